Context: an optimization exercise on an open-source flow, tuned for small area. The choices shown serve that exercise and are no tape-out recipe.
RTL that was checked went through simulation tests only; none was proved equivalent to the original.
The runs stand in the order in which they began. Some may have run side by side, so a run need not build on the results above it, and the first need not be the original design.
The series may have gaps, and a smaller design here may also do less where the tests do not look.
For runs 1 to 6, only the layout was checked, not whether the RTL still works.
Power and IR drop assume default switching activity. The clock port is modelled as an ideal driver; clocking choices that lean on that would not hold on a real chip.

===== flow/config.mk =====
export PLATFORM = sky130hd
export DESIGN_NAME = top_PF
export DESIGN_NICKNAME = top_PF
export VERILOG_FILES = /design/flow/design.v
export SDC_FILE = /design/flow/constraint.sdc
export NUM_CORES = 4
export LEC_CHECK = 0
export CAP_MARGIN = 20
export CORE_MARGIN = 2
export CORE_UTILIZATION = 40
export SLEW_MARGIN = 20

===== flow/constraint.sdc =====
create_clock -name core_clock -period 20.0 [get_ports {clk}]
set_input_delay 4.0000 -clock core_clock [delete_from_list [all_inputs] [get_ports {clk}]]
set_output_delay 4.0000 -clock core_clock [all_outputs]
set_load 0.01 [all_outputs]

===== flow/design.v =====
module LSCLK	 
        #(
            parameter NB_COUNTER = 11,      
			parameter COUNT_LIM  = 11'd900  
        )
        (
        input clk,   
        input rst,
        output o_clock  
        );
reg r_o_clock;
reg [NB_COUNTER-1:0] clock_counter;
always @(posedge clk or posedge rst) begin
	if(rst) begin
		r_o_clock 	  <= 1'b0;
		clock_counter <= {NB_COUNTER{1'b0}};
	end
	else begin
		if(clock_counter == COUNT_LIM/2 - 1) begin
		r_o_clock     <= 1'b1;        								 
        clock_counter <= clock_counter + {{NB_COUNTER-1{1'b0}},{1'b1}};  
		end
		else if(clock_counter == COUNT_LIM - 1) begin
		    r_o_clock       <= 1'b0;  				 
            clock_counter   <= {NB_COUNTER{1'b0}};   
		end
		else begin
			clock_counter <= clock_counter + {{NB_COUNTER-1{1'b0}},{1'b1}};  
		end
	end
end
assign o_clock = r_o_clock;
endmodule
module signal_demux 
        #(
            parameter NB_SAMPLE = 8
        )
        (
        input signed [NB_SAMPLE-1:0] i_signals,  
        input clk,  							 
        input rst,
		input i_enable,							 
        output o_demux, 						 
        output signed [NB_SAMPLE-1:0] o_xn,		 
        output signed [NB_SAMPLE-1:0] o_dn 		 
        );
reg flag_enable;
reg r_demux;
reg [NB_SAMPLE-1:0] r_i_dn;
reg [NB_SAMPLE-1:0] r_i_xn;
reg [NB_SAMPLE-1:0] r_i_xn_aux;  
always @(posedge clk or posedge rst) begin
	if(rst) begin
		flag_enable <= 1'b0;
		r_demux		<= 1'b0;
		r_i_dn      <= {NB_SAMPLE{1'b0}};
        r_i_xn      <= {NB_SAMPLE{1'b0}};
		r_i_xn_aux  <= {NB_SAMPLE{1'b0}};
	end
	else begin
		if(i_enable && flag_enable) begin
			flag_enable <= 1'b0;
			if(r_demux) begin
                r_i_dn  <= i_signals;    
				r_i_xn_aux<=r_i_xn;		 
                r_demux <= 1'b0;         
            end
            else begin
                r_i_xn  <= i_signals;    
                r_demux <= 1'b1;         
            end
		end
		else if(!i_enable && !flag_enable)
			flag_enable <= 1'b1;
	end
end
assign o_xn = r_i_xn_aux;
assign o_dn = r_i_dn;
assign o_demux = ~r_demux;
endmodule
module MAF
        #(
            parameter NB_SAMPLE = 8 ,
            parameter NB_COEFF 	= 16,
            parameter MAF1 		= 20, 	 
			parameter MAF2 		= 12,	 
			parameter NB_COUNTER= 6  	 
        )
        (
        input signed [NB_SAMPLE-1:0] i_xn,   	 
        input clk,  						  	 
        input rst,
        input i_enable, 						 
        output signed [NB_SAMPLE-1:0] o_signal   
        );
localparam NB_SAT  		= NB_COUNTER;   
localparam NB_ADD  		= NB_SAMPLE + NB_SAT;  
localparam NBF_SAMPLE	= 7;	
localparam NBF_COEFF 	= 15;
wire signed [NB_COEFF-1:0] N1;  
wire signed [NB_COEFF-1:0] N2;  
wire signed [NB_COEFF-1:0] CF;  
assign N1 = 16'd328;   
assign N2 = 16'd546;   
assign CF = 16'd18500;  
reg  signed [NB_SAMPLE-1:0] 			r_xn [MAF1-1:1]; 	 
reg signed  [NB_ADD   -1:0] 			acum;				 
reg signed  [NB_ADD   + NB_COEFF-1 :0] 	y1; 				 
reg  signed [NB_SAMPLE	-1:0] 			r_yn [MAF2-1:1]; 	 
reg signed  [NB_ADD   	-2:0] 			acum2;				 
reg signed  [NB_ADD	-1+ NB_COEFF-1 :0] 	y2; 			 	 
wire signed [NB_COEFF	-1:0] 			y2_aux;				 
wire signed [NB_COEFF + NB_COEFF-1 :0] 	y3;  			 	 
reg flag_enable;
reg [NB_COUNTER-1:0] op_count;  
integer ptr1;
integer ptr2;
always @(posedge clk or posedge rst) begin
	if(rst) begin
		flag_enable <= 1'b0;
		op_count	<= {NB_COUNTER{1'b0}};
		acum 		<= {NB_ADD{1'b0}};
		acum2		<= {NB_ADD - 1{1'b0}};
		y1			<= {NB_ADD + NB_COEFF{1'b0}};
		y2			<= {NB_ADD + NB_COEFF - 1{1'b0}};
		for(ptr1=1;ptr1<MAF1;ptr1=ptr1+1) begin:reiniciar
			r_xn[ptr1] <= {NB_SAMPLE{1'b0}};
			if(ptr1<MAF2)
				r_yn[ptr1] <= {NB_SAMPLE{1'b0}};
        end
	end
	else begin
		if(i_enable && flag_enable) begin
			flag_enable <= 1'b0;
			op_count 	<= {NB_COUNTER{1'b0}};  
			for(ptr2=1;ptr2<MAF1;ptr2=ptr2+1) begin:actualizar
				if(ptr2==1) begin
					r_xn[ptr2] <= i_xn;
					r_yn[ptr2] <= y1[NBF_SAMPLE+NBF_COEFF -: NB_SAMPLE];
				end
				else begin
					r_xn[ptr2] <= r_xn[ptr2-1];
					if(ptr2<MAF2)
						r_yn[ptr2] <= r_yn[ptr2-1];  
				end
			end
			y1 <= acum  * N1;  
		    y2 <= acum2 * N2;  
		end
		else if(!i_enable && !flag_enable)
			flag_enable <= 1'b1;
		if(op_count<MAF1) begin
			op_count <= op_count + {{NB_COUNTER-1{1'b0}},{1'b1}};  
			if(op_count) begin
				acum <= acum + r_xn[op_count];
				if(op_count<MAF2) begin
					acum2 <= acum2 + r_yn[op_count];
				end
			end
			else begin
				acum <= {{NB_SAT{i_xn[NB_SAMPLE-1]}},{i_xn}}; 				 
				acum2 <= y1[NBF_SAMPLE+NBF_COEFF + NB_SAT-1 -: NB_ADD-1];	 
			end
		end
	end
end
assign y2_aux = y2[NBF_SAMPLE+NBF_COEFF -: NB_COEFF];	 
assign y3 = y2_aux * CF;  
assign o_signal = y3[NB_COEFF + NB_COEFF-3-:NB_SAMPLE];  
endmodule
module AF 
        #(
            parameter NB_SAMPLE  = 8,
            parameter NBF_SAMPLE = 7,
            parameter NB_COEFF   = 16,
            parameter NBF_COEFF  = 16,  
            parameter FILTER_ORDER = 30,		 
			parameter NB_COUNTER   = 5     		 
        )
        (
        input signed [NB_SAMPLE-1:0] i_dn,    	 
        input signed [NB_SAMPLE-1:0] i_xn,    	 
        input clk,  							 
        input rst,								 
		input i_enable,							 
        output signed [NB_COEFF-1:0] o_en   	 
        );
localparam NB_SAT  = 5;   
localparam NB_PROD = NB_SAMPLE + NB_COEFF; 		 
localparam NB_ADD  = NB_PROD + NB_SAT; 	   		 
reg flag_enable;
reg [NB_COUNTER-1:0] op_count;
reg  signed [NB_SAMPLE-1:0] r_i_xn [FILTER_ORDER-1:1];   
wire signed [NB_COEFF -1:0] w_i_dn;						 
wire signed [NB_COEFF	:0] w_o_en;
reg signed [NB_COEFF-1:0] hn0 [FILTER_ORDER-1:0];   
reg signed [NB_COEFF  :0] hn1 [FILTER_ORDER-1:0];   
reg signed [NB_PROD -1:0] prod;   
reg signed [NB_ADD  -1:0] acum;   
reg signed [NB_COEFF-1:0] yn; 	  
wire signed [NB_COEFF-1:0] mu2;	 
wire signed [NB_COEFF + NB_COEFF : 0] mu2en;  
reg signed [NB_COEFF + NB_COEFF + NB_SAMPLE : 0] mu2enxn;  
wire signed [NB_COEFF-1:0] LF;	 
reg signed [NB_COEFF-1 + NB_COEFF : 0] LFhn0;  
wire signed [NB_COEFF-1:0] CF;	 
wire signed [NB_COEFF+NB_COEFF-1:0] yn_comp;	 
assign mu2	= 16'h0021;		 
assign LF 	= 16'd32735;	 
assign CF	= 16'd16384;	 
integer ptr1;
integer ptr2;
always @(posedge clk or posedge rst) begin
	if(rst) begin
		flag_enable <= 1'b0;
		op_count	<= {NB_COUNTER{1'b0}};
		prod	<= {NB_PROD{1'b0}};
		acum	<= {NB_ADD{1'b0}};
		yn		<= {NB_COEFF{1'b0}};
		mu2enxn	<= {NB_COEFF + NB_COEFF + NB_SAMPLE + 1{1'b0}};  
		for(ptr1=0;ptr1<FILTER_ORDER;ptr1=ptr1+1) begin:reiniciar
			hn1[ptr1]  	<= {NB_COEFF+1{1'b0}};
			hn0[ptr1]  	<= {NB_COEFF{1'b0}};
			if(ptr1)
				r_i_xn[ptr1]<= {NB_SAMPLE{1'b0}};
        end
	end
	else begin
		if(i_enable && flag_enable) begin
			op_count 	<= {NB_COUNTER{1'b0}};  
			flag_enable <= 1'b0;
			r_i_xn[1] 	<= i_xn;  
			for(ptr2=0;ptr2<FILTER_ORDER;ptr2=ptr2+1) begin:actualizar
				if(ptr2>1)
					r_i_xn[ptr2] <= r_i_xn[ptr2-1];
				hn0[ptr2] <= hn1[ptr2][NB_COEFF-1:0];
			end 
			yn 		<= acum[NB_ADD-1 - NB_SAT -: NB_COEFF];	 
		end
		else if(!i_enable && !flag_enable)
			flag_enable <= 1'b1;
		if(op_count<FILTER_ORDER) begin
			op_count <= op_count + {{NB_COUNTER-1{1'b0}},{1'b1}};  
			if(op_count) begin
				prod <= hn0[op_count] * r_i_xn[op_count];	 
				acum <= acum + {{NB_SAT{prod[NB_PROD-1]}},{prod}};  
				mu2enxn <= mu2en * r_i_xn[op_count];	 
			end
			else begin
				prod <= hn0[op_count] * i_xn;
				mu2enxn <= mu2en * i_xn;	 
				acum <= {{NB_SAT{prod[NB_PROD-1]}},{prod}};
			end
			hn1[op_count] <= LFhn0[30-:NB_COEFF] + mu2enxn[37-:NB_COEFF];  
		end
	end
end
always@(*) begin
	if(op_count<FILTER_ORDER)
		LFhn0 = LF * hn0[op_count];
	else
		LFhn0 = LF * hn0[op_count-1];
end
assign mu2en = mu2 * w_o_en;  
assign w_i_dn = {i_dn,{NB_COEFF-NB_SAMPLE{1'b0}}};	 
assign w_o_en = w_i_dn - yn;	 
assign o_en = w_o_en[NB_COEFF-1 -: NB_COEFF];  
endmodule
module portadora
				#(
					parameter NB_DATA 	= 16,	 
					parameter NB_COUNT	= 5 ,	 
					parameter NB_SAMPLE	= 30
				)
				(
                 i_clock,
                 i_reset,
				 i_enable,
                 o_signal                 
                 );
   localparam MEM_INIT_FILE = "triang30.hex";
   output [NB_DATA - 1 : 0] o_signal;
   reg    [NB_DATA - 1 : 0] w_signal;
   input                    i_clock;	 
   input                    i_reset;
   input					i_enable;	 
   reg [NB_COUNT - 1 : 0] counter; 				 
   reg [NB_DATA  - 1 : 0] data[NB_SAMPLE-1:0] ; 	 
	reg flag_enable;
  initial begin
    $readmemh("triang30.hex", data);
  end
   always@(posedge i_clock or posedge i_reset) begin
      if(i_reset) begin
		 flag_enable <= 1'b0;
         counter  <= {NB_COUNT{1'b0}};
	  end
      else begin
		if(i_enable && flag_enable) begin
		flag_enable <= 1'b0;
			if(counter<NB_SAMPLE) 
				counter  <= counter + {{NB_COUNT-1{1'b0}},{1'b1}};
			else
				counter  <= {NB_COUNT{1'b0}};
		end
		else if(!i_enable && !flag_enable)
			flag_enable <= 1'b1;
	  end
   end
   assign o_signal = w_signal;
	always@(*) begin
		if(counter<NB_SAMPLE)
			w_signal = data[counter];
		else
			w_signal = data[0];
	end
endmodule
module spwm
			#(
				parameter NB_DATA = 16	 
			)
			(
            input signed [NB_DATA-1:0] i_c,     
            input signed [NB_DATA-1:0] i_p,     
            output [1:0] pwm   
            );
reg g1, g4;	 
wire signed [NB_DATA-1:0] i_c_n;  
wire signed [1:0] gQ;
assign i_c_n = ~i_c + {{NB_DATA-1{1'b0}},{1'b1}};  
always @(*) begin
        if(i_p<=i_c)  
            g1 = 1'b1;
        else
            g1 = 1'b0;
        if(i_p<=i_c_n)
            g4 = 1'b1;
        else
            g4 = 1'b0;
end
assign gQ = g1 - g4;  
assign pwm[1] = gQ[1];
assign pwm[0] = gQ[1]^gQ[0];
endmodule
module dead_time
				(
				input [1:0] i_pwm,	 
				input clk,			 
				input rst,
				output [1:0] o_pwm	 
				);
localparam N = 10;	 
reg [1:0] r_pwm[N-1:1];
reg dead_time_control;
integer ptr1;
integer ptr2;
always@(posedge clk or posedge rst) begin
	if(rst) begin
		for(ptr1=1;ptr1<N;ptr1=ptr1+1) begin:reiniciar
			r_pwm[ptr1] <= {2{1'b0}};
        end
	end
	else begin
		for(ptr2=1;ptr2<N;ptr2=ptr2+1) begin:actualizar
			if(ptr2==1)			
				r_pwm[ptr2] <= i_pwm;			
			else			
				r_pwm[ptr2] <= r_pwm[ptr2-1];
		end
	end
end
always@(*) begin
		if((r_pwm[N-1]==2'b01 && i_pwm==2'b10) || (r_pwm[N-1]==2'b10 && i_pwm==2'b01))
			dead_time_control = 1'b1;
		else
			dead_time_control = 1'b0;
end
assign o_pwm[0] = (dead_time_control) ? (1'b0) : i_pwm[0];
assign o_pwm[1] = (dead_time_control) ? (1'b0) : i_pwm[1];
endmodule
module top_PF
        #(
			parameter NB_CLOCK_COUNTER 		= 10,     	 
			parameter COUNT_LIM  			= 10'd180, 	 
            parameter MAF1 					= 100, 		 
			parameter MAF2 					= 60,	 	 
            parameter NB_MAF_COUNTER        = 7,
			parameter NB_SAMPLE  			= 8,
            parameter NBF_SAMPLE 			= 7,
            parameter NB_COEFF   			= 16,
            parameter NBF_COEFF  			= 16, 		 
            parameter FILTER_ORDER 			= 30,		 
			parameter NB_FILTER_COUNTER		= 5     	 
        )
        (
        input signed [NB_SAMPLE-1:0] i_signals,    		 
        input clk,  									 
        input rst,										 
		output o_clock,									 
		output signed [NB_SAMPLE-1:0] o_signal,			 
        output [1:0] pwm  								 
        );
localparam COUNT_LIM2 =24;	 
wire ls_clock;
wire demux_clock;
wire carrier_clock;
wire signed [NB_SAMPLE-1:0] i_xn_to_filter;
wire signed [NB_SAMPLE-1:0] i_xn_filtered;  
wire signed [NB_SAMPLE-1:0] i_dn;
wire signed [NB_COEFF-1:0] w_o_en;
wire signed [NB_COEFF-1:0] carrier_signal;
wire [1:0] w_pwm;
assign o_clock = ls_clock;
wire clk_o;
wire signed [NB_SAMPLE-1:0] i_signals_aux;  
wire signed [NB_SAMPLE-1:0] o_signal_aux;   
assign i_signals_aux = {~i_signals[NB_SAMPLE-1],i_signals   [NB_SAMPLE-2:0]};
assign o_signal =   {~o_signal_aux[NB_SAMPLE-1],o_signal_aux[NB_SAMPLE-2:0]};
assign o_signal_aux = w_o_en[NB_COEFF-1-:NB_SAMPLE];
assign clk_o = clk;
LSCLK	 
        #(
            .NB_COUNTER(NB_CLOCK_COUNTER),    	 
			.COUNT_LIM (COUNT_LIM )				 
        )
		u_LSCLK
        (
        .clk	(clk_o),		 
        .rst	(~rst),
        .o_clock(ls_clock)	 
        );
LSCLK	 
        #(
           .NB_COUNTER(NB_CLOCK_COUNTER),    	 
			.COUNT_LIM (24)				 
        )
		u_LSCLK2
        (
        .clk	(clk_o),		 
        .rst	(~rst),
        .o_clock(carrier_clock)	 
        );
signal_demux 
        #(
            .NB_SAMPLE(NB_SAMPLE)
        )
		u_signal_demux
        (
        .i_signals	(i_signals_aux),		 
        .clk		(clk_o),				 
        .rst		(~rst),				 
		.i_enable	(ls_clock),			 
        .o_demux	(demux_clock),		 
        .o_xn		(i_xn_to_filter),	 
        .o_dn 		(i_dn) 				 
        );
MAF
        #(
            .NB_SAMPLE	(NB_SAMPLE	),
            .NB_COEFF 	(NB_COEFF 	),
            .MAF1 		(MAF1 		),    
			.MAF2 		(MAF2 		),	  
            .NB_COUNTER(NB_MAF_COUNTER)
        )
		u_MAF
        (
        .i_xn		(i_xn_to_filter), 	 
        .clk		(clk_o), 				 
        .rst		(~rst),
		.i_enable	(demux_clock),  	 
        .o_signal	(i_xn_filtered) 	 
        );
AF 
        #(
            .NB_SAMPLE		(NB_SAMPLE		  ),
            .NBF_SAMPLE		(NBF_SAMPLE		  ),
            .NB_COEFF		(NB_COEFF		  ),
            .NBF_COEFF		(NBF_COEFF		  ), 	 
            .FILTER_ORDER	(FILTER_ORDER	  ),	 
			.NB_COUNTER		(NB_FILTER_COUNTER)      
        )
		u_AF
        (
        .i_dn		(i_dn),    				 
        .i_xn		(i_xn_filtered),    	 
        .clk		(clk_o),  				 
        .rst		(~rst),					 
		.i_enable	(demux_clock),			 
        .o_en		(w_o_en)   			 
        );
portadora
		#(
			.NB_DATA 	(16),	 
			.NB_COUNT	(5 ),	 
			.NB_SAMPLE	(30)
		)
		u_portadora
		(
        .i_clock	(clk_o),
        .i_reset	(~rst),
		.i_enable	(carrier_clock),
        .o_signal	(carrier_signal)                 
        );
spwm
			#(
				.NB_DATA (16)	 
			)
			u_spwm
			(
            .i_c(w_o_en),     
            .i_p(carrier_signal),     
            .pwm(w_pwm)      
            );
dead_time
	u_DT
				(
				.i_pwm	(w_pwm),	 
				.clk	(clk_o),			 
				.rst	(~rst),
				.o_pwm	(pwm)	 
				);
endmodule

===== flow/triang30.hex =====
8000
9111
A222
B333
C444
D555
E666
F777
0889
199A
2AAB
3BBC
4CCD
5DDE
6EEF
7FFF
6EEF
5DDE
4CCD
3BBC
2AAB
199A
0889
F777
E666
D555
C444
B333
A222
9111

===== flow/run.sh =====
#!/bin/bash
# synth_recipe.tcl (not shown) runs the flow's synth.tcl, then flattens the netlist and writes it again
# the make line also repeats each setting of config.mk as NAME=value (left out here)
make -C /OpenROAD-flow-scripts/flow DESIGN_CONFIG=/design/flow/config.mk WORK_HOME=/design/flow/orfs CLKGATE_MAP_FILE= SYNTH_SCRIPT=/design/flow/synth_recipe.tcl finish

==> results of run 1 <==
[sequential cells by signal (all words and copies together), names as in the netlist, 10 cells and up]
name and flops:
u_AF.acum 24, u_AF.hn0 480, u_AF.hn1 480, u_AF.mu2enxn 10
u_AF.prod 24, u_AF.r_i_xn 232, u_AF.yn 16, u_DT.r_pwm 18
u_LSCLK.clock_counter 10, u_LSCLK2.clock_counter 10, u_MAF.acum 15, u_MAF.acum2 14
u_MAF.r_xn 792, u_MAF.r_yn 472, u_MAF.y1 10, u_MAF.y2 16
[power groups by stage]
stage / Clock [uW] / Sequential, uW / Combinational, uW
after CTS: 5620 / 5410 / 260
after floorplan: 0 / 5510 / 76.6
final: 5550 / 5410 / 253
after global routing: 5840 / 5410 / 284
after detailed placement: 0 / 5510 / 259
after global placement: 0 / 5510 / 259
[layer usage]
layer  vias to the layer above  track usage  share of wire  wire length, um
li1                      47600            -              -                -
met1                     56600        0.338           0.40           207000
met2                      4627        0.412           0.46           234000
met3                      1469       0.0471          0.078            39700
met4                        12        0.134          0.062            31600
met5                         -            0        0.00018               94
[cells in the mapped netlist, drive strengths merged, types with 41 or more instances]
master  number  area share
xor2        77      0.0044
a21o        68      0.0033
nand3      197      0.0064
xnor2      151      0.0086
o21ai      670       0.022
fa         778        0.10
nand2     1157       0.028
inv       1231       0.030
nand4      140      0.0057
buf         73      0.0023
a21oi      289      0.0094
nand2b      66      0.0027
nor2       638       0.016
clkbuf     727       0.018
and2        67      0.0027
and3        45      0.0018
ha         762       0.062
mux2      2046        0.15
nor3       121      0.0040
o21a        41      0.0020
a22o       210       0.012
dfrtp     2671        0.43
a222oi      91      0.0059
mux2i       45      0.0029
nor2b       68      0.0028
a31oi       67      0.0027
a22oi      473       0.023
a221oi     257       0.015
[final cells by class]
type	count	area, um^2
sequential	2671	66800
timing repair buffer	334	2720
clock inverter	98	1270
antenna	8	20.0
tap	5060	6330
fill	35800	214000
multi-input combinational	8997	81000
inverter	1235	4640
clock buffer	420	8500
[stage by stage]
stage / utilization / hold slack, ns / std cells
after floorplan: - / 0.331 / 13700
after global placement: 0.420 / 0.333 / 18300
after detailed placement: 0.420 / 0.335 / 18300
after CTS: 0.445 / 0.339 / 18800
after global routing: 0.445 / 0.342 / 18800
final: 0.445 / 0.339 / 18800
[logic make-up (layout without fill, tap and decap cells)]
group	count (synthesis)	after routing
buf+inv	2035	2087
fa+ha+maj	1540	1540
other cells	0	8
simple gates	2666	2666
mux	2093	2093
xor+xnor	228	228
compound gates	2470	2470
flops	2671	2671
[worst min path at each step]
stage / start / to / slack [ns] / cells past startpoint
after floorplan: u_DT.r_pwm[1][0]$_DFF_PN0_ / u_DT.r_pwm[2][0]$_DFF_PN0_ / 0.33 / 0
after global placement: u_DT.r_pwm[4][1]$_DFF_PN0_ / u_DT.r_pwm[5][1]$_DFF_PN0_ / 0.33 / 0
after detailed placement: u_DT.r_pwm[4][1]$_DFF_PN0_ / u_DT.r_pwm[5][1]$_DFF_PN0_ / 0.33 / 0
after CTS: u_DT.r_pwm[4][1]$_DFF_PN0_ / u_DT.r_pwm[5][1]$_DFF_PN0_ / 0.34 / 0
after global routing: u_DT.r_pwm[4][1]$_DFF_PN0_ / u_DT.r_pwm[5][1]$_DFF_PN0_ / 0.34 / 0
final: u_DT.r_pwm[4][1]$_DFF_PN0_ / u_DT.r_pwm[5][1]$_DFF_PN0_ / 0.34 / 0
==> impl_results.md, run 1 <==
- Status: finished clean
- Syn-to-layout area delta: 11.0%
- Mapped Nets: 15300
- Detailed Place HPWL: 344 mm
- Most frequent cells in the layout: dfrtp_1 (2668), mux2_2 (2045), inv_1 (1230)
- Via/cell ratio: 5.86
- CTS Hold Bufs: 0
- Final Cell Area: 171000 um^2
- Startpoint Class: register
- Share of post-route cells with drive strength above 1: 0.221
- CP max stage cell: nor3b_4
- Synth Cell Area: 154000 um^2
- Comb power frac: 0.023
- Vias in the first global route: 110000
- Power Internal: 8690 uW
- CP arrival: 15.12 ns
- Xor and xnor area share after synthesis: 0.0130
- GP Congestion: 0.955
- Clock power share: 0.495
- RSZ-0062 raised after global routing: false
- I/O pins: 21
- Routed Antenna Nets: 0
- Adder-cell share of the synthesized area: 0.163
- Average wire per standard cell: 27.2 um
- Crit-path leading delay family: adder cells
- CTS Buf Count: 292
- Leak: 0.0825 uW
- WP buf/inv: 11
- DP Area: 162000 um^2
- Final WL: 512 mm
- Worst setup path class: register to register
- Total power: 11200 uW
- Setup WS pre-CTS: 5.81 ns
- Port bufs: 20
- First-pass GRT wire length: 756 mm
- Fin nets: 15100
- Post-synth top flop: dfrtp_1
- Clk sink count: 2671
- Max incr delay on CP: 0.70 ns
- Simple-gate share of the synthesized area: 0.0778
- Post-synthesis register bit count: 2671
- Max-slew headroom: 0.171
- Most common cell after layout, fill and taps aside: dfrtp_1
- Overall routing resource usage: 0.259
- Mapped Cells: 13700
- Seq pwr share: 0.483
- CP Capture Type: register
- Compound-Gate Fraction of Synth Area: 0.111
- First drt pass iteration count: 12
- Tcrit/Tclk final: 0.722
- Worst-margin pin slew: 1.23 ns
- Pwr dens: 65.5 nW/um^2
- Final WS setup: 5.57 ns
- Asr flop ratio synth: 1.00
- DRT iter0 DRCs: 12100
- Max Freq: 69.3 MHz
- Max Slew Vio Count: 0
- Die height: 625 um
- Sw Ratio: 0.225
- Clk_skew: 0.0737 ns
- Worst setup path endpoint: u_AF.hn1[7][15]$_DFFE_PN0P_
- Worst r2r src: u_AF.op_count[1]$_DFFE_PN0P_
- CP Data Required Time: 20.68 ns
- Hold WC Path Type: register to register
- Longest Clk Path Bufs: 4
- Initial Util: 0.401
- Largest net degree at the start of global routing: 199
- TritonCTS clock tree: built
- Postcts setup bufs: 0
- Clk Latency, worst-skew pair: 0.91 ns
- Yosys cell types: 104
- Hold Fails Final Rpt: 0
- Synth warnings: 38
- Num rows: 228
- CTS root buf: clkbuf_16
- Switching power: 2530 uW
- Maxcap violations: 0
- H-tree depth: 5
- DR vias: 110000
- Syn Area/Cell: 11.3 um^2
- Core area: 385000 um^2
- Peak supply drop: 0.0677 mV
- Gr ovfl total: 0
- Worst path depth: 47
- TNS Setup: 0 ns
- Post-synthesis mux area share: 0.152
- Final setup violation count: 0
- R2R setup slack: 5.57 ns
- Clock slew at reported path FFs: 0.06 ns
- Die Area: 391000 um^2
- Crit. Startpoint: u_AF.op_count[1]$_DFFE_PN0P_
- Initial antenna violation count: 18
- Worst-case reg-to-reg path depth: 47
- Post-cts resize count: 0
- Fraction of the yosys area taken by sequential cells: 0.433
- Reg-to-reg endpoint: u_AF.hn1[7][15]$_DFFE_PN0P_
- Die X: 625 um
- Largest family of logic cells by synthesized area: adder cells
- DR DRC count: 0
- Post-synth EDFFs: 0
- Crit path max fanout: 34
- Tmin final: 14.43 ns
==> run 2, diff against run 1 <==
==> flow/design.v (replaced) <==
module top_PF (
    input  signed [7:0] i_signals,
    input               clk,
    input               rst,
    output              o_clock,
    output signed [7:0] o_signal,
    output        [1:0] pwm
);
reg [3:0] pa;    
reg [4:0] pb;    
wire pb_wrap = (pb == 5'd23);
always @(posedge clk or negedge rst)
  if (!rst) begin
    pa <= 4'd0;
    pb <= 5'd0;
  end else begin
    pb <= pb_wrap ? 5'd0 : pb + 5'd1;
    if (pb_wrap) pa <= (pa == 4'd14) ? 4'd0 : pa + 4'd1;
  end
wire pa3  = (pa == 4'd3);
wire pa7  = (pa == 4'd7);
wire pa11 = (pa == 4'd11);
wire pa12 = (pa == 4'd12);
wire pa13 = (pa == 4'd13);
wire ev_x    = pa3  && (pb == 5'd18);    
wire ev_dn   = pa11 && (pb == 5'd6);     
wire ev_s    = pa11 && (pb == 5'd7);     
wire c0      = pa11 && (pb == 5'd8);     
wire ev_p2   = pa11 && (pb == 5'd21);    
wire c31     = pa12 && (pb == 5'd15);    
wire c60     = pa13 && (pb == 5'd20);    
wire lapA    = (pa11 && pb >= 5'd9) || (pa12 && pb <= 5'd13);    
wire mcalc   = (pa12 && pb >= 5'd15) || (pa13 && pb <= 5'd19);   
wire slip    = mcalc || c60;                                     
wire ge90  = (pa > 4'd3) || (pa3 && pb >= 5'd18);
wire le179 = (pa < 4'd7) || (pa7 && pb <= 5'd11);
wire ge270 = (pa > 4'd11) || (pa11 && pb >= 5'd6);
assign o_clock = (ge90 && le179) || ge270;
reg clr;
reg  [7:0] r1 [0:97];
reg  [7:0] xin;
reg  [6:0] q1;
reg        pend1, run1;
wire [7:0] h1 = r1[0];
wire       start1 = pend1 && (q1 == 7'd0);
reg  signed [14:0] acc1;
integer i;
always @(posedge clk) begin
  for (i = 0; i < 97; i = i + 1) r1[i] <= r1[i+1];
  r1[97] <= clr ? 8'd0 : (start1 ? xin : h1);
end
always @(posedge clk)
  if (ev_x) xin <= {~i_signals[7], i_signals[6:0]};
always @(posedge clk or negedge rst)
  if (!rst) begin
    q1 <= 7'd0;
    pend1 <= 1'b0;
    run1 <= 1'b0;
    clr <= 1'b1;
  end else begin
    q1 <= (start1 || q1 == 7'd97) ? 7'd0 : q1 + 7'd1;
    if (ev_x) pend1 <= 1'b1;
    else if (start1) pend1 <= 1'b0;
    if (start1) run1 <= 1'b1;
    else if (q1 == 7'd96) run1 <= 1'b0;
    if (q1 == 7'd97) clr <= 1'b0;
  end
always @(posedge clk)
  if (start1) acc1 <= $signed({{6{xin[7]}}, xin, 1'b0}) + $signed({{7{h1[7]}}, h1});
  else if (run1) acc1 <= acc1 + $signed({{7{h1[7]}}, h1});
wire signed [23:0] y1 = $signed({{9{acc1[14]}}, acc1}) * 24'sd328;
wire [8:0] W = y1[23:15];
reg  [7:0] r2 [0:58];
reg  [5:0] q2;
reg        pend2, run2;
wire [7:0] h2 = r2[0];
wire       start2 = pend2 && (q2 == 6'd0);
reg  signed [13:0] acc2;
always @(posedge clk) begin
  for (i = 0; i < 58; i = i + 1) r2[i] <= r2[i+1];
  r2[58] <= clr ? 8'd0 : (start2 ? W[7:0] : h2);
end
always @(posedge clk or negedge rst)
  if (!rst) begin
    q2 <= 6'd0;
    pend2 <= 1'b0;
    run2 <= 1'b0;
    acc2 <= 14'sd0;
  end else begin
    q2 <= (start2 || q2 == 6'd58) ? 6'd0 : q2 + 6'd1;
    if (ev_p2) pend2 <= 1'b1;
    else if (start2) pend2 <= 1'b0;
    if (start2) run2 <= 1'b1;
    else if (q2 == 6'd57) run2 <= 1'b0;
    if (start2) acc2 <= $signed({{5{W[8]}}, W}) + $signed({{6{h2[7]}}, h2});
    else if (run2) acc2 <= acc2 + $signed({{6{h2[7]}}, h2});
  end
wire signed [22:0] y2  = $signed({{9{acc2[13]}}, acc2}) * 23'sd546;
wire signed [15:0] y2a = y2[22:7];
wire signed [29:0] y3  = $signed({{14{y2a[15]}}, y2a}) * 30'sd18500;
wire [7:0] V = y3[29:22];
reg  [7:0]  xr [0:29];
reg  [15:0] hr [0:29];
reg  [7:0]  vreg;
reg  signed [23:0] acc;
reg  signed [15:0] yn;
reg  [7:0]  dn;
reg  [7:0]  mreg, mleft;
wire [7:0]  xh = xr[0];
wire [15:0] hh = hr[0];
wire signed [16:0] wo = $signed({dn, 8'd0}) - $signed(yn);
wire signed [16:0] mop1 = slip ? wo : $signed({hh[15], hh});
wire signed [7:0]  mop2 = c0 ? vreg : xh;
wire signed [24:0] mp   = mop1 * mop2;
wire signed [30:0] m33  = $signed({{6{mp[24]}}, mp}) * 31'sd33;
wire [7:0] mnew = m33[29:22];
wire [7:0] msel = c31 ? mleft : mreg;
wire signed [31:0] lf = $signed({{16{hh[15]}}, hh}) * 32'sd32735;
wire [15:0] hnew = lf[30:15] + {{8{msel[7]}}, msel};
wire hupd = c0 || mcalc;
always @(posedge clk) begin
  for (i = 0; i < 29; i = i + 1) begin
    xr[i] <= xr[i+1];
    hr[i] <= hr[i+1];
  end
  xr[29] <= clr ? 8'd0 : (slip ? vreg : xh);
  hr[29] <= clr ? 16'd0 : (hupd ? hnew : hh);
  if (c0) vreg <= V;
  else if (slip) vreg <= xh;
end
always @(posedge clk or negedge rst)
  if (!rst) begin
    acc <= 24'sd0;
    yn <= 16'sd0;
    dn <= 8'd0;
    mreg <= 8'd0;
    mleft <= 8'd0;
  end else begin
    if (c0) acc <= mp[23:0];
    else if (lapA) acc <= acc + mp[23:0];
    if (ev_s) yn <= acc[23:8];
    if (ev_dn) dn <= {~i_signals[7], i_signals[6:0]};
    if (mcalc) mreg <= mnew;
    if (c60) mleft <= mnew;
  end
assign o_signal = {~wo[15], wo[14:8]};
reg [4:0] c31c;   
always @(posedge clk or negedge rst)
  if (!rst) c31c <= 5'd0;
  else if (pb == 5'd12) c31c <= (c31c < 5'd30) ? c31c + 5'd1 : 5'd0;
wire [4:0] tri5 = (c31c <= 5'd15) ? c31c : 5'd30 - c31c;
wire [3:0] t = tri5[3:0];
wire [15:0] T16 = {t, t, t, t};
wire [15:0] c  = wo[15:0];
wire [15:0] cn = ~c + 16'd1;
wire g1 = (T16 <= (c  ^ 16'h8000));
wire g4 = (T16 <= (cn ^ 16'h8000));
wire [1:0] raw = {~g1 & g4, g1 & ~g4};
reg [1:0] dt [1:9];
always @(posedge clk) begin
  dt[1] <= raw;
  for (i = 2; i <= 9; i = i + 1) dt[i] <= dt[i-1];
end
wire young = clr && (pa == 4'd0) && (pb < 5'd9);
wire [1:0] r9 = young ? 2'b00 : dt[9];
wire dead = (r9 == 2'b01 && raw == 2'b10) || (r9 == 2'b10 && raw == 2'b01);
assign pwm = dead ? 2'b00 : raw;
endmodule
removed: flow/triang30.hex
==> impl_results.md, run 2 <==
- Startpoint Class: register
- Overall routing resource usage: 0.132 (-0.127)
- Max reg flops: 784 (-1.0%)
- Worst-margin pin slew: 1.13 ns (-0.0981 ns)
- Hold Fails Final Rpt: 0 (unchanged)
- Tcrit/Tclk final: 0.505 (-0.216)
- Worst r2r src: pb[1]$_DFF_PN0_
- Port bufs: 20 (unchanged)
- Mapped Cells: 5254 (-62%)
- I/O pins: 21 (unchanged)
- Gr ovfl total: 0 (unchanged)
- Post-synth EDFFs: 31 (+31)
- Clk sink count: 2135 (-20%)
- Post-synthesis register bit count: 2135 (-20%)
- H-tree depth: 4 (-1)
- DR DRC count: 0 (unchanged)
- Synth warnings: 6 (-84%)
- Post-synth top area share: 0.580 (+0.147)
- GP Congestion: 0.855 (-10%)
- Worst setup path class: register to register
- Max-slew headroom: 0.240 (+0.0686)
- Mapped Nets: 6105 (-60%)
- CP max stage cell: mux2i_1
- Largest net degree at the start of global routing: 60 (-70%)
- Asr flop ratio synth: 0.0515 (-0.948)
- TritonCTS clock tree: built
- Final setup violation count: 0 (unchanged)
- Status: finished clean
- Met2 routed WL: 50.4 mm (-78%)
- Worst-case reg-to-reg path depth: 35 (-26%)
- Top Registers: r1 x784, hr x480, r2 x472
- Clock slew at reported path FFs: 0.06 ns (about the same)
- HP Start: xr[28][1]$_DFF_P_
- Max Slew Vio Count: 0 (unchanged)
- Initial antenna violation count: 2 (-16)
- DP Area: 71700 um^2 (-56%)
- First drt pass iteration count: 6 (-6)
- First-pass GRT wire length: 184 mm (-76%)
- Postcts setup bufs: 0 (unchanged)
- Fin nets: 6264 (-58%)
- DRT iter0 DRCs: 1399 (-88%)
- Syn-to-layout area delta: 13.7%
- CP Data Required Time: 20.65 ns (-0.03 ns)
- Initial Util: 0.402 (+0.000713)
- Final Cell Area: 78200 um^2 (-54%)
- Largest register by flop count: r1
- Top-count cell post-synth: dfxtp_1
- CTS root buf: clkbuf_16
- Longest Clk Path Bufs: 3 (-1)
- Final WL: 112 mm (-78%)
- Tmin final: 10.10 ns (-4.33 ns)
- Crit path max fanout: 32 (-5.9%)
- Max Freq: 99.0 MHz (+43%)
- Clk_skew: 0.0673 ns (-0.00641 ns)
- CP arrival: 10.76 ns (-4.36 ns)
- RSZ-0062 raised after global routing: false
- Reg-to-reg endpoint: mleft[6]$_DFFE_PN0P_
- Detailed-routed wire length on met3: 4.38 mm (-89%)
- Clk Latency, worst-skew pair: 0.83 ns (-0.08 ns)
- TNS Setup: 0 ns (unchanged)
- Most frequent cells in the layout: dfxtp_1 (1993), inv_1 (671), ha_1 (512)
- Synth Cell Area: 68800 um^2 (-55%)
- Detailed Place HPWL: 77.8 mm (-77%)
- R2R setup slack: 9.90 ns (+4.33 ns)
- Vias in the first global route: 34800 (-68%)
- Post-synth top flop: dfxtp_1
- Maxcap violations: 0 (unchanged)
- Die Area: 175000 um^2 (-55%)
- Die X: 419 um (-33%)
- Max incr delay on CP: 0.71 ns (about the same)
- Most common cell after layout, fill and taps aside: dfxtp_1
- Share of post-route cells with drive strength above 1: 0.0789 (-0.142)
- Routed met1 length: 55.0 mm (-73%)
- Via/cell ratio: 4.38 (-25%)
- Routed Antenna Nets: 0 (unchanged)
- Hold WC Path Type: register to register
- Die height: 419 um (-33%)
- Syn Area/Cell: 13.1 um^2 (+16%)
- Post-cts resize count: 0 (unchanged)
- Average wire per standard cell: 14.4 um (-47%)
- Hold endpoint: xr[27][1]$_DFF_P_
- Yosys cell types: 74 (-29%)
- Synth cell count leaders: dfxtp_1 (1994), inv_1 (671), ha_1 (512)
- Num rows: 152 (-33%)
- Hold Crit Depth: 0 (unchanged)
- CTS Hold Bufs: 0 (unchanged)
- Synth area leaders: dfxtp_1 (58%), fa_1 (9.6%), ha_1 (9.3%)
- CP Capture Type: register
- Fraction of the yosys area taken by sequential cells: 0.634 (+0.201)
- Post-synth top area cell: dfxtp_1
- CTS Buf Count: 183 (-37%)
- DR vias: 34200 (-69%)
- Core area: 171000 um^2 (-56%)
- Fill count: 15300 (-57%)
- Top layer in use: met5
run 2: cell types whose count changed after synthesis, moves of 250 or more:
cell and change:
a22oi_1 -472, dfrtp_1 -2562, dfxtp_1 +1994, fa_1 -449
nor2_1 -391, clkbuf_1 -676, mux2_2 -1996, inv_1 -559
ha_1 -250, nand2_1 -971, o21ai_0 -558, a221oi_1 -256
run 2: metal layers:
layer,GRT usage,up-vias
met3,0.0273,174
met1,0.182,16500
met2,0.208,441
li1,-,17100
met5,0,-
met4,0.0424,2
run 2: final cells by class:
cell class              instances  area, um^2  share of cell area
clock buffers                 255        5290              0.0677
repair buffers                 43         374             0.00478
multi-input cells            2379       22400               0.286
diodes                          1        2.50           0.0000320
inverters                     671        2520              0.0322
flip-flops and latches       2135       43600               0.558
clock inverters                83        1220              0.0156
well taps                    2233        2790              0.0357
run 2: cell families (layout without fill, tap and decap cells):
logic type                 count (synthesis)  in the layout  synth area share
AOI/OAI and AO/OA                        537            537            0.0486
buffers and inverters                    740           1052            0.0410
other                                      0              1                 0
DFF                                     2135           2135             0.634
muxes                                     79             79            0.0126
adders and majority gates                841            841             0.189
xor gates and xnor gates                 214            214            0.0275
and+or+nand+nor                          708            708            0.0475
run 2: metrics by stage:
step	std cells	hold WS (ns)	utilization	setup WS, ns
detailed placement	7460	0.312	0.419	9.98
global route	7799	0.283	0.457	9.12
global placement	7460	0.310	0.419	10.05
finish	7800	0.283	0.457	9.90
CTS	7798	0.292	0.457	9.91
floorplan	5254	0.310	-	11.07
run 2: worst max-delay path by stage:
stage / start / to / slack [ns] / cells after the start
floorplan: pb[3]$_DFF_PN0_ / mleft[6]$_DFFE_PN0P_ / 11.07 / 37
detailed placement: pb[1]$_DFF_PN0_ / mleft[6]$_DFFE_PN0P_ / 9.98 / 35
global placement: pb[1]$_DFF_PN0_ / mreg[6]$_DFFE_PN0N_ / 10.05 / 35
CTS: pb[1]$_DFF_PN0_ / mleft[6]$_DFFE_PN0P_ / 9.91 / 35
global route: pb[1]$_DFF_PN0_ / mreg[6]$_DFFE_PN0N_ / 9.12 / 35
finish: pb[1]$_DFF_PN0_ / mleft[6]$_DFFE_PN0P_ / 9.90 / 35
run 2: critical path: cells and delay by family (launching register included):
kind | cells | cell delay, ns
AND/OR/NAND/NOR | 3 | 0.46
flip-flops | 1 | 0.49
AO/OA/AOI/OAI | 16 | 3.40
buffers and inverters | 4 | 0.60
XOR/XNOR | 2 | 0.66
multiplexers | 2 | 0.97
adder cells (fa/ha/maj) | 8 | 3.33
Power of run 2 is not shown: the default activity estimate is doubtful for this run.
==> run 3, diff against run 2 <==
--- a/flow/design.v
+++ b/flow/design.v
@@ -1,3 +1,46 @@
+module pf_add #(parameter W = 8) (
+    input  [W-1:0] a,
+    input  [W-1:0] b,
+    input          ci,
+    output [W-1:0] s,
+    output         co
+);
+wire [W:0] c;
+assign c[0] = ci;
+genvar k;
+generate
+  for (k = 0; k < W; k = k + 1) begin : bit_
+    wire p = a[k] ^ b[k];
+    assign s[k]   = p ^ c[k];
+    assign c[k+1] = (a[k] & b[k]) | (p & c[k]);
+  end
+endgenerate
+assign co = c[W];
+endmodule
+module pf_mul #(parameter WA = 17) (
+    input  [WA-1:0]   a,
+    input  [7:0]      b,
+    output [WA+7:0]   p
+);
+wire [WA:0] ax = {a[WA-1], a};
+wire [WA:0] s [0:7];
+assign s[0] = b[0] ? ax : {(WA+1){1'b0}};
+genvar r;
+generate
+  for (r = 1; r < 8; r = r + 1) begin : row_
+    wire [WA:0] sh = {s[r-1][WA], s[r-1][WA:1]};
+    wire [WA:0] pp = b[r] ? ax : {(WA+1){1'b0}};
+    wire co;
+    if (r < 7) begin : add_
+      pf_add #(WA+1) u (.a(sh), .b(pp), .ci(1'b0), .s(s[r]), .co(co));
+    end else begin : sub_
+      pf_add #(WA+1) u (.a(sh), .b(~pp), .ci(1'b1), .s(s[r]), .co(co));
+    end
+    assign p[r-1] = s[r-1][0];
+  end
+endgenerate
+assign p[WA+7:7] = s[7];
+endmodule
 module top_PF (
     input  signed [7:0] i_signals,
     input               clk,
@@ -26,7 +69,8 @@
 wire ev_dn   = pa11 && (pb == 5'd6);     
 wire ev_s    = pa11 && (pb == 5'd7);     
 wire c0      = pa11 && (pb == 5'd8);     
-wire ev_p2   = pa11 && (pb == 5'd21);    
+wire ev_p2   = pa12 && (pb == 5'd14);    
+wire c30     = pa12 && (pb == 5'd14);    
 wire c31     = pa12 && (pb == 5'd15);    
 wire c60     = pa13 && (pb == 5'd20);    
 wire lapA    = (pa11 && pb >= 5'd9) || (pa12 && pb <= 5'd13);    
@@ -65,20 +109,35 @@
     else if (q1 == 7'd96) run1 <= 1'b0;
     if (q1 == 7'd97) clr <= 1'b0;
   end
+wire [14:0] a1_in = start1 ? {{6{xin[7]}}, xin, 1'b0} : acc1;
+wire [14:0] a1_sum;
+pf_add #(15) u_a1 (.a(a1_in), .b({{7{h1[7]}}, h1}), .ci(1'b0), .s(a1_sum), .co());
 always @(posedge clk)
-  if (start1) acc1 <= $signed({{6{xin[7]}}, xin, 1'b0}) + $signed({{7{h1[7]}}, h1});
-  else if (run1) acc1 <= acc1 + $signed({{7{h1[7]}}, h1});
-wire signed [23:0] y1 = $signed({{9{acc1[14]}}, acc1}) * 24'sd328;
-wire [8:0] W = y1[23:15];
-reg  [7:0] r2 [0:58];
+  if (start1 || run1) acc1 <= a1_sum;
+wire [20:0] a1x = {{6{acc1[14]}}, acc1};
+wire [20:0] t9, t41;
+pf_add #(21) u_w1 (.a(a1x), .b({a1x[17:0], 3'b000}), .ci(1'b0), .s(t9),  .co());
+pf_add #(21) u_w2 (.a(t9),  .b({a1x[15:0], 5'b00000}), .ci(1'b0), .s(t41), .co());
+wire [8:0] W = t41[20:12];
+reg  [3:0] r2 [0:57];
 reg  [5:0] q2;
 reg        pend2, run2;
-wire [7:0] h2 = r2[0];
-wire       start2 = pend2 && (q2 == 6'd0);
+wire [3:0] h2 = r2[0];
+wire       start2 = pend2 && !run2 && (q2 == 6'd0);
+wire       end2   = run2 && (q2 == 6'd0);
 reg  signed [13:0] acc2;
-always @(posedge clk) begin
-  for (i = 0; i < 58; i = i + 1) r2[i] <= r2[i+1];
-  r2[58] <= clr ? 8'd0 : (start2 ? W[7:0] : h2);
+reg  [7:0] zold, zrun;
+wire [7:0] zsrc = start2 ? zold : zrun;
+wire [7:0] znext;
+pf_add #(8) u_z (.a(zsrc), .b({{4{h2[3]}}, h2}), .ci(1'b0), .s(znext), .co());
+wire [13:0] a2_in = start2 ? {{5{W[8]}}, W} : acc2;
+wire [13:0] a2_sum;
+pf_add #(14) u_a2 (.a(a2_in), .b({{6{zsrc[7]}}, zsrc}), .ci(1'b0), .s(a2_sum), .co());
+wire [3:0] enew = W[3:0] - zrun[3:0];
+always @(posedge clk) begin
+  for (i = 0; i < 57; i = i + 1) r2[i] <= r2[i+1];
+  r2[57] <= clr ? 4'd0 : (end2 ? enew : h2);
+  if (start2 || run2) zrun <= znext;
 end
 always @(posedge clk or negedge rst)
   if (!rst) begin
@@ -86,62 +145,88 @@
     pend2 <= 1'b0;
     run2 <= 1'b0;
     acc2 <= 14'sd0;
-  end else begin
-    q2 <= (start2 || q2 == 6'd58) ? 6'd0 : q2 + 6'd1;
+    zold <= 8'd0;
+  end else begin
+    q2 <= (end2 || q2 == 6'd57) ? 6'd0 : q2 + 6'd1;
     if (ev_p2) pend2 <= 1'b1;
     else if (start2) pend2 <= 1'b0;
     if (start2) run2 <= 1'b1;
-    else if (q2 == 6'd57) run2 <= 1'b0;
-    if (start2) acc2 <= $signed({{5{W[8]}}, W}) + $signed({{6{h2[7]}}, h2});
-    else if (run2) acc2 <= acc2 + $signed({{6{h2[7]}}, h2});
-  end
-wire signed [22:0] y2  = $signed({{9{acc2[13]}}, acc2}) * 23'sd546;
-wire signed [15:0] y2a = y2[22:7];
-wire signed [29:0] y3  = $signed({{14{y2a[15]}}, y2a}) * 30'sd18500;
-wire [7:0] V = y3[29:22];
-reg  [7:0]  xr [0:29];
+    else if (end2) run2 <= 1'b0;
+    if (start2 || run2) acc2 <= a2_sum;
+    if (start2) zold <= znext;
+  end
+wire [22:0] bx = {{9{acc2[13]}}, acc2};
+wire [22:0] b17, b273;
+pf_add #(23) u_v1 (.a(bx),  .b({bx[18:0], 4'b0000}), .ci(1'b0), .s(b17),  .co());
+pf_add #(23) u_v2 (.a(b17), .b({bx[14:0], 8'b00000000}), .ci(1'b0), .s(b273), .co());
+wire [27:0] qx = {{12{b273[21]}}, b273[21:6]};
+wire [27:0] q17, q529, q4625;
+pf_add #(28) u_v3 (.a(qx),   .b({qx[23:0], 4'b0000}), .ci(1'b0), .s(q17),  .co());
+pf_add #(28) u_v4 (.a(q17),  .b({qx[18:0], 9'b0}),    .ci(1'b0), .s(q529), .co());
+pf_add #(28) u_v5 (.a(q529), .b({qx[15:0], 12'b0}),   .ci(1'b0), .s(q4625), .co());
+wire [7:0] V = q4625[27:20];
+reg  [3:0]  xr [0:29];
+reg  [3:0]  dv;
+reg  [7:0]  x0r, xrun;
 reg  [15:0] hr [0:29];
-reg  [7:0]  vreg;
 reg  signed [23:0] acc;
 reg  signed [15:0] yn;
 reg  [7:0]  dn;
 reg  [7:0]  mreg, mleft;
-wire [7:0]  xh = xr[0];
+wire [3:0]  xh = xr[0];
 wire [15:0] hh = hr[0];
-wire signed [16:0] wo = $signed({dn, 8'd0}) - $signed(yn);
-wire signed [16:0] mop1 = slip ? wo : $signed({hh[15], hh});
-wire signed [7:0]  mop2 = c0 ? vreg : xh;
-wire signed [24:0] mp   = mop1 * mop2;
-wire signed [30:0] m33  = $signed({{6{mp[24]}}, mp}) * 31'sd33;
+wire [16:0] wo;
+pf_add #(17) u_wo (.a({dn[7], dn, 8'd0}), .b(~{yn[15], yn}), .ci(1'b1), .s(wo), .co());
+wire [16:0] mop1 = slip ? wo : {hh[15], hh};
+wire [7:0]  mop2 = xrun;
+wire [24:0] mp;
+pf_mul #(17) u_mul (.a(mop1), .b(mop2), .p(mp));
+wire [29:0] mpx = {{5{mp[24]}}, mp};
+wire [29:0] m33;
+pf_add #(30) u_m33 (.a(mpx), .b({mpx[24:0], 5'b00000}), .ci(1'b0), .s(m33), .co());
 wire [7:0] mnew = m33[29:22];
 wire [7:0] msel = c31 ? mleft : mreg;
-wire signed [31:0] lf = $signed({{16{hh[15]}}, hh}) * 32'sd32735;
-wire [15:0] hnew = lf[30:15] + {{8{msel[7]}}, msel};
+wire [20:0] hx = {{5{hh[15]}}, hh};
+wire [20:0] h33;
+pf_add #(21) u_h33 (.a(hx), .b({hx[15:0], 5'b00000}), .ci(1'b0), .s(h33), .co());
+wire [7:0] fl = {{2{h33[20]}}, h33[20:15]};    
+wire nz = |hh[14:0];
+wire [7:0] dlt;
+pf_add #(8) u_dl (.a(msel), .b(~fl), .ci(~nz), .s(dlt), .co());
+wire [15:0] hnew;
+pf_add #(16) u_hn (.a(hh), .b({{8{dlt[7]}}, dlt}), .ci(1'b0), .s(hnew), .co());
 wire hupd = c0 || mcalc;
+wire [7:0] xstep;
+pf_add #(8) u_xs (.a(xrun), .b(~{{4{xh[3]}}, xh}), .ci(1'b1), .s(xstep), .co());
+wire [23:0] acc_sum;
+pf_add #(24) u_acc (.a(c0 ? 24'd0 : acc), .b(mp[23:0]), .ci(1'b0), .s(acc_sum), .co());
 always @(posedge clk) begin
   for (i = 0; i < 29; i = i + 1) begin
     xr[i] <= xr[i+1];
     hr[i] <= hr[i+1];
   end
-  xr[29] <= clr ? 8'd0 : (slip ? vreg : xh);
+  xr[29] <= clr ? 4'd0 : (slip ? dv : xh);
   hr[29] <= clr ? 16'd0 : (hupd ? hnew : hh);
-  if (c0) vreg <= V;
-  else if (slip) vreg <= xh;
+  if (c0) dv <= V[3:0] - x0r[3:0];
+  else if (slip) dv <= xh;
+  if (c0 || c30) xrun <= x0r;
+  else if (lapA || mcalc) xrun <= xstep;
 end
 always @(posedge clk or negedge rst)
   if (!rst) begin
     acc <= 24'sd0;
     yn <= 16'sd0;
     dn <= 8'd0;
+    x0r <= 8'd0;
     mreg <= 8'd0;
     mleft <= 8'd0;
   end else begin
-    if (c0) acc <= mp[23:0];
-    else if (lapA) acc <= acc + mp[23:0];
+    if (c0 || lapA) acc <= acc_sum;
     if (ev_s) yn <= acc[23:8];
     if (ev_dn) dn <= {~i_signals[7], i_signals[6:0]};
     if (mcalc) mreg <= mnew;
     if (c60) mleft <= mnew;
+    if (c30) x0r <= V;
   end
 assign o_signal = {~wo[15], wo[14:8]};
 reg [4:0] c31c;   
@@ -152,9 +237,11 @@
 wire [3:0] t = tri5[3:0];
 wire [15:0] T16 = {t, t, t, t};
 wire [15:0] c  = wo[15:0];
-wire [15:0] cn = ~c + 16'd1;
-wire g1 = (T16 <= (c  ^ 16'h8000));
-wire g4 = (T16 <= (cn ^ 16'h8000));
+wire [15:0] cn;
+pf_add #(16) u_neg (.a(~c), .b(16'd0), .ci(1'b1), .s(cn), .co());
+wire g1, g4;    
+pf_add #(16) u_g1 (.a(c  ^ 16'h8000), .b(~T16), .ci(1'b1), .s(), .co(g1));
+pf_add #(16) u_g4 (.a(cn ^ 16'h8000), .b(~T16), .ci(1'b1), .s(), .co(g4));
 wire [1:0] raw = {~g1 & g4, g1 & ~g4};
 reg [1:0] dt [1:9];
 always @(posedge clk) begin
--- a/flow/config.mk
+++ b/flow/config.mk
@@ -7,5 +7,6 @@
 export LEC_CHECK = 0
 export CAP_MARGIN = 20
 export CORE_MARGIN = 2
-export CORE_UTILIZATION = 40
+export CORE_UTILIZATION = 70
+export CTS_BUF_LIST = sky130_fd_sc_hd__clkbuf_4
 export SLEW_MARGIN = 20
==> impl_results.md, run 3 <==
- Register area: 37200 um^2 (-15%)
- CTS root buf: clkbuf_4
- Max incr delay on CP: 0.59 ns (-0.12 ns)
- Max reg flops: 784 (unchanged)
- Syn-to-layout area delta: 12.2%
- Port bufs: 20 (unchanged)
- Worst setup path class: register to register
- GP Congestion: 0.859 (+0.46%)
- Fraction of the yosys area taken by sequential cells: 0.737 (+0.103)
- Clk sink count: 1803 (-16%)
- Tmin final: 18.38 ns (+8.27 ns)
- Hold Fails Final Rpt: 0 (unchanged)
- Hold endpoint: hr[24][3]$_DFF_P_
- Post-synth top area cell: dfxtp_1
- Status: finished clean
- Footprint of the multi-input gates: 11900 um^2 (-47%)
- Final WL: 89.3 mm (-21%)
- TNS Setup: 0 ns (unchanged)
- Max Freq: 54.4 MHz (-45%)
- Routed Antenna Nets: 0 (unchanged)
- Crit path max fanout: 11 (-66%)
- Worst r2r src: pb[1]$_DFF_PN0_
- Top-count cell post-synth: dfxtp_1
- Die Area: 74200 um^2 (-58%)
- R2R setup slack: 1.62 ns (-8.27 ns)
- Worst-margin pin slew: 1.08 ns (-0.0514 ns)
- Overall routing resource usage: 0.256 (+0.124)
- Clk Latency, worst-skew pair: 1.18 ns (+0.35 ns)
- Post-synth top area share: 0.649 (+0.0688)
- Synth cell count leaders: dfxtp_1 (1634), fa_1 (285), inv_1 (278)
- Tcrit/Tclk final: 0.919 (+0.414)
- Synth area leaders: dfxtp_1 (65%), fa_1 (11%), dfrtp_1 (6.2%)
- Num rows: 98 (-36%)
- Syn Area/Cell: 15.0 um^2 (+14%)
- Post-synthesis register bit count: 1803 (-16%)
- Max Slew Vio Count: 0 (unchanged)
- DRT iter0 DRCs: 1482 (+5.9%)
- Postcts setup bufs: 0 (unchanged)
- Most common cell after layout, fill and taps aside: dfxtp_1
- Mapped Nets: 3795 (-38%)
- Via/cell ratio: 4.96 (+13%)
- Largest register by flop count: r1
- Average wire per standard cell: 18.0 um (+25%)
- Detailed Place HPWL: 53.7 mm (-31%)
- Die height: 272 um (-35%)
- Post-cts resize count: 0 (unchanged)
- RSZ-0062 raised after global routing: false
- Mapped Cells: 3367 (-36%)
- DR DRC count: 0 (unchanged)
- First-pass GRT wire length: 147 mm (-21%)
- Share of post-route cells with drive strength above 1: 0.173 (+0.0937)
- Largest net degree at the start of global routing: 80 (+33%)
- Clock slew at reported path FFs: 0.08 ns (+0.02 ns)
- Synth Cell Area: 50400 um^2 (-27%)
- CP Data Required Time: 20.93 ns (+0.28 ns)
- Final Cell Area: 56500 um^2 (-28%)
- Synth warnings: 7 (+1)
- Clk_skew: 0.165 ns (+0.0975 ns)
- CTS Buf Count: 402 (+120%)
- Initial Util: 0.706 (+0.304)
- HP Start: hr[25][3]$_DFF_P_
- H-tree depth: 5 (+1)
- Top Registers: r1 x784, hr x480, r2 x232
- Reg-to-reg endpoint: mleft[6]$_DFFE_PN0P_
- Startpoint Class: register
- Vias in the first global route: 28300 (-19%)
- CTS Hold Bufs: 0 (unchanged)
- Core area: 71400 um^2 (-58%)
- CP max stage cell: fa_1
- Asr flop ratio synth: 0.0699 (+0.0184)
- DR vias: 24600 (-28%)
- I/O pins: 21 (unchanged)
- DP Area: 51600 um^2 (-28%)
- Hold WC Path Type: register to register
- Longest Clk Path Bufs: 4 (+1)
- Post-synth top flop: dfxtp_1
- CP Capture Type: register
- Die X: 272 um (-35%)
- CP arrival: 19.31 ns (+8.55 ns)
- Fill count: 3828 (-75%)
- Max-slew headroom: 0.258 (+0.0180)
- Initial antenna violation count: 9 (+7)
- Most frequent cells in the layout: dfxtp_1 (1634), clkbuf_4 (590), fa_1 (285)
- Post-synth EDFFs: 43 (+39%)
- First drt pass iteration count: 8 (+2)
- Hold Crit Depth: 0 (unchanged)
- Maxcap violations: 0 (unchanged)
- Final setup violation count: 0 (unchanged)
- Fin nets: 4168 (-33%)
- Yosys cell types: 65 (-12%)
- Gr ovfl total: 0 (unchanged)
- TritonCTS clock tree: built
- Most frequent CP cell: fa_1
- Worst-case reg-to-reg path depth: 53 (+51%)
run 3: worst max-delay path by stage:
stage	startpoint	endpoint	slack [ns]	cells after the start
after floorplan	pb[0]$_DFF_PN0_	mreg[6]$_DFFE_PN0P_	2.78	52
after global placement	pb[0]$_DFF_PN0_	mleft[6]$_DFFE_PN0P_	2.05	53
after detailed placement	pb[0]$_DFF_PN0_	mleft[6]$_DFFE_PN0P_	1.59	53
after CTS	pb[1]$_DFF_PN0_	mleft[6]$_DFFE_PN0P_	1.51	53
after global routing	pb[0]$_DFF_PN0_	mleft[6]$_DFFE_PN0P_	0.90	53
final	pb[1]$_DFF_PN0_	mleft[6]$_DFFE_PN0P_	1.62	53
run 3: cell type report:
| type | instances | area share |
|---|---|---|
| Clock buffer | 590 | 0.0784 |
| Antenna cell | 4 | 0.000177 |
| Inverter | 278 | 0.0185 |
| Tap cell | 950 | 0.0210 |
| Sequential cell | 1803 | 0.657 |
| Multi-Input combinational cell | 1223 | 0.211 |
| Timing Repair Buffer | 32 | 0.00516 |
| Clock inverter | 83 | 0.00837 |
run 3: cell families after synthesis:
group / after synthesis / share of synthesized area
flops: 1803 / 0.737
simple gates: 460 / 0.0407
fa+ha+maj: 418 / 0.146
buf+inv: 341 / 0.0261
compound gates: 250 / 0.0304
mux: 62 / 0.0134
xor+xnor: 33 / 0.00574
run 3: through the flow:
stage	util	setup slack, ns	hold WS (ns)	instances
after floorplan	-	2.78	0.310	3367
after global placement	0.723	2.05	0.310	4286
after detailed placement	0.723	1.59	0.312	4286
after CTS	0.792	1.51	0.224	4959
after global routing	0.792	0.898	0.232	4962
final	0.792	1.62	0.229	4963
run 3: metal layers:
metal	GRT usage	wire length (um)	part of all wire	vias up
li1	-	-	-	11500
met1	0.311	36700	0.41	12200
met2	0.431	45400	0.51	650
met3	0.0668	4460	0.050	223
met4	0.118	2790	0.031	4
met5	0	32	0.00036	-
run 3: critical path: cells and delay by family (launching register included):
family,cells,cell delay [ns]
fa+ha+maj,37,14.87
compound gates,7,1.68
simple gates,3,0.52
flops,1,0.50
buf+inv,5,0.34
mux,1,0.33
Power of run 3 is not shown: the default activity estimate is doubtful for this run.
==> run 4, diff against run 3 <==
--- a/flow/config.mk
+++ b/flow/config.mk
@@ -7,6 +7,5 @@
 export LEC_CHECK = 0
 export CAP_MARGIN = 20
 export CORE_MARGIN = 2
-export CORE_UTILIZATION = 70
-export CTS_BUF_LIST = sky130_fd_sc_hd__clkbuf_4
+export CORE_UTILIZATION = 40
 export SLEW_MARGIN = 20
==> impl_results.md, run 4 <==
- First-pass GRT wire length: 121 mm (-17%)
- CP Capture Type: register
- Mapped Nets: 3795 (unchanged)
- Synth Cell Area: 50400 um^2 (unchanged)
- Initial antenna violation count: 1 (-8)
- Top-count cell post-synth: dfxtp_1
- Clock slew at reported path FFs: 0.06 ns (-0.02 ns)
- Max incr delay on CP: 0.70 ns (+0.11 ns)
- Most frequent cells in the layout: dfxtp_1 (1634), fa_1 (285), inv_1 (278)
- Core area: 125000 um^2 (+76%)
- H-tree depth: 4 (-1)
- Post-cts resize count: 0 (unchanged)
- Die height: 359 um (+32%)
- Mapped Cells: 3367 (unchanged)
- Final Cell Area: 58400 um^2 (+3.3%)
- DR vias: 22200 (-9.8%)
- First drt pass iteration count: 7 (-1)
- Routed Antenna Nets: 0 (unchanged)
- Longest Clk Path Bufs: 3 (-1)
- Final setup violation count: 0 (unchanged)
- Final WL: 71.0 mm (-20%)
- Worst-margin pin slew: 0.981 ns (-0.102 ns)
- Synth area leaders: dfxtp_1 (65%), fa_1 (11%), dfrtp_1 (6.2%)
- RSZ-0062 raised after global routing: false
- Initial Util: 0.402 (-0.304)
- Share of post-route cells with drive strength above 1: 0.0981 (-0.0745)
- Syn Area/Cell: 15.0 um^2 (unchanged)
- Startpoint Class: register
- Max reg flops: 784 (unchanged)
- Tmin final: 18.39 ns (+0.0113 ns)
- Clk sink count: 1803 (unchanged)
- DR DRC count: 0 (unchanged)
- CTS root buf: clkbuf_16
- Largest net degree at the start of global routing: 51 (-36%)
- DP Area: 52500 um^2 (+1.7%)
- Max Freq: 54.4 MHz (about the same)
- Post-synth EDFFs: 43 (unchanged)
- Maxcap violations: 0 (unchanged)
- Post-synth top area share: 0.649 (unchanged)
- Crit path max fanout: 11 (unchanged)
- CP arrival: 19.07 ns (-0.24 ns)
- I/O pins: 21 (unchanged)
- Hold WC Path Type: register to register
- Tcrit/Tclk final: 0.920 (about the same)
- Die X: 359 um (+32%)
- CTS Hold Bufs: 0 (unchanged)
- Synth cell count leaders: dfxtp_1 (1634), fa_1 (285), inv_1 (278)
- Hold Fails Final Rpt: 0 (unchanged)
- Max Slew Vio Count: 0 (unchanged)
- Postcts setup bufs: 0 (unchanged)
- Gr ovfl total: 0 (unchanged)
- Via/cell ratio: 4.19 (-16%)
- Die Area: 129000 um^2 (+74%)
- Worst setup path class: register to register
- DRT iter0 DRCs: 1032 (-30%)
- Fraction of the yosys area taken by sequential cells: 0.737 (unchanged)
- Yosys cell types: 65 (unchanged)
- TNS Setup: 0 ns (unchanged)
- Synth warnings: 7 (unchanged)
- Overall routing resource usage: 0.116 (-0.140)
- Post-synth top area cell: dfxtp_1
- Most frequent CP cell: fa_1
- GP Congestion: 0.828 (-3.7%)
- Largest register by flop count: r1
- Most common cell after layout, fill and taps aside: dfxtp_1
- Detailed Place HPWL: 45.1 mm (-16%)
- Status: finished clean
- Max-slew headroom: 0.327 (+0.0697)
- CP Data Required Time: 20.68 ns (-0.25 ns)
- Port bufs: 20 (unchanged)
- CP max stage cell: o31ai_4
- Num rows: 130 (+33%)
- Vias in the first global route: 23400 (-17%)
- Fin nets: 3937 (-5.5%)
- Average wire per standard cell: 13.4 um (-26%)
- Clk Latency, worst-skew pair: 0.79 ns (-0.39 ns)
- Top Registers: r1 x784, hr x480, r2 x232
- Post-synthesis register bit count: 1803 (unchanged)
- CTS Buf Count: 170 (-58%)
- Clk_skew: 0.0510 ns (-0.114 ns)
- Post-synth top flop: dfxtp_1
- Asr flop ratio synth: 0.0699 (unchanged)
- Syn-to-layout area delta: 15.8%
- TritonCTS clock tree: built
## run 4: cell counts after synthesis
No cell type changed its count.
## run 4: path summary, 6_finish.rpt
| path | start | endpoint | slack [ns] | depth (start not counted) |
|---|---|---|---|---|
| worst max-delay path | pb[1]$_DFF_PN0_ | mreg[6]$_DFFE_PN0P_ | 1.61 | 53 |
| worst min-delay path | dt[6][0]$_DFF_P_ | dt[7][0]$_DFF_P_ | 0.30 | 0 |
| worst max register to register | pb[1]$_DFF_PN0_ | mreg[6]$_DFFE_PN0P_ | 1.61 | 53 |
| worst min register to register | dt[6][0]$_DFF_P_ | dt[7][0]$_DFF_P_ | 0.30 | 0 |
| max in group asynchronous | rst | pend2$_DFFE_PN0P_ | 15.75 | 2 |
| min in group asynchronous | rst | pb[4]$_DFF_PN0_ | 3.19 | 1 |
## run 4: kinds of logic (layout without fill, tap and decap cells)
kind of cell / after synthesis / in the layout / share of synthesized area
flops: 1803 / 1803 / 0.737
compound gates: 250 / 250 / 0.0304
xor+xnor: 33 / 33 / 0.00574
mux: 62 / 62 / 0.0134
other cells: 0 / 2 / 0
buf+inv: 341 / 622 / 0.0261
fa+ha+maj: 418 / 418 / 0.146
simple gates: 460 / 460 / 0.0407
## run 4: cell type report
cell class,count,area [um^2]
inverters,278,1040
clock inverters,75,966
diodes,2,5.00
well taps,1650,2060
flip-flops and latches,1803,37200
fillers,11000,66900
repair buffers,33,295
clock buffers,236,4900
multi-input cells,1223,11900
## run 4: routing by layer
layer / global-route usage / vias up / wire length (um)
met5: 0 / - / 0
met4: 0.0544 / 0 / 2450
met3: 0.0299 / 170 / 3200
met2: 0.166 / 348 / 29000
met1: 0.165 / 10800 / 36400
li1: - / 10900 / -
## run 4: critical path: cells and delay by family (launching register included)
family                     cells  cell delay (ns)
muxes                          1             0.39
and+or+nand+nor                3             0.50
buffers and inverters          5             0.32
adders and majority gates     37            14.70
DFF                            1             0.49
AOI/OAI and AO/OA              7             1.86
## run 4: metrics by stage
stage | util | hold slack (ns) | setup slack (ns) | std cells
detailed placement | 0.419 | 0.312 | 1.63 | 4987
floorplan | - | 0.310 | 2.78 | 3367
CTS | 0.466 | 0.300 | 1.58 | 5298
finish | 0.466 | 0.302 | 1.61 | 5300
global placement | 0.419 | 0.310 | 1.85 | 4987
global route | 0.466 | 0.294 | 0.936 | 5298
Power of run 4 is not shown: the default activity estimate is doubtful for this run.
==> run 5, diff against run 4 <==
--- a/flow/config.mk
+++ b/flow/config.mk
@@ -7,5 +7,8 @@
 export LEC_CHECK = 0
 export CAP_MARGIN = 20
 export CORE_MARGIN = 2
-export CORE_UTILIZATION = 40
+export CORE_UTILIZATION = 70
+export CTS_BUF_LIST = sky130_fd_sc_hd__clkbuf_16
+export CTS_CLUSTER_DIAMETER = 40
+export CTS_CLUSTER_SIZE = 30
 export SLEW_MARGIN = 20
==> impl_results.md, run 5 <==
- Yosys cell types: 65 (unchanged)
- Die Area: 74200 um^2 (-42%)
- Post-cts resize count: 0 (unchanged)
- Hold Crit Depth: 0 (unchanged)
- Post-synth top area share: 0.649 (unchanged)
- Most frequent cells in the layout: dfxtp_1 (1634), inv_1 (285), fa_1 (285)
- Final WL: 96.1 mm (+35%)
- Final Cell Area: 56300 um^2 (-3.5%)
- Synth area leaders: dfxtp_1 (65%), fa_1 (11%), dfrtp_1 (6.2%)
- Num rows: 98 (-25%)
- HP Start: hr[9][14]$_DFF_P_
- Status: finished clean
- Die height: 272 um (-24%)
- Crit path max fanout: 10 (-1)
- DR vias: 23800 (+7.4%)
- Hold WC Path Type: register to register
- Hold Fails Final Rpt: 0 (unchanged)
- Share of post-route cells with drive strength above 1: 0.0852 (-0.0129)
- Max incr delay on CP: 0.58 ns (-0.12 ns)
- CTS Hold Bufs: 0 (unchanged)
- Die X: 272 um (-24%)
- Fraction of the yosys area taken by sequential cells: 0.737 (unchanged)
- DR DRC count: 0 (unchanged)
- Vias in the first global route: 26500 (+13%)
- Clk_skew: 0.0732 ns (+0.0223 ns)
- Gr ovfl total: 0 (unchanged)
- Synth warnings: 7 (unchanged)
- CP Data Required Time: 20.58 ns (-0.10 ns)
- Clk Latency, worst-skew pair: 0.75 ns (-0.04 ns)
- Synth Cell Area: 50400 um^2 (unchanged)
- Mapped Nets: 3795 (unchanged)
- Core area: 71400 um^2 (-43%)
- Post-synth EDFFs: 43 (unchanged)
- Longest Clk Path Bufs: 3 (unchanged)
- RSZ-0062 raised after global routing: false
- Synth cell count leaders: dfxtp_1 (1634), fa_1 (285), inv_1 (278)
- Worst-case reg-to-reg path depth: 53 (unchanged)
- Post-synth top area cell: dfxtp_1
- Worst setup path class: register to register
- I/O pins: 21 (unchanged)
- Initial antenna violation count: 3 (+2)
- First drt pass iteration count: 6 (-1)
- Crit. Startpoint: pb[0]$_DFF_PN0_
- Post-synthesis register bit count: 1803 (unchanged)
- H-tree depth: 4 (unchanged)
- Worst-margin pin slew: 1.04 ns (+0.0640 ns)
- Fin nets: 3898 (-0.99%)
- Maxcap violations: 0 (unchanged)
- Syn Area/Cell: 15.0 um^2 (unchanged)
- Average wire per standard cell: 21.2 um (+58%)
- Fin util: 0.790 (+0.323)
- First-pass GRT wire length: 153 mm (+26%)
- Startpoint Class: register
- Initial Util: 0.706 (+0.304)
- Max Freq: 54.0 MHz (-0.72%)
- Final setup violation count: 0 (unchanged)
- Clock slew at reported path FFs: 0.10 ns (+0.04 ns)
- Top Registers: r1 x784, hr x480, r2 x232
- Post-synth top flop: dfxtp_1
- Max reg flops: 784 (unchanged)
- Clk sink count: 1803 (unchanged)
- CP Capture Type: register
- TNS Setup: 0 ns (unchanged)
- Mapped Cells: 3367 (unchanged)
- Routed Antenna Nets: 0 (unchanged)
- Max-slew headroom: 0.283 (-0.0439)
- CP arrival: 19.10 ns (+0.03 ns)
- Largest register by flop count: r1
- Antenna cells: 0 (-2)
- TritonCTS clock tree: built
- Top-count cell post-synth: dfxtp_1
- Detailed Place HPWL: 53.7 mm (+19%)
- Fill count: 3623 (-67%)
- Worst r2r src: pb[0]$_DFF_PN0_
- Via/cell ratio: 5.26 (+26%)
- Tmin final: 18.52 ns (+0.133 ns)
- DRT iter0 DRCs: 1847 (+79%)
- DP Area: 51600 um^2 (-1.7%)
- GP Congestion: 0.859 (+3.8%)
- Asr flop ratio synth: 0.0699 (unchanged)
- Most common cell after layout, fill and taps aside: dfxtp_1
- Tcrit/Tclk final: 0.926 (+0.00667)
- CP max stage cell: fa_1
- Most frequent CP cell: fa_1
- Syn-to-layout area delta: 11.8%
- Port bufs: 20 (unchanged)
- Largest net degree at the start of global routing: 80 (+57%)
- CTS Buf Count: 132 (-22%)
- Overall routing resource usage: 0.273 (+0.157)
- Max Slew Vio Count: 0 (unchanged)
- Postcts setup bufs: 0 (unchanged)
- CTS root buf: clkbuf_16
==> run 5: path summary, 6_finish.rpt <==
kind,endpoint,slack (ns)
max in group asynchronous,q1[5]$_DFF_PN0_,15.45
setup reg to reg,mleft[6]$_DFFE_PN0P_,1.48
setup / recovery,mleft[6]$_DFFE_PN0P_,1.48
hold reg to reg,hr[8][14]$_DFF_P_,0.31
hold / removal,hr[8][14]$_DFF_P_,0.31
min in group asynchronous,acc[3]$_DFFE_PN0P_,3.30
==> run 5: logic make-up (layout without fill, tap and decap cells) <==
family,Yosys count,in the layout,synth area share
simple gates,460,460,0.0407
flops,1803,1803,0.737
fa+ha+maj,418,418,0.146
xor+xnor,33,33,0.00574
buf+inv,341,553,0.0261
mux,62,62,0.0134
compound gates,250,250,0.0304
==> run 5: area by class of cell <==
| class | instances | area (um^2) | share of cell area |
|---|---|---|---|
| Timing Repair Buffer | 32 | 292 | 0.00517 |
| Tap cell | 950 | 1190 | 0.0211 |
| Inverter | 278 | 1040 | 0.0185 |
| Clock inverter | 109 | 1380 | 0.0244 |
| Multi-Input combinational cell | 1223 | 11900 | 0.212 |
| Clock buffer | 134 | 3350 | 0.0595 |
| Sequential cell | 1803 | 37200 | 0.659 |
==> run 5: metrics by stage <==
| step | setup WS [ns] | hold WS, ns | std cells |
|---|---|---|---|
| final | 1.48 | 0.311 | 4529 |
| after global routing | 0.800 | 0.311 | 4529 |
| after CTS | 1.39 | 0.303 | 4529 |
| after detailed placement | 1.59 | 0.312 | 4286 |
| after global placement | 2.05 | 0.310 | 4286 |
| after floorplan | 2.78 | 0.310 | 3367 |
==> run 5: worst max-delay path: cells and delay by family (launching register included) <==
| family | cells | cell delay, ns |
|---|---|---|
| fa+ha+maj | 37 | 14.88 |
| compound gates | 7 | 1.70 |
| simple gates | 3 | 0.56 |
| flops | 1 | 0.51 |
| buf+inv | 5 | 0.34 |
| mux | 1 | 0.33 |
==> run 5: routing by layer <==
| layer | GRT usage | share of wire |
|---|---|---|
| met1 | 0.339 | 0.40 |
| met2 | 0.473 | 0.51 |
| met4 | 0.124 | 0.043 |
| met3 | 0.0462 | 0.049 |
| met5 | 0 | 0 |
Power of run 5 is not shown: the default activity estimate is doubtful for this run.
==> run 6, diff against run 5 <==
--- a/flow/config.mk
+++ b/flow/config.mk
@@ -8,7 +8,7 @@
 export CAP_MARGIN = 20
 export CORE_MARGIN = 2
 export CORE_UTILIZATION = 70
-export CTS_BUF_LIST = sky130_fd_sc_hd__clkbuf_16
+export CTS_BUF_LIST = sky130_fd_sc_hd__clkbuf_8
 export CTS_CLUSTER_DIAMETER = 40
-export CTS_CLUSTER_SIZE = 30
+export CTS_CLUSTER_SIZE = 16
 export SLEW_MARGIN = 20
==> impl_results.md, run 6 <==
- CTS root buf: clkbuf_8
- Post-synth EDFFs: 43 (unchanged)
- Worst setup path class: register to register
- Startpoint Class: register
- Top-count cell post-synth: dfxtp_1
- Clk Latency, worst-skew pair: 0.83 ns (+0.08 ns)
- Crit path max fanout: 11 (+1)
- Syn-to-layout area delta: 8.22%
- Synth cell count leaders: dfxtp_1 (1634), fa_1 (285), inv_1 (278)
- CTS Buf Count: 152 (+15%)
- Hold Fails Final Rpt: 0 (unchanged)
- Post-cts resize count: 0 (unchanged)
- R2R setup slack: 1.57 ns (+0.09 ns)
- First-pass GRT wire length: 134 mm (-13%)
- Syn Area/Cell: 15.0 um^2 (unchanged)
- Hold Crit Depth: 0 (unchanged)
- Clk sink count: 1803 (unchanged)
- Average wire per standard cell: 17.9 um (-16%)
- Core area: 71400 um^2 (unchanged)
- Fill count: 3996 (+10%)
- Mapped Cells: 3367 (unchanged)
- Mapped Nets: 3795 (unchanged)
- First drt pass iteration count: 7 (+1)
- Fin util: 0.764 (-0.0254)
- Post-synth top flop: dfxtp_1
- Fraction of the yosys area taken by sequential cells: 0.737 (unchanged)
- Longest Clk Path Bufs: 3 (unchanged)
- Postcts setup bufs: 0 (unchanged)
- Maxcap violations: 0 (unchanged)
- Post-synthesis register bit count: 1803 (unchanged)
- Die Area: 74200 um^2 (unchanged)
- Max incr delay on CP: 0.59 ns (about the same)
- Max reg flops: 784 (unchanged)
- HP Start: hr[28][5]$_DFF_P_
- RSZ-0062 raised after global routing: false
- GP Congestion: 0.859 (unchanged)
- Overall routing resource usage: 0.232 (-0.0412)
- Most frequent CP cell: fa_1
- Final WL: 80.8 mm (-16%)
- Largest register by flop count: r1
- Clk_skew: 0.0720 ns (-0.00124 ns)
- Port bufs: 20 (unchanged)
- Initial Util: 0.706 (unchanged)
- Vias in the first global route: 25000 (-5.7%)
- CP Capture Type: register
- Worst-margin pin slew: 1.05 ns (+0.00568 ns)
- Top Registers: r1 x784, hr x480, r2 x232
- Num rows: 98 (unchanged)
- Synth warnings: 7 (unchanged)
- Most frequent cells in the layout: dfxtp_1 (1634), inv_1 (298), fa_1 (285)
- Reg-to-reg endpoint: mleft[6]$_DFFE_PN0P_
- Tmin final: 18.43 ns (-0.0906 ns)
- Worst r2r src: pb[1]$_DFF_PN0_
- Hold WC Path Type: register to register
- Detailed Place HPWL: 53.7 mm (unchanged)
- Yosys cell types: 65 (unchanged)
- Die height: 272 um (unchanged)
- Post-synth top area cell: dfxtp_1
- Die X: 272 um (unchanged)
- H-tree depth: 4 (unchanged)
- TritonCTS clock tree: built
- DRT iter0 DRCs: 1456 (-21%)
- Initial antenna violation count: 4 (+1)
- Most common cell after layout, fill and taps aside: dfxtp_1
- Tcrit/Tclk final: 0.922 (-0.00453)
- Share of post-route cells with drive strength above 1: 0.0807 (-0.00448)
- Synth Cell Area: 50400 um^2 (unchanged)
- Synth area leaders: dfxtp_1 (65%), fa_1 (11%), dfrtp_1 (6.2%)
- Crit-path leading delay family: adder cells
- TNS Setup: 0 ns (unchanged)
- CP arrival: 19.10 ns (about the same)
- Clock slew at reported path FFs: 0.10 ns (about the same)
- Worst-case reg-to-reg path depth: 53 (unchanged)
- Post-synth top area share: 0.649 (unchanged)
- CP max stage cell: fa_1
- DR DRC count: 0 (unchanged)
- CP Data Required Time: 20.66 ns (+0.08 ns)
- Max Slew Vio Count: 0 (unchanged)
- WP buf/inv: 5 (unchanged)
- CTS Hold Bufs: 0 (unchanged)
- Largest net degree at the start of global routing: 80 (unchanged)
- Crit. Startpoint: pb[1]$_DFF_PN0_
- I/O pins: 21 (unchanged)
- Asr flop ratio synth: 0.0699 (unchanged)
- Fin nets: 3918 (+0.51%)
- Gr ovfl total: 0 (unchanged)
- Via/cell ratio: 5.01 (-4.7%)
- DR vias: 22600 (-5.0%)
- Max Freq: 54.3 MHz (+0.49%)
- Status: finished clean
- Hold endpoint: hr[27][5]$_DFF_P_
- Max-slew headroom: 0.280 (-0.00390)
- Final setup violation count: 0 (unchanged)
- Routed Antenna Nets: 0 (unchanged)
-- run 6: cell counts after synthesis --
No cell type changed its count.
-- run 6: worst max-delay path by stage --
stage	to	cells past startpoint
6_report	mleft[6]$_DFFE_PN0P_	53
5_1_grt	mleft[6]$_DFFE_PN0P_	53
4_1_cts	mleft[6]$_DFFE_PN0P_	53
3_5_place_dp	mleft[6]$_DFFE_PN0P_	53
3_3_place_gp	mleft[6]$_DFFE_PN0P_	53
2_1_floorplan	mreg[6]$_DFFE_PN0P_	52
-- run 6: cell families after synthesis --
group           count (synthesis)  share of synthesized area
xor+xnor                       33                    0.00574
flops                        1803                      0.737
compound gates                250                     0.0304
buf+inv                       341                     0.0261
simple gates                  460                     0.0407
fa+ha+maj                     418                      0.146
mux                            62                     0.0134
-- run 6: area by class of cell --
cell class,instances,area (um^2),area share
sequential,1803,37200,0.681
multi-input combinational,1223,11900,0.219
clock buffer,159,2190,0.0401
tap,950,1190,0.0218
inverter,278,1040,0.0191
clock inverter,72,731,0.0134
timing repair buffer,32,292,0.00535
antenna,1,2.50,0.0000459
-- run 6: layer usage --
metal | routed length, um | track usage | up-vias
met5 | 0 | 0 | -
met4 | 2040 | 0.0779 | 0
met3 | 3580 | 0.0430 | 166
met2 | 39400 | 0.385 | 503
met1 | 35800 | 0.313 | 11200
li1 | - | - | 10800
-- run 6: per-stage QoR --
step	hold WS, ns	worst slack [ns]	std cells	instance area, um^2
after global routing	0.294	0.892	4518	54500
after global placement	0.310	2.05	4286	51600
after CTS	0.298	1.50	4517	54500
final	0.298	1.57	4518	54500
after floorplan	0.310	2.78	3367	50400
after detailed placement	0.312	1.59	4286	51600
Power of run 6 is not shown: the default activity estimate is doubtful for this run.
==> run 7, diff against run 6 <==
--- a/flow/design.v
+++ b/flow/design.v
@@ -193,8 +193,9 @@
 wire nz = |hh[14:0];
 wire [7:0] dlt;
 pf_add #(8) u_dl (.a(msel), .b(~fl), .ci(~nz), .s(dlt), .co());
-wire [15:0] hnew;
-pf_add #(16) u_hn (.a(hh), .b({{8{dlt[7]}}, dlt}), .ci(1'b0), .s(hnew), .co());
+wire [15:0] hnew;    
+wire [7:0]  dlg = hupd ? dlt : 8'd0;
+pf_add #(16) u_hn (.a(hh), .b({{8{dlg[7]}}, dlg}), .ci(1'b0), .s(hnew), .co());
 wire hupd = c0 || mcalc;
 wire [7:0] xstep;
 pf_add #(8) u_xs (.a(xrun), .b(~{{4{xh[3]}}, xh}), .ci(1'b1), .s(xstep), .co());
@@ -206,7 +207,7 @@
     hr[i] <= hr[i+1];
   end
   xr[29] <= clr ? 4'd0 : (slip ? dv : xh);
-  hr[29] <= clr ? 16'd0 : (hupd ? hnew : hh);
+  hr[29] <= clr ? 16'd0 : hnew;
   if (c0) dv <= V[3:0] - x0r[3:0];
   else if (slip) dv <= xh;
   if (c0 || c30) xrun <= x0r;
@@ -236,20 +237,25 @@
 wire [4:0] tri5 = (c31c <= 5'd15) ? c31c : 5'd30 - c31c;
 wire [3:0] t = tri5[3:0];
 wire [15:0] T16 = {t, t, t, t};
+wire tp1 = t[3] & ~(&t[2:0]);
 wire [15:0] c  = wo[15:0];
 wire [15:0] cn;
 pf_add #(16) u_neg (.a(~c), .b(16'd0), .ci(1'b1), .s(cn), .co());
 wire g1, g4;    
-pf_add #(16) u_g1 (.a(c  ^ 16'h8000), .b(~T16), .ci(1'b1), .s(), .co(g1));
-pf_add #(16) u_g4 (.a(cn ^ 16'h8000), .b(~T16), .ci(1'b1), .s(), .co(g4));
+pf_add #(16) u_g1 (.a(c  ^ 16'h8000), .b(~T16), .ci(~tp1), .s(), .co(g1));
+pf_add #(16) u_g4 (.a(cn ^ 16'h8000), .b(~T16), .ci(~tp1), .s(), .co(g4));
 wire [1:0] raw = {~g1 & g4, g1 & ~g4};
-reg [1:0] dt [1:9];
-always @(posedge clk) begin
-  dt[1] <= raw;
-  for (i = 2; i <= 9; i = i + 1) dt[i] <= dt[i-1];
+reg [1:0] s6, s7, s12;
+always @(posedge clk) begin
+  if (pb == 5'd6)  s6  <= raw;
+  if (pb == 5'd7)  s7  <= raw;
+  if (pb == 5'd12) s12 <= raw;
 end
 wire young = clr && (pa == 4'd0) && (pb < 5'd9);
-wire [1:0] r9 = young ? 2'b00 : dt[9];
+wire [1:0] d9 = (pb >= 5'd7  && pb <= 5'd15) ? s6  :
+                (pb == 5'd16)                ? s7  :
+                (pb >= 5'd17 && pb <= 5'd21) ? s12 : raw;
+wire [1:0] r9 = young ? 2'b00 : d9;
 wire dead = (r9 == 2'b01 && raw == 2'b10) || (r9 == 2'b10 && raw == 2'b01);
 assign pwm = dead ? 2'b00 : raw;
 endmodule
--- a/flow/config.mk
+++ b/flow/config.mk
@@ -5,6 +5,7 @@
 export SDC_FILE = /design/flow/constraint.sdc
 export NUM_CORES = 4
 export LEC_CHECK = 0
+export ABC_AREA = 1
 export CAP_MARGIN = 20
 export CORE_MARGIN = 2
 export CORE_UTILIZATION = 70
==> impl_results.md, run 7 <==
- CTS Hold Bufs: 0 (unchanged)
- Initial Util: 0.705 (-0.000734)
- Synth cell count leaders: dfxtp_1 (1616), inv_1 (416), nand2_1 (348)
- Crit-path leading delay family: adder cells
- Simple-gate share of the synthesized area: 0.0480 (+0.00731)
- Worst-margin pin slew: 0.965 ns (-0.0857 ns)
- First drt pass iteration count: 6 (-1)
- Register area: 37000 um^2 (-0.48%)
- Mapped Cells: 3575 (+6.2%)
- Adder-cell share of the synthesized area: 0.147 (+0.000653)
- DR vias: 23000 (+1.4%)
- TritonCTS clock tree: built
- Largest family of logic cells by synthesized area: adder cells
- DP Area: 51500 um^2 (-0.23%)
- Tmin final: 18.07 ns (-0.362 ns)
- Die X: 272 um (-0.14%)
- Yosys cell types: 47 (-28%)
- Die height: 272 um (-0.14%)
- Top-count cell post-synth: dfxtp_1
- Initial antenna violation count: 4 (unchanged)
- Asr flop ratio synth: 0.0704 (+0.000468)
- Clk sink count: 1791 (-0.67%)
- Compound-Gate Fraction of Synth Area: 0.0260 (-0.00447)
- Longest Clk Path Bufs: 3 (unchanged)
- Num rows: 98 (unchanged)
- H-tree depth: 4 (unchanged)
- Syn Area/Cell: 14.1 um^2 (-6.1%)
- Max Slew Vio Count: 0 (unchanged)
- DRT iter0 DRCs: 1273 (-13%)
- Final setup violation count: 0 (unchanged)
- Synth area leaders: dfxtp_1 (64%), fa_1 (11%), dfrtp_1 (6.2%)
- Clk Latency, worst-skew pair: 0.83 ns (about the same)
- Xor and xnor area share after synthesis: 0.00471 (-0.00103)
- Mapped Nets: 4004 (+5.5%)
- GP Congestion: 0.887 (+3.3%)
- Max-slew headroom: 0.354 (+0.0748)
- CP max stage cell: fa_1
- Port bufs: 20 (unchanged)
- CTS Buf Count: 153 (+0.66%)
- DR DRC count: 0 (unchanged)
- Share of post-route cells with drive strength above 1: 0.0687 (-0.0120)
- Status: finished clean
- Maxcap violations: 0 (unchanged)
- Max incr delay on CP: 0.54 ns (-0.05 ns)
- CP arrival: 18.76 ns (-0.34 ns)
- Largest register by flop count: r1
- Worst setup path class: register to register
- Via/cell ratio: 4.83 (-3.6%)
- Max reg flops: 784 (unchanged)
- Post-cts resize count: 0 (unchanged)
- Synth warnings: 6 (-1)
- Post-synth top area share: 0.644 (-0.00538)
- Fin util: 0.766 (+0.00167)
- Footprint of the multi-input gates: 11500 um^2 (-4.0%)
- Postcts setup bufs: 0 (unchanged)
- Hold WC Path Type: register to register
- Final Cell Area: 54600 um^2 (about the same)
- Crit path max fanout: 33 (+22)
- Detailed Place HPWL: 51.8 mm (-3.5%)
- WP buf/inv: 6 (+1)
- CP Data Required Time: 20.69 ns (+0.03 ns)
- Clk_skew: 0.0708 ns (-0.00114 ns)
- Average wire per standard cell: 16.6 um (-7.3%)
- CP Capture Type: register
- I/O pins: 21 (unchanged)
- Fraction of the yosys area taken by sequential cells: 0.736 (-0.00155)
- WHS: 0.286 ns (-0.0120 ns)
- Most frequent CP cell: fa_1
- Routed Antenna Nets: 0 (unchanged)
- Post-synth top flop: dfxtp_1
- Vias in the first global route: 24900 (-0.38%)
- Fin nets: 4138 (+5.6%)
- Overall routing resource usage: 0.227 (-0.00563)
- Startpoint Class: register
- First-pass GRT wire length: 130 mm (-2.5%)
- Post-synthesis mux area share: 0.00219 (-0.0112)
- Clock slew at reported path FFs: 0.10 ns (about the same)
- TNS Setup: 0 ns (unchanged)
- CTS root buf: clkbuf_8
- Max Freq: 55.3 MHz (+2.0%)
- Most frequent cells in the layout: dfxtp_1 (1616), inv_1 (441), nand2_1 (347)
- Core area: 71200 um^2 (-0.17%)
- Post-synth EDFFs: 49 (+14%)
- RSZ-0062 raised after global routing: false
- Largest net degree at the start of global routing: 60 (-25%)
- Top Registers: r1 x784, hr x480, r2 x232
- Final WL: 78.7 mm (-2.6%)
- Tcrit/Tclk final: 0.904 (-0.0181)
- Post-synth top area cell: dfxtp_1
- Most common cell after layout, fill and taps aside: dfxtp_1
- Syn-to-layout area delta: 8.56%
- Die Area: 74000 um^2 (-0.27%)
- Gr ovfl total: 0 (unchanged)
- Post-synthesis register bit count: 1791 (-0.67%)
- Hold Fails Final Rpt: 0 (unchanged)
- Synth Cell Area: 50300 um^2 (-0.28%)
- Fill count: 3994 (-0.050%)
## run 7: cell count changes in the layout (fill, tap and decap cells not counted), moves of 18 or more
cell,delta
nand2_1,+217
nand2b_1,-32
dfxtp_1,-18
mux2_2,-34
nor2b_1,-19
inv_1,+143
and2_1,-18
o21ai_0,+38
## run 7: cell families (layout without fill, tap and decap cells)
kind of cell    after synthesis  count (layout)
mux                          10              10
xor+xnor                     27              27
simple gates                610             610
other cells                   0               1
fa+ha+maj                   419             419
flops                      1791            1791
compound gates              238             238
buf+inv                     480             704
## run 7: metal layers
| layer | global-route usage | part of all wire | vias to the layer above |
|---|---|---|---|
| met2 | 0.368 | 0.47 | 448 |
| met5 | 0 | 0.00039 | - |
| li1 | - | - | 11200 |
| met4 | 0.0643 | 0.020 | 4 |
| met3 | 0.0459 | 0.042 | 145 |
| met1 | 0.315 | 0.46 | 11200 |
## run 7: area by class of cell
cell class | count | share of cell area
Inverter | 431 | 0.0297
Sequential cell | 1791 | 0.678
Tap cell | 950 | 0.0218
Antenna cell | 1 | 0.0000459
Multi-Input combinational cell | 1304 | 0.210
Timing Repair Buffer | 28 | 0.00472
Clock inverter | 77 | 0.0138
Clock buffer | 168 | 0.0424
## run 7: worst register-to-register path, delay by kind of cell, from the launching register on
kind	cells	cell delay (ns)
AOI/OAI and AO/OA	3	0.43
and+or+nand+nor	6	1.41
DFF	1	0.47
buffers and inverters	6	0.84
adders and majority gates	36	14.77
## run 7: worst paths after layout
path,to,cells past startpoint,startpoint,slack (ns)
min in group asynchronous,yn[2]$_DFFE_PN0P_,1,rst,3.11
worst min register to register,hr[1][14]$_DFF_P_,0,hr[2][14]$_DFF_P_,0.29
worst max register to register,mreg[6]$_DFFE_PN0P_,51,pb[0]$_DFF_PN0_,1.93
worst min-delay path,hr[1][14]$_DFF_P_,0,hr[2][14]$_DFF_P_,0.29
worst max-delay path,mreg[6]$_DFFE_PN0P_,51,pb[0]$_DFF_PN0_,1.93
max in group asynchronous,acc2[12]$_DFFE_PN0P_,3,rst,15.09
## run 7: metrics by stage
| step | std cells | setup WS (ns) |
|---|---|---|
| 5_1_grt | 4750 | 1.07 |
| 2_1_floorplan | 3575 | 3.46 |
| 6_report | 4750 | 1.93 |
| 3_3_place_gp | 4504 | 2.35 |
| 4_1_cts | 4749 | 1.87 |
| 3_5_place_dp | 4504 | 1.95 |
Power of run 7 is not shown: the default activity estimate is doubtful for this run.
==> run 8, diff against run 7 <==
--- a/flow/config.mk
+++ b/flow/config.mk
@@ -9,7 +9,7 @@
 export CAP_MARGIN = 20
 export CORE_MARGIN = 2
 export CORE_UTILIZATION = 70
-export CTS_BUF_LIST = sky130_fd_sc_hd__clkbuf_8
-export CTS_CLUSTER_DIAMETER = 40
-export CTS_CLUSTER_SIZE = 16
+export CTS_BUF_LIST = sky130_fd_sc_hd__clkbuf_16
+export CTS_CLUSTER_DIAMETER = 60
+export CTS_CLUSTER_SIZE = 28
 export SLEW_MARGIN = 20
==> impl_results.md, run 8 <==
- CP arrival: 18.80 ns (+0.04 ns)
- Final Cell Area: 54300 um^2 (-0.47%)
- Most common cell after layout, fill and taps aside: dfxtp_1
- Maxcap violations: 0 (unchanged)
- Clk_skew: 0.0519 ns (-0.0190 ns)
- Fin nets: 4071 (-1.6%)
- Worst-margin pin slew: 0.983 ns (+0.0182 ns)
- Largest register by flop count: r1
- CTS Hold Bufs: 0 (unchanged)
- Max Freq: 54.8 MHz (-1.0%)
- Clk Latency, worst-skew pair: 0.67 ns (-0.16 ns)
- Max-slew headroom: 0.345 (-0.00977)
- Gr ovfl total: 0 (unchanged)
- HP Start: hr[2][14]$_DFF_P_
- Hold Fails Final Rpt: 0 (unchanged)
- WP buf/inv: 7 (+1)
- Clk sink count: 1791 (unchanged)
- CTS Buf Count: 86 (-44%)
- Clock slew at reported path FFs: 0.09 ns (about the same)
- Initial antenna violation count: 3 (-1)
- Syn-to-layout area delta: 8.05%
- I/O pins: 21 (unchanged)
- Hold endpoint: hr[1][14]$_DFF_P_
- Average wire per standard cell: 18.0 um (+8.4%)
- Yosys cell types: 47 (unchanged)
- Final WL: 83.3 mm (+5.9%)
- Largest net degree at the start of global routing: 60 (unchanged)
- TritonCTS clock tree: built
- Placed cells: 4504 (unchanged)
- H-tree depth: 3 (-1)
- Die height: 272 um (unchanged)
- Synth cell count leaders: dfxtp_1 (1616), inv_1 (416), nand2_1 (348)
- Max incr delay on CP: 0.54 ns (about the same)
- Status: finished clean
- Crit path max fanout: 33 (unchanged)
- CTS root buf: clkbuf_16
- Worst setup path class: register to register
- Core area: 71200 um^2 (unchanged)
- Syn Area/Cell: 14.1 um^2 (unchanged)
- Post-cts resize count: 0 (unchanged)
- Overall routing resource usage: 0.237 (+0.0104)
- Asr flop ratio synth: 0.0704 (unchanged)
- Top-count cell post-synth: dfxtp_1
- Port bufs: 20 (unchanged)
- Share of post-route cells with drive strength above 1: 0.0442 (-0.0245)
- CP max stage cell: fa_1
- Final non-filler cell total: 4638 (-2.4%)
- CP Capture Type: register
- Hold Crit Depth: 0 (unchanged)
- Tcrit/Tclk final: 0.913 (+0.00912)
- Post-synth EDFFs: 49 (unchanged)
- Mapped Cells: 3575 (unchanged)
- Max Slew Vio Count: 0 (unchanged)
- GP Congestion: 0.887 (unchanged)
- DRT iter0 DRCs: 1590 (+25%)
- Post-synth top area share: 0.644 (unchanged)
- DP Area: 51500 um^2 (unchanged)
- Reg-to-reg endpoint: mleft[6]$_DFFE_PN0P_
- First drt pass iteration count: 5 (-1)
- Hold WC Path Type: register to register
- Post-synthesis register bit count: 1791 (unchanged)
- Antenna cells: 0 (-1)
- Final setup violation count: 0 (unchanged)
- Most frequent cells in the layout: dfxtp_1 (1616), inv_1 (426), nand2_1 (347)
- DR vias: 22900 (-0.35%)
- Mapped Nets: 4004 (unchanged)
- Vias in the first global route: 25000 (+0.23%)
- Most frequent CP cell: fa_1
- Post-synth top flop: dfxtp_1
- First-pass GRT wire length: 136 mm (+4.3%)
- Die X: 272 um (unchanged)
- Fraction of the yosys area taken by sequential cells: 0.736 (unchanged)
- Post-synth top area cell: dfxtp_1
- Tmin final: 18.25 ns (+0.182 ns)
- Initial Util: 0.705 (unchanged)
- Longest Clk Path Bufs: 3 (unchanged)
- Max reg flops: 784 (unchanged)
- Crit. Startpoint: pb[0]$_DFF_PN0_
- R2R setup slack: 1.75 ns (-0.18 ns)
- Detailed Place HPWL: 51.8 mm (unchanged)
- Startpoint Class: register
- CP Data Required Time: 20.54 ns (-0.15 ns)
- Worst r2r src: pb[0]$_DFF_PN0_
- Routed Antenna Nets: 0 (unchanged)
- Top Registers: r1 x784, hr x480, r2 x232
- DR DRC count: 0 (unchanged)
- Postcts setup bufs: 0 (unchanged)
- Num rows: 98 (unchanged)
- Synth warnings: 6 (unchanged)
- RSZ-0062 raised after global routing: false
- Via/cell ratio: 4.93 (+2.1%)
- TNS Setup: 0 ns (unchanged)
- Crit-path leading delay family: adder cells
- Synth Cell Area: 50300 um^2 (unchanged)
- Worst-case reg-to-reg path depth: 53 (+3.9%)
- Die Area: 74000 um^2 (unchanged)
- Synth area leaders: dfxtp_1 (64%), fa_1 (11%), dfrtp_1 (6.2%)
==> run 8: cell counts after synthesis <==
Identical to the previous run, type by type.
==> run 8: layer usage <==
layer / vias to the layer above / wire length [um] / part of all wire / track usage
met5: - / 28 / 0.00034 / 0
li1: 11000 / - / - / -
met1: 11300 / 37600 / 0.45 / 0.328
met4: 4 / 1950 / 0.023 / 0.0638
met3: 136 / 2730 / 0.033 / 0.0290
met2: 435 / 41100 / 0.49 / 0.402
==> run 8: cell families (layout without fill, tap and decap cells) <==
family | count (synthesis) | count (layout) | share of synthesized area
muxes | 10 | 10 | 0.00219
buffers and inverters | 480 | 593 | 0.0365
adders and majority gates | 419 | 419 | 0.147
AOI/OAI and AO/OA | 238 | 238 | 0.0260
xor gates and xnor gates | 27 | 27 | 0.00471
DFF | 1791 | 1791 | 0.736
and+or+nand+nor | 610 | 610 | 0.0480
==> run 8: final cells by class <==
cell class	count	area, um^2
multi-input combinational	1304	11500
tap	950	1190
clock buffer	88	2200
timing repair buffer	28	258
inverter	431	1620
clock inverter	46	606
fill	3966	16900
sequential	1791	37000
==> run 8: worst max-delay path by stage <==
stage	to	cells after the start
floorplan	mleft[6]$_DFFE_PN0P_	51
global placement	mleft[6]$_DFFE_PN0P_	51
detailed placement	mleft[6]$_DFFE_PN0P_	51
CTS	mleft[6]$_DFFE_PN0P_	53
global route	mleft[6]$_DFFE_PN0P_	55
finish	mleft[6]$_DFFE_PN0P_	53
==> run 8: metrics by stage <==
| step | util | hold slack (ns) | setup slack, ns |
|---|---|---|---|
| after global placement | 0.723 | 0.310 | 2.35 |
| after floorplan | - | 0.310 | 3.46 |
| after CTS | 0.762 | 0.305 | 1.72 |
| final | 0.762 | 0.303 | 1.75 |
| after detailed placement | 0.723 | 0.312 | 1.95 |
| after global routing | 0.762 | 0.320 | 0.903 |
Power of run 8 is not shown: the default activity estimate is doubtful for this run.
==> run 9, diff against run 8 <==
--- a/flow/config.mk
+++ b/flow/config.mk
@@ -9,7 +9,7 @@
 export CAP_MARGIN = 20
 export CORE_MARGIN = 2
 export CORE_UTILIZATION = 70
-export CTS_BUF_LIST = sky130_fd_sc_hd__clkbuf_16
-export CTS_CLUSTER_DIAMETER = 60
-export CTS_CLUSTER_SIZE = 28
+export CTS_BUF_LIST = sky130_fd_sc_hd__clkbuf_8
+export CTS_CLUSTER_DIAMETER = 35
+export CTS_CLUSTER_SIZE = 18
 export SLEW_MARGIN = 20
==> impl_results.md, run 9 <==
- Tcrit/Tclk final: 0.902 (-0.0108)
- Synth cell count leaders: dfxtp_1 (1616), inv_1 (416), nand2_1 (348)
- Largest family of logic cells by synthesized area: adder cells
- Max incr delay on CP: 0.54 ns (about the same)
- Simple-gate share of the synthesized area: 0.0480 (unchanged)
- First drt pass iteration count: 7 (+2)
- Synth warnings: 6 (unchanged)
- Routed Antenna Nets: 0 (unchanged)
- Gr ovfl total: 0 (unchanged)
- Via/cell ratio: 4.82 (-2.2%)
- Top-count cell post-synth: dfxtp_1
- Clock slew at reported path FFs: 0.10 ns (about the same)
- Initial Util: 0.705 (unchanged)
- Overall routing resource usage: 0.232 (-0.00526)
- Hold WC Path Type: register to register
- CP Capture Type: register
- Share of post-route cells with drive strength above 1: 0.0832 (+0.0390)
- First-pass GRT wire length: 133 mm (-1.9%)
- Maxcap violations: 0 (unchanged)
- Max-slew headroom: 0.355 (+0.0102)
- Syn-to-layout area delta: 9.95%
- Final WL: 80.9 mm (-3.0%)
- Max reg flops: 784 (unchanged)
- H-tree depth: 4 (+1)
- Post-synth top area share: 0.644 (unchanged)
- Tmin final: 18.04 ns (-0.216 ns)
- Max Slew Vio Count: 0 (unchanged)
- Postcts setup bufs: 0 (unchanged)
- Final WS setup: 1.96 ns (+0.216 ns)
- TNS Setup: 0 ns (unchanged)
- CTS Buf Count: 161 (+87%)
- Final Cell Area: 55300 um^2 (+1.8%)
- CP arrival: 18.73 ns (-0.07 ns)
- Crit path max fanout: 33 (unchanged)
- Die Area: 74000 um^2 (unchanged)
- Port bufs: 20 (unchanged)
- Post-synth top area cell: dfxtp_1
- Average wire per standard cell: 16.9 um (-6.2%)
- Initial antenna violation count: 3 (unchanged)
- Post-synth EDFFs: 49 (unchanged)
- Most common cell after layout, fill and taps aside: dfxtp_1
- Final setup violation count: 0 (unchanged)
- Adder-cell share of the synthesized area: 0.147 (unchanged)
- Syn Area/Cell: 14.1 um^2 (unchanged)
- Clk Latency, worst-skew pair: 0.82 ns (+0.15 ns)
- Asr flop ratio synth: 0.0704 (unchanged)
- Xor and xnor area share after synthesis: 0.00471 (unchanged)
- DR DRC count: 0 (unchanged)
- Num rows: 98 (unchanged)
- CTS Hold Bufs: 0 (unchanged)
- Most frequent cells in the layout: dfxtp_1 (1616), inv_1 (429), nand2_1 (347)
- Post-cts resize count: 0 (unchanged)
- Top Registers: r1 x784, hr x480, r2 x232
- Mapped Nets: 4004 (unchanged)
- Clk sink count: 1791 (unchanged)
- Fraction of the yosys area taken by sequential cells: 0.736 (unchanged)
- Post-synthesis register bit count: 1791 (unchanged)
- CP Data Required Time: 20.70 ns (+0.16 ns)
- CTS root buf: clkbuf_8
- I/O pins: 21 (unchanged)
- Compound-Gate Fraction of Synth Area: 0.0260 (unchanged)
- Vias in the first global route: 25200 (+0.87%)
- Post-synth top flop: dfxtp_1
- Clk_skew: 0.0588 ns (+0.00697 ns)
- Detailed Place HPWL: 51.8 mm (unchanged)
- RSZ-0062 raised after global routing: false
- Worst setup path class: register to register
- TritonCTS clock tree: built
- Worst-margin pin slew: 0.964 ns (-0.0188 ns)
- Mapped Cells: 3575 (unchanged)
- Synth area leaders: dfxtp_1 (64%), fa_1 (11%), dfrtp_1 (6.2%)
- Most frequent CP cell: fa_1
- Largest register by flop count: r1
- DP Area: 51500 um^2 (unchanged)
- Yosys cell types: 47 (unchanged)
- Max Freq: 55.4 MHz (+1.2%)
- DR vias: 23100 (+1.2%)
- DRT iter0 DRCs: 1291 (-19%)
- Status: finished clean
- CP max stage cell: fa_1
- Hold Fails Final Rpt: 0 (unchanged)
- Core area: 71200 um^2 (unchanged)
- GP Congestion: 0.887 (unchanged)
- Die height: 272 um (unchanged)
- Die X: 272 um (unchanged)
- Synth Cell Area: 50300 um^2 (unchanged)
- Setup WS pre-CTS: 1.95 ns (unchanged)
- Fin nets: 4146 (+1.8%)
- Largest net degree at the start of global routing: 60 (unchanged)
- Longest Clk Path Bufs: 3 (unchanged)
- Startpoint Class: register
- Post-synthesis mux area share: 0.00219 (unchanged)
## run 9: cell counts after synthesis
No cell type changed its count.
## run 9: through the flow
stage / util / hold WS (ns) / cells
global placement: 0.723 / 0.310 / 4504
floorplan: - / 0.310 / 3575
finish: 0.776 / 0.291 / 4797
CTS: 0.776 / 0.285 / 4796
detailed placement: 0.723 / 0.312 / 4504
global route: 0.776 / 0.297 / 4797
## run 9: area by class of cell
class | instances | area (um^2)
clock inverter | 121 | 1410
clock buffer | 171 | 2350
fill | 3860 | 16000
tap | 950 | 1190
sequential | 1791 | 37000
inverter | 431 | 1620
multi-input combinational | 1304 | 11500
timing repair buffer | 28 | 258
antenna | 1 | 2.50
## run 9: critical path: cells and delay by family, from the launching register on
family | cells | cell delay (ns)
AO/OA/AOI/OAI | 3 | 0.44
buffers and inverters | 7 | 0.86
adder cells (fa/ha/maj) | 37 | 14.94
AND/OR/NAND/NOR | 6 | 1.21
flip-flops | 1 | 0.47
## run 9: cell families (layout without fill, tap and decap cells)
kind of cell    after synthesis  in the layout
mux                          10             10
simple gates                610            610
compound gates              238            238
xor+xnor                     27             27
flops                      1791           1791
other cells                   0              1
buf+inv                     480            751
fa+ha+maj                   419            419
## run 9: path summary, 6_finish.rpt
kind	start	slack [ns]	cells past startpoint	to
min in group asynchronous	rst	3.13	1	acc[9]$_DFFE_PN0P_
max	pb[0]$_DFF_PN0_	1.96	53	mleft[6]$_DFFE_PN0P_
min reg2reg	hr[23][0]$_DFF_P_	0.29	0	hr[22][0]$_DFF_P_
max in group asynchronous	rst	15.03	3	x0r[5]$_DFFE_PN0P_
max reg2reg	pb[0]$_DFF_PN0_	1.96	53	mleft[6]$_DFFE_PN0P_
min	hr[23][0]$_DFF_P_	0.29	0	hr[22][0]$_DFF_P_
## run 9: per-layer routing
metal,GRT usage,up-vias,share of wire
met2,0.382,444,0.48
met4,0.0743,0,0.022
met5,0,-,0
met3,0.0392,144,0.038
met1,0.319,11300,0.46
li1,-,11200,-
Power of run 9 is not shown: the default activity estimate is doubtful for this run.
==> run 10, diff against run 9 <==
--- a/flow/design.v
+++ b/flow/design.v
@@ -17,29 +17,34 @@
 endgenerate
 assign co = c[W];
 endmodule
-module pf_mul #(parameter WA = 17) (
+module pf_mulb #(parameter WA = 17) (
     input  [WA-1:0]   a,
     input  [7:0]      b,
     output [WA+7:0]   p
 );
-wire [WA:0] ax = {a[WA-1], a};
-wire [WA:0] s [0:7];
-assign s[0] = b[0] ? ax : {(WA+1){1'b0}};
-genvar r;
+localparam W = WA + 2;            
+wire [W-1:0] ax  = {{2{a[WA-1]}}, a};
+wire [W-1:0] ax2 = {a[WA-1], a, 1'b0};
+wire [8:0] bb = {b, 1'b0};
+wire [W-1:0] s [0:3];
+genvar i;
 generate
-  for (r = 1; r < 8; r = r + 1) begin : row_
-    wire [WA:0] sh = {s[r-1][WA], s[r-1][WA:1]};
-    wire [WA:0] pp = b[r] ? ax : {(WA+1){1'b0}};
-    wire co;
-    if (r < 7) begin : add_
-      pf_add #(WA+1) u (.a(sh), .b(pp), .ci(1'b0), .s(s[r]), .co(co));
-    end else begin : sub_
-      pf_add #(WA+1) u (.a(sh), .b(~pp), .ci(1'b1), .s(s[r]), .co(co));
+  for (i = 0; i < 4; i = i + 1) begin : dig_
+    wire b0 = bb[2*i], b1 = bb[2*i+1], b2 = bb[2*i+2];
+    wire one = b0 ^ b1;
+    wire two = (b2 & ~b1 & ~b0) | (~b2 & b1 & b0);
+    wire neg = b2;
+    wire [W-1:0] q = (({W{one}} & ax) | ({W{two}} & ax2)) ^ {W{neg}};
+    if (i == 0) begin : first_
+      pf_add #(W) u (.a(q), .b({W{1'b0}}), .ci(neg), .s(s[0]), .co());
+    end else begin : row_
+      wire [W-1:0] sh = {{2{s[i-1][W-1]}}, s[i-1][W-1:2]};
+      pf_add #(W) u (.a(sh), .b(q), .ci(neg), .s(s[i]), .co());
+      assign p[2*i-1:2*i-2] = s[i-1][1:0];
     end
-    assign p[r-1] = s[r-1][0];
   end
 endgenerate
-assign p[WA+7:7] = s[7];
+assign p[WA+7:6] = s[3][WA+1:0];
 endmodule
 module top_PF (
     input  signed [7:0] i_signals,
@@ -180,11 +185,11 @@
 wire [16:0] mop1 = slip ? wo : {hh[15], hh};
 wire [7:0]  mop2 = xrun;
 wire [24:0] mp;
-pf_mul #(17) u_mul (.a(mop1), .b(mop2), .p(mp));
-wire [29:0] mpx = {{5{mp[24]}}, mp};
-wire [29:0] m33;
-pf_add #(30) u_m33 (.a(mpx), .b({mpx[24:0], 5'b00000}), .ci(1'b0), .s(m33), .co());
-wire [7:0] mnew = m33[29:22];
+pf_mulb #(17) u_mul (.a(mop1), .b(mop2), .p(mp));
+wire c22;
+pf_add #(17) u_c22 (.a(mp[16:0]), .b(mp[21:5]), .ci(1'b0), .s(), .co(c22));
+wire [7:0] mnew;
+pf_add #(8) u_mn (.a(mp[24:17]), .b({{5{mp[24]}}, mp[24:22]}), .ci(c22), .s(mnew), .co());
 wire [7:0] msel = c31 ? mleft : mreg;
 wire [20:0] hx = {{5{hh[15]}}, hh};
 wire [20:0] h33;
@@ -238,12 +243,19 @@
 wire [3:0] t = tri5[3:0];
 wire [15:0] T16 = {t, t, t, t};
 wire tp1 = t[3] & ~(&t[2:0]);
-wire [15:0] c  = wo[15:0];
-wire [15:0] cn;
-pf_add #(16) u_neg (.a(~c), .b(16'd0), .ci(1'b1), .s(cn), .co());
-wire g1, g4;    
-pf_add #(16) u_g1 (.a(c  ^ 16'h8000), .b(~T16), .ci(~tp1), .s(), .co(g1));
-pf_add #(16) u_g4 (.a(cn ^ 16'h8000), .b(~T16), .ci(~tp1), .s(), .co(g4));
+wire [15:0] u  = wo[15:0] ^ 16'h8000;
+wire [15:0] un = ~u;
+wire [3:0]  tl1 = t + {3'b000, tp1};
+wire [3:0]  tl4 = t + {3'b000, tp1} - 4'd1;
+wire ge1a = (u[3:0] >= tl1);
+wire ge1b = (u[7:4] > t)   || (u[7:4] == t   && ge1a);
+wire ge1c = (u[11:8] > t)  || (u[11:8] == t  && ge1b);
+wire g1   = (u[15:12] > t) || (u[15:12] == t && ge1c);
+wire ge4a = (un[3:0] >= tl4);
+wire ge4b = (un[7:4] > t)   || (un[7:4] == t   && ge4a);
+wire ge4c = (un[11:8] > t)  || (un[11:8] == t  && ge4b);
+wire ge4d = (un[15:12] > t) || (un[15:12] == t && ge4c);
+wire g4   = (t == 4'd0) || ((|u) && ge4d);
 wire [1:0] raw = {~g1 & g4, g1 & ~g4};
 reg [1:0] s6, s7, s12;
 always @(posedge clk) begin
==> flow/flow/run.sh (new file) <==
#!/bin/bash
# The standard layout (standard.sh, every ORFS step unchanged), with
# one CTS option added: no dummy loads on the clock tree's leaf nets.  The
# other CTS options are the ones cts.tcl builds from config.mk.
set -euo pipefail
CTS="-sink_clustering_enable -repair_clock_nets -dont_use_dummy_load"
CTS="$CTS -buf_list sky130_fd_sc_hd__clkbuf_16"
CTS="$CTS -sink_clustering_size 28 -sink_clustering_max_diameter 60"
bash standard.sh "CTS_ARGS=$CTS" finish > standard_flow.log 2>&1
==> flow/standard.sh (new file) <==
#!/bin/bash
# synth_recipe.tcl (not shown) runs the flow's synth.tcl, then flattens the netlist and writes it again
# the make line also repeats each setting of config.mk as NAME=value (left out here)
make -C /OpenROAD-flow-scripts/flow DESIGN_CONFIG=/design/flow/config.mk WORK_HOME=/design/flow/orfs CLKGATE_MAP_FILE= SYNTH_SCRIPT=/design/flow/synth_recipe.tcl "${@:-finish}"
--- a/flow/config.mk
+++ b/flow/config.mk
@@ -9,7 +9,7 @@
 export CAP_MARGIN = 20
 export CORE_MARGIN = 2
 export CORE_UTILIZATION = 70
-export CTS_BUF_LIST = sky130_fd_sc_hd__clkbuf_8
-export CTS_CLUSTER_DIAMETER = 35
-export CTS_CLUSTER_SIZE = 18
+export CTS_BUF_LIST = sky130_fd_sc_hd__clkbuf_16
+export CTS_CLUSTER_DIAMETER = 60
+export CTS_CLUSTER_SIZE = 28
 export SLEW_MARGIN = 20
removed: flow/run.sh
==> impl_results.md, run 10 <==
- Post-synth EDFFs: 49 (unchanged)
- Max Freq: 61.4 MHz (+11%)
- First drt pass iteration count: 5 (-2)
- Num rows: 97 (-1.0%)
- Fill count: 3989 (+3.3%)
- Syn Area/Cell: 14.2 um^2 (+0.79%)
- Yosys cell types: 61 (+30%)
- Final setup violation count: 0 (unchanged)
- Fin nets: 3955 (-4.6%)
- DR vias: 23100 (unchanged)
- Clk_skew: 0.0906 ns (+0.0317 ns)
- Status: finished clean
- Tcrit/Tclk final: 0.815 (-0.0872)
- Synth warnings: 6 (unchanged)
- Met3 Use GR: 0.0426 (+0.00337)
- Largest net degree at the start of global routing: 76 (+27%)
- GP Congestion: 0.845 (-4.7%)
- First-pass GRT wire length: 142 mm (+6.4%)
- Vias in the first global route: 25200 (+0.20%)
- Top Registers: r1 x784, hr x480, r2 x232
- Core area: 70300 um^2 (-1.4%)
- CP max stage cell: nor2_4
- Max Slew Vio Count: 0 (unchanged)
- Synth area leaders: dfxtp_1 (65%), fa_1 (9.0%), dfrtp_1 (6.3%)
- Die X: 271 um (-0.39%)
- CP Capture Type: register
- Top-count cell post-synth: dfxtp_1
- Mapped Nets: 3893 (-2.8%)
- Post-synth top flop: dfxtp_1
- Fraction of the yosys area taken by sequential cells: 0.742 (+0.00587)
- Detailed Place HPWL: 55.9 mm (+8.0%)
- Clk sink count: 1791 (unchanged)
- Maxcap violations: 0 (unchanged)
- Routed Antenna Nets: 0 (unchanged)
- Post-synthesis register bit count: 1791 (unchanged)
- GR Util met1: 0.340 (+0.0207)
- Max-slew headroom: 0.385 (+0.0305)
- Share of post-route cells with drive strength above 1: 0.0455 (-0.0377)
- I/O pins: 21 (unchanged)
- Asr flop ratio synth: 0.0704 (unchanged)
- Largest register by flop count: r1
- TritonCTS clock tree: built
- Crit path max fanout: 22 (-33%)
- Die height: 271 um (-0.39%)
- Hold WC Path Type: register to register
- DRT iter0 DRCs: 1676 (+30%)
- Clock slew at reported path FFs: 0.10 ns (about the same)
- Average wire per standard cell: 19.7 um (+17%)
- Most frequent CP cell: fa_1
- Startpoint Class: register
- Max reg flops: 784 (unchanged)
- Synth Cell Area: 49900 um^2 (-0.79%)
- Post-synth top area share: 0.649 (+0.00514)
- H-tree depth: 3 (-1)
- Antenna cells: 0 (-1)
- Port bufs: 20 (unchanged)
- Die Area: 73400 um^2 (-0.78%)
- Hold Fails Final Rpt: 0 (unchanged)
- Post-cts resize count: 0 (unchanged)
- RSZ-0062 raised after global routing: false
- Clk Latency, worst-skew pair: 0.67 ns (-0.15 ns)
- CTS root buf: clkbuf_16
- Most Used Layer, Global Route: met2
- Max incr delay on CP: 0.56 ns (+0.02 ns)
- TNS Setup: 0 ns (unchanged)
- Gr ovfl total: 0 (unchanged)
- CP arrival: 16.86 ns (-1.87 ns)
- Post-synth top area cell: dfxtp_1
- Postcts setup bufs: 0 (unchanged)
- Initial antenna violation count: 0 (-3)
- Final WL: 88.9 mm (+9.9%)
- Initial Util: 0.709 (+0.00407)
- Synth cell count leaders: dfxtp_1 (1616), inv_1 (368), nand2_1 (266)
- Overall routing resource usage: 0.252 (+0.0199)
- DR DRC count: 0 (unchanged)
- CP Data Required Time: 20.56 ns (-0.14 ns)
- CTS Buf Count: 85 (-47%)
- CTS Hold Bufs: 0 (unchanged)
- Syn-to-layout area delta: 6.74%
- Longest Clk Path Bufs: 3 (unchanged)
- Tmin final: 16.29 ns (-1.74 ns)
- GR Util met2: 0.417 (+0.0350)
- Worst setup path class: register to register
- Mapped Cells: 3519 (-1.6%)
- Worst-margin pin slew: 0.915 ns (-0.0497 ns)
- Via/cell ratio: 5.12 (+6.2%)
- Most frequent cells in the layout: dfxtp_1 (1616), inv_1 (368), nand2_1 (265)
- Most common cell after layout, fill and taps aside: dfxtp_1
run 10: cell types whose count changed after synthesis, sizes merged, moves of 11 or more:
cell / previous run / this run
o21ai: 121 / 132
fa: 285 / 224
inv: 424 / 381
buf: 10 / 24
nand2: 350 / 273
o22ai: 2 / 66
nor2: 211 / 136
xor2: 15 / 83
run 10: metal layers:
layer,share of wire,wire length [um]
met1,0.43,38100
met3,0.050,4400
met4,0.035,3120
met5,0,0
met2,0.49,43300
run 10: layout make-up:
| cell class | instances | area, um^2 | share of cell area |
|---|---|---|---|
| Sequential cell | 1791 | 37000 | 0.695 |
| Multi-Input combinational cell | 1286 | 11200 | 0.210 |
| Clock buffer | 85 | 2130 | 0.0400 |
| Inverter | 384 | 1450 | 0.0272 |
| Tap cell | 940 | 1180 | 0.0221 |
| Timing Repair Buffer | 33 | 299 | 0.00562 |
run 10: worst paths after layout:
| check | slack [ns] | depth (start not counted) | endpoint | from |
|---|---|---|---|---|
| worst min-delay path | 0.28 | 0 | r2[48][0]$_DFF_P_ | r2[49][0]$_DFF_P_ |
| worst max register to register | 3.71 | 46 | mreg[6]$_DFFE_PN0P_ | pb[0]$_DFF_PN0_ |
| worst min register to register | 0.28 | 0 | r2[48][0]$_DFF_P_ | r2[49][0]$_DFF_P_ |
| min in group asynchronous | 3.38 | 1 | acc[2]$_DFFE_PN0P_ | rst |
| max in group asynchronous | 15.28 | 2 | dn[1]$_DFFE_PN0P_ | rst |
| worst max-delay path | 3.71 | 46 | mreg[6]$_DFFE_PN0P_ | pb[0]$_DFF_PN0_ |
run 10: critical path: cells and delay by family (launching register included):
kind	cells	cell delay [ns]
compound gates	4	1.10
xor+xnor	1	0.18
fa+ha+maj	33	12.91
simple gates	4	1.02
buf+inv	4	0.48
flops	1	0.48
run 10: cell families (layout without fill, tap and decap cells):
kind of cell,count (synthesis),after routing,share of synthesized area
xor+xnor,94,94,0.0165
mux,10,10,0.00221
simple gates,477,477,0.0398
flops,1791,1791,0.742
fa+ha+maj,364,364,0.125
compound gates,341,341,0.0405
buf+inv,442,502,0.0343
run 10: per-stage QoR:
step | instances | utilization | worst slack (ns) | cell area [um^2] | hold WS (ns)
after floorplan | 3519 | - | 5.00 | 49900 | 0.310
after global placement | 4434 | 0.727 | 3.99 | 51100 | 0.310
after detailed placement | 4434 | 0.727 | 3.75 | 51100 | 0.312
after CTS | 4519 | 0.757 | 3.69 | 53200 | 0.266
after global routing | 4519 | 0.757 | 2.97 | 53200 | 0.269
final | 4519 | 0.757 | 3.71 | 53200 | 0.276
Power of run 10 is not shown: the default activity estimate is doubtful for this run.
==> run 11, diff against run 10 <==
==> flow/run.sh (new file) <==
#!/bin/bash
# synth_recipe.tcl (not shown) runs the flow's synth.tcl, then flattens the netlist and writes it again
# the make line also repeats each setting of config.mk as NAME=value (left out here)
make -C /OpenROAD-flow-scripts/flow DESIGN_CONFIG=/design/flow/config.mk WORK_HOME=/design/flow/orfs CLKGATE_MAP_FILE= SYNTH_SCRIPT=/design/flow/synth_recipe.tcl finish
removed: flow/flow/run.sh
removed: flow/standard.sh
==> impl_results.md, run 11 <==
- Die height: 271 um (unchanged)
- Post-synthesis register bit count: 1791 (unchanged)
- I/O pins: 21 (unchanged)
- Adder-cell share of the synthesized area: 0.125 (unchanged)
- Initial antenna violation count: 1 (+1)
- Worst r2r src: pb[0]$_DFF_PN0_
- Synth cell count leaders: dfxtp_1 (1616), inv_1 (368), nand2_1 (266)
- Fraction of the yosys area taken by sequential cells: 0.742 (unchanged)
- Detailed Place HPWL: 55.9 mm (unchanged)
- Largest register by flop count: r1
- Most frequent cells in the layout: dfxtp_1 (1616), inv_1 (381), nand2_1 (265)
- TNS Setup: 0 ns (unchanged)
- Maxcap violations: 0 (unchanged)
- Yosys cell types: 61 (unchanged)
- Most common cell after layout, fill and taps aside: dfxtp_1
- Final WL: 91.8 mm (+3.3%)
- Top Registers: r1 x784, hr x480, r2 x232
- Routed Antenna Nets: 0 (unchanged)
- DRT iter0 DRCs: 1615 (-3.6%)
- Clock slew at reported path FFs: 0.10 ns (about the same)
- Synth Cell Area: 49900 um^2 (unchanged)
- Core area: 70300 um^2 (unchanged)
- Syn-to-layout area delta: 8.09%
- Share of post-route cells with drive strength above 1: 0.0543 (+0.00877)
- CTS Hold Bufs: 0 (unchanged)
- Vias in the first global route: 25600 (+1.4%)
- Die X: 271 um (unchanged)
- Hold Fails Final Rpt: 0 (unchanged)
- Worst setup path class: register to register
- Postcts setup bufs: 0 (unchanged)
- Clk sink count: 1791 (unchanged)
- Worst setup path endpoint: mreg[6]$_DFFE_PN0P_
- First-pass GRT wire length: 146 mm (+3.1%)
- Asr flop ratio synth: 0.0704 (unchanged)
- Max-slew headroom: 0.405 (+0.0196)
- Mapped Cells: 3519 (unchanged)
- Post-synth top area share: 0.649 (unchanged)
- Longest Clk Path Bufs: 3 (unchanged)
- Tcrit/Tclk final: 0.814 (about the same)
- Tmin final: 16.29 ns (-0.00875 ns)
- Post-synthesis mux area share: 0.00221 (unchanged)
- Post-synth top area cell: dfxtp_1
- Initial Util: 0.709 (unchanged)
- CP Data Required Time: 20.60 ns (+0.04 ns)
- Fin nets: 3955 (unchanged)
- Most frequent CP cell: fa_1
- Simple-gate share of the synthesized area: 0.0398 (unchanged)
- CTS root buf: clkbuf_16
- Via/cell ratio: 5.16 (+0.81%)
- Setup WS pre-CTS: 3.75 ns (unchanged)
- DR DRC count: 0 (unchanged)
- Average wire per standard cell: 20.1 um (+2.2%)
- Worst-margin pin slew: 0.885 ns (-0.0292 ns)
- CP arrival: 16.88 ns (+0.02 ns)
- DR vias: 23600 (+1.9%)
- Final setup violation count: 0 (unchanged)
- Final WS setup: 3.71 ns (+0.00875 ns)
- Final Cell Area: 53900 um^2 (+1.3%)
- Num rows: 97 (unchanged)
- First drt pass iteration count: 8 (+3)
- Synth warnings: 6 (unchanged)
- Largest family of logic cells by synthesized area: adder cells
- Clk Latency, worst-skew pair: 0.69 ns (+0.02 ns)
- Compound-Gate Fraction of Synth Area: 0.0405 (unchanged)
- Post-synth top flop: dfxtp_1
- Port bufs: 20 (unchanged)
- Max reg flops: 784 (unchanged)
- H-tree depth: 3 (unchanged)
- Overall routing resource usage: 0.260 (+0.00858)
- Startpoint Class: register
- Crit path max fanout: 22 (unchanged)
- Max Slew Vio Count: 0 (unchanged)
- Max incr delay on CP: 0.56 ns (about the same)
- Crit. Startpoint: pb[0]$_DFF_PN0_
- R2R setup slack: 3.71 ns (about the same)
- Gr ovfl total: 0 (unchanged)
- Die Area: 73400 um^2 (unchanged)
- Post-synth EDFFs: 49 (unchanged)
- GP Congestion: 0.845 (unchanged)
- Synth area leaders: dfxtp_1 (65%), fa_1 (9.0%), dfrtp_1 (6.3%)
- Syn Area/Cell: 14.2 um^2 (unchanged)
- Max Freq: 61.4 MHz (about the same)
- RSZ-0062 raised after global routing: false
- Antenna cells: 0 (unchanged)
- Mapped Nets: 3893 (unchanged)
- Largest net degree at the start of global routing: 76 (unchanged)
- CTS Buf Count: 85 (unchanged)
- Clk_skew: 0.0401 ns (-0.0505 ns)
- Worst-case reg-to-reg path depth: 46 (unchanged)
- CP max stage cell: nor2_4
- Xor and xnor area share after synthesis: 0.0165 (unchanged)
- Hold WC Path Type: register to register
- Post-cts resize count: 0 (unchanged)
- DP Area: 51100 um^2 (unchanged)
- TritonCTS clock tree: built
- CP Capture Type: register
- Status: finished clean
- Reg-to-reg endpoint: mreg[6]$_DFFE_PN0P_
- Top-count cell post-synth: dfxtp_1
==> run 11: how the worst min path moves through the flow <==
stage | startpoint | to | slack (ns) | cells after the start
finish | r2[54][0]$_DFF_P_ | r2[53][0]$_DFF_P_ | 0.31 | 0
global route | hr[28][8]$_DFF_P_ | hr[27][8]$_DFF_P_ | 0.31 | 0
CTS | hr[28][8]$_DFF_P_ | hr[27][8]$_DFF_P_ | 0.31 | 0
detailed placement | hr[16][13]$_DFF_P_ | hr[15][13]$_DFF_P_ | 0.31 | 0
global placement | hr[14][0]$_DFF_P_ | hr[13][0]$_DFF_P_ | 0.31 | 0
floorplan | hr[1][0]$_DFF_P_ | hr[0][0]$_DFF_P_ | 0.31 | 0
==> run 11: cell families after synthesis <==
kind of cell,count (synthesis)
flops,1791
simple gates,477
buf+inv,442
fa+ha+maj,364
compound gates,341
xor+xnor,94
mux,10
==> run 11: metal layers <==
metal	wire length, um	vias to the layer above	GRT usage	share of wire
met3	3340	196	0.0359	0.036
li1	-	11100	-	-
met1	39400	11800	0.351	0.43
met4	2810	0	0.0803	0.031
met2	46200	574	0.442	0.50
met5	0	-	0	0
==> run 11: per-stage QoR <==
step | instances | hold slack (ns) | util
2_1_floorplan | 3519 | 0.310 | -
3_3_place_gp | 4434 | 0.310 | 0.727
3_5_place_dp | 4434 | 0.312 | 0.727
4_1_cts | 4567 | 0.313 | 0.767
5_1_grt | 4567 | 0.311 | 0.767
6_report | 4567 | 0.313 | 0.767
==> run 11: critical path, delay by kind of cell (launching register included) <==
family | cells | cell delay (ns)
buffers and inverters | 4 | 0.46
and+or+nand+nor | 4 | 1.02
AOI/OAI and AO/OA | 4 | 1.08
adders and majority gates | 33 | 12.92
xor gates and xnor gates | 1 | 0.19
DFF | 1 | 0.48
==> run 11: final cells by class <==
type | instances | area (um^2)
sequential | 1791 | 37000
fill | 3901 | 16400
multi-input combinational | 1286 | 11200
clock buffer | 86 | 2150
inverter | 384 | 1450
tap | 940 | 1180
clock inverter | 47 | 651
timing repair buffer | 33 | 299
Power of run 11 is not shown: the default activity estimate is doubtful for this run.
==> run 12, diff against run 11 <==
--- a/flow/design.v
+++ b/flow/design.v
@@ -86,39 +86,35 @@
 wire ge270 = (pa > 4'd11) || (pa11 && pb >= 5'd6);
 assign o_clock = (ge90 && le179) || ge270;
 reg clr;
-reg  [7:0] r1 [0:97];
-reg  [7:0] xin;
-reg  [6:0] q1;
-reg        pend1, run1;
-wire [7:0] h1 = r1[0];
-wire       start1 = pend1 && (q1 == 7'd0);
+always @(posedge clk or negedge rst)
+  if (!rst) clr <= 1'b1;
+  else if (pa == 4'd2 && pb == 5'd9) clr <= 1'b0;     
+reg  [7:0] re [0:48];
+reg  [7:0] ro [0:48];
+reg        par;           
 reg  signed [14:0] acc1;
+wire [7:0] xnew = {~i_signals[7], i_signals[6:0]};
+wire w1 = (pa3 && pb >= 5'd19) || (pa == 4'd4) || (pa == 4'd5 && pb <= 5'd18);    
+wire w2 = (pa == 4'd5 && pb >= 5'd19) || (pa == 4'd6) || (pa7 && pb <= 5'd19);    
+wire rsel = w1 ? ~par : par;
+wire [7:0] h1 = rsel ? ro[0] : re[0];
 integer i;
 always @(posedge clk) begin
-  for (i = 0; i < 97; i = i + 1) r1[i] <= r1[i+1];
-  r1[97] <= clr ? 8'd0 : (start1 ? xin : h1);
-end
-always @(posedge clk)
-  if (ev_x) xin <= {~i_signals[7], i_signals[6:0]};
-always @(posedge clk or negedge rst)
-  if (!rst) begin
-    q1 <= 7'd0;
-    pend1 <= 1'b0;
-    run1 <= 1'b0;
-    clr <= 1'b1;
-  end else begin
-    q1 <= (start1 || q1 == 7'd97) ? 7'd0 : q1 + 7'd1;
-    if (ev_x) pend1 <= 1'b1;
-    else if (start1) pend1 <= 1'b0;
-    if (start1) run1 <= 1'b1;
-    else if (q1 == 7'd96) run1 <= 1'b0;
-    if (q1 == 7'd97) clr <= 1'b0;
-  end
-wire [14:0] a1_in = start1 ? {{6{xin[7]}}, xin, 1'b0} : acc1;
+  for (i = 0; i < 48; i = i + 1) begin
+    re[i] <= re[i+1];
+    ro[i] <= ro[i+1];
+  end
+  re[48] <= clr ? 8'd0 : ((ev_x && !par) ? xnew : re[0]);
+  ro[48] <= clr ? 8'd0 : ((ev_x &&  par) ? xnew : ro[0]);
+end
+always @(posedge clk or negedge rst)
+  if (!rst) par <= 1'b0;
+  else if (ev_x) par <= ~par;
+wire [14:0] a1_in = ev_x ? {{6{xnew[7]}}, xnew, 1'b0} : acc1;
 wire [14:0] a1_sum;
 pf_add #(15) u_a1 (.a(a1_in), .b({{7{h1[7]}}, h1}), .ci(1'b0), .s(a1_sum), .co());
 always @(posedge clk)
-  if (start1 || run1) acc1 <= a1_sum;
+  if (ev_x || w1 || w2) acc1 <= a1_sum;
 wire [20:0] a1x = {{6{acc1[14]}}, acc1};
 wire [20:0] t9, t41;
 pf_add #(21) u_w1 (.a(a1x), .b({a1x[17:0], 3'b000}), .ci(1'b0), .s(t9),  .co());
==> flow/flow/run.sh (new file) <==
#!/bin/bash
# The standard layout (standard.sh, every ORFS step unchanged), with
# one CTS option added: no dummy loads on the clock tree's leaf nets.  The
# other CTS options are the ones cts.tcl builds from config.mk.
set -euo pipefail
CTS="-sink_clustering_enable -repair_clock_nets -dont_use_dummy_load"
CTS="$CTS -buf_list sky130_fd_sc_hd__clkbuf_16"
CTS="$CTS -sink_clustering_size 28 -sink_clustering_max_diameter 60"
bash standard.sh "CTS_ARGS=$CTS" finish > standard_flow.log 2>&1
==> flow/standard.sh (new file) <==
#!/bin/bash
# synth_recipe.tcl (not shown) runs the flow's synth.tcl, then flattens the netlist and writes it again
# the make line also repeats each setting of config.mk as NAME=value (left out here)
make -C /OpenROAD-flow-scripts/flow DESIGN_CONFIG=/design/flow/config.mk WORK_HOME=/design/flow/orfs CLKGATE_MAP_FILE= SYNTH_SCRIPT=/design/flow/synth_recipe.tcl "${@:-finish}"
removed: flow/run.sh
==> impl_results.md, run 12 <==
- Mapped Nets: 3896 (+0.077%)
- Tmin final: 16.19 ns (-0.0903 ns)
- GP Congestion: 0.919 (+8.8%)
- First-pass GRT wire length: 166 mm (+14%)
- Fraction of the yosys area taken by sequential cells: 0.738 (-0.00415)
- Max incr delay on CP: 0.54 ns (-0.02 ns)
- DR vias: 24800 (+5.2%)
- Core area: 70000 um^2 (-0.35%)
- Hold endpoint: xr[28][1]$_DFF_P_
- Via/cell ratio: 5.49 (+6.3%)
- Status: finished clean
- Hold WC Path Type: register to register
- Initial Util: 0.707 (-0.00206)
- Max Freq: 61.7 MHz (+0.56%)
- CP Capture Type: register
- Gr ovfl total: 0 (unchanged)
- I/O pins: 21 (unchanged)
- Crit path max fanout: 35 (+59%)
- Asr flop ratio synth: 0.0665 (-0.00387)
- Largest register by flop count: hr
- RSZ-0062 raised after global routing: false
- HP Start: xr[29][1]$_SDFF_PP0_
- Post-synth EDFFs: 41 (-16%)
- Largest net degree at the start of global routing: 76 (unchanged)
- Maxcap violations: 0 (unchanged)
- Average wire per standard cell: 24.0 um (+19%)
- Clock slew at reported path FFs: 0.11 ns (about the same)
- Synth warnings: 7 (+1)
- Port bufs: 20 (unchanged)
- CP arrival: 16.66 ns (-0.22 ns)
- Startpoint Class: register
- CTS Buf Count: 84 (-1.2%)
- Synth Cell Area: 49500 um^2 (-0.63%)
- Post-synth top area share: 0.653 (+0.00415)
- Hold Fails Final Rpt: 0 (unchanged)
- Worst-case reg-to-reg path depth: 48 (+4.3%)
- Die X: 270 um (-0.31%)
- Worst r2r src: pb[0]$_DFF_PN0_
- Reg-to-reg endpoint: mleft[6]$_DFFE_PN0P_
- Synth cell count leaders: dfxtp_1 (1616), inv_1 (366), nand2_1 (257)
- Final setup violation count: 0 (unchanged)
- Top Registers: hr x480, re x392, ro x392
- First drt pass iteration count: 8 (unchanged)
- CP Data Required Time: 20.46 ns (-0.14 ns)
- Syn-to-layout area delta: 6.72%
- Max reg flops: 480 (-39%)
- Clk sink count: 1775 (-0.89%)
- Syn Area/Cell: 14.1 um^2 (-0.80%)
- CP max stage cell: fa_1
- Post-cts resize count: 0 (unchanged)
- Post-synth top flop: dfxtp_1
- Post-synth top area cell: dfxtp_1
- TritonCTS clock tree: built
- Top-count cell post-synth: dfxtp_1
- R2R setup slack: 3.81 ns (+0.09 ns)
- Most frequent CP cell: fa_1
- Overall routing resource usage: 0.305 (+0.0450)
- Postcts setup bufs: 0 (unchanged)
- CTS root buf: clkbuf_16
- DR DRC count: 0 (unchanged)
- Initial antenna violation count: 4 (+3)
- Vias in the first global route: 27000 (+5.4%)
- Most frequent cells in the layout: dfxtp_1 (1616), inv_1 (366), nand2_1 (256)
- H-tree depth: 3 (unchanged)
- TNS Setup: 0 ns (unchanged)
- Routed Antenna Nets: 0 (unchanged)
- Detailed Place HPWL: 63.3 mm (+13%)
- Max Slew Vio Count: 0 (unchanged)
- Fin nets: 3954 (-0.025%)
- Tcrit/Tclk final: 0.810 (-0.00451)
- Hold Crit Depth: 0 (unchanged)
- CTS Hold Bufs: 0 (unchanged)
- Post-synthesis register bit count: 1775 (-0.89%)
- DRT iter0 DRCs: 2450 (+52%)
- Worst-margin pin slew: 1.05 ns (+0.164 ns)
- Die height: 270 um (-0.31%)
- Fill count: 3753 (-3.8%)
- Longest Clk Path Bufs: 3 (unchanged)
- Clk Latency, worst-skew pair: 0.69 ns (about the same)
- Num rows: 97 (unchanged)
- Die Area: 72900 um^2 (-0.62%)
- Synth area leaders: dfxtp_1 (65%), fa_1 (9.1%), dfrtp_1 (5.9%)
- Clk_skew: 0.147 ns (+0.107 ns)
- Worst setup path class: register to register
- Yosys cell types: 62 (+1.6%)
- Share of post-route cells with drive strength above 1: 0.0486 (-0.00573)
- Final WL: 108 mm (+18%)
- Antenna cells: 0 (unchanged)
- Mapped Cells: 3525 (+0.17%)
- Most common cell after layout, fill and taps aside: dfxtp_1
- Max-slew headroom: 0.293 (-0.112)
-- run 12: critical path: cells and delay by family (launching register included) --
kind | cells | cell delay [ns]
AOI/OAI and AO/OA | 4 | 0.99
and+or+nand+nor | 5 | 0.89
buffers and inverters | 4 | 0.37
xor gates and xnor gates | 1 | 0.18
DFF | 1 | 0.47
adders and majority gates | 34 | 13.13
-- run 12: how the worst max path moves through the flow --
stage               startpoint                   end  slack (ns)  cells after the start
4_1_cts        pb[0]$_DFF_PN0_  mleft[6]$_DFFE_PN0P_        3.72                     48
3_3_place_gp   pb[0]$_DFF_PN0_  mleft[6]$_DFFE_PN0P_        4.06                     48
6_report       pb[0]$_DFF_PN0_  mleft[6]$_DFFE_PN0P_        3.81                     48
5_1_grt        pb[0]$_DFF_PN0_  mleft[6]$_DFFE_PN0P_        2.98                     48
2_1_floorplan  pb[0]$_DFF_PN0_  mleft[6]$_DFFE_PN0P_        5.06                     49
3_5_place_dp   pb[0]$_DFF_PN0_  mleft[6]$_DFFE_PN0P_        3.77                     48
-- run 12: cells by family (layout without fill, tap and decap cells) --
group / after synthesis / after routing / share of synthesized area
fa+ha+maj: 361 / 361 / 0.125
xor+xnor: 95 / 95 / 0.0169
flops: 1775 / 1775 / 0.738
compound gates: 363 / 363 / 0.0425
mux: 14 / 14 / 0.00313
simple gates: 468 / 468 / 0.0398
buf+inv: 449 / 505 / 0.0350
-- run 12: through the flow --
| stage | setup WS, ns | std cells | util | hold WS, ns | instance area (um^2) |
|---|---|---|---|---|---|
| floorplan | 5.06 | 3525 | - | 0.310 | 49500 |
| CTS | 3.72 | 4521 | 0.755 | 0.219 | 52800 |
| global route | 2.98 | 4521 | 0.755 | 0.214 | 52900 |
| global placement | 4.06 | 4437 | 0.725 | 0.310 | 50700 |
| detailed placement | 3.77 | 4437 | 0.725 | 0.312 | 50700 |
| finish | 3.81 | 4521 | 0.755 | 0.216 | 52900 |
-- run 12: cell type report --
| cell class | count | area [um^2] | area share |
|---|---|---|---|
| Sequential cell | 1775 | 36500 | 0.691 |
| Multi-Input combinational cell | 1301 | 11300 | 0.213 |
| Clock buffer | 84 | 2100 | 0.0398 |
| Inverter | 386 | 1450 | 0.0275 |
| Tap cell | 940 | 1180 | 0.0222 |
| Timing Repair Buffer | 35 | 314 | 0.00594 |
-- run 12: metal layers --
metal	part of all wire	routed length [um]	global-route usage
met5	0.00042	45	0
met4	0.066	7120	0.168
met3	0.067	7280	0.0629
met2	0.50	53800	0.518
met1	0.37	40100	0.367
Power of run 12 is not shown: the default activity estimate is doubtful for this run.
==> run 13, diff against run 12 <==
--- a/flow/flow/run.sh
+++ b/flow/flow/run.sh
@@ -5,5 +5,5 @@
 set -euo pipefail
 CTS="-sink_clustering_enable -repair_clock_nets -dont_use_dummy_load"
 CTS="$CTS -buf_list sky130_fd_sc_hd__clkbuf_16"
-CTS="$CTS -sink_clustering_size 28 -sink_clustering_max_diameter 60"
+CTS="$CTS -sink_clustering_size 28 -sink_clustering_max_diameter 90"
 bash standard.sh "CTS_ARGS=$CTS" finish > standard_flow.log 2>&1
==> impl_results.md, run 13 <==
- Post-synth EDFFs: 41 (unchanged)
- First drt pass iteration count: 6 (-2)
- Initial Util: 0.707 (unchanged)
- Mapped Nets: 3896 (unchanged)
- RSZ-0062 raised after global routing: false
- Xor and xnor area share after synthesis: 0.0169 (unchanged)
- TritonCTS clock tree: built
- Port bufs: 20 (unchanged)
- Clk sink count: 1775 (unchanged)
- Post-synthesis register bit count: 1775 (unchanged)
- Fraction of the yosys area taken by sequential cells: 0.738 (unchanged)
- Hold Crit Depth: 0 (unchanged)
- Syn Area/Cell: 14.1 um^2 (unchanged)
- Most common cell after layout, fill and taps aside: dfxtp_1
- Synth warnings: 7 (unchanged)
- R2R setup slack: 3.78 ns (-0.02 ns)
- Gr ovfl total: 0 (unchanged)
- H-tree depth: 3 (unchanged)
- Top Registers: hr x480, re x392, ro x392
- DP Area: 50700 um^2 (unchanged)
- Status: finished clean
- GP Congestion: 0.919 (unchanged)
- Placed cells: 4437 (unchanged)
- CTS root buf: clkbuf_16
- Worst setup path endpoint: mleft[6]$_DFFE_PN0P_
- Tmin final: 16.22 ns (+0.0240 ns)
- CP arrival: 16.73 ns (+0.07 ns)
- Max reg flops: 480 (unchanged)
- Final WL: 108 mm (-0.27%)
- Fin nets: 3947 (-0.18%)
- Post-synth top flop: dfxtp_1
- Final setup violation count: 0 (unchanged)
- Hold Fails Final Rpt: 0 (unchanged)
- Die Area: 72900 um^2 (unchanged)
- Yosys cell types: 62 (unchanged)
- Max Slew Vio Count: 0 (unchanged)
- Die X: 270 um (unchanged)
- Synth area leaders: dfxtp_1 (65%), fa_1 (9.1%), dfrtp_1 (5.9%)
- CP max stage cell: fa_1
- I/O pins: 21 (unchanged)
- Crit path max fanout: 35 (unchanged)
- DRT iter0 DRCs: 2079 (-15%)
- Crit. Startpoint: pb[0]$_DFF_PN0_
- Max Freq: 61.7 MHz (-0.15%)
- HP Start: hr[27][1]$_DFF_P_
- Final non-filler cell total: 4516 (-0.11%)
- Largest register by flop count: hr
- Routed Antenna Nets: 0 (unchanged)
- Post-cts resize count: 0 (unchanged)
- Compound-Gate Fraction of Synth Area: 0.0425 (unchanged)
- Simple-gate share of the synthesized area: 0.0398 (unchanged)
- Detailed Place HPWL: 63.3 mm (unchanged)
- Worst-case reg-to-reg path depth: 48 (unchanged)
- First-pass GRT wire length: 165 mm (-0.26%)
- Average wire per standard cell: 23.9 um (-0.16%)
- Post-synthesis mux area share: 0.00313 (unchanged)
- Largest net degree at the start of global routing: 76 (unchanged)
- Vias in the first global route: 27000 (+0.12%)
- Worst-margin pin slew: 1.07 ns (+0.0250 ns)
- Final Cell Area: 52700 um^2 (-0.32%)
- Overall routing resource usage: 0.304 (-0.00148)
- CP Capture Type: register
- Hold WC Path Type: register to register
- Startpoint Class: register
- Adder-cell share of the synthesized area: 0.125 (unchanged)
- Worst r2r src: pb[0]$_DFF_PN0_
- Synth Cell Area: 49500 um^2 (unchanged)
- Clock slew at reported path FFs: 0.10 ns (about the same)
- Asr flop ratio synth: 0.0665 (unchanged)
- Max incr delay on CP: 0.54 ns (about the same)
- CTS Buf Count: 76 (-9.5%)
- DR DRC count: 0 (unchanged)
- Postcts setup bufs: 0 (unchanged)
- CP Data Required Time: 20.51 ns (+0.05 ns)
- Longest Clk Path Bufs: 3 (unchanged)
- Largest family of logic cells by synthesized area: adder cells
- Most frequent cells in the layout: dfxtp_1 (1616), inv_1 (366), nand2_1 (256)
- Max-slew headroom: 0.283 (-0.0101)
- Die height: 270 um (unchanged)
- Initial antenna violation count: 3 (-1)
- CTS Hold Bufs: 0 (unchanged)
- Clk Latency, worst-skew pair: 0.67 ns (-0.02 ns)
- Clk_skew: 0.123 ns (-0.0247 ns)
- Top-count cell post-synth: dfxtp_1
- Post-synth top area share: 0.653 (unchanged)
- Tcrit/Tclk final: 0.811 (+0.00120)
- Maxcap violations: 0 (unchanged)
- Synth cell count leaders: dfxtp_1 (1616), inv_1 (366), nand2_1 (257)
- Worst setup path class: register to register
- Post-synth top area cell: dfxtp_1
- Most frequent CP cell: fa_1
- Syn-to-layout area delta: 6.37%
- Num rows: 97 (unchanged)
- Core area: 70000 um^2 (unchanged)
- Reg-to-reg endpoint: mleft[6]$_DFFE_PN0P_
- DR vias: 24800 (-0.044%)
- Via/cell ratio: 5.49 (about the same)
- Share of post-route cells with drive strength above 1: 0.0467 (-0.00186)
- TNS Setup: 0 ns (unchanged)
- Mapped Cells: 3525 (unchanged)
-- run 13: how the worst min path moves through the flow --
stage	to	slack, ns
2_1_floorplan	hr[0][0]$_DFF_P_	0.31
3_3_place_gp	re[34][1]$_DFF_P_	0.31
3_5_place_dp	hr[18][10]$_DFF_P_	0.31
4_1_cts	hr[23][1]$_DFF_P_	0.28
5_1_grt	hr[23][1]$_DFF_P_	0.27
6_report	hr[26][1]$_DFF_P_	0.27
-- run 13: logic make-up after synthesis --
kind of cell	count (synthesis)
xor+xnor	95
mux	14
buf+inv	449
fa+ha+maj	361
flops	1775
simple gates	468
compound gates	363
-- run 13: per-layer routing --
metal  part of all wire  track usage
met5            0.00011            0
met4              0.070        0.176
met3              0.062       0.0632
met2               0.50        0.515
met1               0.37        0.361
-- run 13: final cells by class --
class,instances,area [um^2]
flip-flops and latches,1775,36500
fillers,3750,17300
multi-input cells,1301,11300
clock buffers,76,1900
inverters,386,1450
well taps,940,1180
repair buffers,36,338
diodes,2,5.00
-- run 13: metrics by stage --
| stage | util | worst slack (ns) | hold slack, ns |
|---|---|---|---|
| floorplan | - | 5.06 | 0.310 |
| global placement | 0.725 | 4.06 | 0.310 |
| detailed placement | 0.725 | 3.77 | 0.312 |
| CTS | 0.752 | 3.75 | 0.277 |
| global route | 0.752 | 3.01 | 0.270 |
| finish | 0.753 | 3.78 | 0.273 |
-- run 13: critical path: cells and delay by family (launching register included) --
family                     cells  cell delay, ns
adders and majority gates     34           13.14
AOI/OAI and AO/OA              4            0.99
and+or+nand+nor                5            0.89
DFF                            1            0.48
buffers and inverters          4            0.37
xor gates and xnor gates       1            0.18
Power of run 13 is not shown: the default activity estimate is doubtful for this run.
==> run 14, diff against run 13 <==
--- a/flow/design.v
+++ b/flow/design.v
@@ -211,7 +211,7 @@
   hr[29] <= clr ? 16'd0 : hnew;
   if (c0) dv <= V[3:0] - x0r[3:0];
   else if (slip) dv <= xh;
-  if (c0 || c30) xrun <= x0r;
+  if (c0 || c30 || clr) xrun <= x0r;    
   else if (lapA || mcalc) xrun <= xstep;
 end
 always @(posedge clk or negedge rst)
--- a/flow/flow/run.sh
+++ b/flow/flow/run.sh
@@ -5,5 +5,5 @@
 set -euo pipefail
 CTS="-sink_clustering_enable -repair_clock_nets -dont_use_dummy_load"
 CTS="$CTS -buf_list sky130_fd_sc_hd__clkbuf_16"
-CTS="$CTS -sink_clustering_size 28 -sink_clustering_max_diameter 90"
+CTS="$CTS -sink_clustering_size 28 -sink_clustering_max_diameter 90 -tree_buf sky130_fd_sc_hd__clkbuf_8"
 bash standard.sh "CTS_ARGS=$CTS" finish > standard_flow.log 2>&1
==> impl_results.md, run 14 <==
- Status: finished clean
- Longest Clk Path Bufs: 3 (unchanged)
- Tcrit/Tclk final: 0.802 (-0.00850)
- Clk sink count: 1775 (unchanged)
- Setup WS pre-CTS: 3.87 ns (+0.0991 ns)
- Hold endpoint: r2[36][3]$_DFF_P_
- Antenna cells: 0 (-2)
- R2R setup slack: 3.95 ns (+0.17 ns)
- TNS Setup: 0 ns (unchanged)
- Register area: 36500 um^2 (unchanged)
- Final setup violation count: 0 (unchanged)
- Initial antenna violation count: 2 (-1)
- Vias in the first global route: 25900 (-3.9%)
- Synth warnings: 7 (unchanged)
- Mapped Nets: 3887 (-0.23%)
- Num rows: 97 (unchanged)
- First drt pass iteration count: 10 (+4)
- Post-synth EDFFs: 41 (unchanged)
- Largest net degree at the start of global routing: 73 (-3.9%)
- Clk_skew: 0.103 ns (-0.0199 ns)
- Final WL: 95.5 mm (-12%)
- CP Data Required Time: 20.49 ns (-0.02 ns)
- WHS: 0.289 ns (+0.0162 ns)
- Asr flop ratio synth: 0.0665 (unchanged)
- DP Area: 50700 um^2 (-0.17%)
- Fill count: 3893 (+3.8%)
- Gr ovfl total: 0 (unchanged)
- Crit path max fanout: 35 (unchanged)
- Post-synth top flop: dfxtp_1
- Max Slew Vio Count: 0 (unchanged)
- Fin nets: 3935 (-0.30%)
- Worst r2r src: pb[0]$_DFF_PN0_
- Post-cts resize count: 0 (unchanged)
- Die Area: 72800 um^2 (-0.16%)
- Fraction of the yosys area taken by sequential cells: 0.739 (+0.00118)
- DR vias: 23800 (-3.9%)
- HP Start: r2[37][3]$_DFF_P_
- Syn-to-layout area delta: 6.26%
- RSZ-0062 raised after global routing: false
- Maxcap violations: 0 (unchanged)
- Final WS setup: 3.95 ns (+0.170 ns)
- Via/cell ratio: 5.29 (-3.6%)
- Post-synth top area cell: dfxtp_1
- Port bufs: 20 (unchanged)
- Syn Area/Cell: 14.1 um^2 (about the same)
- Reg-to-reg endpoint: mleft[6]$_DFFE_PN0P_
- DRT iter0 DRCs: 2200 (+5.8%)
- Die X: 270 um (about the same)
- CTS Hold Bufs: 0 (unchanged)
- Post-synthesis register bit count: 1775 (unchanged)
- Core area: 70000 um^2 (unchanged)
- Most frequent CP cell: fa_1
- Yosys cell types: 58 (-6.5%)
- Top Registers: hr x480, re x392, ro x392
- First-pass GRT wire length: 151 mm (-8.7%)
- Worst setup path class: register to register
- Hold WC Path Type: register to register
- Average wire per standard cell: 21.2 um (-11%)
- Detailed Place HPWL: 56.6 mm (-11%)
- I/O pins: 21 (unchanged)
- Die height: 270 um (about the same)
- CP arrival: 16.53 ns (-0.20 ns)
- Most frequent cells in the layout: dfxtp_1 (1616), inv_1 (376), nand2_1 (257)
- Post-synth top area share: 0.654 (+0.00104)
- Top-count cell post-synth: dfxtp_1
- Hold Fails Final Rpt: 0 (unchanged)
- Hold Crit Depth: 0 (unchanged)
- Mapped Cells: 3516 (-0.26%)
- Initial Util: 0.706 (-0.00113)
- Max incr delay on CP: 0.55 ns (about the same)
- Worst-case reg-to-reg path depth: 48 (unchanged)
- CTS Buf Count: 75 (-1.3%)
- Routed Antenna Nets: 0 (unchanged)
- Overall routing resource usage: 0.271 (-0.0330)
- Synth cell count leaders: dfxtp_1 (1616), inv_1 (376), nand2_1 (257)
- Max Freq: 62.3 MHz (+1.1%)
- Largest register by flop count: hr
- Tmin final: 16.05 ns (-0.170 ns)
- CP Capture Type: register
- TritonCTS clock tree: built
- CP max stage cell: fa_1
- Worst-margin pin slew: 1.12 ns (+0.0424 ns)
- Max-slew headroom: 0.247 (-0.0353)
- Final Cell Area: 52600 um^2 (-0.26%)
- Max reg flops: 480 (unchanged)
- Synth area leaders: dfxtp_1 (65%), fa_1 (9.1%), dfrtp_1 (5.9%)
- Postcts setup bufs: 0 (unchanged)
- DR DRC count: 0 (unchanged)
- H-tree depth: 3 (unchanged)
- Share of post-route cells with drive strength above 1: 0.0413 (-0.00546)
- Clk Latency, worst-skew pair: 0.68 ns (about the same)
- GP Congestion: 0.900 (-2.2%)
- Footprint of the multi-input gates: 11200 um^2 (-0.55%)
- Clock slew at reported path FFs: 0.10 ns (about the same)
- Most common cell after layout, fill and taps aside: dfxtp_1
- CTS root buf: clkbuf_16
- Synth Cell Area: 49500 um^2 (-0.16%)
- Startpoint Class: register
## run 14: cell count changes after synthesis, sizes merged, moves of 2 or more
cell    delta
nand3      -4
clkinv     -2
a21oi      +3
nor2       -6
o21a       +2
nor4       -2
## run 14: layer usage
metal	up-vias	wire length [um]	track usage
met2	839	48800	0.475
met3	301	4270	0.0356
met5	-	16	0
li1	11000	-	-
met4	2	4240	0.108
met1	11700	38100	0.343
## run 14: final cells by class
cell class,count,area share
timing repair buffer,33,0.00562
inverter,385,0.0276
clock buffer,75,0.0357
tap,940,0.0224
multi-input combinational,1294,0.214
sequential,1775,0.695
## run 14: logic make-up (layout without fill, tap and decap cells)
group | count (synthesis) | after routing | synth area share
mux | 14 | 14 | 0.00314
simple gates | 454 | 454 | 0.0383
compound gates | 370 | 370 | 0.0430
flops | 1775 | 1775 | 0.739
buf+inv | 447 | 493 | 0.0348
xor+xnor | 95 | 95 | 0.0168
fa+ha+maj | 361 | 361 | 0.125
## run 14: how the worst max path moves through the flow
stage	startpoint	to	slack (ns)	cells past startpoint
after detailed placement	pb[0]$_DFF_PN0_	mleft[6]$_DFFE_PN0P_	3.87	48
after global placement	pb[0]$_DFF_PN0_	mleft[6]$_DFFE_PN0P_	4.22	48
after floorplan	pb[0]$_DFF_PN0_	mleft[6]$_DFFE_PN0P_	5.06	49
after global routing	pb[0]$_DFF_PN0_	mreg[6]$_DFFE_PN0P_	3.24	48
after CTS	pb[0]$_DFF_PN0_	mleft[6]$_DFFE_PN0P_	3.86	48
final	pb[0]$_DFF_PN0_	mleft[6]$_DFFE_PN0P_	3.95	48
## run 14: critical path: cells and delay by family, from the launching register on
family                   cells  cell delay [ns]
buffers and inverters        4             0.36
XOR/XNOR                     1             0.18
AO/OA/AOI/OAI                4             0.93
AND/OR/NAND/NOR              5             0.88
adder cells (fa/ha/maj)     34            13.04
flip-flops                   1             0.47
## run 14: per-stage QoR
step                      std cells  utilization
after global placement         4427        0.723
after detailed placement       4427        0.723
after CTS                      4502        0.750
after floorplan                3516            -
final                          4502        0.751
after global routing           4502        0.751
Power of run 14 is not shown: the default activity estimate is doubtful for this run.
==> run 15, diff against run 14 <==
--- a/flow/flow/run.sh
+++ b/flow/flow/run.sh
@@ -5,5 +5,5 @@
 set -euo pipefail
 CTS="-sink_clustering_enable -repair_clock_nets -dont_use_dummy_load"
 CTS="$CTS -buf_list sky130_fd_sc_hd__clkbuf_16"
-CTS="$CTS -sink_clustering_size 28 -sink_clustering_max_diameter 90 -tree_buf sky130_fd_sc_hd__clkbuf_8"
+CTS="$CTS -sink_clustering_size 28 -sink_clustering_max_diameter 90"
 bash standard.sh "CTS_ARGS=$CTS" finish > standard_flow.log 2>&1
==> impl_results.md, run 15 <==
- Detailed-routed wire length on met3: 4.27 mm (unchanged)
- Port bufs: 20 (unchanged)
- Hold Fails Final Rpt: 0 (unchanged)
- Synth cell count leaders: dfxtp_1 (1616), inv_1 (376), nand2_1 (257)
- Initial antenna violation count: 2 (unchanged)
- Post-cts resize count: 0 (unchanged)
- Num rows: 97 (unchanged)
- Longest Clk Path Bufs: 3 (unchanged)
- Top layer in use: met5
- Mapped Cells: 3516 (unchanged)
- Post-synthesis register bit count: 1775 (unchanged)
- Max-slew headroom: 0.247 (unchanged)
- Synth warnings: 7 (unchanged)
- Detailed Place HPWL: 56.6 mm (unchanged)
- Top Registers: hr x480, re x392, ro x392
- Routed Antenna Nets: 0 (unchanged)
- CP Data Required Time: 20.49 ns (about the same)
- Yosys cell types: 58 (unchanged)
- H-tree depth: 3 (unchanged)
- DR vias: 23800 (unchanged)
- Footprint of the multi-input gates: 11200 um^2 (unchanged)
- Fill count: 3893 (unchanged)
- First-pass GRT wire length: 151 mm (unchanged)
- Fraction of the yosys area taken by sequential cells: 0.739 (unchanged)
- Startpoint Class: register
- Hold Crit Depth: 0 (unchanged)
- Clk sink count: 1775 (unchanged)
- DRT iter0 DRCs: 2200 (unchanged)
- Worst r2r src: pb[0]$_DFF_PN0_
- Setup WS pre-CTS: 3.87 ns (unchanged)
- Worst-case reg-to-reg path depth: 48 (unchanged)
- Die height: 270 um (unchanged)
- HP Start: r2[37][3]$_DFF_P_
- R2R setup slack: 3.95 ns (about the same)
- Asr flop ratio synth: 0.0665 (unchanged)
- CTS Hold Bufs: 0 (unchanged)
- Max reg flops: 480 (unchanged)
- DR DRC count: 0 (unchanged)
- Die Area: 72800 um^2 (unchanged)
- Die X: 270 um (unchanged)
- I/O pins: 21 (unchanged)
- Most common cell after layout, fill and taps aside: dfxtp_1
- Share of post-route cells with drive strength above 1: 0.0413 (unchanged)
- Register area: 36500 um^2 (unchanged)
- Reg-to-reg endpoint: mleft[6]$_DFFE_PN0P_
- Maxcap violations: 0 (unchanged)
- Core area: 70000 um^2 (unchanged)
- CP Capture Type: register
- Post-synth top area share: 0.654 (unchanged)
- Postcts setup bufs: 0 (unchanged)
- Vias in the first global route: 25900 (unchanged)
- GP Congestion: 0.900 (unchanged)
- Synth Cell Area: 49500 um^2 (unchanged)
- First drt pass iteration count: 10 (unchanged)
- Final setup violation count: 0 (unchanged)
- Met2 routed WL: 48.8 mm (unchanged)
- Syn Area/Cell: 14.1 um^2 (unchanged)
- Largest net degree at the start of global routing: 73 (unchanged)
- CP max stage cell: fa_1
- CTS root buf: clkbuf_16
- Tcrit/Tclk final: 0.802 (unchanged)
- Max incr delay on CP: 0.55 ns (about the same)
- Worst setup path class: register to register
- Final WL: 95.5 mm (unchanged)
- Overall routing resource usage: 0.271 (unchanged)
- Gr ovfl total: 0 (unchanged)
- Largest register by flop count: hr
- TritonCTS clock tree: built
- Syn-to-layout area delta: 6.26% (unchanged)
- Synth area leaders: dfxtp_1 (65%), fa_1 (9.1%), dfrtp_1 (5.9%)
- CP arrival: 16.53 ns (about the same)
- Via/cell ratio: 5.29 (unchanged)
- Crit path max fanout: 35 (unchanged)
- Hold endpoint: r2[36][3]$_DFF_P_
- Average wire per standard cell: 21.2 um (unchanged)
- Routed met1 length: 38.1 mm (unchanged)
- Status: finished clean
- Mapped Nets: 3887 (unchanged)
- TNS Setup: 0 ns (unchanged)
- Antenna cells: 0 (unchanged)
- Post-synth top flop: dfxtp_1
- Hold WC Path Type: register to register
- Max Slew Vio Count: 0 (unchanged)
- Final WS setup: 3.95 ns (unchanged)
- Clk_skew: 0.103 ns (unchanged)
- CTS Buf Count: 75 (unchanged)
- Worst-margin pin slew: 1.12 ns (unchanged)
- RSZ-0062 raised after global routing: false
- Max Freq: 62.3 MHz (unchanged)
- Clk Latency, worst-skew pair: 0.68 ns (about the same)
- Final non-filler cell total: 4502 (unchanged)
- Clock slew at reported path FFs: 0.10 ns (about the same)
- Post-synth EDFFs: 41 (unchanged)
- Tmin final: 16.05 ns (unchanged)
- Post-synth top area cell: dfxtp_1
- Most frequent cells in the layout: dfxtp_1 (1616), inv_1 (376), nand2_1 (257)
- Placed cells: 4427 (unchanged)
- Fin nets: 3935 (unchanged)
- Initial Util: 0.706 (unchanged)
- Most frequent CP cell: fa_1
- Top-count cell post-synth: dfxtp_1
-- run 15: cell counts after synthesis --
No cell type changed its count.
-- run 15: cell families (layout without fill, tap and decap cells) --
logic type,count (synthesis),in the layout,share of synthesized area
AO/OA/AOI/OAI,370,370,0.0430
multiplexers,14,14,0.00314
AND/OR/NAND/NOR,454,454,0.0383
flip-flops,1775,1775,0.739
adder cells (fa/ha/maj),361,361,0.125
XOR/XNOR,95,95,0.0168
buffers and inverters,447,493,0.0348
-- run 15: worst max path at each step --
stage                               start                    to  slack [ns]
final                     pb[0]$_DFF_PN0_  mleft[6]$_DFFE_PN0P_        3.95
after global routing      pb[0]$_DFF_PN0_   mreg[6]$_DFFE_PN0P_        3.24
after CTS                 pb[0]$_DFF_PN0_  mleft[6]$_DFFE_PN0P_        3.86
after detailed placement  pb[0]$_DFF_PN0_  mleft[6]$_DFFE_PN0P_        3.87
after global placement    pb[0]$_DFF_PN0_  mleft[6]$_DFFE_PN0P_        4.22
after floorplan           pb[0]$_DFF_PN0_  mleft[6]$_DFFE_PN0P_        5.06
-- run 15: per-stage QoR --
step | utilization | cell area [um^2] | hold slack, ns
6_report | 0.751 | 52600 | 0.289
5_1_grt | 0.751 | 52600 | 0.294
4_1_cts | 0.750 | 52500 | 0.284
3_5_place_dp | 0.723 | 50700 | 0.312
3_3_place_gp | 0.723 | 50700 | 0.310
2_1_floorplan | - | 49500 | 0.310
-- run 15: layout make-up --
cell class / count / share of cell area
sequential: 1775 / 0.695
tap: 940 / 0.0224
timing repair buffer: 33 / 0.00562
multi-input combinational: 1294 / 0.214
clock buffer: 75 / 0.0357
inverter: 385 / 0.0276
-- run 15: critical path, delay by kind of cell, from the launching register on --
family                   cells  cell delay, ns
AND/OR/NAND/NOR              5            0.88
adder cells (fa/ha/maj)     34           13.04
AO/OA/AOI/OAI                4            0.93
flip-flops                   1            0.47
buffers and inverters        4            0.36
XOR/XNOR                     1            0.18
-- run 15: metal layers --
layer,vias to the layer above,global-route usage
li1,11000,-
met1,11700,0.343
met2,839,0.475
met3,301,0.0356
met4,2,0.108
met5,-,0
Power of run 15 is not shown: the default activity estimate is doubtful for this run.
==> run 16, diff against run 15 <==
--- a/flow/flow/run.sh
+++ b/flow/flow/run.sh
@@ -5,5 +5,5 @@
 set -euo pipefail
 CTS="-sink_clustering_enable -repair_clock_nets -dont_use_dummy_load"
 CTS="$CTS -buf_list sky130_fd_sc_hd__clkbuf_16"
-CTS="$CTS -sink_clustering_size 28 -sink_clustering_max_diameter 90"
+CTS="$CTS -sink_clustering_size 24 -sink_clustering_max_diameter 90"
 bash standard.sh "CTS_ARGS=$CTS" finish > standard_flow.log 2>&1
==> impl_results.md, run 16 <==
- Status: finished clean
- Fraction of the yosys area taken by sequential cells: 0.739 (unchanged)
- Initial antenna violation count: 5 (+3)
- Fin nets: 3945 (+0.25%)
- RSZ-0062 raised after global routing: false
- Num rows: 97 (unchanged)
- TNS Setup: 0 ns (unchanged)
- Die X: 270 um (unchanged)
- Top-count cell post-synth: dfxtp_1
- Max reg flops: 480 (unchanged)
- Routed Antenna Nets: 0 (unchanged)
- Post-cts resize count: 0 (unchanged)
- Yosys cell types: 58 (unchanged)
- Initial Util: 0.706 (unchanged)
- TritonCTS clock tree: built
- Asr flop ratio synth: 0.0665 (unchanged)
- CP Data Required Time: 20.49 ns (about the same)
- Share of post-route cells with drive strength above 1: 0.0442 (+0.00296)
- Vias in the first global route: 26400 (+1.6%)
- Hold Fails Final Rpt: 0 (unchanged)
- GP Congestion: 0.900 (unchanged)
- Die height: 270 um (unchanged)
- Max Freq: 62.4 MHz (about the same)
- Longest Clk Path Bufs: 3 (unchanged)
- Overall routing resource usage: 0.274 (+0.00307)
- Startpoint Class: register
- Gr ovfl total: 0 (unchanged)
- Most common cell after layout, fill and taps aside: dfxtp_1
- Post-synth top flop: dfxtp_1
- Post-synthesis mux area share: 0.00314 (unchanged)
- Final WL: 101 mm (+5.4%)
- Synth cell count leaders: dfxtp_1 (1616), inv_1 (376), nand2_1 (257)
- Clk_skew: 0.0981 ns (-0.00452 ns)
- Mapped Nets: 3887 (unchanged)
- I/O pins: 21 (unchanged)
- Average wire per standard cell: 22.3 um (+5.2%)
- Largest family of logic cells by synthesized area: adder cells
- Worst-margin pin slew: 0.970 ns (-0.147 ns)
- Syn-to-layout area delta: 6.78%
- Syn Area/Cell: 14.1 um^2 (unchanged)
- Clock slew at reported path FFs: 0.09 ns (about the same)
- CTS root buf: clkbuf_16
- CP max stage cell: fa_1
- Postcts setup bufs: 0 (unchanged)
- Max-slew headroom: 0.346 (+0.0990)
- CP arrival: 16.53 ns (about the same)
- Post-synthesis register bit count: 1775 (unchanged)
- Fin util: 0.754 (+0.00368)
- First-pass GRT wire length: 152 mm (+1.0%)
- Final WS setup: 3.96 ns (+0.0131 ns)
- Post-synth top area share: 0.654 (unchanged)
- Tcrit/Tclk final: 0.802 (about the same)
- Mapped Cells: 3516 (unchanged)
- Post-synth top area cell: dfxtp_1
- H-tree depth: 3 (unchanged)
- DR vias: 24300 (+2.0%)
- Largest register by flop count: hr
- Most frequent cells in the layout: dfxtp_1 (1616), inv_1 (376), nand2_1 (257)
- Maxcap violations: 0 (unchanged)
- Detailed Place HPWL: 56.6 mm (unchanged)
- Xor and xnor area share after synthesis: 0.0168 (unchanged)
- First drt pass iteration count: 6 (-4)
- Max incr delay on CP: 0.55 ns (about the same)
- Most frequent CP cell: fa_1
- Post-synth EDFFs: 41 (unchanged)
- Adder-cell share of the synthesized area: 0.125 (unchanged)
- Clk Latency, worst-skew pair: 0.68 ns (about the same)
- Setup WS pre-CTS: 3.87 ns (unchanged)
- Antenna cells: 0 (unchanged)
- CP Capture Type: register
- Top Registers: hr x480, re x392, ro x392
- Max Slew Vio Count: 0 (unchanged)
- Worst setup path class: register to register
- Final setup violation count: 0 (unchanged)
- CTS Hold Bufs: 0 (unchanged)
- Core area: 70000 um^2 (unchanged)
- Compound-Gate Fraction of Synth Area: 0.0430 (unchanged)
- CTS Buf Count: 85 (+13%)
- Synth Cell Area: 49500 um^2 (unchanged)
- Clk sink count: 1775 (unchanged)
- DRT iter0 DRCs: 2279 (+3.6%)
- Via/cell ratio: 5.39 (+1.8%)
- Hold WC Path Type: register to register
- Crit path max fanout: 35 (unchanged)
- Die Area: 72800 um^2 (unchanged)
- Simple-gate share of the synthesized area: 0.0383 (unchanged)
- Tmin final: 16.04 ns (-0.0131 ns)
- Largest net degree at the start of global routing: 73 (unchanged)
- Port bufs: 20 (unchanged)
- Synth warnings: 7 (unchanged)
- Synth area leaders: dfxtp_1 (65%), fa_1 (9.1%), dfrtp_1 (5.9%)
- DR DRC count: 0 (unchanged)
run 16: cell counts after synthesis:
No cell type changed its count.
run 16: worst paths after layout:
check                             startpoint              endpoint  slack [ns]  cells past startpoint
setup / recovery             pb[0]$_DFF_PN0_  mleft[6]$_DFFE_PN0P_        3.96                     48
min in group asynchronous                rst   zold[5]$_DFFE_PN0P_        3.43                      1
setup reg to reg             pb[0]$_DFF_PN0_  mleft[6]$_DFFE_PN0P_        3.96                     48
max in group asynchronous                rst       pb[2]$_DFF_PN0_       15.08                      2
hold reg to reg            xr[22][3]$_DFF_P_     xr[21][3]$_DFF_P_        0.27                      0
hold / removal             xr[22][3]$_DFF_P_     xr[21][3]$_DFF_P_        0.27                      0
run 16: through the flow:
| stage | hold slack, ns | instances | cell area (um^2) |
|---|---|---|---|
| final | 0.274 | 4512 | 52800 |
| after global routing | 0.271 | 4512 | 52800 |
| after CTS | 0.270 | 4512 | 52800 |
| after detailed placement | 0.312 | 4427 | 50700 |
| after global placement | 0.310 | 4427 | 50700 |
| after floorplan | 0.310 | 3516 | 49500 |
run 16: layout make-up:
| cell class | count | area [um^2] |
|---|---|---|
| inverter | 385 | 1450 |
| multi-input combinational | 1294 | 11200 |
| timing repair buffer | 33 | 295 |
| clock buffer | 85 | 2130 |
| sequential | 1775 | 36500 |
| fill | 3869 | 17200 |
| tap | 940 | 1180 |
run 16: kinds of logic after synthesis:
group,after synthesis
flip-flops,1775
adder cells (fa/ha/maj),361
buffers and inverters,447
XOR/XNOR,95
AND/OR/NAND/NOR,454
AO/OA/AOI/OAI,370
multiplexers,14
run 16: critical path: cells and delay by family (launching register included):
family | cells | cell delay, ns
fa+ha+maj | 34 | 13.04
compound gates | 4 | 0.93
flops | 1 | 0.47
simple gates | 5 | 0.88
xor+xnor | 1 | 0.18
buf+inv | 4 | 0.36
run 16: routing by layer:
| metal | up-vias | global-route usage | part of all wire | wire, um |
|---|---|---|---|---|
| li1 | 11000 | - | - | - |
| met1 | 12000 | 0.341 | 0.38 | 38500 |
| met2 | 962 | 0.477 | 0.52 | 51900 |
| met3 | 340 | 0.0381 | 0.052 | 5240 |
| met4 | 8 | 0.126 | 0.049 | 4950 |
| met5 | - | 0 | 0.00051 | 51 |
Power of run 16 is not shown: the default activity estimate is doubtful for this run.
==> run 17, diff against run 16 <==
==> flow/run.sh (new file) <==
#!/bin/bash
# synth_recipe.tcl (not shown) runs the flow's synth.tcl, then flattens the netlist and writes it again
# the make line also repeats each setting of config.mk as NAME=value (left out here)
make -C /OpenROAD-flow-scripts/flow DESIGN_CONFIG=/design/flow/config.mk WORK_HOME=/design/flow/orfs CLKGATE_MAP_FILE= SYNTH_SCRIPT=/design/flow/synth_recipe.tcl finish
--- a/flow/config.mk
+++ b/flow/config.mk
@@ -10,6 +10,6 @@
 export CORE_MARGIN = 2
 export CORE_UTILIZATION = 70
 export CTS_BUF_LIST = sky130_fd_sc_hd__clkbuf_16
-export CTS_CLUSTER_DIAMETER = 60
+export CTS_CLUSTER_DIAMETER = 90
 export CTS_CLUSTER_SIZE = 28
 export SLEW_MARGIN = 20
removed: flow/flow/run.sh
removed: flow/standard.sh
==> impl_results.md, run 17 <==
- First drt pass iteration count: 6 (unchanged)
- Top Registers: hr x480, re x392, ro x392
- Post-cts resize count: 0 (unchanged)
- Initial antenna violation count: 4 (-1)
- Longest Clk Path Bufs: 3 (unchanged)
- CP max stage cell: fa_1
- Largest register by flop count: hr
- Most common cell after layout, fill and taps aside: dfxtp_1
- Top-count cell post-synth: dfxtp_1
- Vias in the first global route: 25800 (-2.0%)
- Post-synth EDFFs: 41 (unchanged)
- TritonCTS clock tree: built
- Num rows: 97 (unchanged)
- HP Start: re[34][2]$_DFF_P_
- Via/cell ratio: 5.26 (-2.4%)
- RSZ-0062 raised after global routing: false
- Max Freq: 62.4 MHz (about the same)
- CP Data Required Time: 20.55 ns (+0.06 ns)
- Mapped Cells: 3516 (unchanged)
- Synth Cell Area: 49500 um^2 (unchanged)
- Met2 routed WL: 48.8 mm (-5.8%)
- Startpoint Class: register
- Clk sink count: 1775 (unchanged)
- Top layer in use: met5
- Port bufs: 20 (unchanged)
- Synth cell count leaders: dfxtp_1 (1616), inv_1 (376), nand2_1 (257)
- CP arrival: 16.58 ns (+0.05 ns)
- Postcts setup bufs: 0 (unchanged)
- Max-slew headroom: 0.232 (-0.114)
- GP Congestion: 0.900 (unchanged)
- Routed Antenna Nets: 0 (unchanged)
- Post-synthesis register bit count: 1775 (unchanged)
- Fraction of the yosys area taken by sequential cells: 0.739 (unchanged)
- Routed met1 length: 38.4 mm (-0.25%)
- Clock slew at reported path FFs: 0.10 ns (about the same)
- Max reg flops: 480 (unchanged)
- Hold endpoint: re[33][2]$_DFF_P_
- Adder-cell share of the synthesized area: 0.125 (unchanged)
- Syn Area/Cell: 14.1 um^2 (unchanged)
- Synth area leaders: dfxtp_1 (65%), fa_1 (9.1%), dfrtp_1 (5.9%)
- Hold Crit Depth: 0 (unchanged)
- Maxcap violations: 0 (unchanged)
- Worst setup path class: register to register
- Simple-gate share of the synthesized area: 0.0383 (unchanged)
- Reg-to-reg endpoint: mleft[6]$_DFFE_PN0P_
- CTS Buf Count: 75 (-12%)
- Core area: 70000 um^2 (unchanged)
- Detailed-routed wire length on met3: 4.09 mm (-22%)
- Post-synth top area cell: dfxtp_1
- Yosys cell types: 58 (unchanged)
- Share of post-route cells with drive strength above 1: 0.0443 (+0.0000938)
- Tcrit/Tclk final: 0.801 (about the same)
- Fin nets: 3935 (-0.25%)
- Die Area: 72800 um^2 (unchanged)
- Worst-case reg-to-reg path depth: 48 (unchanged)
- Fill count: 3847 (-0.57%)
- Max Slew Vio Count: 0 (unchanged)
- Post-synthesis mux area share: 0.00314 (unchanged)
- Most frequent CP cell: fa_1
- Post-synth top area share: 0.654 (unchanged)
- Worst r2r src: pb[0]$_DFF_PN0_
- DRT iter0 DRCs: 2069 (-9.2%)
- Status: finished clean
- Final WL: 95.3 mm (-5.3%)
- DR DRC count: 0 (unchanged)
- CP Capture Type: register
- R2R setup slack: 3.97 ns (about the same)
- Tmin final: 16.03 ns (-0.00593 ns)
- Most frequent cells in the layout: dfxtp_1 (1616), inv_1 (388), nand2_1 (257)
- Compound-Gate Fraction of Synth Area: 0.0430 (unchanged)
- TNS Setup: 0 ns (unchanged)
- CTS Hold Bufs: 0 (unchanged)
- Final setup violation count: 0 (unchanged)
- Die X: 270 um (unchanged)
- Xor and xnor area share after synthesis: 0.0168 (unchanged)
- Placed cells: 4427 (unchanged)
- I/O pins: 21 (unchanged)
- Gr ovfl total: 0 (unchanged)
- Post-synth top flop: dfxtp_1
- Overall routing resource usage: 0.270 (-0.00357)
- First-pass GRT wire length: 151 mm (-1.2%)
- Final non-filler cell total: 4528 (+0.35%)
- Clk_skew: 0.0551 ns (-0.0431 ns)
- Asr flop ratio synth: 0.0665 (unchanged)
- Largest net degree at the start of global routing: 73 (unchanged)
- Worst-margin pin slew: 1.14 ns (+0.173 ns)
- Crit path max fanout: 35 (unchanged)
- Synth warnings: 7 (unchanged)
- Average wire per standard cell: 21.0 um (-5.6%)
- Max incr delay on CP: 0.55 ns (about the same)
- Detailed Place HPWL: 56.6 mm (unchanged)
- Largest family of logic cells by synthesized area: adder cells
- Hold WC Path Type: register to register
- Clk Latency, worst-skew pair: 0.67 ns (about the same)
- Die height: 270 um (unchanged)
- H-tree depth: 3 (unchanged)
- Syn-to-layout area delta: 6.82% (about the same)
- Hold Fails Final Rpt: 0 (unchanged)
- Initial Util: 0.706 (unchanged)
- DR vias: 23800 (-2.0%)
- Mapped Nets: 3887 (unchanged)
- CTS root buf: clkbuf_16
==> run 17: per-layer routing <==
metal,global-route usage,vias to the layer above
met5,0,-
met4,0.106,4
met3,0.0343,254
met2,0.474,816
met1,0.344,11800
li1,-,11000
==> run 17: metrics by stage <==
stage / hold WS, ns / cell area, um^2 / util / setup slack [ns]
after floorplan: 0.310 / 49500 / - / 5.06
after global placement: 0.310 / 50700 / 0.723 / 4.22
after detailed placement: 0.312 / 50700 / 0.723 / 3.87
after CTS: 0.307 / 52800 / 0.754 / 3.88
after global routing: 0.315 / 52800 / 0.754 / 3.27
final: 0.308 / 52800 / 0.754 / 3.97
==> run 17: cell type report <==
class	instances	area (um^2)	area share
Antenna cell	1	2.50	0.0000474
Clock buffer	75	1880	0.0355
Clock inverter	25	280	0.00530
Inverter	385	1450	0.0274
Multi-Input combinational cell	1294	11200	0.212
Sequential cell	1775	36500	0.692
Tap cell	940	1180	0.0223
Timing Repair Buffer	33	295	0.00559
==> run 17: kinds of logic after synthesis <==
family                     after synthesis
AOI/OAI and AO/OA                      370
xor gates and xnor gates                95
adders and majority gates              361
buffers and inverters                  447
DFF                                   1775
muxes                                   14
and+or+nand+nor                        454
==> run 17: worst max-delay path, delay by kind of cell, from the launching register on <==
kind	cells	cell delay, ns
xor+xnor	1	0.18
fa+ha+maj	34	13.05
simple gates	5	0.89
buf+inv	4	0.36
compound gates	4	0.93
flops	1	0.48
==> run 17: how the worst max path moves through the flow <==
stage | from | to | slack [ns]
after CTS | pb[0]$_DFF_PN0_ | mleft[6]$_DFFE_PN0P_ | 3.88
after floorplan | pb[0]$_DFF_PN0_ | mleft[6]$_DFFE_PN0P_ | 5.06
after detailed placement | pb[0]$_DFF_PN0_ | mleft[6]$_DFFE_PN0P_ | 3.87
after global placement | pb[0]$_DFF_PN0_ | mleft[6]$_DFFE_PN0P_ | 4.22
after global routing | pb[0]$_DFF_PN0_ | mreg[6]$_DFFE_PN0P_ | 3.27
final | pb[0]$_DFF_PN0_ | mleft[6]$_DFFE_PN0P_ | 3.97
Power of run 17 is not shown: the default activity estimate is doubtful for this run.
==> run 18, diff against run 17 <==
==> flow/flow/run.sh (new file) <==
#!/bin/bash
# The standard layout (standard.sh, every ORFS step unchanged), with
# one CTS option added: no dummy loads on the clock tree's leaf nets.  The
# other CTS options are the ones cts.tcl builds from config.mk.
set -euo pipefail
CTS="-sink_clustering_enable -repair_clock_nets -dont_use_dummy_load"
CTS="$CTS -buf_list sky130_fd_sc_hd__clkbuf_16"
CTS="$CTS -sink_clustering_size 28 -sink_clustering_max_diameter 90"
bash standard.sh "CTS_ARGS=$CTS" "BUFFER_PORTS_ARGS=-buffer_cell sky130_fd_sc_hd__buf_1" finish > standard_flow.log 2>&1
==> flow/standard.sh (new file) <==
#!/bin/bash
# synth_recipe.tcl (not shown) runs the flow's synth.tcl, then flattens the netlist and writes it again
# the make line also repeats each setting of config.mk as NAME=value (left out here)
make -C /OpenROAD-flow-scripts/flow DESIGN_CONFIG=/design/flow/config.mk WORK_HOME=/design/flow/orfs CLKGATE_MAP_FILE= SYNTH_SCRIPT=/design/flow/synth_recipe.tcl "${@:-finish}"
--- a/flow/config.mk
+++ b/flow/config.mk
@@ -10,6 +10,6 @@
 export CORE_MARGIN = 2
 export CORE_UTILIZATION = 70
 export CTS_BUF_LIST = sky130_fd_sc_hd__clkbuf_16
-export CTS_CLUSTER_DIAMETER = 90
+export CTS_CLUSTER_DIAMETER = 60
 export CTS_CLUSTER_SIZE = 28
 export SLEW_MARGIN = 20
removed: flow/run.sh
==> impl_results.md, run 18 <==
- Die X: 270 um (unchanged)
- Max Freq: 62.1 MHz (-0.39%)
- Average wire per standard cell: 22.4 um (+6.6%)
- H-tree depth: 3 (unchanged)
- Mapped Cells: 3516 (unchanged)
- Syn Area/Cell: 14.1 um^2 (unchanged)
- Status: finished clean
- Fill count: 3826 (-0.55%)
- Register area: 36500 um^2 (unchanged)
- CP Data Required Time: 20.52 ns (-0.03 ns)
- Antenna cells: 0 (-1)
- Die Area: 72800 um^2 (unchanged)
- I/O pins: 21 (unchanged)
- Initial antenna violation count: 1 (-3)
- TNS Setup: 0 ns (unchanged)
- Longest Clk Path Bufs: 3 (unchanged)
- GP Congestion: 0.889 (-1.2%)
- Post-synthesis register bit count: 1775 (unchanged)
- Initial Util: 0.706 (unchanged)
- Max-slew headroom: 0.263 (+0.0305)
- CTS Buf Count: 76 (+1.3%)
- TritonCTS clock tree: built
- Die height: 270 um (unchanged)
- CTS Hold Bufs: 0 (unchanged)
- CTS root buf: clkbuf_16
- DRT iter0 DRCs: 2081 (+0.58%)
- Fraction of the yosys area taken by sequential cells: 0.739 (unchanged)
- Fin nets: 3935 (unchanged)
- Max reg flops: 480 (unchanged)
- Asr flop ratio synth: 0.0665 (unchanged)
- Share of post-route cells with drive strength above 1: 0.0413 (-0.00306)
- Worst-case reg-to-reg path depth: 48 (unchanged)
- Overall routing resource usage: 0.288 (+0.0181)
- Tmin final: 16.09 ns (+0.0626 ns)
- Most frequent CP cell: fa_1
- Clk sink count: 1775 (unchanged)
- Worst setup path class: register to register
- Top-count cell post-synth: dfxtp_1
- Max Slew Vio Count: 0 (unchanged)
- Post-synth top area share: 0.654 (unchanged)
- Clk_skew: 0.109 ns (+0.0537 ns)
- Synth warnings: 7 (unchanged)
- Post-cts resize count: 0 (unchanged)
- Max incr delay on CP: 0.54 ns (about the same)
- Hold WC Path Type: register to register
- GR Util met2: 0.500 (+0.0255)
- Synth cell count leaders: dfxtp_1 (1616), inv_1 (376), nand2_1 (257)
- DR vias: 24100 (+1.4%)
- Hold Crit Depth: 0 (unchanged)
- Maxcap violations: 0 (unchanged)
- Detailed Place HPWL: 59.9 mm (+5.8%)
- Met3 Use GR: 0.0413 (+0.00702)
- First-pass GRT wire length: 159 mm (+5.4%)
- DR DRC count: 0 (unchanged)
- Routed Antenna Nets: 0 (unchanged)
- Post-synth top area cell: dfxtp_1
- Mapped Nets: 3887 (unchanged)
- GR Util met1: 0.358 (+0.0144)
- Core area: 70000 um^2 (unchanged)
- Top Registers: hr x480, re x392, ro x392
- Most Used Layer, Global Route: met2
- Footprint of the multi-input gates: 11200 um^2 (about the same)
- Largest register by flop count: hr
- Final WL: 101 mm (+6.0%)
- Most frequent cells in the layout: dfxtp_1 (1616), inv_1 (376), nand2_1 (257)
- Most common cell after layout, fill and taps aside: dfxtp_1
- Syn-to-layout area delta: 6.06%
- Worst-margin pin slew: 1.09 ns (-0.0512 ns)
- Synth area leaders: dfxtp_1 (65%), fa_1 (9.1%), dfrtp_1 (5.9%)
- Largest net degree at the start of global routing: 77 (+5.5%)
- Final setup violation count: 0 (unchanged)
- Startpoint Class: register
- CP max stage cell: fa_1
- Num rows: 97 (unchanged)
- First drt pass iteration count: 6 (unchanged)
- Hold Fails Final Rpt: 0 (unchanged)
- Synth Cell Area: 49500 um^2 (unchanged)
- Gr ovfl total: 0 (unchanged)
- Via/cell ratio: 5.36 (+2.0%)
- Crit path max fanout: 35 (unchanged)
- Vias in the first global route: 26500 (+2.6%)
- Post-synth top flop: dfxtp_1
- Clock slew at reported path FFs: 0.12 ns (+0.02 ns)
- Yosys cell types: 58 (unchanged)
- CP arrival: 16.62 ns (+0.04 ns)
- Port bufs: 20 (unchanged)
- Postcts setup bufs: 0 (unchanged)
- Tcrit/Tclk final: 0.805 (+0.00313)
- CP Capture Type: register
- Post-synth EDFFs: 41 (unchanged)
- Clk Latency, worst-skew pair: 0.68 ns (about the same)
- RSZ-0062 raised after global routing: false
==> run 18: cell counts after synthesis <==
No cell type changed its count.
==> run 18: path summary, 6_finish.rpt <==
kind / start / to / slack (ns)
setup / recovery: pb[0]$_DFF_PN0_ / mreg[6]$_DFFE_PN0P_ / 3.91
max in group asynchronous: rst / mreg[0]$_DFFE_PN0P_ / 15.01
hold / removal: re[47][5]$_DFF_P_ / re[46][5]$_DFF_P_ / 0.27
hold reg to reg: re[47][5]$_DFF_P_ / re[46][5]$_DFF_P_ / 0.27
min in group asynchronous: rst / zold[6]$_DFFE_PN0P_ / 3.44
setup reg to reg: pb[0]$_DFF_PN0_ / mreg[6]$_DFFE_PN0P_ / 3.91
==> run 18: per-layer routing <==
metal | vias to the layer above | share of wire
met5 | - | 0.00011
met1 | 11800 | 0.39
met2 | 966 | 0.51
met4 | 2 | 0.056
li1 | 11000 | -
met3 | 348 | 0.050
==> run 18: area by class of cell <==
type | instances | area share
sequential | 1775 | 0.697
timing repair buffer | 32 | 0.00322
tap | 940 | 0.0224
clock buffer | 76 | 0.0363
inverter | 385 | 0.0276
multi-input combinational | 1294 | 0.214
==> run 18: through the flow <==
| step | hold slack [ns] | worst slack, ns | instance area (um^2) | instances | util |
|---|---|---|---|---|---|
| 3_3_place_gp | 0.310 | 4.17 | 50500 | 4426 | 0.722 |
| 4_1_cts | 0.267 | 3.82 | 52400 | 4502 | 0.749 |
| 2_1_floorplan | 0.310 | 5.06 | 49500 | 3516 | - |
| 3_5_place_dp | 0.312 | 3.80 | 50500 | 4426 | 0.722 |
| 5_1_grt | 0.272 | 3.13 | 52500 | 4502 | 0.749 |
| 6_report | 0.272 | 3.91 | 52500 | 4502 | 0.749 |
==> run 18: cells by family (layout without fill, tap and decap cells) <==
family	after synthesis	in the layout	share of synthesized area
simple gates	454	454	0.0383
xor+xnor	95	95	0.0168
mux	14	14	0.00314
compound gates	370	370	0.0430
fa+ha+maj	361	361	0.125
flops	1775	1775	0.739
buf+inv	447	493	0.0348
==> run 18: worst max-delay path, delay by kind of cell, from the launching register on <==
kind | cells | cell delay [ns]
simple gates | 5 | 0.91
compound gates | 4 | 0.92
xor+xnor | 1 | 0.18
flops | 1 | 0.48
buf+inv | 4 | 0.35
fa+ha+maj | 34 | 13.13
Power of run 18 is not shown: the default activity estimate is doubtful for this run.
==> run 19, diff against run 18 <==
==> flow/flow/run.sh (replaced) <==
#!/bin/bash
# The standard layout (standard.sh: every ORFS step, synthesis included,
# unchanged), with two options passed to it:
#  - CTS_ARGS: the clock tree as cts.tcl would build it from config.mk's CTS
#    settings, plus -dont_use_dummy_load (no dummy loads on the leaf nets);
#  - BUFFER_PORTS_ARGS: every input and output port is still buffered, with
#    sky130_fd_sc_hd__buf_1 instead of the delay cell buffer_ports picks.
# ORFS writes each step's full log under orfs/logs/; make's own output goes
# to standard_flow.log.
set -euo pipefail
CTS="-sink_clustering_enable -repair_clock_nets -dont_use_dummy_load"
CTS="$CTS -buf_list sky130_fd_sc_hd__clkbuf_16"
CTS="$CTS -sink_clustering_size 28 -sink_clustering_max_diameter 90"
bash standard.sh "CTS_ARGS=$CTS" "BUFFER_PORTS_ARGS=-buffer_cell sky130_fd_sc_hd__buf_1" finish > standard_flow.log 2>&1
--- a/flow/config.mk
+++ b/flow/config.mk
@@ -10,6 +10,6 @@
 export CORE_MARGIN = 2
 export CORE_UTILIZATION = 70
 export CTS_BUF_LIST = sky130_fd_sc_hd__clkbuf_16
-export CTS_CLUSTER_DIAMETER = 60
+export CTS_CLUSTER_DIAMETER = 90
 export CTS_CLUSTER_SIZE = 28
 export SLEW_MARGIN = 20
==> impl_results.md, run 19 <==
- Vias in the first global route: 26500 (unchanged)
- CTS Hold Bufs: 0 (unchanged)
- Routed Antenna Nets: 0 (unchanged)
- Fill count: 3826 (unchanged)
- TritonCTS clock tree: built
- DP Area: 50500 um^2 (unchanged)
- RSZ-0062 raised after global routing: false
- Clock slew at reported path FFs: 0.12 ns (about the same)
- DR vias: 24100 (unchanged)
- Hold WC Path Type: register to register
- Post-synthesis register bit count: 1775 (unchanged)
- Postcts setup bufs: 0 (unchanged)
- First drt pass iteration count: 6 (unchanged)
- Top Registers: hr x480, re x392, ro x392
- Num rows: 97 (unchanged)
- Overall routing resource usage: 0.288 (unchanged)
- Worst setup path endpoint: mreg[6]$_DFFE_PN0P_
- Top-count cell post-synth: dfxtp_1
- Antenna cells: 0 (unchanged)
- Mapped Nets: 3887 (unchanged)
- Hold Fails Final Rpt: 0 (unchanged)
- Syn Area/Cell: 14.1 um^2 (unchanged)
- Status: finished clean
- First-pass GRT wire length: 159 mm (unchanged)
- Gr ovfl total: 0 (unchanged)
- Max reg flops: 480 (unchanged)
- Fraction of the yosys area taken by sequential cells: 0.739 (unchanged)
- Maxcap violations: 0 (unchanged)
- Die Area: 72800 um^2 (unchanged)
- Yosys cell types: 58 (unchanged)
- Clk_skew: 0.109 ns (unchanged)
- Port bufs: 20 (unchanged)
- Clk sink count: 1775 (unchanged)
- Asr flop ratio synth: 0.0665 (unchanged)
- Max incr delay on CP: 0.54 ns (about the same)
- CTS root buf: clkbuf_16
- CP Capture Type: register
- Longest Clk Path Bufs: 3 (unchanged)
- DR DRC count: 0 (unchanged)
- Clk Latency, worst-skew pair: 0.68 ns (about the same)
- GP Congestion: 0.889 (unchanged)
- H-tree depth: 3 (unchanged)
- Post-cts resize count: 0 (unchanged)
- Synth warnings: 7 (unchanged)
- CP arrival: 16.62 ns (about the same)
- Max Slew Vio Count: 0 (unchanged)
- Average wire per standard cell: 22.4 um (unchanged)
- Final setup violation count: 0 (unchanged)
- Post-synth top area share: 0.654 (unchanged)
- Worst setup path class: register to register
- Synth Cell Area: 49500 um^2 (unchanged)
- TNS Setup: 0 ns (unchanged)
- Post-synth top flop: dfxtp_1
- Most frequent cells in the layout: dfxtp_1 (1616), inv_1 (376), nand2_1 (257)
- Max-slew headroom: 0.263 (unchanged)
- Largest net degree at the start of global routing: 77 (unchanged)
- Most common cell after layout, fill and taps aside: dfxtp_1
- DRT iter0 DRCs: 2081 (unchanged)
- Initial Util: 0.706 (unchanged)
- Final Cell Area: 52500 um^2 (unchanged)
- Post-synth top area cell: dfxtp_1
- Startpoint Class: register
- I/O pins: 21 (unchanged)
- Largest register by flop count: hr
- Initial antenna violation count: 1 (unchanged)
- Tmin final: 16.09 ns (unchanged)
- Post-synth EDFFs: 41 (unchanged)
- CP max stage cell: fa_1
- Mapped Cells: 3516 (unchanged)
- Detailed Place HPWL: 59.9 mm (unchanged)
- Tcrit/Tclk final: 0.805 (unchanged)
- Synth cell count leaders: dfxtp_1 (1616), inv_1 (376), nand2_1 (257)
- Synth area leaders: dfxtp_1 (65%), fa_1 (9.1%), dfrtp_1 (5.9%)
- Most frequent CP cell: fa_1
- Max Freq: 62.1 MHz (unchanged)
- CP Data Required Time: 20.52 ns (about the same)
- Crit. Startpoint: pb[0]$_DFF_PN0_
- WHS: 0.272 ns (unchanged)
- Worst r2r src: pb[0]$_DFF_PN0_
- Worst-margin pin slew: 1.09 ns (unchanged)
- Crit path max fanout: 35 (unchanged)
- Fin nets: 3935 (unchanged)
- Via/cell ratio: 5.36 (unchanged)
- CTS Buf Count: 76 (unchanged)
- Core area: 70000 um^2 (unchanged)
- Share of post-route cells with drive strength above 1: 0.0413 (unchanged)
- R2R setup slack: 3.91 ns (about the same)
- Worst-case reg-to-reg path depth: 48 (unchanged)
- Final WL: 101 mm (unchanged)
- Reg-to-reg endpoint: mreg[6]$_DFFE_PN0P_
- Syn-to-layout area delta: 6.06% (unchanged)
- Die X: 270 um (unchanged)
- Die height: 270 um (unchanged)
-- run 19: worst min-delay path by stage --
stage / from / end / slack, ns / cells after the start
after global placement: ro[1][5]$_DFF_P_ / ro[0][5]$_DFF_P_ / 0.31 / 0
after CTS: re[47][5]$_DFF_P_ / re[46][5]$_DFF_P_ / 0.27 / 0
after global routing: re[47][5]$_DFF_P_ / re[46][5]$_DFF_P_ / 0.27 / 0
after floorplan: hr[1][0]$_DFF_P_ / hr[0][0]$_DFF_P_ / 0.31 / 0
after detailed placement: hr[7][1]$_DFF_P_ / hr[6][1]$_DFF_P_ / 0.31 / 0
final: re[47][5]$_DFF_P_ / re[46][5]$_DFF_P_ / 0.27 / 0
-- run 19: area by class of cell --
class | count | area (um^2) | share of cell area
Clock buffer | 76 | 1900 | 0.0363
Inverter | 385 | 1450 | 0.0276
Multi-Input combinational cell | 1294 | 11200 | 0.214
Sequential cell | 1775 | 36500 | 0.697
Tap cell | 940 | 1180 | 0.0224
Timing Repair Buffer | 32 | 169 | 0.00322
-- run 19: stage by stage --
stage	util	cells	setup WS (ns)
after floorplan	-	3516	5.06
after global placement	0.722	4426	4.17
after detailed placement	0.722	4426	3.80
after CTS	0.749	4502	3.82
after global routing	0.749	4502	3.13
final	0.749	4502	3.91
-- run 19: cells by family (layout without fill, tap and decap cells) --
group                      after synthesis  in the layout  share of synthesized area
AOI/OAI and AO/OA                      370            370                     0.0430
DFF                                   1775           1775                      0.739
adders and majority gates              361            361                      0.125
muxes                                   14             14                    0.00314
xor gates and xnor gates                95             95                     0.0168
buffers and inverters                  447            493                     0.0348
and+or+nand+nor                        454            454                     0.0383
-- run 19: critical path: cells and delay by family (launching register included) --
kind            cells  cell delay [ns]
flops               1             0.48
xor+xnor            1             0.18
compound gates      4             0.92
simple gates        5             0.91
buf+inv             4             0.35
fa+ha+maj          34            13.13
-- run 19: layer usage --
metal,global-route usage,vias up,wire length (um),share of wire
met5,0.000658,-,11,0.00011
li1,-,11000,-,-
met4,0.139,2,5650,0.056
met3,0.0413,348,5010,0.050
met2,0.500,966,51100,0.51
met1,0.358,11800,39200,0.39
Power of run 19 is not shown: the default activity estimate is doubtful for this run.
==> run 20, diff against run 19 <==
--- a/flow/design.v
+++ b/flow/design.v
@@ -81,10 +81,15 @@
 wire lapA    = (pa11 && pb >= 5'd9) || (pa12 && pb <= 5'd13);    
 wire mcalc   = (pa12 && pb >= 5'd15) || (pa13 && pb <= 5'd19);   
 wire slip    = mcalc || c60;                                     
-wire ge90  = (pa > 4'd3) || (pa3 && pb >= 5'd18);
-wire le179 = (pa < 4'd7) || (pa7 && pb <= 5'd11);
-wire ge270 = (pa > 4'd11) || (pa11 && pb >= 5'd6);
-assign o_clock = (ge90 && le179) || ge270;
+wire ge89  = (pa > 4'd3) || (pa3 && pb >= 5'd17);
+wire le178 = (pa < 4'd7) || (pa7 && pb <= 5'd10);
+wire ge269 = (pa > 4'd11) || (pa11 && pb >= 5'd5);
+wire le358 = !(pa == 4'd14 && pb == 5'd23);
+reg  r_oclk;
+always @(posedge clk or negedge rst)
+  if (!rst) r_oclk <= 1'b0;
+  else r_oclk <= (ge89 && le178) || (ge269 && le358);
+assign o_clock = r_oclk;
 reg clr;
 always @(posedge clk or negedge rst)
   if (!rst) clr <= 1'b1;
==> impl_results.md, run 20 <==
- Core area: 70000 um^2 (unchanged)
- Synth Cell Area: 49500 um^2 (+0.15%)
- WP buf/inv: 4 (unchanged)
- Reg-to-reg endpoint: mreg[6]$_DFFE_PN0P_
- Synth area leaders: dfxtp_1 (65%), fa_1 (9.1%), dfrtp_1 (6.0%)
- Most common cell after layout, fill and taps aside: dfxtp_1
- Final non-filler cell total: 4519 (+0.38%)
- Max Freq: 62.5 MHz (+0.50%)
- Worst setup path class: register to register
- Synth warnings: 7 (unchanged)
- Clk_skew: 0.114 ns (+0.00492 ns)
- CP max stage cell: fa_1
- Longest Clk Path Bufs: 3 (unchanged)
- Port bufs: 20 (unchanged)
- Max Slew Vio Count: 0 (unchanged)
- Worst-margin pin slew: 1.02 ns (-0.0694 ns)
- CP Capture Type: register
- Crit-path leading delay family: adder cells
- CP Data Required Time: 20.50 ns (-0.02 ns)
- DRT iter0 DRCs: 2010 (-3.4%)
- Die X: 270 um (about the same)
- Fin nets: 3947 (+0.30%)
- Max-slew headroom: 0.318 (+0.0558)
- Startpoint Class: register
- Top Registers: hr x480, re x392, ro x392
- Post-synth top flop: dfxtp_1
- Syn Area/Cell: 14.0 um^2 (-0.19%)
- Final Cell Area: 52500 um^2 (+0.15%)
- Initial antenna violation count: 3 (+2)
- Gr ovfl total: 0 (unchanged)
- DR DRC count: 0 (unchanged)
- Worst r2r src: pb[0]$_DFF_PN0_
- Hold WC Path Type: register to register
- GP Congestion: 0.900 (+1.3%)
- Syn-to-layout area delta: 6.06% (about the same)
- Post-synth top area cell: dfxtp_1
- Worst setup path endpoint: mreg[6]$_DFFE_PN0P_
- First-pass GRT wire length: 152 mm (-4.3%)
- Fraction of the yosys area taken by sequential cells: 0.738 (about the same)
- Clk Latency, worst-skew pair: 0.69 ns (about the same)
- Yosys cell types: 61 (+5.2%)
- Post-synth top area share: 0.653 (-0.00101)
- Clk sink count: 1776 (+0.056%)
- Via/cell ratio: 5.28 (-1.5%)
- Average wire per standard cell: 21.4 um (-4.5%)
- Max reg flops: 480 (unchanged)
- Crit. Startpoint: pb[0]$_DFF_PN0_
- Setup WS pre-CTS: 3.96 ns (+0.158 ns)
- Vias in the first global route: 26000 (-2.1%)
- Asr flop ratio synth: 0.0670 (+0.000526)
- Final WL: 96.8 mm (-4.1%)
- Worst-case reg-to-reg path depth: 48 (unchanged)
- Share of post-route cells with drive strength above 1: 0.0478 (+0.00652)
- Tmin final: 16.01 ns (-0.0801 ns)
- Crit path max fanout: 35 (unchanged)
- Placed cells: 4442 (+0.36%)
- DR vias: 23900 (-1.1%)
- Max incr delay on CP: 0.55 ns (about the same)
- Initial Util: 0.707 (+0.00109)
- Top-count cell post-synth: dfxtp_1
- Post-cts resize count: 0 (unchanged)
- CTS Hold Bufs: 0 (unchanged)
- I/O pins: 21 (unchanged)
- Clock slew at reported path FFs: 0.12 ns (about the same)
- Die Area: 72900 um^2 (+0.15%)
- H-tree depth: 3 (unchanged)
- Largest net degree at the start of global routing: 62 (-19%)
- CTS root buf: clkbuf_16
- Die height: 270 um (about the same)
- CTS Buf Count: 75 (-1.3%)
- Post-synth EDFFs: 41 (unchanged)
- Final setup violation count: 0 (unchanged)
- Worst path depth: 48 (unchanged)
- R2R setup slack: 3.99 ns (+0.08 ns)
- RSZ-0062 raised after global routing: false
- TritonCTS clock tree: built
- First drt pass iteration count: 8 (+2)
- Detailed Place HPWL: 60.1 mm (+0.36%)
- Maxcap violations: 0 (unchanged)
- DP Area: 50600 um^2 (+0.21%)
- Post-synthesis register bit count: 1776 (+0.056%)
- Synth cell count leaders: dfxtp_1 (1616), inv_1 (370), nand2_1 (287)
- Overall routing resource usage: 0.274 (-0.0141)
- Num rows: 97 (unchanged)
- Final WS setup: 3.99 ns (+0.0801 ns)
- Largest register by flop count: hr
- Mapped Cells: 3528 (+0.34%)
- Most frequent cells in the layout: dfxtp_1 (1616), inv_1 (370), nand2_1 (287)
- Postcts setup bufs: 0 (unchanged)
- CP arrival: 16.51 ns (-0.11 ns)
- Most frequent CP cell: fa_1
- Tcrit/Tclk final: 0.801 (-0.00400)
- Mapped Nets: 3895 (+0.21%)
- Hold Fails Final Rpt: 0 (unchanged)
- Routed Antenna Nets: 0 (unchanged)
- TNS Setup: 0 ns (unchanged)
- Status: finished clean
run 20: kinds of logic after synthesis:
kind of cell	synth area share
DFF	0.738
and+or+nand+nor	0.0393
muxes	0.00313
AOI/OAI and AO/OA	0.0437
adders and majority gates	0.124
xor gates and xnor gates	0.0164
buffers and inverters	0.0353
run 20: routing by layer:
metal / vias to the layer above / global-route usage / wire length (um)
li1: 11000 / - / -
met1: 11800 / 0.352 / 39000
met2: 825 / 0.473 / 48800
met3: 251 / 0.0451 / 5170
met4: 4 / 0.101 / 3850
met5: - / 0 / 24
run 20: how the worst min path moves through the flow:
stage | startpoint | to | slack [ns] | cells after the start
after floorplan | hr[1][0]$_DFF_P_ | hr[0][0]$_DFF_P_ | 0.31 | 0
after detailed placement | hr[22][10]$_DFF_P_ | hr[21][10]$_DFF_P_ | 0.31 | 0
after CTS | re[5][0]$_DFF_P_ | re[4][0]$_DFF_P_ | 0.27 | 0
after global placement | ro[6][4]$_DFF_P_ | ro[5][4]$_DFF_P_ | 0.31 | 0
final | hr[25][13]$_DFF_P_ | hr[24][13]$_DFF_P_ | 0.28 | 0
after global routing | re[5][0]$_DFF_P_ | re[4][0]$_DFF_P_ | 0.28 | 0
run 20: through the flow:
step | hold slack (ns) | utilization
2_1_floorplan | 0.310 | -
6_report | 0.282 | 0.750
3_5_place_dp | 0.312 | 0.723
4_1_cts | 0.270 | 0.750
5_1_grt | 0.278 | 0.750
3_3_place_gp | 0.309 | 0.723
run 20: final cells by class:
type,count,area [um^2]
flip-flops and latches,1776,36600
well taps,940,1180
inverters,390,1470
clock buffers,75,1880
fillers,3919,17500
diodes,1,2.50
repair buffers,37,214
multi-input cells,1300,11200
Power of run 20 is not shown: the default activity estimate is doubtful for this run.
==> run 21, diff against run 20 <==
--- a/flow/flow/run.sh
+++ b/flow/flow/run.sh
@@ -10,5 +10,5 @@
 set -euo pipefail
 CTS="-sink_clustering_enable -repair_clock_nets -dont_use_dummy_load"
 CTS="$CTS -buf_list sky130_fd_sc_hd__clkbuf_16"
-CTS="$CTS -sink_clustering_size 28 -sink_clustering_max_diameter 90"
+CTS="$CTS -sink_clustering_size 30 -sink_clustering_max_diameter 100"
 bash standard.sh "CTS_ARGS=$CTS" "BUFFER_PORTS_ARGS=-buffer_cell sky130_fd_sc_hd__buf_1" finish > standard_flow.log 2>&1
==> impl_results.md, run 21 <==
- Final Cell Area: 52400 um^2 (-0.18%)
- Routed Antenna Nets: 0 (unchanged)
- Maxcap violations: 0 (unchanged)
- Top layer in use: met5
- Post-synthesis register bit count: 1776 (unchanged)
- Adder-cell share of the synthesized area: 0.124 (unchanged)
- Syn Area/Cell: 14.0 um^2 (unchanged)
- Share of post-route cells with drive strength above 1: 0.0467 (-0.00107)
- Synth warnings: 7 (unchanged)
- CTS Hold Bufs: 0 (unchanged)
- Vias in the first global route: 25800 (-0.65%)
- H-tree depth: 3 (unchanged)
- Die height: 270 um (unchanged)
- Port bufs: 20 (unchanged)
- Max Freq: 62.2 MHz (-0.37%)
- Fraction of the yosys area taken by sequential cells: 0.738 (unchanged)
- Clk Latency, worst-skew pair: 0.68 ns (about the same)
- Top Registers: hr x480, re x392, ro x392
- Most frequent CP cell: fa_1
- Synth cell count leaders: dfxtp_1 (1616), inv_1 (370), nand2_1 (287)
- Clk sink count: 1776 (unchanged)
- Max-slew headroom: 0.419 (+0.100)
- Max incr delay on CP: 0.55 ns (about the same)
- RSZ-0062 raised after global routing: false
- Fin util: 0.749 (-0.00136)
- Mapped Cells: 3528 (unchanged)
- Xor and xnor area share after synthesis: 0.0164 (unchanged)
- Worst-margin pin slew: 0.871 ns (-0.151 ns)
- Final WL: 96.1 mm (-0.72%)
- TritonCTS clock tree: built
- Longest Clk Path Bufs: 3 (unchanged)
- WP buf/inv: 4 (unchanged)
- Status: finished clean
- Simple-gate share of the synthesized area: 0.0393 (unchanged)
- Post-synth top area cell: dfxtp_1
- Setup WS pre-CTS: 3.96 ns (unchanged)
- Routed met1 length: 39.2 mm (+0.58%)
- Largest net degree at the start of global routing: 62 (unchanged)
- Startpoint Class: register
- CP Data Required Time: 20.49 ns (about the same)
- Detailed Place HPWL: 60.1 mm (unchanged)
- Post-synth EDFFs: 41 (unchanged)
- Hold WC Path Type: register to register
- Crit path max fanout: 35 (unchanged)
- Final WS setup: 3.93 ns (-0.0601 ns)
- Die Area: 72900 um^2 (unchanged)
- Initial Util: 0.707 (unchanged)
- Post-synth top flop: dfxtp_1
- Asr flop ratio synth: 0.0670 (unchanged)
- CP Capture Type: register
- Top-count cell post-synth: dfxtp_1
- Max Slew Vio Count: 0 (unchanged)
- Initial antenna violation count: 4 (+1)
- Postcts setup bufs: 0 (unchanged)
- Max reg flops: 480 (unchanged)
- I/O pins: 21 (unchanged)
- Average wire per standard cell: 21.3 um (-0.65%)
- Most common cell after layout, fill and taps aside: dfxtp_1
- Synth area leaders: dfxtp_1 (65%), fa_1 (9.1%), dfrtp_1 (6.0%)
- TNS Setup: 0 ns (unchanged)
- Hold Fails Final Rpt: 0 (unchanged)
- Met2 routed WL: 47.8 mm (-1.9%)
- DRT iter0 DRCs: 2026 (+0.80%)
- Via/cell ratio: 5.24 (-0.81%)
- Tcrit/Tclk final: 0.804 (+0.00300)
- DR DRC count: 0 (unchanged)
- Yosys cell types: 61 (unchanged)
- Gr ovfl total: 0 (unchanged)
- Die X: 270 um (unchanged)
- Post-synthesis mux area share: 0.00313 (unchanged)
- DP Area: 50600 um^2 (unchanged)
- Detailed-routed wire length on met3: 5.32 mm (+2.9%)
- Compound-Gate Fraction of Synth Area: 0.0437 (unchanged)
- Largest family of logic cells by synthesized area: adder cells
- Synth Cell Area: 49500 um^2 (unchanged)
- Fin nets: 3943 (-0.10%)
- Crit-path leading delay family: adder cells
- Worst setup path class: register to register
- Most frequent cells in the layout: dfxtp_1 (1616), inv_1 (370), nand2_1 (287)
- Clock slew at reported path FFs: 0.11 ns (about the same)
- Overall routing resource usage: 0.273 (-0.00153)
- First-pass GRT wire length: 151 mm (-0.51%)
- DR vias: 23700 (-0.87%)
- Core area: 70000 um^2 (unchanged)
- Largest register by flop count: hr
- CP arrival: 16.56 ns (+0.05 ns)
- Post-synth top area share: 0.653 (unchanged)
- CTS root buf: clkbuf_16
- Tmin final: 16.07 ns (+0.0601 ns)
- Final setup violation count: 0 (unchanged)
- Num rows: 97 (unchanged)
- CP max stage cell: fa_1
- First drt pass iteration count: 6 (-2)
- Clk_skew: 0.102 ns (-0.0118 ns)
- Post-cts resize count: 0 (unchanged)
- Syn-to-layout area delta: 5.86%
- CTS Buf Count: 70 (-6.7%)
- Mapped Nets: 3895 (unchanged)
- Fill count: 3926 (+0.18%)
- GP Congestion: 0.900 (unchanged)
## run 21: cell types whose count changed in the layout (fill, tap and decap cells not counted), sizes merged
cell    before  now
clkbuf      76   71
buf         36   37
diode        1    2
## run 21: routing by layer
| layer | track usage | up-vias |
|---|---|---|
| met3 | 0.0407 | 238 |
| met4 | 0.0987 | 2 |
| met1 | 0.354 | 11600 |
| met5 | 0 | - |
| li1 | - | 11000 |
| met2 | 0.469 | 817 |
## run 21: cells by family (layout without fill, tap and decap cells)
kind of cell	count (synthesis)	in the layout
DFF	1776	1776
AOI/OAI and AO/OA	372	372
xor gates and xnor gates	93	93
muxes	14	14
other	0	2
buffers and inverters	452	498
adders and majority gates	357	357
and+or+nand+nor	464	464
## run 21: final timing paths
kind / startpoint / end / slack (ns) / cells past startpoint
hold / removal: hr[29][0]$_SDFF_PP0_ / hr[28][0]$_DFF_P_ / 0.31 / 0
min in group asynchronous: rst / r_oclk$_DFF_PN0_ / 3.26 / 1
setup / recovery: pb[0]$_DFF_PN0_ / mreg[6]$_DFFE_PN0P_ / 3.93 / 48
max in group asynchronous: rst / dn[7]$_DFFE_PN0P_ / 15.21 / 3
hold reg to reg: hr[29][0]$_SDFF_PP0_ / hr[28][0]$_DFF_P_ / 0.31 / 0
setup reg to reg: pb[0]$_DFF_PN0_ / mreg[6]$_DFFE_PN0P_ / 3.93 / 48
## run 21: cell type report
class / instances / area (um^2) / share of cell area
flip-flops and latches: 1776 / 36600 / 0.697
multi-input cells: 1300 / 11200 / 0.214
clock buffers: 70 / 1750 / 0.0334
inverters: 390 / 1470 / 0.0280
well taps: 940 / 1180 / 0.0224
repair buffers: 38 / 241 / 0.00460
diodes: 2 / 5.00 / 0.0000954
## run 21: stage by stage
stage | std cells | hold WS (ns)
after CTS | 4512 | 0.306
final | 4516 | 0.306
after global placement | 4442 | 0.309
after floorplan | 3528 | 0.310
after global routing | 4514 | 0.311
after detailed placement | 4442 | 0.312
Power of run 21 is not shown: the default activity estimate is doubtful for this run.
==> run 22, diff against run 21 <==
--- a/flow/flow/run.sh
+++ b/flow/flow/run.sh
@@ -10,5 +10,5 @@
 set -euo pipefail
 CTS="-sink_clustering_enable -repair_clock_nets -dont_use_dummy_load"
 CTS="$CTS -buf_list sky130_fd_sc_hd__clkbuf_16"
-CTS="$CTS -sink_clustering_size 30 -sink_clustering_max_diameter 100"
+CTS="$CTS -sink_clustering_size 26 -sink_clustering_max_diameter 110"
 bash standard.sh "CTS_ARGS=$CTS" "BUFFER_PORTS_ARGS=-buffer_cell sky130_fd_sc_hd__buf_1" finish > standard_flow.log 2>&1
==> impl_results.md, run 22 <==
- Status: finished clean
- CP Capture Type: register
- Max Slew Vio Count: 0 (unchanged)
- Average wire per standard cell: 21.4 um (+0.31%)
- Clk_skew: 0.0796 ns (-0.0223 ns)
- First drt pass iteration count: 6 (unchanged)
- Largest register by flop count: hr
- Fin nets: 3950 (+0.18%)
- Initial Util: 0.707 (unchanged)
- Syn Area/Cell: 14.0 um^2 (unchanged)
- Top-count cell post-synth: dfxtp_1
- Worst setup path class: register to register
- Port bufs: 20 (unchanged)
- Final setup violation count: 0 (unchanged)
- First-pass GRT wire length: 151 mm (+0.21%)
- Clk sink count: 1776 (unchanged)
- Overall routing resource usage: 0.273 (about the same)
- Reg-to-reg endpoint: mreg[6]$_DFFE_PN0P_
- Top layer in use: met5
- CTS Hold Bufs: 0 (unchanged)
- Tcrit/Tclk final: 0.808 (+0.00443)
- Post-synthesis register bit count: 1776 (unchanged)
- CTS root buf: clkbuf_16
- Final WL: 96.6 mm (+0.45%)
- Clock slew at reported path FFs: 0.12 ns (about the same)
- Max reg flops: 480 (unchanged)
- Startpoint Class: register
- Crit path max fanout: 35 (unchanged)
- Largest net degree at the start of global routing: 62 (unchanged)
- Most common cell after layout, fill and taps aside: dfxtp_1
- Tmin final: 16.16 ns (+0.0885 ns)
- Post-synth top flop: dfxtp_1
- TritonCTS clock tree: built
- Synth cell count leaders: dfxtp_1 (1616), inv_1 (370), nand2_1 (287)
- Num rows: 97 (unchanged)
- Routed met1 length: 38.9 mm (-0.95%)
- DRT iter0 DRCs: 2121 (+4.7%)
- Syn-to-layout area delta: 6.23%
- I/O pins: 21 (unchanged)
- DR vias: 24000 (+1.4%)
- Initial antenna violation count: 5 (+1)
- CTS Buf Count: 78 (+11%)
- Asr flop ratio synth: 0.0670 (unchanged)
- Max incr delay on CP: 0.55 ns (about the same)
- Clk Latency, worst-skew pair: 0.68 ns (about the same)
- Gr ovfl total: 0 (unchanged)
- Most frequent cells in the layout: dfxtp_1 (1616), inv_1 (370), nand2_1 (287)
- CP max stage cell: fa_1
- Worst-margin pin slew: 1.08 ns (+0.207 ns)
- Post-synth top area cell: dfxtp_1
- Core area: 70000 um^2 (unchanged)
- Hold endpoint: hr[24][7]$_DFF_P_
- Via/cell ratio: 5.31 (+1.2%)
- GP Congestion: 0.900 (unchanged)
- RSZ-0062 raised after global routing: false
- Mapped Cells: 3528 (unchanged)
- Mapped Nets: 3895 (unchanged)
- Detailed Place HPWL: 60.1 mm (unchanged)
- Crit. Startpoint: pb[0]$_DFF_PN0_
- Max-slew headroom: 0.280 (-0.139)
- Post-synth top area share: 0.653 (unchanged)
- Synth warnings: 7 (unchanged)
- CP arrival: 16.70 ns (+0.14 ns)
- TNS Setup: 0 ns (unchanged)
- Worst-case reg-to-reg path depth: 48 (unchanged)
- Top Registers: hr x480, re x392, ro x392
- Die X: 270 um (unchanged)
- Met2 routed WL: 48.1 mm (+0.61%)
- H-tree depth: 3 (unchanged)
- Post-cts resize count: 0 (unchanged)
- CP Data Required Time: 20.53 ns (+0.04 ns)
- Final WS setup: 3.84 ns (-0.0885 ns)
- Hold Fails Final Rpt: 0 (unchanged)
- Hold Crit Depth: 0 (unchanged)
- Setup WS pre-CTS: 3.96 ns (unchanged)
- Share of post-route cells with drive strength above 1: 0.0486 (+0.00186)
- Synth area leaders: dfxtp_1 (65%), fa_1 (9.1%), dfrtp_1 (6.0%)
- DR DRC count: 0 (unchanged)
- Longest Clk Path Bufs: 3 (unchanged)
- Vias in the first global route: 26100 (+1.3%)
- R2R setup slack: 3.84 ns (-0.09 ns)
- Most frequent CP cell: fa_1
- Routed Antenna Nets: 0 (unchanged)
- Die height: 270 um (unchanged)
- Detailed-routed wire length on met3: 5.45 mm (+2.4%)
- HP Start: hr[25][7]$_DFF_P_
- Die Area: 72900 um^2 (unchanged)
- Post-synth EDFFs: 41 (unchanged)
- Yosys cell types: 61 (unchanged)
- Postcts setup bufs: 0 (unchanged)
- Maxcap violations: 0 (unchanged)
- Fraction of the yosys area taken by sequential cells: 0.738 (unchanged)
- Max Freq: 61.9 MHz (-0.55%)
- Hold WC Path Type: register to register
- Worst r2r src: pb[0]$_DFF_PN0_
- Synth Cell Area: 49500 um^2 (unchanged)
-- run 22: cell families (layout without fill, tap and decap cells) --
logic type	after synthesis	count (layout)	share of synthesized area
other	0	1	0
multiplexers	14	14	0.00313
flip-flops	1776	1776	0.738
AND/OR/NAND/NOR	464	464	0.0393
adder cells (fa/ha/maj)	357	357	0.124
buffers and inverters	452	505	0.0353
XOR/XNOR	93	93	0.0164
AO/OA/AOI/OAI	372	372	0.0437
-- run 22: metal layers --
metal,up-vias,track usage
met5,-,0
met4,4,0.113
met3,274,0.0410
met2,908,0.468
met1,11800,0.350
li1,11000,-
-- run 22: metrics by stage --
step,hold WS (ns),std cells,cell area [um^2],util
3_3_place_gp,0.309,4442,50600,0.723
3_5_place_dp,0.312,4442,50600,0.723
2_1_floorplan,0.310,3528,49500,-
5_1_grt,0.304,4521,52600,0.751
6_report,0.291,4522,52600,0.751
4_1_cts,0.302,4520,52600,0.751
-- run 22: cell type report --
type	instances	area, um^2
fillers	3904	17400
well taps	940	1180
multi-input cells	1300	11200
diodes	1	2.50
inverters	390	1470
clock buffers	78	1950
repair buffers	37	226
flip-flops and latches	1776	36600
-- run 22: how the worst max path moves through the flow --
stage / endpoint / depth (start not counted)
after floorplan: mleft[6]$_DFFE_PN0P_ / 49
after global placement: mleft[6]$_DFFE_PN0P_ / 48
after detailed placement: mleft[6]$_DFFE_PN0P_ / 48
after CTS: mreg[6]$_DFFE_PN0P_ / 48
after global routing: mreg[6]$_DFFE_PN0P_ / 48
final: mreg[6]$_DFFE_PN0P_ / 48
-- run 22: worst max-delay path, delay by kind of cell (launching register included) --
| kind | cells | cell delay (ns) |
|---|---|---|
| adder cells (fa/ha/maj) | 34 | 13.24 |
| buffers and inverters | 4 | 0.36 |
| flip-flops | 1 | 0.51 |
| AO/OA/AOI/OAI | 4 | 0.91 |
| XOR/XNOR | 1 | 0.18 |
| AND/OR/NAND/NOR | 5 | 0.75 |
Power of run 22 is not shown: the default activity estimate is doubtful for this run.
==> run 23, diff against run 22 <==
--- a/flow/design.v
+++ b/flow/design.v
@@ -117,9 +117,10 @@
   else if (ev_x) par <= ~par;
 wire [14:0] a1_in = ev_x ? {{6{xnew[7]}}, xnew, 1'b0} : acc1;
 wire [14:0] a1_sum;
-pf_add #(15) u_a1 (.a(a1_in), .b({{7{h1[7]}}, h1}), .ci(1'b0), .s(a1_sum), .co());
+wire [7:0] h1g = (ev_x || w1 || w2) ? h1 : 8'd0;    
+pf_add #(15) u_a1 (.a(a1_in), .b({{7{h1g[7]}}, h1g}), .ci(1'b0), .s(a1_sum), .co());
 always @(posedge clk)
-  if (ev_x || w1 || w2) acc1 <= a1_sum;
+  acc1 <= a1_sum;
 wire [20:0] a1x = {{6{acc1[14]}}, acc1};
 wire [20:0] t9, t41;
 pf_add #(21) u_w1 (.a(a1x), .b({a1x[17:0], 3'b000}), .ci(1'b0), .s(t9),  .co());
@@ -135,15 +136,17 @@
 reg  [7:0] zold, zrun;
 wire [7:0] zsrc = start2 ? zold : zrun;
 wire [7:0] znext;
-pf_add #(8) u_z (.a(zsrc), .b({{4{h2[3]}}, h2}), .ci(1'b0), .s(znext), .co());
+wire [3:0] h2g = (start2 || run2) ? h2 : 4'd0;
+pf_add #(8) u_z (.a(zsrc), .b({{4{h2g[3]}}, h2g}), .ci(1'b0), .s(znext), .co());
 wire [13:0] a2_in = start2 ? {{5{W[8]}}, W} : acc2;
 wire [13:0] a2_sum;
-pf_add #(14) u_a2 (.a(a2_in), .b({{6{zsrc[7]}}, zsrc}), .ci(1'b0), .s(a2_sum), .co());
+wire [7:0] zadd = (start2 || run2) ? zsrc : 8'd0;    
+pf_add #(14) u_a2 (.a(a2_in), .b({{6{zadd[7]}}, zadd}), .ci(1'b0), .s(a2_sum), .co());
 wire [3:0] enew = W[3:0] - zrun[3:0];
 always @(posedge clk) begin
   for (i = 0; i < 57; i = i + 1) r2[i] <= r2[i+1];
   r2[57] <= clr ? 4'd0 : (end2 ? enew : h2);
-  if (start2 || run2) zrun <= znext;
+  zrun <= znext;
 end
 always @(posedge clk or negedge rst)
   if (!rst) begin
@@ -158,7 +161,7 @@
     else if (start2) pend2 <= 1'b0;
     if (start2) run2 <= 1'b1;
     else if (end2) run2 <= 1'b0;
-    if (start2 || run2) acc2 <= a2_sum;
+    acc2 <= a2_sum;
     if (start2) zold <= znext;
   end
 wire [22:0] bx = {{9{acc2[13]}}, acc2};
@@ -204,9 +207,11 @@
 pf_add #(16) u_hn (.a(hh), .b({{8{dlg[7]}}, dlg}), .ci(1'b0), .s(hnew), .co());
 wire hupd = c0 || mcalc;
 wire [7:0] xstep;
-pf_add #(8) u_xs (.a(xrun), .b(~{{4{xh[3]}}, xh}), .ci(1'b1), .s(xstep), .co());
+wire [3:0] xd = (lapA || mcalc) ? xh : 4'd0;           
+pf_add #(8) u_xs (.a(xrun), .b(~{{4{xd[3]}}, xd}), .ci(1'b1), .s(xstep), .co());
 wire [23:0] acc_sum;
-pf_add #(24) u_acc (.a(c0 ? 24'd0 : acc), .b(mp[23:0]), .ci(1'b0), .s(acc_sum), .co());
+wire [23:0] pacc = (c0 || lapA) ? mp[23:0] : 24'd0;    
+pf_add #(24) u_acc (.a(c0 ? 24'd0 : acc), .b(pacc), .ci(1'b0), .s(acc_sum), .co());
 always @(posedge clk) begin
   for (i = 0; i < 29; i = i + 1) begin
     xr[i] <= xr[i+1];
@@ -217,7 +222,7 @@
   if (c0) dv <= V[3:0] - x0r[3:0];
   else if (slip) dv <= xh;
   if (c0 || c30 || clr) xrun <= x0r;    
-  else if (lapA || mcalc) xrun <= xstep;
+  else xrun <= xstep;
 end
 always @(posedge clk or negedge rst)
   if (!rst) begin
@@ -228,7 +233,7 @@
     mreg <= 8'd0;
     mleft <= 8'd0;
   end else begin
-    if (c0 || lapA) acc <= acc_sum;
+    acc <= acc_sum;
     if (ev_s) yn <= acc[23:8];
     if (ev_dn) dn <= {~i_signals[7], i_signals[6:0]};
     if (mcalc) mreg <= mnew;
--- a/flow/flow/run.sh
+++ b/flow/flow/run.sh
@@ -10,5 +10,5 @@
 set -euo pipefail
 CTS="-sink_clustering_enable -repair_clock_nets -dont_use_dummy_load"
 CTS="$CTS -buf_list sky130_fd_sc_hd__clkbuf_16"
-CTS="$CTS -sink_clustering_size 26 -sink_clustering_max_diameter 110"
+CTS="$CTS -sink_clustering_size 28 -sink_clustering_max_diameter 90"
 bash standard.sh "CTS_ARGS=$CTS" "BUFFER_PORTS_ARGS=-buffer_cell sky130_fd_sc_hd__buf_1" finish > standard_flow.log 2>&1
==> impl_results.md, run 23 <==
- Fin nets: 3956 (+0.15%)
- DP Area: 50300 um^2 (-0.62%)
- Post-synthesis register bit count: 1776 (unchanged)
- Final WL: 103 mm (+6.2%)
- Fill count: 3894 (-0.26%)
- Syn-to-layout area delta: 6.07%
- Port bufs: 20 (unchanged)
- Largest register by flop count: hr
- Final setup violation count: 0 (unchanged)
- Via/cell ratio: 5.35 (+0.92%)
- RSZ-0062 raised after global routing: false
- I/O pins: 21 (unchanged)
- Post-cts resize count: 0 (unchanged)
- Initial Util: 0.705 (-0.00200)
- Core area: 69800 um^2 (-0.35%)
- Synth Cell Area: 49200 um^2 (-0.63%)
- DR DRC count: 0 (unchanged)
- Fraction of the yosys area taken by sequential cells: 0.736 (-0.00163)
- Reg-to-reg endpoint: mleft[6]$_DFFE_PN0P_
- Hold endpoint: xr[0][2]$_DFF_P_
- Postcts setup bufs: 0 (unchanged)
- TritonCTS clock tree: built
- Post-synth EDFFs: 10 (-76%)
- GP Congestion: 0.912 (+1.3%)
- Average wire per standard cell: 22.6 um (+6.1%)
- Synth warnings: 7 (unchanged)
- Tcrit/Tclk final: 0.815 (+0.00670)
- First drt pass iteration count: 5 (-1)
- Synth area leaders: dfxtp_1 (67%), fa_1 (9.1%), dfrtp_1 (6.0%)
- Mapped Cells: 3534 (+0.17%)
- Most frequent CP cell: fa_1
- Startpoint Class: register
- TNS Setup: 0 ns (unchanged)
- CP max stage cell: dfrtp_1
- Crit path max fanout: 25 (-29%)
- Clk Latency, worst-skew pair: 0.67 ns (about the same)
- CTS Hold Bufs: 0 (unchanged)
- Hold Fails Final Rpt: 0 (unchanged)
- Worst r2r src: pb[0]$_DFF_PN0_
- Tmin final: 16.30 ns (+0.134 ns)
- Max-slew headroom: 0.250 (-0.0304)
- R2R setup slack: 3.71 ns (-0.13 ns)
- Hold WC Path Type: register to register
- Maxcap violations: 0 (unchanged)
- Most frequent cells in the layout: dfxtp_1 (1647), inv_1 (401), nand2_1 (276)
- Max Slew Vio Count: 0 (unchanged)
- Asr flop ratio synth: 0.0670 (unchanged)
- Worst-case reg-to-reg path depth: 47 (-2.1%)
- Num rows: 97 (unchanged)
- Detailed Place HPWL: 57.9 mm (-3.6%)
- Die height: 269 um (-0.31%)
- Post-synth top area cell: dfxtp_1
- Worst setup path class: register to register
- Syn Area/Cell: 13.9 um^2 (-0.80%)
- Synth cell count leaders: dfxtp_1 (1647), inv_1 (401), nand2_1 (276)
- CP arrival: 16.83 ns (+0.13 ns)
- Overall routing resource usage: 0.279 (+0.00637)
- Post-synth top flop: dfxtp_1
- Max reg flops: 480 (unchanged)
- Largest net degree at the start of global routing: 67 (+8.1%)
- Clk_skew: 0.106 ns (+0.0260 ns)
- Share of post-route cells with drive strength above 1: 0.0454 (-0.00315)
- Max incr delay on CP: 0.49 ns (-0.06 ns)
- Antenna cells: 0 (-1)
- Die X: 269 um (-0.31%)
- Vias in the first global route: 26300 (+0.63%)
- Die Area: 72500 um^2 (-0.62%)
- CTS Buf Count: 75 (-3.8%)
- Clock slew at reported path FFs: 0.11 ns (about the same)
- Mapped Nets: 3901 (+0.15%)
- Worst-margin pin slew: 1.12 ns (+0.0414 ns)
- Top-count cell post-synth: dfxtp_1
- Post-synth top area share: 0.670 (+0.0167)
- H-tree depth: 3 (unchanged)
- DR vias: 24200 (+1.0%)
- Longest Clk Path Bufs: 3 (unchanged)
- Final Cell Area: 52200 um^2 (-0.78%)
- Routed Antenna Nets: 0 (unchanged)
- Clk sink count: 1776 (unchanged)
- Top Registers: hr x480, re x392, ro x392
- CP Capture Type: register
- First-pass GRT wire length: 155 mm (+2.4%)
- HP Start: xr[1][2]$_DFF_P_
- Max Freq: 61.4 MHz (-0.82%)
- CP Data Required Time: 20.54 ns (about the same)
- WHS: 0.237 ns (-0.0530 ns)
- Gr ovfl total: 0 (unchanged)
- Hold Crit Depth: 0 (unchanged)
- DRT iter0 DRCs: 2051 (-3.3%)
- Initial antenna violation count: 2 (-3)
- CTS root buf: clkbuf_16
- Most common cell after layout, fill and taps aside: dfxtp_1
- Yosys cell types: 64 (+4.9%)
- Status: finished clean
-- run 23: worst max-delay path, delay by kind of cell, from the launching register on --
| family | cells | cell delay, ns |
|---|---|---|
| AOI/OAI and AO/OA | 3 | 0.59 |
| and+or+nand+nor | 5 | 1.45 |
| DFF | 1 | 0.49 |
| buffers and inverters | 4 | 0.36 |
| xor gates and xnor gates | 1 | 0.18 |
| adders and majority gates | 34 | 13.13 |
-- run 23: worst max path at each step --
stage	startpoint	to	slack, ns	cells past startpoint
after floorplan	pb[0]$_DFF_PN0_	mleft[6]$_DFFE_PN0P_	5.15	48
after global placement	pb[0]$_DFF_PN0_	mleft[6]$_DFFE_PN0P_	4.04	47
after detailed placement	pb[0]$_DFF_PN0_	mleft[6]$_DFFE_PN0P_	3.70	47
after CTS	pb[0]$_DFF_PN0_	mleft[6]$_DFFE_PN0P_	3.66	47
after global routing	pb[0]$_DFF_PN0_	mleft[6]$_DFFE_PN0P_	3.00	47
final	pb[0]$_DFF_PN0_	mleft[6]$_DFFE_PN0P_	3.71	47
-- run 23: metal layers --
| layer | vias up | track usage | wire length [um] |
|---|---|---|---|
| li1 | 11000 | - | - |
| met1 | 12000 | 0.363 | 41100 |
| met2 | 947 | 0.471 | 51300 |
| met3 | 310 | 0.0479 | 5510 |
| met4 | 2 | 0.111 | 4660 |
| met5 | - | 0 | 13 |
-- run 23: per-stage QoR --
stage | cells | setup slack [ns] | utilization
after floorplan | 3534 | 5.15 | -
after global placement | 4452 | 4.04 | 0.721
after detailed placement | 4452 | 3.70 | 0.721
after CTS | 4527 | 3.66 | 0.748
after global routing | 4527 | 3.00 | 0.748
final | 4527 | 3.71 | 0.748
-- run 23: area by class of cell --
cell class                      count  area, um^2  area share
Clock buffer                       75        1880      0.0359
Inverter                          418        1580      0.0303
Multi-Input combinational cell   1283       11100       0.213
Sequential cell                  1776       36300       0.694
Tap cell                          940        1180      0.0225
Timing Repair Buffer               35         191     0.00367
-- run 23: kinds of logic after synthesis --
logic type,Yosys count,synth area share
multiplexers,6,0.00132
AO/OA/AOI/OAI,341,0.0406
flip-flops,1776,0.736
buffers and inverters,475,0.0375
AND/OR/NAND/NOR,485,0.0422
adder cells (fa/ha/maj),357,0.125
XOR/XNOR,94,0.0170
Power of run 23 is not shown: the default activity estimate is doubtful for this run.
==> run 24, diff against run 23 <==
--- a/flow/flow/run.sh
+++ b/flow/flow/run.sh
@@ -10,5 +10,5 @@
 set -euo pipefail
 CTS="-sink_clustering_enable -repair_clock_nets -dont_use_dummy_load"
 CTS="$CTS -buf_list sky130_fd_sc_hd__clkbuf_16"
-CTS="$CTS -sink_clustering_size 28 -sink_clustering_max_diameter 90"
+CTS="$CTS -sink_clustering_size 24 -sink_clustering_max_diameter 90"
 bash standard.sh "CTS_ARGS=$CTS" "BUFFER_PORTS_ARGS=-buffer_cell sky130_fd_sc_hd__buf_1" finish > standard_flow.log 2>&1
--- a/flow/config.mk
+++ b/flow/config.mk
@@ -11,5 +11,5 @@
 export CORE_UTILIZATION = 70
 export CTS_BUF_LIST = sky130_fd_sc_hd__clkbuf_16
 export CTS_CLUSTER_DIAMETER = 90
-export CTS_CLUSTER_SIZE = 28
+export CTS_CLUSTER_SIZE = 24
 export SLEW_MARGIN = 20
==> impl_results.md, run 24 <==
- Status: finished clean
- Maxcap violations: 0 (unchanged)
- Max-slew headroom: 0.270 (+0.0205)
- Post-synth top flop: dfxtp_1
- Core area: 69800 um^2 (unchanged)
- TNS Setup: 0 ns (unchanged)
- Mapped Nets: 3901 (unchanged)
- Average wire per standard cell: 21.5 um (-5.2%)
- CP max stage cell: dfrtp_1
- Via/cell ratio: 5.28 (-1.4%)
- Reg-to-reg endpoint: mleft[6]$_DFFE_PN0P_
- I/O pins: 21 (unchanged)
- Port bufs: 20 (unchanged)
- Syn-to-layout area delta: 6.58%
- Worst-case reg-to-reg path depth: 47 (unchanged)
- Final WL: 97.4 mm (-5.0%)
- Initial Util: 0.705 (unchanged)
- Tcrit/Tclk final: 0.818 (+0.00342)
- Die X: 269 um (unchanged)
- Max Slew Vio Count: 0 (unchanged)
- Top Registers: hr x480, re x392, ro x392
- Most frequent cells in the layout: dfxtp_1 (1647), inv_1 (401), nand2_1 (276)
- Worst-margin pin slew: 1.09 ns (-0.0305 ns)
- Clk sink count: 1776 (unchanged)
- CTS root buf: clkbuf_16
- Synth area leaders: dfxtp_1 (67%), fa_1 (9.1%), dfrtp_1 (6.0%)
- CP Data Required Time: 20.49 ns (-0.05 ns)
- Syn Area/Cell: 13.9 um^2 (unchanged)
- Post-cts resize count: 0 (unchanged)
- Crit path max fanout: 25 (unchanged)
- CP Capture Type: register
- Worst setup path class: register to register
- Crit. Startpoint: pb[0]$_DFF_PN0_
- RSZ-0062 raised after global routing: false
- Asr flop ratio synth: 0.0670 (unchanged)
- Num rows: 97 (unchanged)
- Max Freq: 61.1 MHz (-0.42%)
- Worst setup path endpoint: mleft[6]$_DFFE_PN0P_
- CP arrival: 16.85 ns (+0.02 ns)
- Setup WS pre-CTS: 3.70 ns (unchanged)
- Synth Cell Area: 49200 um^2 (unchanged)
- Fin nets: 3966 (+0.25%)
- Max incr delay on CP: 0.50 ns (about the same)
- Vias in the first global route: 26200 (-0.44%)
- Fraction of the yosys area taken by sequential cells: 0.736 (unchanged)
- Detailed Place HPWL: 57.9 mm (unchanged)
- Postcts setup bufs: 0 (unchanged)
- Final setup violation count: 0 (unchanged)
- Largest net degree at the start of global routing: 67 (unchanged)
- Post-synthesis register bit count: 1776 (unchanged)
- Most common cell after layout, fill and taps aside: dfxtp_1
- Post-synth top area share: 0.670 (unchanged)
- GR Util met1: 0.363 (about the same)
- CTS Hold Bufs: 0 (unchanged)
- Synth warnings: 7 (unchanged)
- Post-synth top area cell: dfxtp_1
- WHS: 0.273 ns (+0.0355 ns)
- DR DRC count: 0 (unchanged)
- Clk_skew: 0.107 ns (+0.000906 ns)
- Most frequent CP cell: fa_1
- Tmin final: 16.36 ns (+0.0685 ns)
- Gr ovfl total: 0 (unchanged)
- Largest register by flop count: hr
- Die height: 269 um (unchanged)
- R2R setup slack: 3.64 ns (-0.07 ns)
- Hold WC Path Type: register to register
- Post-synth EDFFs: 10 (unchanged)
- First-pass GRT wire length: 154 mm (-0.62%)
- Final WS setup: 3.64 ns (-0.0685 ns)
- Initial antenna violation count: 3 (+1)
- Max reg flops: 480 (unchanged)
- Synth cell count leaders: dfxtp_1 (1647), inv_1 (401), nand2_1 (276)
- GP Congestion: 0.912 (unchanged)
- DR vias: 23900 (-1.2%)
- Startpoint Class: register
- First drt pass iteration count: 6 (+1)
- Antenna cells: 0 (unchanged)
- Top-count cell post-synth: dfxtp_1
- DRT iter0 DRCs: 1910 (-6.9%)
- DP Area: 50300 um^2 (unchanged)
- Die Area: 72500 um^2 (unchanged)
- Overall routing resource usage: 0.277 (-0.00259)
- Final Cell Area: 52500 um^2 (+0.48%)
- Hold Fails Final Rpt: 0 (unchanged)
- Clock slew at reported path FFs: 0.09 ns (-0.02 ns)
- Routed Antenna Nets: 0 (unchanged)
- H-tree depth: 3 (unchanged)
- Most Used Layer, Global Route: met2
- Yosys cell types: 64 (unchanged)
- Clk Latency, worst-skew pair: 0.68 ns (about the same)
- CTS Buf Count: 85 (+13%)
- Worst r2r src: pb[0]$_DFF_PN0_
- Mapped Cells: 3534 (unchanged)
- Share of post-route cells with drive strength above 1: 0.0481 (+0.00265)
- Met3 Use GR: 0.0423 (-0.00561)
- TritonCTS clock tree: built
- Longest Clk Path Bufs: 3 (unchanged)
- GR Util met2: 0.471 (-0.000610)
-- run 24: cell counts after synthesis --
Identical to the previous run, type by type.
-- run 24: critical path: cells and delay by family, from the launching register on --
family | cells | cell delay (ns)
AO/OA/AOI/OAI | 3 | 0.58
XOR/XNOR | 1 | 0.18
adder cells (fa/ha/maj) | 34 | 13.16
buffers and inverters | 4 | 0.35
flip-flops | 1 | 0.50
AND/OR/NAND/NOR | 5 | 1.46
-- run 24: cell families (layout without fill, tap and decap cells) --
family,after synthesis,in the layout,share of synthesized area
and+or+nand+nor,485,485,0.0422
buffers and inverters,475,538,0.0375
DFF,1776,1776,0.736
xor gates and xnor gates,94,94,0.0170
adders and majority gates,357,357,0.125
muxes,6,6,0.00132
AOI/OAI and AO/OA,341,341,0.0406
-- run 24: stage by stage --
| stage | utilization | instances |
|---|---|---|
| after detailed placement | 0.721 | 4452 |
| final | 0.752 | 4537 |
| after floorplan | - | 3534 |
| after CTS | 0.752 | 4537 |
| after global routing | 0.752 | 4537 |
| after global placement | 0.721 | 4452 |
-- run 24: how the worst min path moves through the flow --
stage	start	endpoint	depth (start not counted)
after floorplan	hr[1][0]$_DFF_P_	hr[0][0]$_DFF_P_	0
after global placement	re[17][1]$_DFF_P_	re[16][1]$_DFF_P_	0
after detailed placement	r2[52][0]$_DFF_P_	r2[51][0]$_DFF_P_	0
after CTS	re[25][3]$_DFF_P_	re[24][3]$_DFF_P_	0
after global routing	re[25][3]$_DFF_P_	re[24][3]$_DFF_P_	0
final	re[25][3]$_DFF_P_	re[24][3]$_DFF_P_	0
-- run 24: final cells by class --
type                            instances  area [um^2]
Clock buffer                           85         2130
Fill cell                            3835        17300
Inverter                              418         1580
Multi-Input combinational cell       1283        11100
Sequential cell                      1776        36300
Tap cell                              940         1180
Timing Repair Buffer                   35          191
-- run 24: per-layer routing --
layer,vias to the layer above,routed length [um],share of wire
met1,11800,40600,0.42
met3,287,4620,0.047
met4,0,3860,0.040
li1,11000,-,-
met2,823,48300,0.50
met5,-,0,0
Power of run 24 is not shown: the default activity estimate is doubtful for this run.

## afterwards: timing with drivers on the ports
The flow's constraints put no driver on any port. The routed layouts listed below were extracted and timed again, unchanged, in two steps. Step 1 (the two cells are an assumption about what drives the block):
set clk [get_ports {clk}]
set_driving_cell -lib_cell sky130_fd_sc_hd__clkbuf_16 $clk
set_driving_cell -lib_cell sky130_fd_sc_hd__buf_2 [delete_from_list [all_inputs] $clk]
Step 2, shift: input delay + t, output delay - t, t = (earliest + latest rising clock arrival at the registers) / 2. This alone moves slack from input paths to output paths. a / b / c = ideal / step 1 / step 2; a / b = the first two.
run | shift t [ns] | slack for setup (ns) | hold slack, ns | clock arrival spread, ns | worst register clock-pin slew, ns
run 1 | 0.994 | 5.566 / 5.566 / 5.566 | 0.339 / 0.339 / 0.339 | 0.106 / 0.107 | 0.07 / 0.07
run 2 | 0.866 | 9.896 / 9.896 / 9.896 | 0.283 / 0.283 / 0.283 | 0.070 / 0.070 | 0.07 / 0.07
run 3 | 1.185 | 1.621 / 1.621 / 1.621 | 0.229 / 0.229 / 0.229 | 0.212 / 0.211 | 0.10 / 0.10
run 4 | 0.827 | 1.610 / 1.610 / 1.610 | 0.302 / 0.302 / 0.302 | 0.052 / 0.053 | 0.07 / 0.07
run 5 | 0.788 | 1.476 / 1.476 / 1.476 | 0.311 / 0.311 / 0.311 | 0.085 / 0.085 | 0.11 / 0.11
run 6 | 0.859 | 1.567 / 1.567 / 1.567 | 0.298 / 0.298 / 0.298 | 0.072 / 0.073 | 0.10 / 0.10
run 7 | 0.863 | 1.928 / 1.928 / 1.928 | 0.286 / 0.286 / 0.286 | 0.080 / 0.081 | 0.10 / 0.10
run 8 | 0.710 | 1.746 / 1.746 / 1.746 | 0.303 / 0.303 / 0.303 | 0.055 / 0.055 | 0.11 / 0.11
run 9 | 0.849 | 1.962 / 1.962 / 1.962 | 0.291 / 0.291 / 0.291 | 0.063 / 0.063 | 0.11 / 0.11
run 10 | 0.694 | 3.706 / 3.706 / 3.706 | 0.276 / 0.276 / 0.276 | 0.101 / 0.102 | 0.11 / 0.11
run 11 | 0.733 | 3.715 / 3.715 / 3.715 | 0.313 / 0.313 / 0.313 | 0.043 / 0.044 | 0.11 / 0.11
run 12 | 0.699 | 3.805 / 3.805 / 3.805 | 0.216 / 0.216 / 0.216 | 0.167 / 0.167 | 0.12 / 0.12
run 13 | 0.688 | 3.781 / 3.781 / 3.781 | 0.273 / 0.273 / 0.273 | 0.129 / 0.129 | 0.12 / 0.12
run 14 | 0.678 | 3.951 / 3.951 / 3.951 | 0.289 / 0.289 / 0.289 | 0.143 / 0.143 | 0.12 / 0.12
run 15 | 0.678 | 3.951 / 3.951 / 3.951 | 0.289 / 0.289 / 0.289 | 0.143 / 0.143 | 0.12 / 0.12
run 16 | 0.701 | 3.964 / 3.964 / 3.964 | 0.274 / 0.274 / 0.274 | 0.102 / 0.102 | 0.11 / 0.11
run 17 | 0.722 | 3.970 / 3.970 / 3.970 | 0.308 / 0.308 / 0.308 | 0.066 / 0.066 | 0.11 / 0.11
run 18 | 0.698 | 3.907 / 3.907 / 3.907 | 0.272 / 0.272 / 0.272 | 0.129 / 0.128 | 0.12 / 0.12
run 19 | 0.698 | 3.907 / 3.907 / 3.907 | 0.272 / 0.272 / 0.272 | 0.129 / 0.128 | 0.12 / 0.12
run 20 | 0.701 | 3.988 / 3.988 / 3.988 | 0.282 / 0.282 / 0.282 | 0.123 / 0.123 | 0.12 / 0.12
run 21 | 0.705 | 3.927 / 3.927 / 3.927 | 0.306 / 0.306 / 0.306 | 0.125 / 0.126 | 0.12 / 0.12
run 22 | 0.722 | 3.839 / 3.839 / 3.839 | 0.291 / 0.291 / 0.291 | 0.106 / 0.107 | 0.12 / 0.12
run 23 | 0.698 | 3.705 / 3.705 / 3.705 | 0.237 / 0.237 / 0.237 | 0.123 / 0.123 | 0.12 / 0.12
run 24 | 0.698 | 3.637 / 3.637 / 3.637 | 0.273 / 0.273 / 0.273 | 0.115 / 0.116 | 0.11 / 0.11
After both steps setup and hold are still met in every run listed.
